This design comes from an exercise in tuning for small area on the open sky130 flow, not from production work.
Where RTL was checked, it was by simulation tests only, not by an equivalence proof against the original.
Runs are listed by start time; runs that overlapped did not see each other's results, and the first one shown may already differ from the original design.
Not every run is shown, and edits may drop behaviour that the tests do not exercise.
No functional check of the RTL was part of run 18.

==> design.v <==
module Concatenate(
input [3:0] x10, x1,
output [6:0] out);
assign out = x10*(4'd10)+x1;
endmodule
module  Calc( 
input clk,
input [3:0] A10, A1, B10, B1,
input [2:0] operation,
output reg signed [14:0] outRes,
output reg flag
    );
wire [6:0]A,B;
Concatenate first(A10,A1,A);
Concatenate second(B10,B1,B);
always @(posedge clk) begin
case(operation) 
0 : begin           
flag=0;
outRes= B1+B10*10+A1*100+A10*1000;
end
1 : begin
outRes=A+B;
flag=0;
end
2 : begin
flag=0;
if(A>=B)
outRes=A-B;
else begin 
outRes=A-B;
 flag=1;
end
end
3 : begin
flag=0;
outRes=A*B;
end
4 : begin
flag=0;
outRes=(B==0)?15'd0:A/B;
end
default: begin           
flag=0;
outRes= B1+B10*10+A1*100+A10*1000;
end
endcase
end
endmodule
module breakDigits(
input [14:0] num,
output  [3:0] A1000, A100, A10, A1
    );
assign A1=num%10;
assign A10=(num/10)%10;
assign A100=(num/100)%10;
assign A1000=(num/1000);
endmodule
module sevSeg(input en, input [3:0] in, output reg [7:0] out);
    always @(*) begin
        if(en)
            case(in)
                 4'b0000: out = 8'b10000001;  
                 4'b0001: out = 8'b11001111;  
                 4'b0010: out = 8'b10010010;  
                 4'b0011: out = 8'b10000110;  
                 4'b0100: out = 8'b11001100;  
                 4'b0101: out = 8'b10100100;  
                 4'b0110: out = 8'b10100000;  
                 4'b0111: out = 8'b10001111;  
                 4'b1000: out = 8'b10000000;  
                 4'b1001: out = 8'b10000100;  
                 4'b1010: out=  8'b11111110; 
                 default: out=  8'b11111111;
            endcase
        else 
          out=8'b1111_111; 
     end       
endmodule
module debouncer(input clk, inp, output out);
reg Qmeta, Qsynch, Q1, Q2, Q3;
always @(posedge clk) begin
Qmeta <= inp;
Qsynch <=Qmeta;
Q1<= Qsynch;
Q2<= Q1;
Q3<=Q2;
end
assign out = Q1 & Q2 & Q3;
endmodule
module risingEdge(input clk, rst, level, output z);
    reg [1:0] state, nextState;
    parameter [1:0] A=2'b00, B=2'b01, C=2'b10;
    always @ (level or state)
    case (state)
    A: if (level) nextState = B;
    else nextState = A;
    B: if (level) nextState = C;
    else nextState = A;
    C: if (level) nextState = C;
    else nextState = A;
    default: nextState = A;
    endcase
    always @ (posedge clk or posedge rst) begin
    if(rst)
    state <= A;
    else
    state <= nextState;
    end
    assign z = (state == B);  
endmodule
module dbAndRise(
input clk, rst,
input [8:0] in, 
output [8:0] out
);
wire [8:0] w;
debouncer d0(clk, in[0], w[0]);
risingEdge r0(clk, rst, w[0], out[0]);
debouncer d1(clk, in[1], w[1]);
risingEdge r1(clk, rst, w[1], out[1]);
debouncer d2(clk, in[2], w[2]);
risingEdge r2(clk, rst, w[2], out[2]);
debouncer d3(clk, in[3], w[3]);
risingEdge r3(clk, rst, w[3], out[3]);
assign out[7:4] = in[7:4];
debouncer d8(clk, in[8], w[8]);
risingEdge r8(clk, rst, w[8], out[8]);
endmodule
module modNum #(parameter n=10, bits=4)(
input clk, reset, enable,
output reg [bits-1:0] count
    );
always @(posedge clk, posedge reset) begin
   if (reset ==1)
        count<=0;
    else begin
    if(enable ==1)begin
        if(count == n-1)
            count<=0;
        else
            count<=count+1;
        end
    else
        count<=count;
    end
end
endmodule
module handleNumberPresses(
input clk, reset,
input [3:0] But,
output  [3:0] A10, A1, B10, B1
);
modNum  modA10(clk, reset, But[0], A10);
modNum  modA1(clk, reset, But[1], A1);
modNum  modB10(clk, reset, But[2],B10);
modNum  modB1(clk, reset,But[3],B1);
endmodule
module handleOperationPresses(
input clk,
input [8:4] But,
output [2:0] operation);
assign operation = But[8]?0:But[4]?1:But[5]?2:But[6]?3:But[7]?4: 5;
endmodule
module clockDivider #(parameter n=50000000)(
input clk, reset,
output reg clk_out,
output rise
    );
reg [31:0] count;
always @ (posedge clk, posedge reset) begin
    if(reset == 1'b1)
        count<= 32'b0;
    else if(count == n-1)
        count<= 32'b0;
    else
        count<=count+1;
end
always @ (posedge clk, posedge reset) begin
    if(reset == 1'b1)
       clk_out<= 1'b0;
   else if(count == n-1)
       clk_out<= ~clk_out;
   else
       clk_out<=clk_out;
end
assign rise = (count == n-1) & ~clk_out;
endmodule
module  nBitCounter #(parameter n=2)(
input clk, 
reset, 
en,
output reg [n-1:0] count);
always @(posedge clk, posedge reset) begin
    if (reset ==1)
        count<=0;
    else if (en)
        count<=count+1;    
end
endmodule
module digitalCalc(
input clk, rst,
input [8:0] in,
output reg [3:0] digitSelect, 
output reg [7:0] out,
output signed [14:0] result
);
wire [8:0] But;  
dbAndRise stabilize(clk, rst, in, But);
wire [3:0] A10, A1, B10, B1; 
handleNumberPresses numberPresses(clk, rst ,But[3:0],A10, A1, B10, B1); 
wire [2:0] operation; 
handleOperationPresses operand(clk,But[8:4],operation);
wire signed [14:0] res;
wire neg;
Calc Calculator(clk, A10, A1, B10, B1, operation, res,neg);
assign result=res;
wire  [3:0] pr1, pr2, pr3, pr4;
breakDigits to_break((res<0?(0-res):res), pr1, pr2, pr3, pr4);
wire [7:0] outA10, outA1, outB10, outB1;
sevSeg ins4(1,(neg?10:pr1),outA10);
sevSeg ins5(1, pr2, outA1);
sevSeg ins6(1, pr3, outB10);
sevSeg ins7(1, pr4, outB1);
wire fastClock, fastRise; wire [1:0] twoCounter;
clockDivider #(4) divClk(clk, rst, fastClock, fastRise);
nBitCounter #(2) selctDig(clk, rst, fastRise, twoCounter);
always@(*) begin
    case(twoCounter) 
     2'b00: begin 
        digitSelect=4'b1110; 
        out=outB1;
     end
     2'b01: begin
      digitSelect=4'b1101; 
      out=outB10;
     end
     2'b10: begin
     digitSelect=4'b1011;
     out[6:0]=outA1[6:0];
     out[7]=0;
     end
     2'b11: begin 
     digitSelect=4'b0111; 
     out=outA10;
     end
    endcase
end
endmodule
==> run.sh <==
#!/bin/bash
# synth_recipe.tcl (not shown) runs the flow's synth.tcl, then flattens the netlist and writes it again
# the make line also repeats each setting of config.mk as NAME=value (left out here)
make -C /OpenROAD-flow-scripts/flow DESIGN_CONFIG=/design/flow/config.mk WORK_HOME=/design/flow/orfs CLKGATE_MAP_FILE= SYNTH_SCRIPT=/design/flow/synth_recipe.tcl finish
==> config.mk <==
export PLATFORM = sky130hd
export DESIGN_NAME = digitalCalc
export DESIGN_NICKNAME = digitalCalc
export VERILOG_FILES = /design/flow/design.v
export SDC_FILE = /design/flow/constraint.sdc
export NUM_CORES = 4
export LEC_CHECK = 0
export ABC_AREA = 1
export CAP_MARGIN = 20
export CORE_MARGIN = 2
export CORE_UTILIZATION = 40
export PLACE_DENSITY = 0.6
export SLEW_MARGIN = 20
==> constraint.sdc <==
create_clock -name core_clock -period 30.0 [get_ports {clk}]
set_input_delay 6.0000 -clock core_clock [delete_from_list [all_inputs] [get_ports {clk}]]
set_output_delay 6.0000 -clock core_clock [all_outputs]
set_load 0.01 [all_outputs]
==> results of run 1 <==
-- state kept, by name (all words and copies together), names as in the netlist, 4 cells and up --
name / cells
numberPresses.modA1.count: 4
numberPresses.modB10.count: 4
Calculator.outRes: 15
divClk.count: 32
numberPresses.modB1.count: 4
numberPresses.modA10.count: 4
-- cell type report --
class	instances	area, um^2	share of cell area (%)
multi-input combinational	2048	13190	69.37
sequential	102	2347	12.34
inverter	521	1972	10.37
tap	585	732.0	3.849
timing repair buffer	49	460.4	2.421
clock buffer	9	225.2	1.184
clock inverter	7	88.84	0.4671
-- placed cells by master, fill, tap and decap left out, types with 8 or more instances in the layout --
cell / n
nand2_1: 577
inv_1: 464
nor2_1: 259
ha_1: 249
nand3_1: 166
o21ai_0: 123
a21oi_1: 110
xor2_1: 76
dfrtp_1: 61
nand2_2: 58
xnor2_1: 49
nand4_1: 47
fa_1: 46
dfxtp_1: 41
inv_2: 40
clkdlybuf4s50_1: 37
o21ai_1: 33
a21o_1: 25
nor3_1: 24
nand3_2: 17
o21bai_1: 16
nor2_2: 15
nand2_4: 13
o21ai_2: 12
or2_2: 12
o31ai_1: 12
buf_4: 12
clkinv_1: 10
nor4_1: 10
clkbuf_16: 9
nor2_4: 8
o211ai_1: 8
nor3b_1: 8
conb_1: 8
-- per-layer routing --
metal / routed length (um) / part of all wire [%] / vias up
met5: 0 / 0 / -
met3: 1684 / 3.8 / 75
met2: 20950 / 47 / 299
met4: 1280 / 2.9 / 0
li1: - / - / 8670
met1: 20590 / 46 / 7688
-- logic make-up after synthesis --
| family | after synthesis | synth area share [%] |
|---|---|---|
| fa+ha+maj | 295 | 22.95 |
| mux | 2 | 0.1209 |
| other cells | 1 | 0.02132 |
| compound gates | 377 | 12.68 |
| flops | 102 | 13.35 |
| simple gates | 1235 | 32.24 |
| xor+xnor | 131 | 6.780 |
| buf+inv | 535 | 11.87 |
-- per-stage QoR --
step | util [%] | worst slack (ns) | hold WS (ns)
after floorplan | - | 6.236 | 0.3096
after global placement | 43.19 | 4.027 | 0.3125
after detailed placement | 43.19 | 2.933 | 0.3121
after CTS | 43.92 | 2.794 | 0.3309
after global routing | 43.96 | 0.05786 | 0.3379
final | 43.96 | 3.214 | 0.3290
-- how the worst max path moves through the flow --
stage / to / slack, ns / startpoint / depth (start not counted)
2_1_floorplan: Calculator.outRes[0] / 6.24 / numberPresses.modB10.count[1] / 180
3_3_place_gp: Calculator.outRes[0] / 4.03 / numberPresses.modB10.count[1] / 171
3_5_place_dp: Calculator.outRes[0] / 2.93 / numberPresses.modB10.count[1] / 171
4_1_cts: Calculator.outRes[0] / 2.79 / numberPresses.modB10.count[1] / 171
5_1_grt: Calculator.outRes[0] / 0.06 / numberPresses.modB10.count[1] / 171
6_report: Calculator.outRes[0] / 3.21 / numberPresses.modB10.count[1] / 171
-- what timing repair did --
item                                    CTS  global route
gates resized for setup                   0             4
endpoints found under the setup margin    0             1
hold endpoints to repair                  0             0
-- worst max-delay path: cells and delay by family, from the launching register on --
| kind | cells | cell delay [ns] |
|---|---|---|
| AOI/OAI and AO/OA | 63 | 10.73 |
| and+or+nand+nor | 64 | 7.32 |
| adders and majority gates | 16 | 4.89 |
| buffers and inverters | 28 | 3.22 |
| DFF | 1 | 0.46 |
==> out/results.ini, run 1 <==
[yosys]
syn_area_mm2 = 0.01759
ys.flop_type = dfrtp_1
synth_area_per_cell_um2 = 6.568
yosysWarnings = 14
yosysMostFrequentCell = nand2_1
synth-edff-count = 0
synth_async_sr_flop_share_pct = 59.80
yosysTopAreaCellShare_pct = 17.71
ys_seq_area_share_pct = 13.35
synthTopCellsByCount = nand2_1, inv_1, nor2_1, ha_1, nand3_1
synth.area.top_cells = ha_1, nand2_1, inv_1, dfrtp_1, nor2_1
synth_cells = 2678
synth_cell_types = 69
synth.ff_latch_count = 102
synth.largest_area_cell = ha_1

[outcome]
status = timing/DRC/antenna clean

[critical_path]
timing.rr.end = Calculator.outRes[0]
cp-start-kind = register
cpMaxStageDelayCell = fa_1
crit_fanout = 16
worstSetupPathType = register to register
crit_arrival_ns = 27.03
r2r_start = numberPresses.modB10.count[1]
regToRegSetupSlack_ns = 3.21
path_common_cell = a21o_1
cp_slowest_stage_delay_ns = 0.53
end_kind = register
required_ns = 30.24
r2r_cells = 171

[timing]
tns_ns = 0
rsz0062_at_grt = no
min_period_ns = 26.79
max_freq_ghz = 0.03733
timing.final.max_slew_violations = 0
worst_slew_pin_slew_ns = 1.021
fin_worst_skew_ns = 0.01980
hold_viol = 0
period_share_pct = 89.29
setup_viol = 0
max_slew_margin_pct = 31.65

[floorplan]
dieArea_mm2 = 0.04566
fp-row-count = 76
coreArea_mm2 = 0.04327
die_h_um = 213.7
dieWidth_um = 213.7
ioPinCount = 38
start_util_pct = 40.65

[cells_and_area]
fin_area_mm2 = 0.01902
final_cells = 3321
area_growth_pct = 8.131
fin_nets = 3037
fillers = 4451
drive_gt1_share_pct = 8.553
diodes = 0

[place]
io_buffer_count = 37
dp_hpwl_um = 36540
gp_congestion = 0.9091
place_inst = 3305
placed_cell_area_mm2 = 0.01869

[hold_path]
hp-class = register to register
min_path_cells = 0
min_from = stabilize.d3.Qmeta
whs_endpoint = stabilize.d3.Qsynch

[clocking]
clock_sinks = 102
insertion_delay_ns = 0.36
clock_path_buffers = 2
clkTransAtPathRegs_ns = 0.08
postCtsSetupBuffers = 0
cts_tree = yes
numCtsBuffers = 9
hold_buffers = 0
cts_root_buf = clkbuf_16
htree_num_levels = 3

[route]
drt_iter0_markers = 828
routed_via_density = 5.038
drt_pass1_iterations = 5
drt_wl_total_um = 44510
drc_errors = 0
num_vias = 16730
ant_nets = 0
drt-wirelength-per-cell_um = 13.40

[global_route]
grt.met3_usage_pct = 2.299
grt_pass1_wl_um = 75190
grt_max_degree = 62
grt-ovfl-total = 0
grt_pass1_vias = 16020
met2_usage_pct = 35.52
grt_most_used_layer = met2
use_met1_pct = 25.29
grt_use_total_pct = 20.00
antenna_found_initial = 0

[job]
cap_violations = 0

Power of run 1 is not shown: default switching activity piles up to over one toggle a cycle in this logic, so the estimate is an artifact.
==> run 2, diff against run 1 <==
==> design.v (replaced) <==
module Concatenate(
input [3:0] x10, x1,
output [6:0] out);
function [6:0] add7(input [6:0] a, input [6:0] b);
    integer i;
    reg c;
    begin
        c = 1'b0;
        for (i = 0; i < 7; i = i + 1) begin
            add7[i] = a[i] ^ b[i] ^ c;
            c = a[i] & b[i] | c & (a[i] ^ b[i]);
        end
    end
endfunction
assign out = add7(add7({2'b0, x10, 1'b0}, {3'b0, x1}), {x10[3:0], 3'b0});
endmodule
module Calc(
input clk,
input [3:0] A10, A1, B10, B1,
input [4:0] operation,
output reg [14:0] outRes
);
wire [6:0] A, B;
Concatenate first(A10, A1, A);
Concatenate second(B10, B1, B);
wire show = operation[0], add = operation[1], sub = operation[2],
     mul = operation[3], div = operation[4];
wire [6:0] Q;
divider quot(A, B, Q);
wire [6:0] M = ({7{mul}} & B) | ({7{show}} & 7'd100) | {6'd0, add | sub};
wire [7:0] S = ({8{show | add}} & {1'b0, B}) | ({8{sub}} & {1'b1, ~B}) | ({8{div}} & {1'b0, Q});
wire [14:0] X;
macc mac(A, M, S, sub, X);
always @(posedge clk)
    outRes <= {X[14:9] | {6{sub & ~X[8]}}, X[8] ^ sub, X[7:0]};
endmodule
module macc(input [6:0] A, M, input [7:0] S, input cin, output reg [14:0] X);
integer i, j;
reg c, a, b;
always @(*) begin
    X = {7'd0, S};
    for (i = 0; i < 7; i = i + 1) begin
        c = (i == 0) ? cin : 1'b0;
        for (j = i; j < 15; j = j + 1) begin
            a = X[j];
            b = (j - i < 7) ? (A[j - i] & M[i]) : 1'b0;
            X[j] = a ^ b ^ c;
            c = a & b | c & (a ^ b);
        end
    end
end
endmodule
module divider(input [6:0] A, B, output [6:0] Q);
integer i, j;
reg [6:0] rem, d, q;
reg hz, bo;
always @(*) begin
    rem = A;
    for (i = 6; i >= 0; i = i - 1) begin
        hz = 1'b1;
        for (j = 7 - i; j < 7; j = j + 1)
            hz = hz & ~B[j];
        bo = 1'b0;
        d = 7'd0;
        for (j = 0; j < 7 - i; j = j + 1) begin
            d[j] = rem[i + j] ^ B[j] ^ bo;
            bo = ~rem[i + j] & B[j] | ~(rem[i + j] ^ B[j]) & bo;
        end
        q[i] = hz & ~bo;
        for (j = 0; j < 7 - i; j = j + 1)
            if (q[i]) rem[i + j] = d[j];
    end
end
assign Q = q & {7{|B}};
endmodule
module breakDigits(
input [14:0] num,
input [1:0] sel,
output [3:0] digit
);
wire neg = num[14];
wire [6:0] nlow = ~num[6:0] + 7'd1;
wire [13:0] mag = neg ? {7'd0, nlow} : num[13:0];
function [3:0] add3(input [3:0] x);
    begin
        add3[3] = x[3] | x[2] & (x[1] | x[0]);
        add3[2] = x[2] & ~x[1] & ~x[0] | x[3] & x[0];
        add3[1] = ~x[2] & x[1] | x[2] & x[1] & x[0] | x[3] & ~x[0];
        add3[0] = ~x[3] & ~x[2] & x[0] | x[2] & x[1] & ~x[0] | x[3] & ~x[0];
    end
endfunction
function [15:0] bcd(input [13:0] n);
    integer i, j;
    begin
        bcd = 16'd0;
        for (i = 13; i >= 0; i = i - 1) begin
            for (j = 0; j < 4; j = j + 1)
                bcd[4*j +: 4] = add3(bcd[4*j +: 4]);
            bcd = {bcd[14:0], n[i]};
        end
    end
endfunction
wire [15:0] d = bcd(mag);
assign digit = (sel == 2'd3 && neg) ? 4'd10 : d[4*sel +: 4];
endmodule
module sevSeg(input [3:0] in, output reg [6:0] out);
    always @(*) begin
        case (in)
            4'd0: out = 7'b0000001;
            4'd1: out = 7'b1001111;
            4'd2: out = 7'b0010010;
            4'd3: out = 7'b0000110;
            4'd4: out = 7'b1001100;
            4'd5: out = 7'b0100100;
            4'd6: out = 7'b0100000;
            4'd7: out = 7'b0001111;
            4'd8: out = 7'b0000000;
            4'd9: out = 7'b0000100;
            default: out = 7'b1111110;
        endcase
    end
endmodule
module debouncer(input clk, inp, output out);
reg Qmeta, Qsynch;
reg [1:0] run;
always @(posedge clk) begin
    Qmeta <= inp;
    Qsynch <= Qmeta;
    run[0] <= Qsynch & (~run[0] | run[1]);
    run[1] <= Qsynch & (run[0] | run[1]);
end
assign out = run[1] & run[0];
endmodule
module risingEdge(input clk, rst, level, output z);
reg busy, edg;
always @(posedge clk or posedge rst) begin
    if (rst) begin
        busy <= 1'b0;
        edg <= 1'b0;
    end else begin
        busy <= level;
        edg <= level & ~busy;
    end
end
assign z = edg;
endmodule
module dbAndRise(
input clk, rst,
input [8:0] in,
output [8:0] out
);
wire [8:0] w;
debouncer d0(clk, in[0], w[0]);
risingEdge r0(clk, rst, w[0], out[0]);
debouncer d1(clk, in[1], w[1]);
risingEdge r1(clk, rst, w[1], out[1]);
debouncer d2(clk, in[2], w[2]);
risingEdge r2(clk, rst, w[2], out[2]);
debouncer d3(clk, in[3], w[3]);
risingEdge r3(clk, rst, w[3], out[3]);
assign out[7:4] = in[7:4];
debouncer d8(clk, in[8], w[8]);
risingEdge r8(clk, rst, w[8], out[8]);
endmodule
module modNum(
input clk, reset, enable,
output reg [3:0] count
);
always @(posedge clk, posedge reset) begin
    if (reset)
        count <= 4'd0;
    else if (enable)
        count <= (count == 4'd9) ? 4'd0 : count + 4'd1;
end
endmodule
module handleNumberPresses(
input clk, reset,
input [3:0] But,
output [3:0] A10, A1, B10, B1
);
modNum modA10(clk, reset, But[0], A10);
modNum modA1(clk, reset, But[1], A1);
modNum modB10(clk, reset, But[2], B10);
modNum modB1(clk, reset, But[3], B1);
endmodule
module handleOperationPresses(
input [8:4] But,
output [4:0] operation);
wire show = But[8] | ~(But[4] | But[5] | But[6] | But[7]);
assign operation[0] = show;
assign operation[1] = ~But[8] & But[4];
assign operation[2] = ~But[8] & ~But[4] & But[5];
assign operation[3] = ~But[8] & ~But[4] & ~But[5] & But[6];
assign operation[4] = ~But[8] & ~But[4] & ~But[5] & ~But[6] & But[7];
endmodule
module clockDivider(
input clk, reset,
output [1:0] digitIndex
);
wire [4:0] count;
nBitCounter #(5, 5'd4) scan(clk, reset, count);
assign digitIndex = count[4:3];
endmodule
module nBitCounter #(parameter n = 2, parameter [n-1:0] init = 0)(
input clk, reset,
output reg [n-1:0] count);
always @(posedge clk, posedge reset) begin
    if (reset)
        count <= init;
    else
        count <= count + 1'b1;
end
endmodule
module digitalCalc(
input clk, rst,
input [8:0] in,
output reg [3:0] digitSelect,
output [7:0] out,
output signed [14:0] result
);
wire [8:0] But;
dbAndRise stabilize(clk, rst, in, But);
wire [3:0] A10, A1, B10, B1;
handleNumberPresses numberPresses(clk, rst, But[3:0], A10, A1, B10, B1);
wire [4:0] operation;
handleOperationPresses operand(But[8:4], operation);
Calc Calculator(clk, A10, A1, B10, B1, operation, result);
wire [1:0] twoCounter;
clockDivider selctDig(clk, rst, twoCounter);
wire [3:0] digit;
breakDigits to_break(result, twoCounter, digit);
wire [6:0] seg;
sevSeg decode(digit, seg);
assign out = {~(twoCounter == 2'b10), seg};
always @(*) begin
    case (twoCounter)
        2'b00: digitSelect = 4'b1110;
        2'b01: digitSelect = 4'b1101;
        2'b10: digitSelect = 4'b1011;
        default: digitSelect = 4'b0111;
    endcase
end
endmodule
==> out/results.ini, run 2 <==
[clocking]
clock_sinks = 66  ; -35%
clkTransAtPathRegs_ns = 0.06  ; -0.02 ns
insertion_delay_ns = 0.33  ; -0.03 ns
postCtsResizedCells = 0  ; unchanged
numCtsBuffers = 9  ; unchanged
htree_num_levels = 3  ; unchanged
cts_root_buf = clkbuf_16
cts_tree = yes
postCtsSetupBuffers = 0  ; unchanged
hold_buffers = 0  ; unchanged
clock_path_buffers = 2  ; unchanged

[critical_path]
crit_arrival_ns = 21.90  ; -5.13 ns
timing.rr.end = Calculator.outRes[13]
r2r_cells = 93  ; -46%
cp-start-kind = register
end_kind = register
cpMaxStageDelayCell = fa_1
path_common_cell = fa_1
required_ns = 30.22  ; -0.02 ns
crit_fanout = 8  ; -8
r2r_start = numberPresses.modB10.count[0]
regToRegSetupSlack_ns = 8.32  ; +5.11 ns
cp_slowest_stage_delay_ns = 0.57  ; +0.04 ns
worstSetupPathType = register to register

[floorplan]
fp-row-count = 49  ; -36%
coreArea_mm2 = 0.01784  ; -59%
start_util_pct = 40.60  ; -0.052 points
dieWidth_um = 138.6  ; -35%
dieArea_mm2 = 0.01920  ; -58%
ioPinCount = 38  ; unchanged
die_h_um = 138.6  ; -35%

[outcome]
status = timing/DRC/antenna clean

[hold_path]
min_from = stabilize.d0.Qmeta
whs_endpoint = stabilize.d0.Qsynch
hp-class = register to register
min_path_cells = 0  ; unchanged

[yosys]
yosysMostFrequentCell = nand2_1
synth_async_sr_flop_share_pct = 46.97  ; -13 points
synth_area_per_cell_um2 = 6.938  ; +5.6%
syn_area_mm2 = 0.007243  ; -59%
synth.ff_latch_count = 66  ; -35%
synth.largest_area_cell = fa_1
yosysWarnings = 11  ; -3
synth-edff-count = 0  ; unchanged
yosysTopAreaCellShare_pct = 17.97  ; +0.25 points
ys.flop_type = dfxtp_1
synth.area.top_cells = fa_1, nand2_1, inv_1, dfrtp_1, dfxtp_1
ys_seq_area_share_pct = 20.40  ; +7.1 points
synthTopCellsByCount = nand2_1, inv_1, nor2_1, fa_1, nand3_1
synth_cell_types = 43  ; -38%
synth_cells = 1044  ; -61%

[route]
drt_wl_total_um = 14800  ; -67%
drt_pass1_iterations = 5  ; unchanged
num_vias = 6275  ; -62%
drt_iter0_markers = 273  ; -67%
drt-wirelength-per-cell_um = 11.20  ; -16%
drc_errors = 0  ; unchanged
routed_via_density = 4.747  ; -5.8%
ant_nets = 0  ; unchanged

[timing]
timing.final.max_slew_violations = 0  ; unchanged
worst_slew_pin_slew_ns = 0.6885  ; -0.3330 ns
min_period_ns = 21.68  ; -5.107 ns
max_slew_margin_pct = 53.93  ; +22 points
setup_viol = 0  ; unchanged
hold_viol = 0  ; unchanged
max_freq_ghz = 0.04613  ; +24%
rsz0062_at_grt = no
fin_worst_skew_ns = 0.01106  ; -0.008742 ns
period_share_pct = 72.26  ; -17 points
tns_ns = 0  ; unchanged

[place]
place_inst = 1306  ; -60%
gp_congestion = 0.8719  ; -4.1%
io_buffer_count = 37  ; unchanged
dp_hpwl_um = 12400  ; -66%

[global_route]
grt_pass1_wl_um = 26490  ; -65%
antenna_found_initial = 0  ; unchanged
grt-ovfl-total = 0  ; unchanged
grt_use_total_pct = 16.24  ; -3.8 points
grt_pass1_vias = 5961  ; -63%
grt_max_degree = 32  ; -48%

[cells_and_area]
fin_nets = 1204  ; -60%
regMostFlops = Calculator.outRes
layout_commonest_cell = nand2_1
final_cells = 1322  ; -60%
fillers = 1843  ; -59%
drive_gt1_share_pct = 8.326  ; -0.23 points
area_growth_pct = 13.11
largest_reg_flops = 15  ; -53%
diodes = 0  ; unchanged
final_cell_mix = nand2_1, inv_1, nor2_1

[job]
cap_violations = 0  ; unchanged

## run 2: cell types whose count changed in the layout (fill, tap and decap cells not counted), sizes merged, moves of 29 or more
cell,change
a21oi,-80
dfrtp,-31
ha,-209
inv,-289
nand2,-384
nand3,-113
nand4,-29
nor2,-132
o21ai,-124
xnor2,-48
xor2,-70
## run 2: how the worst max path moves through the flow
stage	from	to	slack (ns)	cells past startpoint
2_1_floorplan	numberPresses.modB1.count[1]	Calculator.outRes[13]	9.68	93
3_3_place_gp	numberPresses.modB1.count[1]	Calculator.outRes[13]	8.69	93
3_5_place_dp	numberPresses.modB1.count[1]	Calculator.outRes[13]	8.31	93
4_1_cts	numberPresses.modB10.count[0]	Calculator.outRes[13]	8.28	93
5_1_grt	numberPresses.modB1.count[1]	Calculator.outRes[13]	6.73	93
6_report	numberPresses.modB10.count[0]	Calculator.outRes[13]	8.32	93
## run 2: metal layers
| metal | routed length [um] | global-route usage [%] | part of all wire [%] |
|---|---|---|---|
| met1 | 7170 | 21.77 | 48 |
| met2 | 6998 | 28.14 | 47 |
| met3 | 447 | 2.417 | 3.0 |
| met4 | 189 | 3.222 | 1.3 |
| met5 | 0 | 0 | 0 |
## run 2: metrics by stage
step	util, %	setup WS, ns	area (um^2)	hold WS, ns
after floorplan	-	9.676	7243	0.3096
after global placement	44.13	8.691	7874	0.3099
after detailed placement	44.13	8.309	7874	0.3121
after CTS	45.92	8.278	8193	0.3257
after global routing	45.92	6.733	8193	0.3330
final	45.92	8.321	8193	0.3249
## run 2: worst max-delay path: cells and delay by family (launching register included)
| kind | cells | cell delay (ns) |
|---|---|---|
| adders and majority gates | 42 | 14.63 |
| and+or+nand+nor | 15 | 2.43 |
| buffers and inverters | 22 | 1.80 |
| AOI/OAI and AO/OA | 12 | 1.77 |
| DFF | 1 | 0.41 |
| muxes | 1 | 0.31 |
| xor gates and xnor gates | 1 | 0.20 |
## run 2: logic make-up after synthesis
logic type	share of synthesized area (%)
AND/OR/NAND/NOR	31.59
buffers and inverters	12.06
adder cells (fa/ha/maj)	24.87
AO/OA/AOI/OAI	8.810
flip-flops	20.40
XOR/XNOR	1.572
multiplexers	0.6910
## run 2: final cells by class
class	instances	area [um^2]	area share (%)
clock buffers	10	229.0	2.795
clock inverters	6	90.09	1.100
inverters	223	839.6	10.25
multi-input cells	750	4892	59.71
flip-flops and latches	66	1478	18.04
well taps	229	286.5	3.497
repair buffers	38	377.9	4.612
Power of run 2 is left out for the same reason.
==> run 3, diff against run 2 <==
==> flow/run.sh (new file) <==
#!/bin/bash
# Own layout flow: the standard synthesis, then the combinational logic between the
# registers is re-mapped by ABC for area (registers, their names and cell types untouched),
# then the standard layout from floorplan to finish, with small port buffers and a
# clock tree of small buffers. Each tool's output goes to a log file in this folder.
set -euo pipefail
W=$PWD
R=$W/orfs/results/$FLOW_PLATFORM/digitalCalc/base
LIB=$FLOW_HOME/platforms/$FLOW_PLATFORM/lib/sky130_fd_sc_hd__tt_025C_1v80.lib
YOSYS=${YOSYS_EXE:-$FLOW_HOME/../tools/install/yosys/bin/yosys}
[ -x "$YOSYS" ] || YOSYS=$(command -v yosys)

# 1. standard synthesis
bash standard.sh synth > $W/log_synth.txt 2>&1

# 2. re-map the combinational logic for area
cp $R/1_2_yosys.v $W/synth_standard.v
python3 $W/flow/libfuncs.py $LIB $W/comb_cells.v > $W/log_libfuncs.txt 2>&1
DONTUSE=$(grep -o -- "-dont_use [A-Za-z0-9_]*" $W/orfs/logs/$FLOW_PLATFORM/digitalCalc/base/1_2_yosys.log | sort -u | tr '\n' ' ')
cat > $W/area.abc <<'ABC'
strash
&get -n
&deepsyn -T 30 -S 2
&nf -R 1000
&put
strash
&get -n
&deepsyn -T 30
&nf -R 1000
&put
ABC
cat > $W/reopt.ys <<YS
read_verilog $W/comb_cells.v
read_liberty -lib -ignore_redef $LIB
read_verilog $W/synth_standard.v
hierarchy -top $FLOW_TOP
flatten
techmap
opt -purge
abc -script $W/area.abc -liberty $LIB $DONTUSE
opt_clean -purge
setundef -zero
hilomap -singleton -hicell sky130_fd_sc_hd__conb_1 HI -locell sky130_fd_sc_hd__conb_1 LO
insbuf -buf sky130_fd_sc_hd__buf_4 A X
opt_clean -purge
stat -liberty $LIB
write_verilog -noattr -noexpr -nohex -nodec $W/synth_area.v
YS
$YOSYS -s $W/reopt.ys > $W/log_reopt.txt 2>&1
cp $W/synth_area.v $R/1_2_yosys.v
rm -f $R/1_synth.odb $R/1_synth.sdc

# 3. standard layout from the re-mapped netlist
export BUFFER_PORTS_ARGS="-buffer_cell sky130_fd_sc_hd__buf_1"
export CTS_ARGS="-sink_clustering_enable -repair_clock_nets -buf_list {sky130_fd_sc_hd__clkbuf_4 sky130_fd_sc_hd__clkbuf_8} -root_buf sky130_fd_sc_hd__clkbuf_8 -dont_use_dummy_load"
bash standard.sh > $W/log_layout.txt 2>&1
==> flow/libfuncs.py (new file) <==
#!/usr/bin/env python3
"""Write Verilog models of the combinational cells of a liberty file (from their pin functions)."""
import re, sys
lib = open(sys.argv[1]).read()
out = []
pos = 0
def conv(f):
    f = f.strip().strip('"')
    f = f.replace('!', '~')
    # implicit AND: juxtaposed operands separated by space
    f = re.sub(r'(?<=[\w)])\s+(?=[\w(~])', ' & ', f)
    return f
for m in re.finditer(r'\n\s*cell\s*\(\s*"?([\w]+)"?\s*\)\s*\{', lib):
    name = m.group(1)
    # find the cell body by brace matching
    i = m.end(); depth = 1
    while depth:
        c = lib[i]
        if c == '{': depth += 1
        elif c == '}': depth -= 1
        i += 1
    body = lib[m.end():i]
    if re.search(r'\n\s*(ff|latch|statetable)\s*\(', body):
        continue
    pins = []
    for pm in re.finditer(r'\n\s*pin\s*\(\s*"?(\w+)"?\s*\)\s*\{', body):
        j = pm.end(); d = 1
        while d:
            c = body[j]
            if c == '{': d += 1
            elif c == '}': d -= 1
            j += 1
        pb = body[pm.end():j]
        dm = re.search(r'direction\s*:\s*"?(\w+)"?', pb)
        fm = re.search(r'\bfunction\s*:\s*"([^"]*)"', pb)
        pins.append((pm.group(1), dm.group(1) if dm else None, fm.group(1) if fm else None))
    outs = [p for p in pins if p[1] == 'output']
    ins = [p for p in pins if p[1] == 'input']
    if not outs or any(p[2] is None for p in outs):
        continue
    ports = [p[0] for p in ins] + [p[0] for p in outs]
    s = 'module %s(%s);\n' % (name, ', '.join(ports))
    for p in ins: s += '  input %s;\n' % p[0]
    for p in outs: s += '  output %s;\n  assign %s = %s;\n' % (p[0], p[0], conv(p[2]))
    s += 'endmodule\n'
    out.append(s)
open(sys.argv[2], 'w').write('\n'.join(out))
print(len(out), 'cells')
==> standard.sh (new file) <==
#!/bin/bash
# synth_recipe.tcl (not shown) runs the flow's synth.tcl, then flattens the netlist and writes it again
# the make line also repeats each setting of config.mk as NAME=value (left out here)
make -C /OpenROAD-flow-scripts/flow DESIGN_CONFIG=/design/flow/config.mk WORK_HOME=/design/flow/orfs CLKGATE_MAP_FILE= SYNTH_SCRIPT=/design/flow/synth_recipe.tcl "${@:-finish}"
removed: run.sh
==> out/results.ini, run 3 <==
[clocking]
cts_root_buf = clkbuf_8
clock_sinks = 66  ; unchanged
cts_tree = yes
postCtsResizedCells = 0  ; unchanged
clock_path_buffers = 2  ; unchanged
htree_num_levels = 3  ; unchanged
numCtsBuffers = 9  ; unchanged
postCtsSetupBuffers = 0  ; unchanged
hold_buffers = 0  ; unchanged
insertion_delay_ns = 0.34  ; about the same
clkTransAtPathRegs_ns = 0.07  ; about the same

[cells_and_area]
regMostFlops = Calculator.outRes
fin_nets = 879  ; -27%
area_growth_pct = 7.158
final_cell_mix = nand2_1, nor2_1, xnor2_1
layout_commonest_cell = nand2_1
diodes = 0  ; unchanged
drive_gt1_share_pct = 2.079  ; -6.2 points
largest_reg_flops = 15  ; unchanged

[route]
drt_wl_total_um = 13390  ; -9.5%
num_vias = 5513  ; -12%
drt_pass1_iterations = 5  ; unchanged
drt-wirelength-per-cell_um = 12.75  ; +14%
drc_errors = 0  ; unchanged
ant_nets = 0  ; unchanged
drt_iter0_markers = 246  ; -9.9%
routed_via_density = 5.250  ; +11%

[yosys]
syn_area_mm2 = 0.006048  ; -16%
yosysWarnings = 11  ; unchanged
synth_cells = 828  ; -21%
synth_area_per_cell_um2 = 7.305  ; +5.3%

[hold_path]
hp-class = register to register

[place]
gp_congestion = 0.9175  ; +5.2%
dp_hpwl_um = 10630  ; -14%
io_buffer_count = 37  ; unchanged

[timing]
hold_viol = 0  ; unchanged
min_period_ns = 16.88  ; -4.799 ns
timing.final.max_slew_violations = 0  ; unchanged
worst_slew_pin_slew_ns = 1.023  ; +0.3341 ns
period_share_pct = 56.27  ; -16 points
fin_worst_skew_ns = 0.02192  ; +0.01086 ns
max_slew_margin_pct = 31.83  ; -22 points
tns_ns = 0  ; unchanged
rsz0062_at_grt = no
setup_viol = 0  ; unchanged
max_freq_ghz = 0.05924  ; +28%

[critical_path]
path_common_cell = xnor2_1
crit_fanout = 12  ; +4
cp_slowest_stage_delay_ns = 0.81  ; +0.24 ns
cpMaxStageDelayCell = a21oi_1
required_ns = 30.22  ; about the same
end_kind = register
crit_arrival_ns = 17.10  ; -4.80 ns
worstSetupPathType = register to register
cp-start-kind = register

[outcome]
status = timing/DRC/antenna clean

[floorplan]
die_h_um = 127.0  ; -8.4%
fp-row-count = 44  ; -10%
dieWidth_um = 127.0  ; -8.4%
coreArea_mm2 = 0.01464  ; -18%
start_util_pct = 41.30  ; +0.70 points
ioPinCount = 38  ; unchanged
dieArea_mm2 = 0.01612  ; -16%

[global_route]
grt_pass1_wl_um = 22450  ; -15%
grt_use_total_pct = 16.87  ; +0.63 points
grt_pass1_vias = 4929  ; -17%
antenna_found_initial = 0  ; unchanged
grt_max_degree = 32  ; unchanged
grt-ovfl-total = 0  ; unchanged

[job]
cap_violations = 0  ; unchanged

==> run 3: cell type report <==
class / count / area (um^2)
Sequential cell: 66 / 1478
Multi-Input combinational cell: 705 / 4297
Tap cell: 184 / 230.2
Inverter: 41 / 153.9
Clock buffer: 9 / 123.9
Timing Repair Buffer: 45 / 198.9
Fill cell: 1484 / 8163
==> run 3: critical path: cells and delay by family (launching register included) <==
kind | cells | cell delay, ns
fa+ha+maj | 7 | 2.68
compound gates | 33 | 6.93
flops | 1 | 0.47
simple gates | 15 | 2.11
buf+inv | 3 | 0.53
xor+xnor | 17 | 3.43
mux | 2 | 0.59
==> run 3: worst paths after layout <==
check	start	to	slack, ns	cells after the start
worst max-delay path	numberPresses.modA10.count[1]	Calculator.outRes[12]	13.12	77
worst min-delay path	stabilize.d2.Qmeta	stabilize.d2.Qsynch	0.33	0
worst max register to register	numberPresses.modA10.count[1]	Calculator.outRes[12]	13.12	77
worst min register to register	stabilize.d2.Qmeta	stabilize.d2.Qsynch	0.33	0
max in group asynchronous	rst	selctDig.scan.count[2]	23.99	3
min in group asynchronous	rst	stabilize.r1.busy	5.69	3
==> run 3: routing by layer <==
| metal | up-vias | global-route usage [%] | share of wire [%] |
|---|---|---|---|
| met1 | 2488 | 21.37 | 49 |
| met3 | 13 | 3.248 | 2.6 |
| met2 | 79 | 29.29 | 47 |
| met4 | 0 | 4.719 | 1.1 |
| li1 | 2933 | - | - |
| met5 | - | 0 | 0 |
==> run 3: through the flow <==
stage	util (%)	cell area (um^2)	hold slack (ns)	cells	setup slack (ns)
floorplan	-	6048	0.3096	828	14.92
global placement	43.41	6357	0.3115	1041	13.62
detailed placement	43.41	6357	0.3138	1041	13.25
CTS	44.26	6481	0.3320	1050	13.17
global route	44.26	6481	0.3339	1050	11.48
finish	44.26	6481	0.3298	1050	13.12
Power of run 3 is left out for the same reason.
==> run 4, diff against run 3 <==
--- a/flow/run.sh
+++ b/flow/run.sh
@@ -35,5 +35,6 @@
 read_verilog $W/synth_standard.v
 hierarchy -top $FLOW_TOP
-flatten
+flatten -noscopeinfo
+rename -hide w:* i:* o:* %u %d
 techmap
 opt -purge
@@ -42,5 +43,5 @@
 setundef -zero
 hilomap -singleton -hicell sky130_fd_sc_hd__conb_1 HI -locell sky130_fd_sc_hd__conb_1 LO
-insbuf -buf sky130_fd_sc_hd__buf_4 A X
+insbuf -buf sky130_fd_sc_hd__buf_1 A X
 opt_clean -purge
 stat -liberty $LIB
--- a/config.mk
+++ b/config.mk
@@ -9,5 +9,6 @@
 export CAP_MARGIN = 20
 export CORE_MARGIN = 2
-export CORE_UTILIZATION = 40
-export PLACE_DENSITY = 0.6
+export CORE_UTILIZATION = 60
+export GPL_TIMING_DRIVEN = 0
+export PLACE_DENSITY = 0.7
 export SLEW_MARGIN = 20
==> out/results.ini, run 4 <==
[outcome]
status = timing/DRC/antenna clean

[clocking]
postCtsResizedCells = 0  ; unchanged
postCtsSetupBuffers = 0  ; unchanged
clkTransAtPathRegs_ns = 0.08  ; about the same
hold_buffers = 0  ; unchanged
htree_num_levels = 3  ; unchanged
cts_tree = yes
insertion_delay_ns = 0.35  ; about the same
clock_sinks = 66  ; unchanged
numCtsBuffers = 9  ; unchanged
cts_root_buf = clkbuf_8
clock_path_buffers = 2  ; unchanged

[place]
gp_congestion = 0.9048  ; -1.4%
dp_hpwl_um = 10930  ; +2.8%
placed_cell_area_mm2 = 0.006332  ; -0.39%
io_buffer_count = 37  ; unchanged

[cells_and_area]
multi_input_area_mm2 = 0.004407  ; +2.6%
layout_commonest_cell = nand2_1
regMostFlops = Calculator.outRes
final-seq-area_mm2 = 0.001478  ; unchanged
fin_nets = 886  ; +0.80%
area_growth_pct = 7.254  ; about the same
drive_gt1_share_pct = 1.375  ; -0.70 points
final_cell_mix = nand2_1, nor2_1, a21oi_1
diodes = 0  ; unchanged
largest_reg_flops = 15  ; unchanged
utilization_pct = 66.05  ; +22 points
fillers = 884  ; -40%
fin_area_mm2 = 0.006456  ; -0.39%

[floorplan]
ioPinCount = 38  ; unchanged
fp-row-count = 36  ; -18%
dieArea_mm2 = 0.01085  ; -33%
coreArea_mm2 = 0.009774  ; -33%
start_util_pct = 61.58  ; +20 points
die_h_um = 104.2  ; -18%
dieWidth_um = 104.2  ; -18%

[timing]
hold_viol = 0  ; unchanged
max_slew_margin_pct = 26.01  ; -5.8 points
period_share_pct = 59.52  ; +3.3 points
tns_ns = 0  ; unchanged
timing.final.max_slew_violations = 0  ; unchanged
rsz0062_at_grt = no
setup_viol = 0  ; unchanged
fin_worst_skew_ns = 0.02507  ; +0.003148 ns
min_period_ns = 17.86  ; +0.9769 ns
worst_slew_pin_slew_ns = 1.102  ; +0.07928 ns
max_freq_ghz = 0.05600  ; -5.5%

[yosys]
syn_area_mm2 = 0.006020  ; -0.48%
synth_cells = 827  ; -0.12%
synth_area_per_cell_um2 = 7.279  ; -0.36%
yosysWarnings = 11  ; unchanged

[critical_path]
cp-start-kind = register
cpMaxStageDelayCell = xor2_1
worst-path-buf-inv = 0  ; -3
crit_fanout = 12  ; unchanged
r2r_start = numberPresses.modA10.count[0]
critPathTopFamily = compound AO/OA/AOI/OAI gates
end_kind = register
critPathLaunch = numberPresses.modA10.count[0]
crit_arrival_ns = 18.13  ; +1.03 ns
required_ns = 30.27  ; +0.05 ns
worstSetupPathType = register to register
path_common_cell = a21oi_1
cp_slowest_stage_delay_ns = 0.82  ; about the same

[global_route]
antenna_found_initial = 0  ; unchanged
grt-ovfl-total = 0  ; unchanged
grt_use_total_pct = 26.15  ; +9.3 points
grt_pass1_wl_um = 23720  ; +5.7%
grt_max_degree = 32  ; unchanged
grt_pass1_vias = 5327  ; +8.1%

[route]
num_vias = 5943  ; +7.8%
routed_via_density = 5.908  ; +13%
drt-wirelength-per-cell_um = 14.04  ; +10%
drc_errors = 0  ; unchanged
ant_nets = 0  ; unchanged
drt_wl_total_um = 14120  ; +5.5%
drt_pass1_iterations = 5  ; unchanged
drt_iter0_markers = 319  ; +30%

[job]
cap_violations = 0  ; unchanged

[hold_path]
hp-class = register to register
min_from = stabilize.d3.Qmeta

## run 4: routing by layer
metal,share of wire [%],vias to the layer above,track usage (%)
met5,0,-,0
met4,1.7,0,7.722
met3,5.0,26,4.574
met2,49,173,46.95
met1,44,2761,31.95
li1,-,2983,-
## run 4: worst reg2reg max path, delay by kind of cell, from the launching register on
family,cells,cell delay (ns)
xor gates and xnor gates,19,4.70
AOI/OAI and AO/OA,31,6.91
and+or+nand+nor,29,4.16
DFF,1,0.60
adders and majority gates,4,1.48
## run 4: path summary, 6_finish.rpt
kind                                                      end  slack [ns]  depth (start not counted)
worst max register to register          Calculator.outRes[11]       12.14                         83
worst min-delay path                      stabilize.d3.Qsynch        0.31                          0
worst max-delay path                    Calculator.outRes[11]       12.14                         83
worst min register to register            stabilize.d3.Qsynch        0.31                          0
min in group asynchronous                    stabilize.r2.edg        5.69                          2
max in group asynchronous       numberPresses.modA10.count[0]       23.87                          2
## run 4: final cells by class
| class | count | area share [%] |
|---|---|---|
| multi-input combinational | 723 | 68.26 |
| clock buffer | 9 | 1.919 |
| timing repair buffer | 37 | 2.151 |
| sequential | 66 | 22.89 |
| inverter | 37 | 2.151 |
| tap | 133 | 2.578 |
| buffer | 1 | 0.05814 |
## run 4: stage by stage
step / std cells / hold WS, ns / setup slack (ns)
CTS: 1006 / 0.3139 / 12.46
global route: 1006 / 0.3192 / 10.47
floorplan: 827 / 0.3096 / 14.81
finish: 1006 / 0.3102 / 12.14
detailed placement: 997 / 0.3147 / 12.51
global placement: 997 / 0.3152 / 13.10
Power of run 4 is left out for the same reason.
==> run 5, diff against run 4 <==
==> flow/run.sh (replaced) <==
#!/bin/bash
# Own layout flow:
#  2. the same synthesis without Yosys's early "abc -fast" pass, kept only if its registers
#     (names and cell types) are exactly the standard synthesis's;
#  3. the combinational logic between the registers re-mapped by ABC for area (registers,
#     their names and cell types untouched);
#  4. the standard layout from floorplan to finish, with small port buffers and a clock
#     tree of small buffers.
# Each tool's output goes to a log file in this folder.
set -euo pipefail
W=$PWD
R=$W/orfs/results/$FLOW_PLATFORM/digitalCalc/base
L=$W/orfs/logs/$FLOW_PLATFORM/digitalCalc/base
LIB=$FLOW_HOME/platforms/$FLOW_PLATFORM/lib/sky130_fd_sc_hd__tt_025C_1v80.lib
YOSYS=${YOSYS_EXE:-$FLOW_HOME/../tools/install/yosys/bin/yosys}
[ -x "$YOSYS" ] || YOSYS=$(command -v yosys)
regs() { grep -E "^\s*sky130_fd_sc_hd__(df|dl|sdf|edf)" "$1" | awk '{print $1, $2}' | sort; }

# 1. standard synthesis
bash standard.sh synth > $W/log_synth_standard.txt 2>&1
cp $R/1_2_yosys.v $W/synth_standard.v
cp $L/1_2_yosys.log $W/log_yosys_standard.txt
regs $W/synth_standard.v > $W/regs_standard.txt

# 2. the same without the early abc pass
START=$W/synth_standard.v
if bash standard.sh clean_synth > $W/log_synth_noabc.txt 2>&1 &&
   SYNTH_ARGS=-noabc bash standard.sh synth >> $W/log_synth_noabc.txt 2>&1; then
    cp $R/1_2_yosys.v $W/synth_noabc.v
    regs $W/synth_noabc.v > $W/regs_noabc.txt
    if cmp -s $W/regs_standard.txt $W/regs_noabc.txt; then
        START=$W/synth_noabc.v
    fi
fi
echo "start netlist: $START" > $W/log_start.txt

# 3. re-map the combinational logic for area
python3 $W/flow/libfuncs.py $LIB $W/comb_cells.v > $W/log_libfuncs.txt 2>&1
DONTUSE=$(grep -o -- "-dont_use [A-Za-z0-9_]*" $W/log_yosys_standard.txt | sort -u | tr '\n' ' ')
cat > $W/area.abc <<'ABC'
strash
&get -n
&deepsyn -T 30 -S 2
&nf -R 1000
&put
strash
&get -n
&deepsyn -T 30
&nf -R 1000
&put
ABC
cat > $W/reopt.ys <<YS
read_verilog $W/comb_cells.v
read_liberty -lib -ignore_redef $LIB
read_verilog $START
hierarchy -top $FLOW_TOP
flatten -noscopeinfo
rename -hide w:* i:* o:* %u %d
techmap
opt -purge
abc -script $W/area.abc -liberty $LIB $DONTUSE
opt_clean -purge
setundef -zero
hilomap -singleton -hicell sky130_fd_sc_hd__conb_1 HI -locell sky130_fd_sc_hd__conb_1 LO
insbuf -buf sky130_fd_sc_hd__buf_1 A X
opt_clean -purge
stat -liberty $LIB
write_verilog -noattr -noexpr -nohex -nodec $W/synth_area.v
YS
$YOSYS -s $W/reopt.ys > $W/log_reopt.txt 2>&1
regs $W/synth_area.v > $W/regs_area.txt
cmp $W/regs_standard.txt $W/regs_area.txt
cp $W/synth_area.v $R/1_2_yosys.v
rm -f $R/1_synth.odb $R/1_synth.sdc

# 4. standard layout from the re-mapped netlist
export BUFFER_PORTS_ARGS="-buffer_cell sky130_fd_sc_hd__buf_1"
export CTS_ARGS="$(cat $W/flow/cts_args.txt)"
bash standard.sh > $W/log_layout.txt 2>&1
==> flow/cts_args.txt (new file) <==
-sink_clustering_enable -repair_clock_nets -buf_list {sky130_fd_sc_hd__clkbuf_4} -root_buf sky130_fd_sc_hd__clkbuf_4 -dont_use_dummy_load
--- a/config.mk
+++ b/config.mk
@@ -9,6 +9,6 @@
 export CAP_MARGIN = 20
 export CORE_MARGIN = 2
-export CORE_UTILIZATION = 60
+export CORE_UTILIZATION = 40
 export GPL_TIMING_DRIVEN = 0
-export PLACE_DENSITY = 0.7
+export PLACE_DENSITY = 0.6
 export SLEW_MARGIN = 20
==> out/results.ini, run 5 <==
[cells_and_area]
area_growth_pct = 7.767
layout_commonest_cell = nand2_1
fin_area_mm2 = 0.006389  ; -1.0%
fillers = 1509  ; +71%
final_cells = 1064  ; +5.8%
largest_reg_flops = 15  ; unchanged
final_cell_mix = nand2_1, nor2_1, xnor2_1
diodes = 0  ; unchanged
fin_nets = 893  ; +0.79%
regMostFlops = Calculator.outRes
drive_gt1_share_pct = 1.591  ; +0.22 points

[timing]
max_slew_margin_pct = 31.71  ; +5.7 points
rsz0062_at_grt = no
max_freq_ghz = 0.05582  ; -0.33%
fin_worst_skew_ns = 0.04160  ; +0.01653 ns
worst_slew_pin_slew_ns = 1.021  ; -0.08108 ns
setup_viol = 0  ; unchanged
period_share_pct = 59.72  ; +0.20 points
finalWorstSetupSlack_ns = 12.08  ; -0.05950 ns
timing.final.max_slew_violations = 0  ; unchanged
hold_viol = 0  ; unchanged
min_period_ns = 17.92  ; +0.05950 ns
tns_ns = 0  ; unchanged

[global_route]
grt_max_degree = 32  ; unchanged
grt-ovfl-total = 0  ; unchanged
grt_pass1_vias = 5059  ; -5.0%
grt_pass1_wl_um = 23560  ; -0.67%
grt_use_total_pct = 17.55  ; -8.6 points
antenna_found_initial = 0  ; unchanged

[route]
drt_iter0_markers = 367  ; +15%
drt-wirelength-per-cell_um = 12.80  ; -8.8%
num_vias = 5643  ; -5.0%
drc_errors = 0  ; unchanged
drt_pass1_iterations = 4  ; -1
routed_via_density = 5.304  ; -10%
ant_nets = 0  ; unchanged
drt_wl_total_um = 13620  ; -3.6%

[yosys]
syn_area_mm2 = 0.005928  ; -1.5%
yosysWarnings = 11  ; unchanged
synth_area_per_cell_um2 = 7.117  ; -2.2%
synth_cells = 833  ; +0.73%

[critical_path]
cp_slowest_stage_delay_ns = 0.61  ; -0.21 ns
end_kind = register
critPathTopFamily = compound AO/OA/AOI/OAI gates
worst-path-buf-inv = 1  ; +1
path_common_cell = a21oi_1
cpMaxStageDelayCell = mux2i_1
crit_fanout = 10  ; -2
worstSetupPathType = register to register
required_ns = 30.25  ; -0.02 ns
cp-start-kind = register
crit_arrival_ns = 18.17  ; +0.04 ns

[floorplan]
dieArea_mm2 = 0.01581  ; +46%
fp-row-count = 44  ; +22%
start_util_pct = 40.79  ; -21 points
coreArea_mm2 = 0.01453  ; +49%
ioPinCount = 38  ; unchanged
dieWidth_um = 125.7  ; +21%
die_h_um = 125.7  ; +21%

[hold_path]
hp-class = register to register

[place]
io_buffer_count = 37  ; unchanged
place_inst = 1055  ; +5.8%
gp_congestion = 0.8687  ; -4.0%
placed_cell_area_mm2 = 0.006321  ; -0.18%
dp_hpwl_um = 10590  ; -3.1%
post-place-ws_ns = 12.37  ; -0.1452 ns

[clocking]
clock_sinks = 66  ; unchanged
hold_buffers = 0  ; unchanged
postCtsResizedCells = 0  ; unchanged
insertion_delay_ns = 0.40  ; +0.05 ns
numCtsBuffers = 9  ; unchanged
cts_tree = yes
cts_root_buf = clkbuf_4
clock_path_buffers = 2  ; unchanged
clkTransAtPathRegs_ns = 0.11  ; +0.03 ns
postCtsSetupBuffers = 0  ; unchanged
htree_num_levels = 3  ; unchanged

[outcome]
status = timing/DRC/antenna clean

[job]
cap_violations = 0  ; unchanged

run 5: cell count changes in the layout (fill, tap and decap cells not counted), sizes merged, moves of 6 or more:
cell,before,now
nor2,92,114
a21oi,75,66
or3,9,3
a31oi,6,15
nand2,108,121
nand2b,24,16
xnor2,68,79
nand3,27,15
o21ai,49,66
run 5: per-stage QoR:
step	hold slack, ns	util, %
after CTS	0.3069	43.96
after global placement	0.3126	43.33
after global routing	0.3141	43.96
after detailed placement	0.3150	43.49
after floorplan	0.3096	-
final	0.3067	43.96
run 5: area by class of cell:
type / count / area [um^2] / share of cell area, %
multi-input cells: 727 / 4315 / 67.55
flip-flops and latches: 66 / 1478 / 23.13
well taps: 184 / 230.2 / 3.604
inverters: 39 / 147.6 / 2.311
repair buffers: 38 / 146.4 / 2.291
clock buffers: 9 / 67.56 / 1.058
plain buffers: 1 / 3.754 / 0.05875
run 5: path summary, 6_finish.rpt:
| path | startpoint | to | slack [ns] | cells past startpoint |
|---|---|---|---|---|
| worst max-delay path | numberPresses.modB10.count[0] | Calculator.outRes[12] | 12.08 | 90 |
| worst min-delay path | stabilize.d0.Qmeta | stabilize.d0.Qsynch | 0.31 | 0 |
| worst max register to register | numberPresses.modB10.count[0] | Calculator.outRes[12] | 12.08 | 90 |
| worst min register to register | stabilize.d0.Qmeta | stabilize.d0.Qsynch | 0.31 | 0 |
| max in group asynchronous | rst | selctDig.scan.count[2] | 24.02 | 2 |
| min in group asynchronous | rst | stabilize.r8.busy | 5.59 | 2 |
run 5: per-layer routing:
| metal | wire [um] | global-route usage [%] | up-vias |
|---|---|---|---|
| li1 | - | - | 2976 |
| met1 | 6757 | 25.10 | 2569 |
| met2 | 6239 | 28.36 | 87 |
| met3 | 484 | 2.761 | 11 |
| met4 | 137 | 3.232 | 0 |
| met5 | 0 | 0 | - |
run 5: worst reg2reg max path, delay by kind of cell, from the launching register on:
family | cells | cell delay (ns)
AO/OA/AOI/OAI | 34 | 6.13
XOR/XNOR | 15 | 3.10
adder cells (fa/ha/maj) | 6 | 2.21
buffers and inverters | 1 | 0.12
flip-flops | 1 | 0.53
multiplexers | 2 | 0.87
AND/OR/NAND/NOR | 32 | 4.84
Power of run 5 is left out for the same reason.
==> run 6, diff against run 5 <==
==> flow/cts_args.txt (replaced) <==
-sink_clustering_enable -repair_clock_nets -buf_list {sky130_fd_sc_hd__clkbuf_8} -root_buf sky130_fd_sc_hd__clkbuf_8 -sink_clustering_size 30 -dont_use_dummy_load
==> out/results.ini, run 6 <==
[hold_path]
hp-class = register to register

[cells_and_area]
fin_area_mm2 = 0.006445  ; +0.88%
layout_commonest_cell = nand2_1
fin_nets = 893  ; unchanged
final_cell_mix = nand2_1, nor2_1, xnor2_1
drive_gt1_share_pct = 1.591  ; unchanged
area_growth_pct = 8.717
regMostFlops = Calculator.outRes
largest_reg_flops = 15  ; unchanged
diodes = 0  ; unchanged

[clocking]
postCtsResizedCells = 0  ; unchanged
postCtsSetupBuffers = 0  ; unchanged
clock_path_buffers = 2  ; unchanged
numCtsBuffers = 9  ; unchanged
cts_root_buf = clkbuf_8
insertion_delay_ns = 0.33  ; -0.07 ns
cts_tree = yes
hold_buffers = 0  ; unchanged
htree_num_levels = 3  ; unchanged
clock_sinks = 66  ; unchanged
clkTransAtPathRegs_ns = 0.07  ; -0.04 ns

[global_route]
grt_pass1_vias = 5052  ; -0.14%
grt_use_total_pct = 17.59  ; +0.036 points
grt_max_degree = 32  ; unchanged
grt-ovfl-total = 0  ; unchanged
antenna_found_initial = 0  ; unchanged
grt_pass1_wl_um = 23580  ; about the same

[floorplan]
ioPinCount = 38  ; unchanged
die_h_um = 125.7  ; unchanged
dieArea_mm2 = 0.01581  ; unchanged
start_util_pct = 40.79  ; unchanged
fp-row-count = 44  ; unchanged
coreArea_mm2 = 0.01453  ; unchanged
dieWidth_um = 125.7  ; unchanged

[timing]
hold_viol = 0  ; unchanged
max_freq_ghz = 0.05581  ; about the same
worst_slew_pin_slew_ns = 1.033  ; +0.01260 ns
min_period_ns = 17.92  ; +0.003400 ns
period_share_pct = 59.73  ; about the same
setup_viol = 0  ; unchanged
timing.final.max_slew_violations = 0  ; unchanged
tns_ns = 0  ; unchanged
rsz0062_at_grt = no
fin_worst_skew_ns = 0.02640  ; -0.01520 ns
hold_slack_ns = 0.3116  ; +0.004887 ns
finalWorstSetupSlack_ns = 12.08  ; -0.003400 ns
max_slew_margin_pct = 30.87  ; -0.84 points

[critical_path]
cp-start-kind = register
cp_slowest_stage_delay_ns = 0.61  ; about the same
path_common_cell = a21oi_1
cpMaxStageDelayCell = mux2i_1
worstSetupPathType = register to register
end_kind = register
crit_arrival_ns = 18.11  ; -0.06 ns
crit_fanout = 10  ; unchanged
required_ns = 30.19  ; -0.06 ns

[place]
gp_congestion = 0.8687  ; unchanged
io_buffer_count = 37  ; unchanged
placed_cell_area_mm2 = 0.006321  ; unchanged
dp_hpwl_um = 10590  ; unchanged
post-place-ws_ns = 12.37  ; unchanged

[route]
drt_wl_total_um = 13610  ; about the same
drt-wirelength-per-cell_um = 12.79  ; about the same
drt-met1-wl_um = 6794  ; +0.55%
drt_pass1_iterations = 5  ; +1
drc_errors = 0  ; unchanged
ant_nets = 0  ; unchanged
num_vias = 5642  ; -0.018%
drt_iter0_markers = 372  ; +1.4%
met2WireLength_um = 6203  ; -0.58%
wl_met3_um = 469  ; -3.1%
routed_via_density = 5.303  ; about the same
routed.top_layer = met4

[yosys]
syn_area_mm2 = 0.005928  ; unchanged
synth_area_per_cell_um2 = 7.117  ; unchanged
yosysWarnings = 11  ; unchanged
synth_cells = 833  ; unchanged

[outcome]
status = timing/DRC/antenna clean

[job]
cap_violations = 0  ; unchanged

## run 6: metrics by stage
step,std cells,util [%]
global placement,1054,43.33
global route,1064,44.34
detailed placement,1055,43.49
floorplan,833,-
finish,1064,44.34
CTS,1064,44.34
## run 6: critical path: cells and delay by family, from the launching register on
family / cells / cell delay, ns
AOI/OAI and AO/OA: 34 / 6.16
xor gates and xnor gates: 15 / 3.09
adders and majority gates: 6 / 2.20
buffers and inverters: 1 / 0.12
DFF: 1 / 0.52
muxes: 2 / 0.87
and+or+nand+nor: 32 / 4.82
## run 6: routing by layer
layer  vias up  GRT usage (%)
li1       2973              -
met1      2570          25.15
met2        86          28.33
met3        13          2.889
met4         0          3.232
met5         -              0
## run 6: final timing paths
check,startpoint,to,slack [ns],depth (start not counted)
worst max-delay path,numberPresses.modB10.count[0],Calculator.outRes[12],12.08,90
worst min-delay path,stabilize.d0.Qmeta,stabilize.d0.Qsynch,0.31,0
max in group asynchronous,rst,selctDig.scan.count[2],23.96,2
worst min register to register,stabilize.d0.Qmeta,stabilize.d0.Qsynch,0.31,0
min in group asynchronous,rst,stabilize.r8.busy,5.67,2
worst max register to register,numberPresses.modB10.count[0],Calculator.outRes[12],12.08,90
## run 6: area by class of cell
class	count	area (um^2)
fill	1501	8089
tap	184	230.2
inverter	39	147.6
sequential	66	1478
multi-input combinational	727	4315
clock buffer	9	123.9
buffer	1	3.754
timing repair buffer	38	146.4
Power of run 6 is left out for the same reason.
==> run 7, diff against run 6 <==
--- a/design.v
+++ b/design.v
@@ -167,9 +167,14 @@
 output reg [3:0] count
 );
+wire [3:0] t;    
+assign t[0] = enable;
+assign t[1] = enable & count[0] & ~count[3];
+assign t[2] = enable & count[0] & count[1];
+assign t[3] = enable & count[0] & (count[3] | count[1] & count[2]);
 always @(posedge clk, posedge reset) begin
     if (reset)
         count <= 4'd0;
-    else if (enable)
-        count <= (count == 4'd9) ? 4'd0 : count + 4'd1;
+    else
+        count <= count ^ t;
 end
 endmodule
==> flow/cts_args.txt (replaced) <==
-sink_clustering_enable -repair_clock_nets -buf_list {sky130_fd_sc_hd__clkbuf_8} -root_buf sky130_fd_sc_hd__clkbuf_8 -sink_clustering_size 40 -sink_clustering_max_diameter 150 -dont_use_dummy_load
==> out/results.ini, run 7 <==
[clocking]
clock_sinks = 66  ; unchanged
cts_tree = yes
insertion_delay_ns = 0.34  ; about the same
hold_buffers = 0  ; unchanged
htree_num_levels = 3  ; unchanged
numCtsBuffers = 9  ; unchanged
cts_root_buf = clkbuf_8
postCtsResizedCells = 0  ; unchanged
postCtsSetupBuffers = 0  ; unchanged
clkTransAtPathRegs_ns = 0.07  ; about the same
clock_path_buffers = 2  ; unchanged

[floorplan]
ioPinCount = 38  ; unchanged
dieArea_mm2 = 0.01595  ; +0.88%
dieWidth_um = 126.3  ; +0.44%
fp-row-count = 44  ; unchanged
start_util_pct = 41.00  ; +0.21 points
die_h_um = 126.3  ; +0.44%
coreArea_mm2 = 0.01459  ; +0.38%

[route]
num_vias = 5588  ; -0.96%
routed_via_density = 5.262  ; -0.77%
drt_wl_total_um = 12930  ; -5.0%
drt_pass1_iterations = 5  ; unchanged
drc_errors = 0  ; unchanged
drt_iter0_markers = 263  ; -29%
drt-wirelength-per-cell_um = 12.18  ; -4.8%
ant_nets = 0  ; unchanged

[cells_and_area]
area_growth_pct = 8.555
fillers = 1508  ; +0.47%
largest_reg_flops = 15  ; unchanged
multi_input_area_mm2 = 0.004344  ; +0.67%
final_cell_mix = nand2_1, nor2_1, xnor2_1
fin_nets = 891  ; -0.22%
drive_gt1_share_pct = 1.595  ; +0.0036 points
final_cells = 1062  ; -0.19%
diodes = 0  ; unchanged
regMostFlops = Calculator.outRes
layout_commonest_cell = nand2_1
final-seq-area_mm2 = 0.001478  ; unchanged

[critical_path]
worstSetupPathType = register to register
timing.rr.end = Calculator.outRes[12]
cp-start-kind = register
crit_fanout = 10  ; unchanged
regToRegSetupSlack_ns = 12.01  ; -0.07 ns
worst-path-buf-inv = 3  ; +2
end_kind = register
cp_slowest_stage_delay_ns = 0.57  ; -0.04 ns
path_common_cell = xnor2_1
required_ns = 30.20  ; about the same
cpMaxStageDelayCell = dfrtp_1
r2r_cells = 94  ; +4.4%
r2r_start = numberPresses.modB10.count[0]
critPathTopFamily = compound AO/OA/AOI/OAI gates
crit_arrival_ns = 18.19  ; +0.08 ns

[timing]
max_slew_margin_pct = 28.73  ; -2.1 points
max_freq_ghz = 0.05558  ; -0.41%
timing.final.max_slew_violations = 0  ; unchanged
fin_worst_skew_ns = 0.01627  ; -0.01013 ns
finalWorstSetupSlack_ns = 12.01  ; -0.07380 ns
setup_viol = 0  ; unchanged
tns_ns = 0  ; unchanged
rsz0062_at_grt = no
min_period_ns = 17.99  ; +0.07380 ns
hold_viol = 0  ; unchanged
worst_slew_pin_slew_ns = 1.058  ; +0.02444 ns
period_share_pct = 59.98  ; +0.25 points

[yosys]
syn_area_mm2 = 0.005982  ; +0.91%
synth_area_per_cell_um2 = 7.199  ; +1.2%
synth_cells = 831  ; -0.24%
yosysWarnings = 11  ; unchanged

[global_route]
grt_use_total_pct = 16.74  ; -0.85 points
grt_pass1_vias = 4997  ; -1.1%
antenna_found_initial = 0  ; unchanged
grt_max_degree = 32  ; unchanged
grt-ovfl-total = 0  ; unchanged
grt_pass1_wl_um = 22520  ; -4.5%

[job]
cap_violations = 0  ; unchanged

[hold_path]
whs_endpoint = stabilize.d1.Qsynch
min_path_cells = 0  ; unchanged
hp-class = register to register
min_from = stabilize.d1.Qmeta

[place]
io_buffer_count = 37  ; unchanged
dp_hpwl_um = 10490  ; -1.0%
gp_congestion = 0.8518  ; -1.9%
post-place-ws_ns = 12.06  ; -0.3108 ns
place_inst = 1052  ; -0.28%

[outcome]
status = timing/DRC/antenna clean

run 7: changes by cell type in the layout (fill, tap and decap cells not counted), moves of 7 or more:
cell,delta
nor2_1,-8
o21ai_0,-8
nor2b_1,+7
a31oi_1,-7
nand3_1,+9
nand2_1,-12
run 7: worst max path at each step:
stage / start / end / cells after the start
after global routing: numberPresses.modB10.count[0] / Calculator.outRes[12] / 94
final: numberPresses.modB10.count[0] / Calculator.outRes[12] / 94
after detailed placement: numberPresses.modB10.count[0] / Calculator.outRes[12] / 94
after floorplan: numberPresses.modB10.count[0] / Calculator.outRes[12] / 91
after CTS: numberPresses.modB10.count[0] / Calculator.outRes[12] / 94
after global placement: numberPresses.modB10.count[0] / Calculator.outRes[12] / 94
run 7: routing by layer:
| metal | global-route usage [%] | up-vias | part of all wire [%] |
|---|---|---|---|
| met4 | 5.042 | 0 | 1.6 |
| li1 | - | 2963 | - |
| met5 | 0 | - | 0 |
| met2 | 28.59 | 72 | 47 |
| met3 | 3.248 | 14 | 2.7 |
| met1 | 21.46 | 2539 | 49 |
run 7: cell type report:
class | count | share of cell area, %
sequential | 66 | 22.76
timing repair buffer | 38 | 2.216
inverter | 45 | 2.620
buffer | 1 | 0.05780
multi-input combinational | 719 | 66.90
tap | 184 | 3.545
clock buffer | 9 | 1.908
run 7: per-stage QoR:
stage / hold slack, ns / instance area, um^2 / util [%]
after global routing: 0.3168 / 6494 / 44.51
after CTS: 0.3096 / 6484 / 44.44
after detailed placement: 0.3132 / 6360 / 43.59
final: 0.3090 / 6494 / 44.51
after global placement: 0.3102 / 6351 / 43.53
after floorplan: 0.3096 / 5982 / -
Power of run 7 is left out for the same reason.
==> run 8, diff against run 7 <==
--- a/flow/run.sh
+++ b/flow/run.sh
@@ -35,23 +35,15 @@
 echo "start netlist: $START" > $W/log_start.txt
 
-# 3. re-map the combinational logic for area
+# 3. re-map the combinational logic for area: several ABC runs (two start netlists, different
+#    seeds) in parallel; the smallest result whose registers match is kept
 python3 $W/flow/libfuncs.py $LIB $W/comb_cells.v > $W/log_libfuncs.txt 2>&1
 DONTUSE=$(grep -o -- "-dont_use [A-Za-z0-9_]*" $W/log_yosys_standard.txt | sort -u | tr '\n' ' ')
-cat > $W/area.abc <<'ABC'
-strash
-&get -n
-&deepsyn -T 30 -S 2
-&nf -R 1000
-&put
-strash
-&get -n
-&deepsyn -T 30
-&nf -R 1000
-&put
-ABC
-cat > $W/reopt.ys <<YS
+reopt() {  # reopt NAME START SEED1 SEED2 SEED3
+    local N=$1
+    printf 'strash\n&get -n\n&deepsyn -T 30 -S %s\n&nf -R 1000\n&put\nstrash\n&get -n\n&deepsyn -T 30 -S %s\n&nf -R 1000\n&put\nstrash\n&get -n\n&deepsyn -T 30 -S %s\n&nf -R 1000\n&put\n' $3 $4 $5 > $W/area_$N.abc
+    cat > $W/reopt_$N.ys <<YS
 read_verilog $W/comb_cells.v
 read_liberty -lib -ignore_redef $LIB
-read_verilog $START
+read_verilog $2
 hierarchy -top $FLOW_TOP
 flatten -noscopeinfo
@@ -59,5 +51,5 @@
 techmap
 opt -purge
-abc -script $W/area.abc -liberty $LIB $DONTUSE
+abc -script $W/area_$N.abc -liberty $LIB $DONTUSE
 opt_clean -purge
 setundef -zero
@@ -65,11 +57,25 @@
 insbuf -buf sky130_fd_sc_hd__buf_1 A X
 opt_clean -purge
-stat -liberty $LIB
-write_verilog -noattr -noexpr -nohex -nodec $W/synth_area.v
+tee -o $W/area_$N.txt stat -liberty $LIB
+write_verilog -noattr -noexpr -nohex -nodec $W/synth_area_$N.v
 YS
-$YOSYS -s $W/reopt.ys > $W/log_reopt.txt 2>&1
-regs $W/synth_area.v > $W/regs_area.txt
-cmp $W/regs_standard.txt $W/regs_area.txt
-cp $W/synth_area.v $R/1_2_yosys.v
+    $YOSYS -s $W/reopt_$N.ys > $W/log_reopt_$N.txt 2>&1 || true
+}
+reopt a $START 2 3 5 &
+reopt b $START 7 11 13 &
+reopt c $W/synth_standard.v 2 3 5 &
+reopt d $START 17 19 23 &
+wait
+BEST=""; BESTA=""
+for N in a b c d; do
+    [ -s $W/synth_area_$N.v ] || continue
+    regs $W/synth_area_$N.v > $W/regs_area_$N.txt
+    cmp -s $W/regs_standard.txt $W/regs_area_$N.txt || continue
+    A=$(grep "Chip area" $W/area_$N.txt | awk '{print $NF}')
+    echo "$N $A" >> $W/log_start.txt
+    if [ -z "$BEST" ] || python3 -c "import sys; sys.exit(0 if $A < $BESTA else 1)"; then BEST=$N; BESTA=$A; fi
+done
+echo "best: $BEST $BESTA" >> $W/log_start.txt
+cp $W/synth_area_$BEST.v $R/1_2_yosys.v
 rm -f $R/1_synth.odb $R/1_synth.sdc
 
==> flow/cts_args.txt (replaced) <==
-sink_clustering_enable -repair_clock_nets -buf_list {sky130_fd_sc_hd__clkbuf_4} -root_buf sky130_fd_sc_hd__clkbuf_4 -dont_use_dummy_load
==> out/results.ini, run 8 <==
[yosys]
synth_cells = 806  ; -3.0%
syn_area_mm2 = 0.005802  ; -3.0%
yosysWarnings = 11  ; unchanged
synth_area_per_cell_um2 = 7.198  ; about the same

[timing]
hold_viol = 0  ; unchanged
min_period_ns = 17.41  ; -0.5831 ns
setup_viol = 0  ; unchanged
fin_worst_skew_ns = 0.03273  ; +0.01646 ns
max_freq_ghz = 0.05744  ; +3.3%
max_slew_margin_pct = 28.74  ; about the same
period_share_pct = 58.03  ; -1.9 points
rsz0062_at_grt = no
timing.final.max_slew_violations = 0  ; unchanged
hold_slack_ns = 0.3297  ; +0.02077 ns
tns_ns = 0  ; unchanged
worst_slew_pin_slew_ns = 1.061  ; +0.002859 ns

[global_route]
grt-ovfl-total = 0  ; unchanged
grt_pass1_vias = 5154  ; +3.1%
grt_use_total_pct = 17.12  ; +0.39 points
antenna_found_initial = 0  ; unchanged
grt_max_degree = 32  ; unchanged
grt_pass1_wl_um = 22690  ; +0.77%

[cells_and_area]
final_cell_mix = nor2_1, nand2_1, a21oi_1
layout_commonest_cell = nor2_1
fin_nets = 865  ; -2.9%
diodes = 0  ; unchanged
multi_input_area_mm2 = 0.004189  ; -3.6%
area_growth_pct = 7.548
largest_reg_flops = 15  ; unchanged
drive_gt1_share_pct = 1.291  ; -0.30 points
final-seq-area_mm2 = 0.001478  ; unchanged
fillers = 1514  ; +0.40%
final_cells = 1036  ; -2.4%
regMostFlops = Calculator.outRes

[hold_path]
min_from = stabilize.d8.Qmeta
min_path_cells = 0  ; unchanged
hp-class = register to register
whs_endpoint = stabilize.d8.Qsynch

[clocking]
postCtsSetupBuffers = 0  ; unchanged
cts_root_buf = clkbuf_4
hold_buffers = 0  ; unchanged
clock_sinks = 66  ; unchanged
clock_path_buffers = 2  ; unchanged
numCtsBuffers = 9  ; unchanged
postCtsResizedCells = 0  ; unchanged
clkTransAtPathRegs_ns = 0.09  ; +0.02 ns
insertion_delay_ns = 0.42  ; +0.08 ns
htree_num_levels = 3  ; unchanged
cts_tree = yes

[place]
dp_hpwl_um = 10160  ; -3.1%
io_buffer_count = 37  ; unchanged
gp_congestion = 0.8553  ; +0.41%
place_inst = 1027  ; -2.4%

[route]
num_vias = 5460  ; -2.3%
drc_errors = 0  ; unchanged
ant_nets = 0  ; unchanged
drt_wl_total_um = 12620  ; -2.4%
drt_pass1_iterations = 4  ; -1
drt-wirelength-per-cell_um = 12.18  ; about the same
routed_via_density = 5.270  ; +0.16%
drt_iter0_markers = 243  ; -7.6%

[floorplan]
fp-row-count = 44  ; unchanged
die_h_um = 124.4  ; -1.5%
coreArea_mm2 = 0.01437  ; -1.5%
dieWidth_um = 124.4  ; -1.5%
start_util_pct = 40.38  ; -0.63 points
dieArea_mm2 = 0.01548  ; -2.9%
ioPinCount = 38  ; unchanged

[job]
cap_violations = 0  ; unchanged

[critical_path]
cp-start-kind = register
path_common_cell = o21ai_0
worstSetupPathType = register to output pin
r2r_cells = 86  ; -8.5%
end_kind = output pin
crit_fanout = 12  ; +2
cp_slowest_stage_delay_ns = 0.65  ; +0.08 ns
cpMaxStageDelayCell = dfxtp_1
regToRegSetupSlack_ns = 12.73  ; +0.72 ns
timing.rr.end = Calculator.outRes[12]
r2r_start = numberPresses.modA10.count[0]
required_ns = 24.00  ; -6.20 ns
crit_arrival_ns = 11.41  ; -6.78 ns

[outcome]
status = timing/DRC/antenna clean

## run 8: cell type report
class | count | share of cell area [%]
timing repair buffer | 37 | 2.226
sequential | 66 | 23.68
multi-input combinational | 704 | 67.13
buffer | 1 | 0.06016
tap | 184 | 3.690
inverter | 35 | 2.126
clock buffer | 9 | 1.083
## run 8: worst max-delay path by stage
stage,start,to,slack [ns],cells past startpoint
after global placement,numberPresses.modA10.count[0],Calculator.outRes[12],12.83,86
after detailed placement,numberPresses.modA10.count[0],Calculator.outRes[12],12.79,86
final,Calculator.outRes[14],out[3],12.59,47
after floorplan,Calculator.outRes[14],out[3],14.74,46
after global routing,numberPresses.modB10.count[0],Calculator.outRes[12],10.31,91
after CTS,Calculator.outRes[14],out[3],12.54,47
## run 8: metrics by stage
stage / cell area, um^2 / utilization [%] / worst slack (ns)
2_1_floorplan: 5802 / - / 14.74
3_3_place_gp: 6171 / 42.95 / 12.83
3_5_place_dp: 6172 / 42.96 / 12.79
4_1_cts: 6240 / 43.43 / 12.54
5_1_grt: 6240 / 43.43 / 10.31
6_report: 6240 / 43.43 / 12.59
## run 8: routing by layer
| metal | share of wire (%) | up-vias | global-route usage (%) | wire [um] |
|---|---|---|---|---|
| li1 | - | 2913 | - | - |
| met1 | 47 | 2466 | 21.55 | 5981 |
| met2 | 48 | 61 | 30.12 | 6074 |
| met3 | 2.7 | 20 | 2.620 | 343 |
| met4 | 1.8 | 0 | 5.221 | 221 |
| met5 | 0 | - | 0 | 0 |
## run 8: critical path, delay by kind of cell (launching register included)
kind                      cells  cell delay (ns)
AOI/OAI and AO/OA            25             6.18
DFF                           1             0.65
buffers and inverters         5             0.97
and+or+nand+nor              12             2.04
muxes                         1             0.32
xor gates and xnor gates      4             0.82
Power of run 8 is left out for the same reason.
==> run 9, diff against run 8 <==
--- a/flow/run.sh
+++ b/flow/run.sh
@@ -35,15 +35,17 @@
 echo "start netlist: $START" > $W/log_start.txt
 
-# 3. re-map the combinational logic for area: several ABC runs (two start netlists, different
-#    seeds) in parallel; the smallest result whose registers match is kept
+# 3. re-map the combinational logic for area. Four chains run in parallel (two from each start
+#    netlist); each chain runs ABC round after round (deep synthesis with a new seed, then area
+#    mapping) on its best netlist so far and keeps a round's result only if it is smaller. The
+#    smallest result whose registers match the standard synthesis's is kept.
 python3 $W/flow/libfuncs.py $LIB $W/comb_cells.v > $W/log_libfuncs.txt 2>&1
 DONTUSE=$(grep -o -- "-dont_use [A-Za-z0-9_]*" $W/log_yosys_standard.txt | sort -u | tr '\n' ' ')
-reopt() {  # reopt NAME START SEED1 SEED2 SEED3
-    local N=$1
-    printf 'strash\n&get -n\n&deepsyn -T 30 -S %s\n&nf -R 1000\n&put\nstrash\n&get -n\n&deepsyn -T 30 -S %s\n&nf -R 1000\n&put\nstrash\n&get -n\n&deepsyn -T 30 -S %s\n&nf -R 1000\n&put\n' $3 $4 $5 > $W/area_$N.abc
-    cat > $W/reopt_$N.ys <<YS
+ROUNDS=${REOPT_ROUNDS:-8}
+round() {  # round IN OUT SEED TAG
+    printf 'strash\n&get -n\n&deepsyn -T 30 -S %s\n&nf -R 1000\n&put\n' $3 > $W/area_$4.abc
+    cat > $W/reopt_$4.ys <<YS
 read_verilog $W/comb_cells.v
 read_liberty -lib -ignore_redef $LIB
-read_verilog $2
+read_verilog $1
 hierarchy -top $FLOW_TOP
 flatten -noscopeinfo
@@ -51,5 +53,5 @@
 techmap
 opt -purge
-abc -script $W/area_$N.abc -liberty $LIB $DONTUSE
+abc -script $W/area_$4.abc -liberty $LIB $DONTUSE
 opt_clean -purge
 setundef -zero
@@ -57,25 +59,31 @@
 insbuf -buf sky130_fd_sc_hd__buf_1 A X
 opt_clean -purge
-tee -o $W/area_$N.txt stat -liberty $LIB
-write_verilog -noattr -noexpr -nohex -nodec $W/synth_area_$N.v
+tee -q -o $W/area_$4.txt stat -liberty $LIB
+write_verilog -noattr -noexpr -nohex -nodec $2
 YS
-    $YOSYS -s $W/reopt_$N.ys > $W/log_reopt_$N.txt 2>&1 || true
+    $YOSYS -s $W/reopt_$4.ys > $W/log_reopt_$4.txt 2>&1 || return 1
+    regs $2 | cmp -s $W/regs_standard.txt - || return 1
+    grep "Chip area" $W/area_$4.txt | awk '{print $NF}'
 }
-reopt a $START 2 3 5 &
-reopt b $START 7 11 13 &
-reopt c $W/synth_standard.v 2 3 5 &
-reopt d $START 17 19 23 &
+chain() {  # chain NAME START SEEDBASE
+    local best=$2 besta=1e99 k a
+    for k in $(seq 1 $ROUNDS); do
+        if a=$(round $best $W/try_$1_$k.v $(( $3 + k )) $1_$k); then
+            echo "$1 round $k: $a" >> $W/log_chain_$1.txt
+            if python3 -c "import sys; sys.exit(0 if $a < $besta else 1)"; then best=$W/try_$1_$k.v; besta=$a; fi
+        fi
+    done
+    echo "$besta $best" > $W/best_$1.txt
+}
+chain a $START 100 &
+chain b $START 200 &
+chain c $W/synth_standard.v 300 &
+chain d $W/synth_standard.v 400 &
 wait
-BEST=""; BESTA=""
-for N in a b c d; do
-    [ -s $W/synth_area_$N.v ] || continue
-    regs $W/synth_area_$N.v > $W/regs_area_$N.txt
-    cmp -s $W/regs_standard.txt $W/regs_area_$N.txt || continue
-    A=$(grep "Chip area" $W/area_$N.txt | awk '{print $NF}')
-    echo "$N $A" >> $W/log_start.txt
-    if [ -z "$BEST" ] || python3 -c "import sys; sys.exit(0 if $A < $BESTA else 1)"; then BEST=$N; BESTA=$A; fi
-done
-echo "best: $BEST $BESTA" >> $W/log_start.txt
-cp $W/synth_area_$BEST.v $R/1_2_yosys.v
+sort -g $W/best_?.txt > $W/log_best.txt
+BEST=$(head -1 $W/log_best.txt | awk '{print $2}')
+echo "best: $(head -1 $W/log_best.txt)" >> $W/log_start.txt
+cp $BEST $W/synth_area.v
+cp $W/synth_area.v $R/1_2_yosys.v
 rm -f $R/1_synth.odb $R/1_synth.sdc
 
==> out/results.ini, run 9 <==
[outcome]
status = timing/DRC/antenna clean

[clocking]
clock_path_buffers = 2  ; unchanged
hold_buffers = 0  ; unchanged
postCtsResizedCells = 0  ; unchanged
cts_root_buf = clkbuf_4
clock_sinks = 66  ; unchanged
cts_tree = yes
numCtsBuffers = 9  ; unchanged
insertion_delay_ns = 0.41  ; about the same
htree_num_levels = 3  ; unchanged
postCtsSetupBuffers = 0  ; unchanged
clkTransAtPathRegs_ns = 0.12  ; +0.03 ns

[timing]
period_share_pct = 65.21  ; +7.2 points
worst_slew_pin_slew_ns = 1.026  ; -0.03423 ns
max_slew_margin_pct = 30.84  ; +2.1 points
setup_viol = 0  ; unchanged
hold_viol = 0  ; unchanged
max_freq_ghz = 0.05112  ; -11%
rsz0062_at_grt = no
fin_worst_skew_ns = 0.03829  ; +0.005568 ns
min_period_ns = 19.56  ; +2.151 ns
timing.final.max_slew_violations = 0  ; unchanged
tns_ns = 0  ; unchanged

[route]
num_vias = 5344  ; -2.1%
drt_iter0_markers = 232  ; -4.5%
drt_pass1_iterations = 4  ; unchanged
ant_nets = 0  ; unchanged
routed_via_density = 5.188  ; -1.6%
drc_errors = 0  ; unchanged
drt-wirelength-per-cell_um = 11.91  ; -2.2%
drt_wl_total_um = 12270  ; -2.8%

[global_route]
grt_use_total_pct = 16.60  ; -0.52 points
grt-ovfl-total = 0  ; unchanged
grt_max_degree = 24  ; -25%
grt_pass1_vias = 4731  ; -8.2%
antenna_found_initial = 0  ; unchanged
grt_pass1_wl_um = 20800  ; -8.4%

[critical_path]
end_kind = register
crit_arrival_ns = 19.84  ; +8.43 ns
path_common_cell = a21oi_1
cp_slowest_stage_delay_ns = 0.81  ; +0.16 ns
cpMaxStageDelayCell = o21ai_0
worstSetupPathType = register to register
cp-start-kind = register
required_ns = 30.28  ; +6.28 ns
crit_fanout = 8  ; -4

[floorplan]
dieArea_mm2 = 0.01541  ; -0.51%
ioPinCount = 38  ; unchanged
coreArea_mm2 = 0.01399  ; -2.6%
fp-row-count = 43  ; -2.3%
dieWidth_um = 124.1  ; -0.25%
die_h_um = 124.1  ; -0.25%
start_util_pct = 41.26  ; +0.88 points

[cells_and_area]
final_cell_mix = nand2_1, nor2_1, a21oi_1
area_growth_pct = 8.259
diodes = 0  ; unchanged
fin_nets = 863  ; -0.23%
largest_reg_flops = 15  ; unchanged
drive_gt1_share_pct = 1.765  ; +0.47 points
regMostFlops = Calculator.outRes
layout_commonest_cell = nand2_1
final_cells = 1030  ; -0.58%

[hold_path]
hp-class = register to register

[yosys]
yosysWarnings = 11  ; unchanged
synth_cells = 803  ; -0.37%
syn_area_mm2 = 0.005772  ; -0.52%
synth_area_per_cell_um2 = 7.188  ; -0.15%

[job]
cap_violations = 0  ; unchanged

[place]
place_inst = 1021  ; -0.58%
dp_hpwl_um = 9822  ; -3.3%
io_buffer_count = 37  ; unchanged
gp_congestion = 0.8722  ; +2.0%

## run 9: final timing paths
path                            slack, ns                     to  cells past startpoint                           from
worst max-delay path                10.44  Calculator.outRes[13]                     93  numberPresses.modB10.count[1]
worst min-delay path                 0.31    stabilize.d8.Qsynch                      0             stabilize.d8.Qmeta
worst max register to register      10.44  Calculator.outRes[13]                     93  numberPresses.modB10.count[1]
worst min register to register       0.31    stabilize.d8.Qsynch                      0             stabilize.d8.Qmeta
max in group asynchronous           24.05       stabilize.r2.edg                      3                            rst
min in group asynchronous            5.48      stabilize.r0.busy                      2                            rst
## run 9: metal layers
metal	track usage, %	vias to the layer above	share of wire, %
met5	0	-	0
met1	20.48	2408	48
li1	-	2873	-
met4	4.073	0	1.2
met2	29.85	53	48
met3	2.885	10	2.4
## run 9: cell type report
cell class | instances | area (um^2)
Fill cell | 1488 | 7740
Multi-Input combinational cell | 693 | 4159
Sequential cell | 66 | 1478
Tap cell | 180 | 225.2
Inverter | 43 | 161.4
Timing Repair Buffer | 38 | 153.9
Clock buffer | 9 | 67.56
Buffer | 1 | 3.754
## run 9: worst max-delay path, delay by kind of cell, from the launching register on
kind	cells	cell delay (ns)
AOI/OAI and AO/OA	33	6.89
and+or+nand+nor	35	5.46
xor gates and xnor gates	14	3.10
adders and majority gates	8	2.97
buffers and inverters	3	0.53
DFF	1	0.46
## run 9: stage by stage
step | hold WS (ns) | instance area, um^2 | utilization (%) | setup slack [ns]
floorplan | 0.3096 | 5772 | - | 13.35
global placement | 0.3119 | 6136 | 43.86 | 10.59
detailed placement | 0.3143 | 6166 | 44.08 | 10.56
CTS | 0.3068 | 6233 | 44.56 | 10.41
global route | 0.3016 | 6248 | 44.67 | 8.261
finish | 0.3095 | 6248 | 44.67 | 10.44
Power of run 9 is left out for the same reason.
==> run 10, diff against run 9 <==
--- a/flow/run.sh
+++ b/flow/run.sh
@@ -41,7 +41,11 @@
 python3 $W/flow/libfuncs.py $LIB $W/comb_cells.v > $W/log_libfuncs.txt 2>&1
 DONTUSE=$(grep -o -- "-dont_use [A-Za-z0-9_]*" $W/log_yosys_standard.txt | sort -u | tr '\n' ' ')
-ROUNDS=${REOPT_ROUNDS:-8}
+ROUNDS=${REOPT_ROUNDS:-3}
 round() {  # round IN OUT SEED TAG
-    printf 'strash\n&get -n\n&deepsyn -T 30 -S %s\n&nf -R 1000\n&put\n' $3 > $W/area_$4.abc
+    local k
+    : > $W/area_$4.abc
+    for k in 1 2 3; do
+        printf 'strash\n&get -n\n&deepsyn -T 30 -S %s\n&nf -R 1000\n&put\n' $(( $3 * 10 + k )) >> $W/area_$4.abc
+    done
     cat > $W/reopt_$4.ys <<YS
 read_verilog $W/comb_cells.v
--- a/config.mk
+++ b/config.mk
@@ -7,8 +7,8 @@
 export LEC_CHECK = 0
 export ABC_AREA = 1
-export CAP_MARGIN = 20
+export CAP_MARGIN = 0
 export CORE_MARGIN = 2
 export CORE_UTILIZATION = 40
 export GPL_TIMING_DRIVEN = 0
 export PLACE_DENSITY = 0.6
-export SLEW_MARGIN = 20
+export SLEW_MARGIN = 0
==> out/results.ini, run 10 <==
[outcome]
status = timing/DRC/antenna clean

[floorplan]
dieWidth_um = 123.9  ; -0.15%
die_h_um = 123.9  ; -0.15%
coreArea_mm2 = 0.01399  ; unchanged
start_util_pct = 41.14  ; -0.13 points
ioPinCount = 38  ; unchanged
dieArea_mm2 = 0.01536  ; -0.29%
fp-row-count = 43  ; unchanged

[route]
drt_pass1_iterations = 5  ; +1
num_vias = 5562  ; +4.1%
drt-wirelength-per-cell_um = 13.31  ; +12%
drt_iter0_markers = 309  ; +33%
ant_nets = 0  ; unchanged
routed_via_density = 5.458  ; +5.2%
drt_wl_total_um = 13560  ; +11%
drc_errors = 0  ; unchanged

[critical_path]
cp.depth = 82  ; -12%
end_kind = register
required_ns = 30.28  ; about the same
r2r_start = numberPresses.modA10.count[0]
critPathLaunch = numberPresses.modA10.count[0]
timing.rr.end = Calculator.outRes[12]
crit_end = Calculator.outRes[12]
crit_fanout = 15  ; +7
regToRegSetupSlack_ns = 13.25  ; +2.82 ns
r2r_cells = 82  ; -12%
cpMaxStageDelayCell = xor2_1
worst-path-buf-inv = 2  ; -1
path_common_cell = nand2_1
crit_arrival_ns = 17.03  ; -2.81 ns
critPathTopFamily = compound AO/OA/AOI/OAI gates
cp_slowest_stage_delay_ns = 0.69  ; -0.12 ns
cp-start-kind = register
worstSetupPathType = register to register

[cells_and_area]
area_growth_pct = 7.697
largest_reg_flops = 15  ; unchanged
diodes = 0  ; unchanged
fillers = 1497  ; +0.60%
drive_gt1_share_pct = 1.311  ; -0.45 points
regMostFlops = Calculator.outRes
final_cell_mix = nand2_1, nor2_1, o21ai_0
fin_nets = 852  ; -1.3%
layout_commonest_cell = nand2_1

[global_route]
grt_max_degree = 32  ; +33%
grt_pass1_wl_um = 22360  ; +7.5%
grt_pass1_vias = 4708  ; -0.49%
grt-ovfl-total = 0  ; unchanged
grt_use_total_pct = 18.15  ; +1.6 points
antenna_found_initial = 0  ; unchanged

[clocking]
clkTransAtPathRegs_ns = 0.09  ; -0.03 ns
postCtsResizedCells = 0  ; unchanged
cts_root_buf = clkbuf_4
insertion_delay_ns = 0.43  ; +0.02 ns
cts_tree = yes
clock_sinks = 66  ; unchanged
numCtsBuffers = 9  ; unchanged
clock_path_buffers = 2  ; unchanged
postCtsSetupBuffers = 0  ; unchanged
hold_buffers = 0  ; unchanged
htree_num_levels = 3  ; unchanged

[place]
gp_congestion = 0.8703  ; -0.22%
io_buffer_count = 37  ; unchanged
dp_hpwl_um = 10250  ; +4.3%

[timing]
max_slew_margin_pct = 12.23  ; -19 points
timing.final.max_slew_violations = 0  ; unchanged
min_period_ns = 16.75  ; -2.816 ns
hold_viol = 0  ; unchanged
setup_viol = 0  ; unchanged
fin_worst_skew_ns = 0.03027  ; -0.008021 ns
max_freq_ghz = 0.05972  ; +17%
rsz0062_at_grt = no
period_share_pct = 55.82  ; -9.4 points
worst_slew_pin_slew_ns = 1.317  ; +0.2901 ns
tns_ns = 0  ; unchanged

[yosys]
synth_cells = 792  ; -1.4%
syn_area_mm2 = 0.005754  ; -0.30%
yosysWarnings = 11  ; unchanged
synth_area_per_cell_um2 = 7.265  ; +1.1%

[hold_path]
hp-class = register to register

[job]
cap_violations = 0  ; unchanged

[run 10: area by class of cell]
cell class              instances  area (um^2)  area share (%)
plain buffers                   1        3.754         0.06057
clock buffers                   9        67.56           1.090
inverters                      34        127.6           2.059
multi-input cells             691         4145           66.89
flip-flops and latches         66         1478           23.84
well taps                     180        225.2           3.634
repair buffers                 38        150.1           2.423
[run 10: worst register-to-register path, delay by kind of cell, from the launching register on]
kind,cells,cell delay (ns)
XOR/XNOR,8,2.11
AO/OA/AOI/OAI,29,6.19
multiplexers,1,0.21
adder cells (fa/ha/maj),4,1.51
flip-flops,1,0.55
AND/OR/NAND/NOR,38,5.50
buffers and inverters,2,0.56
[run 10: how the worst min path moves through the flow]
stage	start	end	slack, ns	cells past startpoint
finish	stabilize.d8.Qmeta	stabilize.d8.Qsynch	0.32	0
global route	stabilize.d8.Qmeta	stabilize.d8.Qsynch	0.34	0
CTS	stabilize.d8.Qmeta	stabilize.d8.Qsynch	0.32	0
detailed placement	stabilize.d3.Qmeta	stabilize.d3.Qsynch	0.32	0
global placement	stabilize.d8.Qmeta	stabilize.d8.Qsynch	0.31	0
floorplan	stabilize.d0.Qmeta	stabilize.d0.Qsynch	0.31	0
[run 10: layer usage]
layer	global-route usage, %	up-vias	share of wire [%]
li1	-	2918	-
met1	25.59	2554	52
met2	29.12	81	44
met3	3.205	9	3.5
met4	3.792	0	0.78
met5	0	-	0
[run 10: through the flow]
stage               util [%]  worst slack (ns)  area, um^2  instances  hold WS [ns]
floorplan                  -             16.10        5754        792        0.3096
global placement       43.74             13.44        6118       1009        0.3109
detailed placement     43.82             13.40        6130       1010        0.3153
CTS                    44.30             13.32        6197       1019        0.3214
global route           44.30             11.43        6197       1019        0.3377
finish                 44.30             13.25        6197       1019        0.3234
Power of run 10 is left out for the same reason.
==> run 11, diff against run 10 <==
--- a/design.v
+++ b/design.v
@@ -82,25 +82,37 @@
 wire [6:0] nlow = ~num[6:0] + 7'd1;
 wire [13:0] mag = neg ? {7'd0, nlow} : num[13:0];
+function [13:0] base100(input [13:0] n);    
+    reg [6:0] h, l;
+    integer i;
+    begin
+        h = 7'd0;
+        l = 7'd0;
+        for (i = 13; i >= 0; i = i - 1) begin
+            if (l >= 7'd50) l = l + 7'd14;
+            {h, l} = {h[5:0], l, n[i]};
+        end
+        base100 = {h, l};
+    end
+endfunction
 function [3:0] add3(input [3:0] x);
+    case (x)
+    4'd5: add3 = 4'd8; 4'd6: add3 = 4'd9; 4'd7: add3 = 4'd10; 4'd8: add3 = 4'd11; 4'd9: add3 = 4'd12;
+    default: add3 = x;
+    endcase
+endfunction
+function [7:0] bcd7(input [6:0] x);    
+    integer i;
     begin
-        add3[3] = x[3] | x[2] & (x[1] | x[0]);
-        add3[2] = x[2] & ~x[1] & ~x[0] | x[3] & x[0];
-        add3[1] = ~x[2] & x[1] | x[2] & x[1] & x[0] | x[3] & ~x[0];
-        add3[0] = ~x[3] & ~x[2] & x[0] | x[2] & x[1] & ~x[0] | x[3] & ~x[0];
-    end
-endfunction
-function [15:0] bcd(input [13:0] n);
-    integer i, j;
-    begin
-        bcd = 16'd0;
-        for (i = 13; i >= 0; i = i - 1) begin
-            for (j = 0; j < 4; j = j + 1)
-                bcd[4*j +: 4] = add3(bcd[4*j +: 4]);
-            bcd = {bcd[14:0], n[i]};
-        end
-    end
-endfunction
-wire [15:0] d = bcd(mag);
-assign digit = (sel == 2'd3 && neg) ? 4'd10 : d[4*sel +: 4];
+        bcd7 = 8'd0;
+        for (i = 6; i >= 0; i = i - 1) begin
+            bcd7[3:0] = add3(bcd7[3:0]);
+            bcd7[7:4] = add3(bcd7[7:4]);
+            bcd7 = {bcd7[6:0], x[i]};
+        end
+    end
+endfunction
+wire [13:0] hl = base100(mag);
+wire [7:0] two = bcd7(sel[1] ? hl[13:7] : hl[6:0]);
+assign digit = (sel == 2'd3 && neg) ? 4'd10 : sel[0] ? two[7:4] : two[3:0];
 endmodule
 module sevSeg(input [3:0] in, output reg [6:0] out);
==> out/results.ini, run 11 <==
[cells_and_area]
area_growth_pct = 7.768  ; about the same
largest_reg_flops = 15  ; unchanged
drive_gt1_share_pct = 1.244  ; -0.067 points
layout_commonest_cell = nand2_1
final_cell_mix = nand2_1, nor2_1, xnor2_1
diodes = 0  ; unchanged
regMostFlops = Calculator.outRes
fin_nets = 817  ; -4.1%

[global_route]
grt_pass1_vias = 5158  ; +9.6%
grt_max_degree = 32  ; unchanged
grt-ovfl-total = 0  ; unchanged
grt_use_total_pct = 18.63  ; +0.48 points
grt_pass1_wl_um = 22710  ; +1.5%
antenna_found_initial = 0  ; unchanged

[floorplan]
die_h_um = 121.2  ; -2.2%
start_util_pct = 41.15  ; about the same
ioPinCount = 38  ; unchanged
dieArea_mm2 = 0.01469  ; -4.4%
coreArea_mm2 = 0.01335  ; -4.6%
dieWidth_um = 121.2  ; -2.2%
fp-row-count = 42  ; -2.3%

[yosys]
synth_cells = 758  ; -4.3%
yosysWarnings = 11  ; unchanged
synth_area_per_cell_um2 = 7.246  ; -0.26%
syn_area_mm2 = 0.005493  ; -4.5%

[route]
drt-wirelength-per-cell_um = 13.29  ; -0.17%
routed_via_density = 5.501  ; +0.78%
drt_iter0_markers = 255  ; -17%
ant_nets = 0  ; unchanged
drt_pass1_iterations = 5  ; unchanged
num_vias = 5391  ; -3.1%
drt_wl_total_um = 13020  ; -4.0%
drc_errors = 0  ; unchanged

[critical_path]
required_ns = 24.00  ; -6.28 ns
crit_arrival_ns = 14.28  ; -2.75 ns
cpMaxStageDelayCell = a311oi_1
regToRegSetupSlack_ns = 11.36  ; -1.89 ns
r2r_start = numberPresses.modB10.count[0]
end_kind = output pin
crit_fanout = 6  ; -9
worstSetupPathType = register to output pin
timing.rr.end = Calculator.outRes[12]
critPathTopFamily = simple AND/OR/NAND/NOR gates
cp_slowest_stage_delay_ns = 0.48  ; -0.21 ns
r2r_cells = 97  ; +18%
worst-path-buf-inv = 3  ; +1
cp-start-kind = register

[clocking]
hold_buffers = 0  ; unchanged
cts_root_buf = clkbuf_4
clock_path_buffers = 2  ; unchanged
htree_num_levels = 3  ; unchanged
postCtsResizedCells = 0  ; unchanged
clkTransAtPathRegs_ns = 0.11  ; +0.02 ns
numCtsBuffers = 9  ; unchanged
insertion_delay_ns = 0.42  ; about the same
postCtsSetupBuffers = 0  ; unchanged
clock_sinks = 66  ; unchanged
cts_tree = yes

[timing]
max_freq_ghz = 0.04931  ; -17%
max_slew_margin_pct = 11.23  ; -1.0 points
hold_viol = 0  ; unchanged
min_period_ns = 20.28  ; +3.533 ns
timing.final.max_slew_violations = 0  ; unchanged
rsz0062_at_grt = no
period_share_pct = 67.60  ; +12 points
setup_viol = 0  ; unchanged
tns_ns = 0  ; unchanged
fin_worst_skew_ns = 0.04086  ; +0.01058 ns
worst_slew_pin_slew_ns = 1.322  ; +0.005449 ns

[job]
cap_violations = 0  ; unchanged

[hold_path]
min_path_cells = 0  ; unchanged
hp-class = register to register
min_from = stabilize.d1.Qmeta
whs_endpoint = stabilize.d1.Qsynch

[place]
io_buffer_count = 37  ; unchanged
gp_congestion = 0.9084  ; +4.4%
dp_hpwl_um = 10210  ; -0.36%

[outcome]
status = timing/DRC/antenna clean

-- run 11: changes by cell type in the layout (fill, tap and decap cells not counted), moves of 4 or more --
cell,delta
nand2_1,+18
xnor2_1,+16
o21ai_0,-11
nor2b_1,-9
nor3_1,-9
xor2_1,-9
nand2b_1,-8
nor2_1,-8
nand3_1,+5
nor3b_1,+4
o21a_1,+4
-- run 11: through the flow --
step                std cells  hold WS [ns]  utilization (%)  cell area [um^2]  setup WS [ns]
detailed placement        971        0.3190            43.84              5852          10.30
global route              980        0.3157            44.35              5919          8.210
floorplan                 758        0.3096                -              5493          12.10
finish                    980        0.3093            44.35              5919          9.721
global placement          971        0.3100            43.84              5852          10.89
CTS                       980        0.3102            44.35              5919          9.775
-- run 11: cell type report --
cell class | instances | area (um^2)
well taps | 176 | 220.2
inverters | 34 | 127.6
flip-flops and latches | 66 | 1478
clock buffers | 9 | 67.56
multi-input cells | 657 | 3884
plain buffers | 1 | 3.754
fillers | 1392 | 7428
repair buffers | 37 | 138.9
-- run 11: worst max path at each step --
stage                               startpoint      to  slack [ns]  cells after the start
after global placement    Calculator.outRes[9]  out[3]       10.89                     67
after CTS                 Calculator.outRes[9]  out[3]        9.78                     67
after global routing      Calculator.outRes[9]  out[3]        8.21                     67
final                     Calculator.outRes[9]  out[3]        9.72                     67
after detailed placement  Calculator.outRes[9]  out[3]       10.30                     67
after floorplan           Calculator.outRes[9]  out[3]       12.10                     66
-- run 11: metal layers --
layer | up-vias | routed length (um) | GRT usage (%)
li1 | 2747 | - | -
met1 | 2535 | 5687 | 21.37
met2 | 87 | 6617 | 34.97
met3 | 22 | 406 | 2.726
met4 | 0 | 310 | 6.394
met5 | - | 0 | 0
Power of run 11 is left out for the same reason.
==> run 12, diff against run 11 <==
--- a/flow/run.sh
+++ b/flow/run.sh
@@ -46,5 +46,5 @@
     : > $W/area_$4.abc
     for k in 1 2 3; do
-        printf 'strash\n&get -n\n&deepsyn -T 30 -S %s\n&nf -R 1000\n&put\n' $(( $3 * 10 + k )) >> $W/area_$4.abc
+        printf 'strash\n&get -n\n&deepsyn -T 30 -S %s\n&nf -p -a -F 8 -A 4 -R 1000\n&put\n' $(( ($3 * 3 + k) % 101 )) >> $W/area_$4.abc
     done
     cat > $W/reopt_$4.ys <<YS
@@ -80,8 +80,8 @@
     echo "$besta $best" > $W/best_$1.txt
 }
-chain a $START 100 &
-chain b $START 200 &
-chain c $W/synth_standard.v 300 &
-chain d $W/synth_standard.v 400 &
+chain a $START 10 &
+chain b $START 20 &
+chain c $W/synth_standard.v 30 &
+chain d $START 40 &
 wait
 sort -g $W/best_?.txt > $W/log_best.txt
==> out/results.ini, run 12 <==
[timing]
setup_viol = 0  ; unchanged
max_freq_ghz = 0.05466  ; +11%
rsz0062_at_grt = no
min_period_ns = 18.29  ; -1.985 ns
fin_worst_skew_ns = 0.03557  ; -0.005287 ns
period_share_pct = 60.98  ; -6.6 points
worst_slew_pin_slew_ns = 1.263  ; -0.05882 ns
tns_ns = 0  ; unchanged
timing.final.max_slew_violations = 0  ; unchanged
max_slew_margin_pct = 15.50  ; +4.3 points
hold_viol = 0  ; unchanged

[place]
dp_hpwl_um = 9885  ; -3.2%
io_buffer_count = 37  ; unchanged
gp_congestion = 0.8672  ; -4.5%

[clocking]
hold_buffers = 0  ; unchanged
numCtsBuffers = 9  ; unchanged
insertion_delay_ns = 0.40  ; -0.02 ns
clkTransAtPathRegs_ns = 0.07  ; -0.04 ns
postCtsSetupBuffers = 0  ; unchanged
postCtsResizedCells = 0  ; unchanged
cts_tree = yes
clock_path_buffers = 2  ; unchanged
cts_root_buf = clkbuf_4
clock_sinks = 66  ; unchanged
htree_num_levels = 3  ; unchanged

[hold_path]
min_from = stabilize.d8.Qmeta
hp-class = register to register
min_path_cells = 0  ; unchanged
whs_endpoint = stabilize.d8.Qsynch

[cells_and_area]
drive_gt1_share_pct = 1.558  ; +0.31 points
layout_commonest_cell = nor2_1
largest_reg_flops = 15  ; unchanged
fin_nets = 783  ; -4.2%
regMostFlops = Calculator.outRes
final_cell_mix = nor2_1, nand2_1, xnor2_1
diodes = 0  ; unchanged
area_growth_pct = 8.095

[global_route]
grt_max_degree = 32  ; unchanged
grt-ovfl-total = 0  ; unchanged
grt_use_total_pct = 17.56  ; -1.1 points
grt_pass1_wl_um = 21270  ; -6.4%
grt_pass1_vias = 4795  ; -7.0%
antenna_found_initial = 0  ; unchanged

[critical_path]
r2r_start = numberPresses.modB10.count[1]
timing.rr.end = Calculator.outRes[12]
end_kind = output pin
worstSetupPathType = register to output pin
r2r_cells = 92  ; -5.2%
path_common_cell = nor2_1
regToRegSetupSlack_ns = 11.96  ; +0.60 ns
cpMaxStageDelayCell = o21ai_0
cp_slowest_stage_delay_ns = 0.49  ; about the same
crit_arrival_ns = 12.29  ; -1.99 ns
required_ns = 24.00  ; about the same
crit_fanout = 6  ; unchanged
cp-start-kind = register

[yosys]
synth_area_per_cell_um2 = 7.537  ; +4.0%
yosysWarnings = 11  ; unchanged
syn_area_mm2 = 0.005456  ; -0.66%
synth_cells = 724  ; -4.5%

[floorplan]
ioPinCount = 38  ; unchanged
coreArea_mm2 = 0.01330  ; -0.39%
dieArea_mm2 = 0.01459  ; -0.64%
dieWidth_um = 120.8  ; -0.32%
start_util_pct = 41.04  ; -0.11 points
die_h_um = 120.8  ; -0.32%
fp-row-count = 42  ; unchanged

[route]
drt_pass1_iterations = 6  ; +1
ant_nets = 0  ; unchanged
drt-wirelength-per-cell_um = 13.29  ; about the same
num_vias = 5274  ; -2.2%
drt_iter0_markers = 337  ; +32%
drc_errors = 0  ; unchanged
drt_wl_total_um = 12570  ; -3.4%
routed_via_density = 5.575  ; +1.3%

[job]
cap_violations = 0  ; unchanged

[outcome]
status = timing/DRC/antenna clean

-- run 12: worst max-delay path by stage --
stage / from / endpoint / slack, ns
finish: Calculator.outRes[13] / out[3] / 11.71
global route: numberPresses.modB10.count[1] / Calculator.outRes[12] / 9.88
CTS: Calculator.outRes[13] / out[3] / 11.79
detailed placement: Calculator.outRes[13] / out[3] / 12.24
global placement: numberPresses.modB10.count[1] / Calculator.outRes[12] / 12.62
floorplan: Calculator.outRes[13] / out[3] / 13.99
-- run 12: critical path, delay by kind of cell (launching register included) --
family	cells	cell delay, ns
buffers and inverters	1	0.13
xor gates and xnor gates	8	1.54
AOI/OAI and AO/OA	16	4.09
adders and majority gates	1	0.19
and+or+nand+nor	30	5.56
DFF	1	0.41
-- run 12: per-stage QoR --
stage                     setup slack [ns]  area (um^2)  cells  util [%]  hold WS (ns)
final                                11.71         5898    946     44.36        0.3302
after global routing                 9.882         5898    946     44.36        0.3362
after CTS                            11.79         5883    946     44.25        0.3309
after detailed placement             12.24         5816    937     43.74        0.3121
after global placement               12.62         5816    937     43.74        0.3110
after floorplan                      13.99         5456    724         -        0.3096
-- run 12: final cells by class --
cell class / instances / area (um^2)
buffer: 1 / 3.754
clock buffer: 9 / 67.56
fill: 1386 / 7397
inverter: 31 / 116.4
multi-input combinational: 626 / 3874
sequential: 66 / 1478
tap: 176 / 220.2
timing repair buffer: 37 / 138.9
-- run 12: routing by layer --
metal | part of all wire, % | track usage [%] | up-vias
li1 | - | - | 2659
met1 | 45 | 21.56 | 2492
met2 | 50 | 31.36 | 109
met3 | 4.1 | 3.255 | 14
met4 | 1.7 | 4.724 | 0
met5 | 0 | 0 | -
Power of run 12 is left out for the same reason.
==> run 13, diff against run 12 <==
--- a/flow/run.sh
+++ b/flow/run.sh
@@ -41,5 +41,5 @@
 python3 $W/flow/libfuncs.py $LIB $W/comb_cells.v > $W/log_libfuncs.txt 2>&1
 DONTUSE=$(grep -o -- "-dont_use [A-Za-z0-9_]*" $W/log_yosys_standard.txt | sort -u | tr '\n' ' ')
-ROUNDS=${REOPT_ROUNDS:-3}
+ROUNDS=${REOPT_ROUNDS:-1}
 round() {  # round IN OUT SEED TAG
     local k
==> flow/cts_args.txt (replaced) <==
-sink_clustering_enable -repair_clock_nets -buf_list {sky130_fd_sc_hd__clkbuf_4} -root_buf sky130_fd_sc_hd__clkbuf_8 -dont_use_dummy_load
==> out/results.ini, run 13 <==
[place]
dp_hpwl_um = 9865  ; -0.21%
io_buffer_count = 37  ; unchanged
post-place-ws_ns = 11.50  ; -0.7315 ns
gp_congestion = 0.8623  ; -0.57%
place_inst = 968  ; +3.3%
placed_cell_area_mm2 = 0.005838  ; +0.39%

[timing]
hold_viol = 0  ; unchanged
rsz0062_at_grt = no
min_period_ns = 18.87  ; +0.5772 ns
max_slew_margin_pct = 11.84  ; -3.7 points
fin_worst_skew_ns = 0.01996  ; -0.01561 ns
period_share_pct = 62.90  ; +1.9 points
setup_viol = 0  ; unchanged
tns_ns = 0  ; unchanged
finalWorstSetupSlack_ns = 11.13  ; -0.5772 ns
worst_slew_pin_slew_ns = 1.313  ; +0.04971 ns
max_freq_ghz = 0.05299  ; -3.1%
timing.final.max_slew_violations = 0  ; unchanged

[cells_and_area]
fillers = 1386  ; unchanged
fin_area_mm2 = 0.005962  ; +1.1%
largest_reg_flops = 15  ; unchanged
final_cells = 977  ; +3.3%
regMostFlops = Calculator.outRes
drive_gt1_share_pct = 1.373  ; -0.19 points
fin_nets = 814  ; +4.0%
diodes = 0  ; unchanged
layout_commonest_cell = nand2_1
area_growth_pct = 8.964
final_cell_mix = nand2_1, a21oi_1, nor2_1

[clocking]
clock_sinks = 66  ; unchanged
numCtsBuffers = 9  ; unchanged
htree_num_levels = 3  ; unchanged
postCtsResizedCells = 0  ; unchanged
hold_buffers = 0  ; unchanged
insertion_delay_ns = 0.36  ; -0.04 ns
cts_tree = yes
clkTransAtPathRegs_ns = 0.07  ; about the same
clock_path_buffers = 2  ; unchanged
postCtsSetupBuffers = 0  ; unchanged
cts_root_buf = clkbuf_8

[route]
drt_wl_total_um = 12960  ; +3.1%
num_vias = 5364  ; +1.7%
drc_errors = 0  ; unchanged
drt_pass1_iterations = 5  ; -1
drt_iter0_markers = 382  ; +13%
drt-wirelength-per-cell_um = 13.27  ; -0.18%
ant_nets = 0  ; unchanged
routed_via_density = 5.490  ; -1.5%

[critical_path]
critPathTopFamily = compound AO/OA/AOI/OAI gates
regToRegSetupSlack_ns = 11.13  ; -0.83 ns
end_kind = register
required_ns = 30.25  ; +6.25 ns
crit_arrival_ns = 19.12  ; +6.83 ns
cp_slowest_stage_delay_ns = 0.94  ; +0.45 ns
timing.rr.end = Calculator.outRes[12]
cpMaxStageDelayCell = xnor2_1
crit_fanout = 16  ; +10
r2r_cells = 89  ; -3.3%
worstSetupPathType = register to register
worst-path-buf-inv = 2  ; +1
path_common_cell = a21oi_1
r2r_start = numberPresses.modA10.count[1]
cp-start-kind = register

[hold_path]
hp-class = register to register
whs_endpoint = stabilize.d8.Qsynch
min_from = stabilize.d8.Qmeta
min_path_cells = 0  ; unchanged

[global_route]
grt_pass1_wl_um = 21780  ; +2.4%
grt_max_degree = 32  ; unchanged
antenna_found_initial = 0  ; unchanged
grt_use_total_pct = 18.12  ; +0.56 points
grt-ovfl-total = 0  ; unchanged
grt_pass1_vias = 4837  ; +0.88%

[floorplan]
fp-row-count = 42  ; unchanged
dieArea_mm2 = 0.01463  ; +0.27%
die_h_um = 121.0  ; +0.13%
ioPinCount = 38  ; unchanged
dieWidth_um = 121.0  ; +0.13%
coreArea_mm2 = 0.01330  ; unchanged
start_util_pct = 41.15  ; +0.11 points

[job]
cap_violations = 0  ; unchanged

[yosys]
synth_area_per_cell_um2 = 7.247  ; -3.8%
synth_cells = 755  ; +4.3%
yosysWarnings = 11  ; unchanged
syn_area_mm2 = 0.005471  ; +0.28%

[outcome]
status = timing/DRC/antenna clean

[run 13: layout make-up]
| type | instances | area (um^2) | share of cell area, % |
|---|---|---|---|
| Tap cell | 176 | 220.2 | 3.694 |
| Clock buffer | 9 | 123.9 | 2.078 |
| Inverter | 21 | 78.83 | 1.322 |
| Buffer | 1 | 3.754 | 0.06296 |
| Sequential cell | 66 | 1478 | 24.78 |
| Timing Repair Buffer | 37 | 138.9 | 2.329 |
| Multi-Input combinational cell | 667 | 3919 | 65.73 |
[run 13: worst max path at each step]
stage                                       start                     to  slack [ns]  cells past startpoint
CTS                 numberPresses.modA10.count[1]  Calculator.outRes[12]       11.41                     89
finish              numberPresses.modA10.count[1]  Calculator.outRes[12]       11.13                     89
global route        numberPresses.modA10.count[1]  Calculator.outRes[12]        8.96                     90
global placement    numberPresses.modA10.count[1]  Calculator.outRes[12]       11.74                     90
detailed placement  numberPresses.modA10.count[1]  Calculator.outRes[12]       11.50                     89
floorplan                   Calculator.outRes[13]                 out[6]       14.33                     55
[run 13: metal layers]
metal  wire length [um]  track usage [%]
met2               6318            31.78
met4                182            5.233
met1               6019            22.64
met3                442            3.195
met5                  0                0
[run 13: stage by stage]
step / utilization (%) / hold slack [ns]
after floorplan: - / 0.3096
after global placement: 43.85 / 0.3110
after detailed placement: 43.91 / 0.3143
after CTS: 44.84 / 0.3271
after global routing: 44.84 / 0.3305
final: 44.84 / 0.3241
Power of run 13 is left out for the same reason.
==> run 14, diff against run 13 <==
==> flow/cts_args.txt (replaced) <==
-sink_clustering_enable -repair_clock_nets -buf_list {sky130_fd_sc_hd__clkbuf_4} -root_buf sky130_fd_sc_hd__clkbuf_4 -sink_clustering_size 7 -sink_clustering_max_diameter 60 -dont_use_dummy_load
==> out/results.ini, run 14 <==
[floorplan]
coreArea_mm2 = 0.01330  ; unchanged
dieWidth_um = 121.0  ; unchanged
start_util_pct = 41.15  ; unchanged
fp-row-count = 42  ; unchanged
die_h_um = 121.0  ; unchanged
ioPinCount = 38  ; unchanged
dieArea_mm2 = 0.01463  ; unchanged

[cells_and_area]
final-seq-area_mm2 = 0.001478  ; unchanged
final_cell_mix = nand2_1, a21oi_1, nor2_1
drive_gt1_share_pct = 1.373  ; unchanged
area_growth_pct = 7.935
diodes = 0  ; unchanged
layout_commonest_cell = nand2_1
largest_reg_flops = 15  ; unchanged
fin_nets = 814  ; unchanged
regMostFlops = Calculator.outRes
multi_input_area_mm2 = 0.003919  ; unchanged
fillers = 1394  ; +0.58%

[yosys]
syn_area_mm2 = 0.005471  ; unchanged
synth_area_per_cell_um2 = 7.247  ; unchanged
synth_cells = 755  ; unchanged
yosysWarnings = 11  ; unchanged

[clocking]
cts_root_buf = clkbuf_4
clock_sinks = 66  ; unchanged
postCtsResizedCells = 0  ; unchanged
clock_path_buffers = 2  ; unchanged
numCtsBuffers = 9  ; unchanged
insertion_delay_ns = 0.41  ; +0.05 ns
postCtsSetupBuffers = 0  ; unchanged
cts_tree = yes
hold_buffers = 0  ; unchanged
clkTransAtPathRegs_ns = 0.11  ; +0.04 ns
htree_num_levels = 3  ; unchanged

[place]
io_buffer_count = 37  ; unchanged
gp_congestion = 0.8623  ; unchanged
dp_hpwl_um = 9865  ; unchanged

[timing]
min_period_ns = 18.87  ; -0.003300 ns
fin_worst_skew_ns = 0.03215  ; +0.01220 ns
hold_viol = 0  ; unchanged
max_slew_margin_pct = 13.39  ; +1.5 points
tns_ns = 0  ; unchanged
period_share_pct = 62.89  ; about the same
setup_viol = 0  ; unchanged
worst_slew_pin_slew_ns = 1.290  ; -0.02300 ns
max_freq_ghz = 0.05300  ; about the same
timing.final.max_slew_violations = 0  ; unchanged
rsz0062_at_grt = no

[global_route]
grt_pass1_vias = 4813  ; -0.50%
grt_pass1_wl_um = 21650  ; -0.57%
antenna_found_initial = 0  ; unchanged
grt_use_total_pct = 17.97  ; -0.15 points
grt_max_degree = 32  ; unchanged
grt-ovfl-total = 0  ; unchanged

[route]
drt-wirelength-per-cell_um = 13.15  ; -0.86%
routed_via_density = 5.478  ; -0.22%
num_vias = 5352  ; -0.22%
drc_errors = 0  ; unchanged
ant_nets = 0  ; unchanged
drt_wl_total_um = 12850  ; -0.86%
drt_iter0_markers = 414  ; +8.4%
drt_pass1_iterations = 5  ; unchanged

[critical_path]
worstSetupPathType = register to register
cpMaxStageDelayCell = xnor2_1
crit_fanout = 16  ; unchanged
end_kind = register
cp_slowest_stage_delay_ns = 0.95  ; about the same
path_common_cell = a21oi_1
cp-start-kind = register
crit_arrival_ns = 19.17  ; +0.05 ns
required_ns = 30.31  ; +0.06 ns

[outcome]
status = timing/DRC/antenna clean

[job]
cap_violations = 0  ; unchanged

[hold_path]
hp-class = register to register

## run 14: critical path, delay by kind of cell, from the launching register on
kind,cells,cell delay (ns)
muxes,1,0.27
xor gates and xnor gates,12,3.07
AOI/OAI and AO/OA,47,9.53
DFF,1,0.49
and+or+nand+nor,26,3.79
buffers and inverters,2,0.77
adders and majority gates,2,0.77
## run 14: area by class of cell
class,instances,area share (%)
flip-flops and latches,66,25.02
well taps,176,3.729
multi-input cells,667,66.36
repair buffers,37,2.352
inverters,21,1.335
plain buffers,1,0.06356
clock buffers,9,1.144
## run 14: worst paths after layout
check	from	to	slack [ns]	cells after the start
worst max-delay path	numberPresses.modA10.count[1]	Calculator.outRes[12]	11.13	90
worst min-delay path	stabilize.d3.Qmeta	stabilize.d3.Qsynch	0.33	0
max in group asynchronous	rst	stabilize.r8.edg	23.80	2
min in group asynchronous	rst	selctDig.scan.count[1]	5.68	2
worst min register to register	stabilize.d3.Qmeta	stabilize.d3.Qsynch	0.33	0
worst max register to register	numberPresses.modA10.count[1]	Calculator.outRes[12]	11.13	90
## run 14: per-stage QoR
step	instances	instance area (um^2)	worst slack, ns	hold WS [ns]	util, %
after global routing	977	5906	8.937	0.3349	44.42
after CTS	977	5906	11.39	0.3265	44.42
after global placement	968	5831	11.74	0.3110	43.85
after detailed placement	968	5838	11.50	0.3143	43.91
final	977	5906	11.13	0.3287	44.42
after floorplan	755	5472	14.33	0.3096	-
## run 14: routing by layer
metal	track usage, %	wire length, um
met4	5.015	139
met2	31.67	6249
met5	0	0
met3	3.055	437
met1	22.47	6026
Power of run 14 is left out for the same reason.
==> run 15, diff against run 14 <==
--- a/design.v
+++ b/design.v
@@ -139,8 +139,8 @@
     Qmeta <= inp;
     Qsynch <= Qmeta;
-    run[0] <= Qsynch & (~run[0] | run[1]);
+    run[0] <= Qsynch & ~run[1];
     run[1] <= Qsynch & (run[0] | run[1]);
 end
-assign out = run[1] & run[0];
+assign out = run[1] & ~run[0];
 endmodule
 module risingEdge(input clk, rst, level, output z);
--- a/flow/run.sh
+++ b/flow/run.sh
@@ -41,5 +41,5 @@
 python3 $W/flow/libfuncs.py $LIB $W/comb_cells.v > $W/log_libfuncs.txt 2>&1
 DONTUSE=$(grep -o -- "-dont_use [A-Za-z0-9_]*" $W/log_yosys_standard.txt | sort -u | tr '\n' ' ')
-ROUNDS=${REOPT_ROUNDS:-1}
+ROUNDS=${REOPT_ROUNDS:-3}
 round() {  # round IN OUT SEED TAG
     local k
==> out/results.ini, run 15 <==
[outcome]
status = timing/DRC/antenna clean

[floorplan]
die_h_um = 120.4  ; -0.44%
start_util_pct = 40.94  ; -0.21 points
ioPinCount = 38  ; unchanged
dieArea_mm2 = 0.01450  ; -0.88%
coreArea_mm2 = 0.01324  ; -0.40%
fp-row-count = 42  ; unchanged
dieWidth_um = 120.4  ; -0.44%

[cells_and_area]
drive_gt1_share_pct = 1.527  ; +0.15 points
fillers = 1381  ; -0.93%
fin_nets = 799  ; -1.8%
area_growth_pct = 8.216
regMostFlops = Calculator.outRes
diodes = 0  ; unchanged
largest_reg_flops = 15  ; unchanged
final_cell_mix = nand2_1, a21oi_1, nor2_1
layout_commonest_cell = nand2_1

[critical_path]
worst-path-buf-inv = 1  ; -1
cpMaxStageDelayCell = o311ai_0
worstSetupPathType = register to output pin
crit_fanout = 6  ; -10
cp-start-kind = register
end_kind = output pin
crit_arrival_ns = 11.56  ; -7.61 ns
cp_slowest_stage_delay_ns = 0.53  ; -0.42 ns
critPathTopFamily = simple AND/OR/NAND/NOR gates
required_ns = 24.00  ; -6.31 ns

[route]
routed_via_density = 5.565  ; +1.6%
drt-wirelength-per-cell_um = 13.42  ; +2.0%
wl_met3_um = 530  ; +21%
drt_pass1_iterations = 5  ; unchanged
met2WireLength_um = 6336  ; +1.4%
drt_iter0_markers = 293  ; -29%
num_vias = 5354  ; +0.037%
drt_wl_total_um = 12910  ; +0.46%
routed.top_layer = met4
drt-met1-wl_um = 5828  ; -3.3%
ant_nets = 0  ; unchanged
drc_errors = 0  ; unchanged

[clocking]
clock_path_buffers = 2  ; unchanged
cts_root_buf = clkbuf_4
cts_tree = yes
htree_num_levels = 3  ; unchanged
postCtsSetupBuffers = 0  ; unchanged
numCtsBuffers = 9  ; unchanged
clock_sinks = 66  ; unchanged
postCtsResizedCells = 0  ; unchanged
insertion_delay_ns = 0.41  ; about the same
hold_buffers = 0  ; unchanged
clkTransAtPathRegs_ns = 0.12  ; about the same

[timing]
rsz0062_at_grt = no
fin_worst_skew_ns = 0.03840  ; +0.006252 ns
setup_viol = 0  ; unchanged
tns_ns = 0  ; unchanged
hold_viol = 0  ; unchanged
max_slew_margin_pct = 17.76  ; +4.4 points
max_freq_ghz = 0.05696  ; +7.5%
period_share_pct = 58.52  ; -4.4 points
worst_slew_pin_slew_ns = 1.225  ; -0.06506 ns
timing.final.max_slew_violations = 0  ; unchanged
min_period_ns = 17.56  ; -1.311 ns

[global_route]
grt_use_total_pct = 18.02  ; +0.055 points
antenna_found_initial = 0  ; unchanged
grt_pass1_wl_um = 21800  ; +0.67%
grt_max_degree = 32  ; unchanged
grt-ovfl-total = 0  ; unchanged
grt_pass1_vias = 4917  ; +2.2%

[hold_path]
hp-class = register to register

[place]
io_buffer_count = 37  ; unchanged
dp_hpwl_um = 9961  ; +0.98%
gp_congestion = 0.8373  ; -2.9%

[yosys]
synth_area_per_cell_um2 = 7.336  ; +1.2%
yosysWarnings = 11  ; unchanged
syn_area_mm2 = 0.005421  ; -0.91%
synth_cells = 739  ; -2.1%

[job]
cap_violations = 0  ; unchanged

==> run 15: through the flow <==
stage | cells | area, um^2 | setup WS [ns] | utilization, % | hold slack (ns)
2_1_floorplan | 739 | 5421 | 14.70 | - | 0.3096
3_3_place_gp | 952 | 5781 | 13.32 | 43.65 | 0.3117
3_5_place_dp | 953 | 5799 | 13.07 | 43.79 | 0.3136
4_1_cts | 962 | 5867 | 12.57 | 44.30 | 0.3250
5_1_grt | 962 | 5867 | 11.55 | 44.30 | 0.3253
6_report | 962 | 5867 | 12.44 | 44.30 | 0.3233
==> run 15: cell type report <==
type / count / area, um^2 / area share (%)
sequential: 66 / 1478 / 25.19
tap: 176 / 220.2 / 3.753
timing repair buffer: 38 / 150.1 / 2.559
clock buffer: 9 / 67.56 / 1.152
multi-input combinational: 643 / 3839 / 65.43
inverter: 29 / 108.9 / 1.855
buffer: 1 / 3.754 / 0.06398
==> run 15: final timing paths <==
path	from	to	slack [ns]	cells past startpoint
min in group asynchronous	rst	stabilize.r3.busy	5.67	2
max in group asynchronous	rst	numberPresses.modA1.count[3]	23.82	2
max	Calculator.outRes[10]	out[6]	12.44	53
min	stabilize.d2.Qmeta	stabilize.d2.Qsynch	0.32	0
min reg2reg	stabilize.d2.Qmeta	stabilize.d2.Qsynch	0.32	0
max reg2reg	numberPresses.modB10.count[1]	Calculator.outRes[12]	16.30	70
==> run 15: routing by layer <==
metal	vias up	global-route usage, %
met5	-	0
li1	2721	-
met1	2521	21.83
met3	17	3.585
met4	0	4.869
met2	95	32.38
Power of run 15 is left out for the same reason.
==> run 16, diff against run 15 <==
--- a/flow/run.sh
+++ b/flow/run.sh
@@ -41,5 +41,5 @@
 python3 $W/flow/libfuncs.py $LIB $W/comb_cells.v > $W/log_libfuncs.txt 2>&1
 DONTUSE=$(grep -o -- "-dont_use [A-Za-z0-9_]*" $W/log_yosys_standard.txt | sort -u | tr '\n' ' ')
-ROUNDS=${REOPT_ROUNDS:-3}
+ROUNDS=${REOPT_ROUNDS:-5}
 round() {  # round IN OUT SEED TAG
     local k
==> out/results.ini, run 16 <==
[outcome]
status = timing/DRC/antenna clean

[global_route]
grt.met3_usage_pct = 3.585  ; unchanged
grt_pass1_vias = 4917  ; unchanged
antenna_found_initial = 0  ; unchanged
grt-ovfl-total = 0  ; unchanged
grt_most_used_layer = met2
grt_pass1_wl_um = 21800  ; unchanged
use_met1_pct = 21.83  ; unchanged
met2_usage_pct = 32.38  ; unchanged
grt_max_degree = 32  ; unchanged
grt_use_total_pct = 18.02  ; unchanged

[clocking]
insertion_delay_ns = 0.41  ; about the same
postCtsSetupBuffers = 0  ; unchanged
clock_sinks = 66  ; unchanged
postCtsResizedCells = 0  ; unchanged
cts_root_buf = clkbuf_4
clock_path_buffers = 2  ; unchanged
hold_buffers = 0  ; unchanged
clkTransAtPathRegs_ns = 0.12  ; about the same
numCtsBuffers = 9  ; unchanged
cts_tree = yes
htree_num_levels = 3  ; unchanged

[route]
ant_nets = 0  ; unchanged
drc_errors = 0  ; unchanged
num_vias = 5354  ; unchanged
drt_pass1_iterations = 5  ; unchanged
drt-wirelength-per-cell_um = 13.42  ; unchanged
drt_iter0_markers = 293  ; unchanged
drt_wl_total_um = 12910  ; unchanged
routed_via_density = 5.565  ; unchanged

[cells_and_area]
multi_input_area_mm2 = 0.003839  ; unchanged
utilization_pct = 44.30  ; unchanged
largest_reg_flops = 15  ; unchanged
fin_nets = 799  ; unchanged
diodes = 0  ; unchanged
drive_gt1_share_pct = 1.527  ; unchanged
fillers = 1381  ; unchanged
area_growth_pct = 8.216  ; unchanged
regMostFlops = Calculator.outRes
final_cell_mix = nand2_1, a21oi_1, nor2_1
final-seq-area_mm2 = 0.001478  ; unchanged
layout_commonest_cell = nand2_1

[yosys]
synth_area_per_cell_um2 = 7.336  ; unchanged
synth_cells = 739  ; unchanged
yosysWarnings = 11  ; unchanged
syn_area_mm2 = 0.005421  ; unchanged

[place]
dp_hpwl_um = 9961  ; unchanged
post-place-ws_ns = 13.07  ; unchanged
io_buffer_count = 37  ; unchanged
gp_congestion = 0.8373  ; unchanged

[floorplan]
fp-row-count = 42  ; unchanged
die_h_um = 120.4  ; unchanged
coreArea_mm2 = 0.01324  ; unchanged
ioPinCount = 38  ; unchanged
dieArea_mm2 = 0.01450  ; unchanged
dieWidth_um = 120.4  ; unchanged
start_util_pct = 40.94  ; unchanged

[timing]
worst_slew_pin_slew_ns = 1.225  ; unchanged
period_share_pct = 58.52  ; unchanged
hold_viol = 0  ; unchanged
tns_ns = 0  ; unchanged
max_freq_ghz = 0.05696  ; unchanged
finalWorstSetupSlack_ns = 12.44  ; unchanged
max_slew_margin_pct = 17.76  ; unchanged
min_period_ns = 17.56  ; unchanged
fin_worst_skew_ns = 0.03840  ; unchanged
timing.final.max_slew_violations = 0  ; unchanged
rsz0062_at_grt = no
setup_viol = 0  ; unchanged

[critical_path]
cp-start-kind = register
end_kind = output pin
worst-path-buf-inv = 1  ; unchanged
worstSetupPathType = register to output pin
crit_fanout = 6  ; unchanged
cp_slowest_stage_delay_ns = 0.53  ; about the same
required_ns = 24.00  ; about the same
cpMaxStageDelayCell = o311ai_0
critPathTopFamily = simple AND/OR/NAND/NOR gates
crit_arrival_ns = 11.56  ; about the same

[hold_path]
hp-class = register to register

[job]
cap_violations = 0  ; unchanged

-- run 16: routing by layer --
| metal | vias to the layer above | wire, um |
|---|---|---|
| met2 | 95 | 6336 |
| met1 | 2521 | 5828 |
| met3 | 17 | 530 |
| li1 | 2721 | - |
| met5 | - | 0 |
| met4 | 0 | 216 |
-- run 16: path summary, 6_finish.rpt --
path	from	slack [ns]	end	cells past startpoint
worst min register to register	stabilize.d2.Qmeta	0.32	stabilize.d2.Qsynch	0
max in group asynchronous	rst	23.82	numberPresses.modA1.count[3]	2
min in group asynchronous	rst	5.67	stabilize.r3.busy	2
worst max-delay path	Calculator.outRes[10]	12.44	out[6]	53
worst min-delay path	stabilize.d2.Qmeta	0.32	stabilize.d2.Qsynch	0
worst max register to register	numberPresses.modB10.count[1]	16.30	Calculator.outRes[12]	70
-- run 16: cell type report --
class,instances,area share (%)
clock buffer,9,1.152
multi-input combinational,643,65.43
timing repair buffer,38,2.559
tap,176,3.753
sequential,66,25.19
buffer,1,0.06398
inverter,29,1.855
-- run 16: per-stage QoR --
stage	hold WS, ns	cell area (um^2)	std cells
finish	0.3233	5867	962
global route	0.3253	5867	962
CTS	0.3250	5867	962
detailed placement	0.3136	5799	953
global placement	0.3117	5781	952
floorplan	0.3096	5421	739
Power of run 16 is left out for the same reason.
==> run 17, diff against run 16 <==
--- a/flow/run.sh
+++ b/flow/run.sh
@@ -42,10 +42,11 @@
 DONTUSE=$(grep -o -- "-dont_use [A-Za-z0-9_]*" $W/log_yosys_standard.txt | sort -u | tr '\n' ' ')
 ROUNDS=${REOPT_ROUNDS:-5}
-round() {  # round IN OUT SEED TAG
-    local k
-    : > $W/area_$4.abc
-    for k in 1 2 3; do
-        printf 'strash\n&get -n\n&deepsyn -T 30 -S %s\n&nf -p -a -F 8 -A 4 -R 1000\n&put\n' $(( ($3 * 3 + k) % 101 )) >> $W/area_$4.abc
-    done
+deep() {  # deep SEED: ABC commands for one deep-synthesis round with area mapping
+    printf 'strash\n&get -n\n&deepsyn -T 30 -S %s\n&nf -p -a -F 8 -A 4 -R 1000\n&put\n' $1
+}
+polish() {  # ABC commands that re-map with structural choices
+    printf 'strash\ndch -f\n&get -n\n&nf -p -a -F 8 -A 4 -R 1000\n&put\n'
+}
+round() {  # round IN OUT ABCFILE TAG: prints the area of OUT if its registers match
     cat > $W/reopt_$4.ys <<YS
 read_verilog $W/comb_cells.v
@@ -57,5 +58,5 @@
 techmap
 opt -purge
-abc -script $W/area_$4.abc -liberty $LIB $DONTUSE
+abc -script $3 -liberty $LIB $DONTUSE
 opt_clean -purge
 setundef -zero
@@ -70,8 +71,10 @@
     grep "Chip area" $W/area_$4.txt | awk '{print $NF}'
 }
-chain() {  # chain NAME START SEEDBASE
-    local best=$2 besta=1e99 k a
+chain() {  # chain NAME START SEEDBASE: keeps a step's result only if it is smaller
+    local best=$2 besta=1e99 k a s
     for k in $(seq 1 $ROUNDS); do
-        if a=$(round $best $W/try_$1_$k.v $(( $3 + k )) $1_$k); then
+        s=$(( ($3 + k) * 3 ))
+        { deep $(( s % 101 )); deep $(( (s + 1) % 101 )); deep $(( (s + 2) % 101 )); } > $W/area_$1_$k.abc
+        if a=$(round $best $W/try_$1_$k.v $W/area_$1_$k.abc $1_$k); then
             echo "$1 round $k: $a" >> $W/log_chain_$1.txt
             if python3 -c "import sys; sys.exit(0 if $a < $besta else 1)"; then best=$W/try_$1_$k.v; besta=$a; fi
@@ -87,4 +90,15 @@
 sort -g $W/best_?.txt > $W/log_best.txt
 BEST=$(head -1 $W/log_best.txt | awk '{print $2}')
+# polish the smallest netlist a few ways; keep any smaller result
+polish > $W/area_p1.abc
+{ deep 91; polish; } > $W/area_p2.abc
+{ deep 93; deep 94; polish; } > $W/area_p3.abc
+{ polish; polish; } > $W/area_p4.abc
+for P in p1 p2 p3 p4; do
+    ( a=$(round $BEST $W/try_$P.v $W/area_$P.abc $P) && echo "$a $W/try_$P.v" > $W/best_$P.txt ) &
+done
+wait
+sort -g $W/best_*.txt > $W/log_best.txt
+BEST=$(head -1 $W/log_best.txt | awk '{print $2}')
 echo "best: $(head -1 $W/log_best.txt)" >> $W/log_start.txt
 cp $BEST $W/synth_area.v
==> out/results.ini, run 17 <==
[outcome]
status = timing/DRC/antenna clean

[timing]
setup_viol = 0  ; unchanged
timing.final.max_slew_violations = 0  ; unchanged
min_period_ns = 18.11  ; +0.5578 ns
period_share_pct = 60.38  ; +1.9 points
tns_ns = 0  ; unchanged
worst_slew_pin_slew_ns = 1.321  ; +0.09618 ns
rsz0062_at_grt = no
fin_worst_skew_ns = 0.03608  ; -0.002324 ns
max_freq_ghz = 0.05520  ; -3.1%
hold_viol = 0  ; unchanged
max_slew_margin_pct = 11.30  ; -6.5 points

[cells_and_area]
area_growth_pct = 8.036
drive_gt1_share_pct = 1.396  ; -0.13 points
final_cell_mix = nand2_1, nor2_1, o21ai_0
regMostFlops = Calculator.outRes
utilization_pct = 44.33  ; about the same
largest_reg_flops = 15  ; unchanged
diodes = 0  ; unchanged
fin_area_mm2 = 0.005871  ; about the same
layout_commonest_cell = nand2_1
fin_nets = 801  ; +0.25%

[clocking]
numCtsBuffers = 9  ; unchanged
clock_path_buffers = 2  ; unchanged
clock_sinks = 66  ; unchanged
hold_buffers = 0  ; unchanged
postCtsSetupBuffers = 0  ; unchanged
postCtsResizedCells = 0  ; unchanged
cts_root_buf = clkbuf_4
cts_tree = yes
htree_num_levels = 3  ; unchanged
clkTransAtPathRegs_ns = 0.09  ; -0.03 ns
insertion_delay_ns = 0.42  ; about the same

[place]
dp_hpwl_um = 9784  ; -1.8%
placed_cell_area_mm2 = 0.005803  ; about the same
io_buffer_count = 37  ; unchanged
gp_congestion = 0.8183  ; -2.3%

[route]
drt_wl_total_um = 12430  ; -3.8%
drt_pass1_iterations = 5  ; unchanged
drc_errors = 0  ; unchanged
drt-wirelength-per-cell_um = 12.89  ; -4.0%
ant_nets = 0  ; unchanged
num_vias = 5215  ; -2.6%
routed_via_density = 5.410  ; -2.8%
drt_iter0_markers = 341  ; +16%

[critical_path]
crit_fanout = 15  ; +9
timing.rr.end = Calculator.outRes[12]
cpMaxStageDelayCell = o31ai_1
crit_arrival_ns = 12.11  ; +0.55 ns
worstSetupPathType = register to output pin
r2r_cells = 86  ; +23%
critPathTopFamily = simple AND/OR/NAND/NOR gates
path_common_cell = nor2_1
worst-path-buf-inv = 2  ; +1
cp_slowest_stage_delay_ns = 0.73  ; +0.20 ns
regToRegSetupSlack_ns = 12.31  ; -3.99 ns
r2r_start = numberPresses.modA10.count[1]
required_ns = 24.00  ; about the same
end_kind = output pin
cp-start-kind = register

[job]
cap_violations = 0  ; unchanged

[global_route]
grt_pass1_vias = 4807  ; -2.2%
grt-ovfl-total = 0  ; unchanged
grt_pass1_wl_um = 21290  ; -2.3%
grt_use_total_pct = 17.47  ; -0.55 points
antenna_found_initial = 0  ; unchanged
grt_max_degree = 32  ; unchanged

[floorplan]
coreArea_mm2 = 0.01324  ; unchanged
dieArea_mm2 = 0.01453  ; +0.22%
start_util_pct = 41.03  ; +0.094 points
fp-row-count = 42  ; unchanged
ioPinCount = 38  ; unchanged
dieWidth_um = 120.6  ; +0.11%
die_h_um = 120.6  ; +0.11%

[hold_path]
min_path_cells = 0  ; unchanged
hp-class = register to register
whs_endpoint = stabilize.d8.Qsynch
min_from = stabilize.d8.Qmeta

[yosys]
yosysWarnings = 11  ; unchanged
synth_cells = 741  ; +0.27%
synth_area_per_cell_um2 = 7.333  ; about the same
syn_area_mm2 = 0.005434  ; +0.23%

## run 17: per-stage QoR
step           cells  hold WS, ns  setup WS, ns
2_1_floorplan    741       0.3096         14.51
3_3_place_gp     954       0.3159         12.88
3_5_place_dp     955       0.3150         12.45
4_1_cts          964       0.3419         11.97
5_1_grt          964       0.3466         10.33
6_report         964       0.3380         11.89
## run 17: cell type report
class / instances / area (um^2)
Buffer: 1 / 3.754
Clock buffer: 9 / 67.56
Fill cell: 1393 / 7372
Inverter: 20 / 75.07
Multi-Input combinational cell: 654 / 3877
Sequential cell: 66 / 1478
Tap cell: 176 / 220.2
Timing Repair Buffer: 38 / 148.9
## run 17: how the worst max path moves through the flow
| stage | startpoint | to | slack, ns | depth (start not counted) |
|---|---|---|---|---|
| finish | Calculator.outRes[14] | out[2] | 11.89 | 53 |
| global route | numberPresses.modB10.count[1] | Calculator.outRes[12] | 10.33 | 88 |
| CTS | Calculator.outRes[14] | out[2] | 11.97 | 53 |
| detailed placement | Calculator.outRes[14] | out[2] | 12.45 | 53 |
| global placement | Calculator.outRes[14] | out[3] | 12.88 | 53 |
| floorplan | Calculator.outRes[11] | out[3] | 14.51 | 52 |
## run 17: metal layers
metal	track usage (%)	up-vias	wire length (um)
met1	21.50	2387	5420
met4	5.523	0	281
li1	-	2685	-
met2	31.07	120	6126
met3	2.830	23	597
met5	0	-	0
Power of run 17 is left out for the same reason.
==> run 18, diff against run 17 <==
--- a/design.v
+++ b/design.v
@@ -81,5 +81,4 @@
 wire neg = num[14];
 wire [6:0] nlow = ~num[6:0] + 7'd1;
-wire [13:0] mag = neg ? {7'd0, nlow} : num[13:0];
 function [13:0] base100(input [13:0] n);    
     reg [6:0] h, l;
@@ -112,5 +111,6 @@
     end
 endfunction
-wire [13:0] hl = base100(mag);
+wire [13:0] hl0 = base100(num[13:0]);
+wire [13:0] hl = neg ? {7'd0, nlow} : hl0;
 wire [7:0] two = bcd7(sel[1] ? hl[13:7] : hl[6:0]);
 assign digit = (sel == 2'd3 && neg) ? 4'd10 : sel[0] ? two[7:4] : two[3:0];
--- a/flow/run.sh
+++ b/flow/run.sh
@@ -42,11 +42,10 @@
 DONTUSE=$(grep -o -- "-dont_use [A-Za-z0-9_]*" $W/log_yosys_standard.txt | sort -u | tr '\n' ' ')
 ROUNDS=${REOPT_ROUNDS:-5}
-deep() {  # deep SEED: ABC commands for one deep-synthesis round with area mapping
-    printf 'strash\n&get -n\n&deepsyn -T 30 -S %s\n&nf -p -a -F 8 -A 4 -R 1000\n&put\n' $1
-}
-polish() {  # ABC commands that re-map with structural choices
-    printf 'strash\ndch -f\n&get -n\n&nf -p -a -F 8 -A 4 -R 1000\n&put\n'
-}
-round() {  # round IN OUT ABCFILE TAG: prints the area of OUT if its registers match
+round() {  # round IN OUT SEED TAG
+    local k
+    : > $W/area_$4.abc
+    for k in 1 2 3; do
+        printf 'strash\n&get -n\n&deepsyn -T 30 -S %s\n&nf -p -a -F 8 -A 4 -R 1000\n&put\n' $(( ($3 * 3 + k) % 101 )) >> $W/area_$4.abc
+    done
     cat > $W/reopt_$4.ys <<YS
 read_verilog $W/comb_cells.v
@@ -58,5 +57,5 @@
 techmap
 opt -purge
-abc -script $3 -liberty $LIB $DONTUSE
+abc -script $W/area_$4.abc -liberty $LIB $DONTUSE
 opt_clean -purge
 setundef -zero
@@ -71,10 +70,8 @@
     grep "Chip area" $W/area_$4.txt | awk '{print $NF}'
 }
-chain() {  # chain NAME START SEEDBASE: keeps a step's result only if it is smaller
-    local best=$2 besta=1e99 k a s
+chain() {  # chain NAME START SEEDBASE
+    local best=$2 besta=1e99 k a
     for k in $(seq 1 $ROUNDS); do
-        s=$(( ($3 + k) * 3 ))
-        { deep $(( s % 101 )); deep $(( (s + 1) % 101 )); deep $(( (s + 2) % 101 )); } > $W/area_$1_$k.abc
-        if a=$(round $best $W/try_$1_$k.v $W/area_$1_$k.abc $1_$k); then
+        if a=$(round $best $W/try_$1_$k.v $(( $3 + k )) $1_$k); then
             echo "$1 round $k: $a" >> $W/log_chain_$1.txt
             if python3 -c "import sys; sys.exit(0 if $a < $besta else 1)"; then best=$W/try_$1_$k.v; besta=$a; fi
@@ -90,15 +87,4 @@
 sort -g $W/best_?.txt > $W/log_best.txt
 BEST=$(head -1 $W/log_best.txt | awk '{print $2}')
-# polish the smallest netlist a few ways; keep any smaller result
-polish > $W/area_p1.abc
-{ deep 91; polish; } > $W/area_p2.abc
-{ deep 93; deep 94; polish; } > $W/area_p3.abc
-{ polish; polish; } > $W/area_p4.abc
-for P in p1 p2 p3 p4; do
-    ( a=$(round $BEST $W/try_$P.v $W/area_$P.abc $P) && echo "$a $W/try_$P.v" > $W/best_$P.txt ) &
-done
-wait
-sort -g $W/best_*.txt > $W/log_best.txt
-BEST=$(head -1 $W/log_best.txt | awk '{print $2}')
 echo "best: $(head -1 $W/log_best.txt)" >> $W/log_start.txt
 cp $BEST $W/synth_area.v
==> out/results.ini, run 18 <==
[critical_path]
path_common_cell = nor2_1
required_ns = 24.00  ; about the same
timing.rr.end = Calculator.outRes[12]
crit_arrival_ns = 12.94  ; +0.83 ns
cp-start-kind = register
crit_fanout = 5  ; -10
worstSetupPathType = register to output pin
regToRegSetupSlack_ns = 12.65  ; +0.34 ns
end_kind = output pin
r2r_start = numberPresses.modA10.count[1]
cp_slowest_stage_delay_ns = 0.72  ; about the same
r2r_cells = 83  ; -3.5%
cpMaxStageDelayCell = o311ai_0

[timing]
min_period_ns = 18.94  ; +0.8239 ns
max_freq_ghz = 0.05280  ; -4.4%
fin_worst_skew_ns = 0.03521  ; -0.0008683 ns
hold_viol = 0  ; unchanged
worst_slew_pin_slew_ns = 1.365  ; +0.04395 ns
period_share_pct = 63.13  ; +2.7 points
timing.final.max_slew_violations = 0  ; unchanged
rsz0062_at_grt = no
setup_viol = 0  ; unchanged
tns_ns = 0  ; unchanged
max_slew_margin_pct = 8.347  ; -3.0 points

[route]
ant_nets = 0  ; unchanged
drt_pass1_iterations = 4  ; -1
drt-wirelength-per-cell_um = 13.01  ; +0.95%
drc_errors = 0  ; unchanged
drt_wl_total_um = 12480  ; +0.43%
num_vias = 5238  ; +0.44%
routed_via_density = 5.462  ; +0.96%
drt_iter0_markers = 260  ; -24%

[floorplan]
die_h_um = 120.5  ; about the same
start_util_pct = 41.02  ; about the same
dieWidth_um = 120.5  ; about the same
fp-row-count = 42  ; unchanged
ioPinCount = 38  ; unchanged
dieArea_mm2 = 0.01453  ; about the same
coreArea_mm2 = 0.01324  ; unchanged

[yosys]
synth_cells = 737  ; -0.54%
yosysWarnings = 11  ; unchanged
synth_area_per_cell_um2 = 7.371  ; +0.52%
syn_area_mm2 = 0.005433  ; about the same

[cells_and_area]
fin_nets = 796  ; -0.62%
area_growth_pct = 7.854
layout_commonest_cell = nand2_1
largest_reg_flops = 15  ; unchanged
diodes = 0  ; unchanged
final_cells = 959  ; -0.52%
final_cell_mix = nand2_1, a21oi_1, nor2_1
regMostFlops = Calculator.outRes
drive_gt1_share_pct = 1.277  ; -0.12 points

[hold_path]
min_from = stabilize.d2.Qmeta
whs_endpoint = stabilize.d2.Qsynch
hp-class = register to register
min_path_cells = 0  ; unchanged

[place]
gp_congestion = 0.8441  ; +3.2%
place_inst = 950  ; -0.52%
io_buffer_count = 37  ; unchanged
dp_hpwl_um = 9730  ; -0.55%

[clocking]
hold_buffers = 0  ; unchanged
cts_tree = yes
clock_sinks = 66  ; unchanged
insertion_delay_ns = 0.40  ; -0.02 ns
postCtsResizedCells = 0  ; unchanged
cts_root_buf = clkbuf_4
postCtsSetupBuffers = 0  ; unchanged
clkTransAtPathRegs_ns = 0.11  ; +0.02 ns
numCtsBuffers = 9  ; unchanged
htree_num_levels = 3  ; unchanged
clock_path_buffers = 2  ; unchanged

[global_route]
grt_pass1_vias = 4930  ; +2.6%
grt_max_degree = 32  ; unchanged
antenna_found_initial = 0  ; unchanged
grt_use_total_pct = 17.63  ; +0.16 points
grt-ovfl-total = 0  ; unchanged
grt_pass1_wl_um = 21600  ; +1.5%

[job]
cap_violations = 0  ; unchanged

[outcome]
status = timing/DRC/antenna clean

[run 18: through the flow]
stage / utilization, % / setup slack (ns) / hold WS [ns] / cell area (um^2)
3_5_place_dp: 43.74 / 11.59 / 0.3154 / 5792
3_3_place_gp: 43.74 / 12.10 / 0.3136 / 5792
6_report: 44.25 / 11.06 / 0.3264 / 5859
4_1_cts: 44.25 / 11.09 / 0.3179 / 5859
5_1_grt: 44.25 / 9.560 / 0.3353 / 5859
2_1_floorplan: - / 13.07 / 0.3096 / 5433
[run 18: area by class of cell]
cell class | instances | area [um^2]
fillers | 1380 | 7383
multi-input cells | 656 | 3899
flip-flops and latches | 66 | 1478
well taps | 176 | 220.2
repair buffers | 37 | 138.9
clock buffers | 9 | 67.56
inverters | 14 | 52.55
plain buffers | 1 | 3.754
[run 18: how the worst max path moves through the flow]
stage / startpoint / to / cells after the start
floorplan: Calculator.outRes[10] / out[2] / 60
global placement: Calculator.outRes[10] / out[2] / 61
detailed placement: Calculator.outRes[10] / out[2] / 63
CTS: Calculator.outRes[10] / out[2] / 63
global route: Calculator.outRes[10] / out[2] / 63
finish: Calculator.outRes[10] / out[2] / 63
[run 18: routing by layer]
metal / part of all wire (%) / wire [um] / up-vias / global-route usage (%)
met2: 50 / 6224 / 65 / 31.89
met3: 3.2 / 403 / 17 / 3.019
met5: 0 / 0 / - / 0
li1: - / - / 2691 / -
met1: 45 / 5636 / 2465 / 20.92
met4: 1.7 / 214 / 0 / 6.105
[run 18: worst max-delay path, delay by kind of cell (launching register included)]
kind / cells / cell delay, ns
xor gates and xnor gates: 6 / 1.32
adders and majority gates: 2 / 0.76
buffers and inverters: 1 / 0.15
AOI/OAI and AO/OA: 24 / 4.82
DFF: 1 / 0.36
and+or+nand+nor: 30 / 5.13
Power of run 18 is left out for the same reason.
==> run 19, diff against run 18 <==
--- a/design.v
+++ b/design.v
@@ -81,4 +81,5 @@
 wire neg = num[14];
 wire [6:0] nlow = ~num[6:0] + 7'd1;
+wire [13:0] mag = neg ? {7'd0, nlow} : num[13:0];
 function [13:0] base100(input [13:0] n);    
     reg [6:0] h, l;
@@ -111,6 +112,5 @@
     end
 endfunction
-wire [13:0] hl0 = base100(num[13:0]);
-wire [13:0] hl = neg ? {7'd0, nlow} : hl0;
+wire [13:0] hl = base100(mag);
 wire [7:0] two = bcd7(sel[1] ? hl[13:7] : hl[6:0]);
 assign digit = (sel == 2'd3 && neg) ? 4'd10 : sel[0] ? two[7:4] : two[3:0];
--- a/flow/run.sh
+++ b/flow/run.sh
@@ -35,6 +35,6 @@
 echo "start netlist: $START" > $W/log_start.txt
 
-# 3. re-map the combinational logic for area. Four chains run in parallel (two from each start
-#    netlist); each chain runs ABC round after round (deep synthesis with a new seed, then area
+# 3. re-map the combinational logic for area. Eight chains, four at a time, from the two start
+#    netlists; each chain runs ABC round after round (deep synthesis with a new seed, then area
 #    mapping) on its best netlist so far and keeps a round's result only if it is smaller. The
 #    smallest result whose registers match the standard synthesis's is kept.
@@ -85,4 +85,9 @@
 chain d $START 40 &
 wait
+chain e $START 50 &
+chain f $W/synth_standard.v 60 &
+chain g $START 70 &
+chain h $W/synth_standard.v 80 &
+wait
 sort -g $W/best_?.txt > $W/log_best.txt
 BEST=$(head -1 $W/log_best.txt | awk '{print $2}')
==> out/results.ini, run 19 <==
[timing]
hold_slack_ns = 0.3169  ; -0.009550 ns
hold_viol = 0  ; unchanged
worst_slew_pin_slew_ns = 1.298  ; -0.06651 ns
period_share_pct = 60.99  ; -2.1 points
min_period_ns = 18.30  ; -0.6412 ns
fin_worst_skew_ns = 0.02362  ; -0.01159 ns
max_freq_ghz = 0.05465  ; +3.5%
max_slew_margin_pct = 13.43  ; +5.1 points
setup_viol = 0  ; unchanged
rsz0062_at_grt = no
timing.final.max_slew_violations = 0  ; unchanged
tns_ns = 0  ; unchanged

[route]
drt_pass1_iterations = 5  ; +1
num_vias = 5222  ; -0.31%
drt_iter0_markers = 270  ; +3.8%
ant_nets = 0  ; unchanged
drt_wl_total_um = 12530  ; +0.38%
routed_via_density = 5.485  ; +0.43%
drt-wirelength-per-cell_um = 13.16  ; +1.1%
drc_errors = 0  ; unchanged

[global_route]
grt_pass1_vias = 4864  ; -1.3%
grt-ovfl-total = 0  ; unchanged
grt_use_total_pct = 17.67  ; +0.046 points
grt_max_degree = 32  ; unchanged
antenna_found_initial = 0  ; unchanged
grt_pass1_wl_um = 21340  ; -1.2%

[place]
gp_congestion = 0.8710  ; +3.2%
io_buffer_count = 37  ; unchanged
place_inst = 943  ; -0.74%
dp_hpwl_um = 9756  ; +0.26%

[critical_path]
cp_slowest_stage_delay_ns = 0.43  ; -0.29 ns
r2r_cells = 87  ; +4.8%
worstSetupPathType = register to output pin
crit_arrival_ns = 12.30  ; -0.64 ns
path_common_cell = nor2_1
regToRegSetupSlack_ns = 11.75  ; -0.90 ns
cp-start-kind = register
end_kind = output pin
cpMaxStageDelayCell = dfxtp_1
crit_fanout = 6  ; +1
critPathLaunch = Calculator.outRes[10]
required_ns = 24.00  ; about the same
r2r_start = numberPresses.modA10.count[1]
timing.rr.end = Calculator.outRes[12]

[cells_and_area]
area_growth_pct = 8.605
layout_commonest_cell = nand2_1
fin_nets = 789  ; -0.88%
drive_gt1_share_pct = 1.933  ; +0.66 points
regMostFlops = Calculator.outRes
final_cells = 952  ; -0.73%
largest_reg_flops = 15  ; unchanged
final_cell_mix = nand2_1, nor2_1, a21oi_1
diodes = 0  ; unchanged

[hold_path]
hp-class = register to register
min_path_cells = 0  ; unchanged
min_from = stabilize.d2.Qmeta
whs_endpoint = stabilize.d2.Qsynch

[floorplan]
dieArea_mm2 = 0.01447  ; -0.42%
ioPinCount = 38  ; unchanged
coreArea_mm2 = 0.01324  ; unchanged
start_util_pct = 40.84  ; -0.18 points
die_h_um = 120.3  ; -0.21%
dieWidth_um = 120.3  ; -0.21%
fp-row-count = 42  ; unchanged

[yosys]
yosysWarnings = 11  ; unchanged
synth_cells = 729  ; -1.1%
syn_area_mm2 = 0.005409  ; -0.44%
synth_area_per_cell_um2 = 7.420  ; +0.66%

[clocking]
postCtsResizedCells = 0  ; unchanged
clkTransAtPathRegs_ns = 0.10  ; about the same
postCtsSetupBuffers = 0  ; unchanged
cts_root_buf = clkbuf_4
htree_num_levels = 3  ; unchanged
cts_tree = yes
clock_sinks = 66  ; unchanged
insertion_delay_ns = 0.40  ; about the same
clock_path_buffers = 2  ; unchanged
numCtsBuffers = 9  ; unchanged
hold_buffers = 0  ; unchanged

[outcome]
status = timing/DRC/antenna clean

[job]
cap_violations = 0  ; unchanged

## run 19: worst max-delay path by stage
stage / slack, ns / endpoint
6_report: 11.70 / out[3]
5_1_grt: 9.88 / Calculator.outRes[12]
4_1_cts: 11.69 / out[3]
3_5_place_dp: 11.97 / Calculator.outRes[12]
3_3_place_gp: 12.46 / Calculator.outRes[12]
2_1_floorplan: 14.01 / out[3]
## run 19: worst max-delay path, delay by kind of cell (launching register included)
family	cells	cell delay, ns
DFF	1	0.43
xor gates and xnor gates	6	1.20
AOI/OAI and AO/OA	15	3.25
and+or+nand+nor	38	6.80
buffers and inverters	2	0.21
## run 19: area by class of cell
class	instances	area (um^2)
Inverter	22	82.58
Sequential cell	66	1478
Fill cell	1397	7368
Timing Repair Buffer	38	150.1
Multi-Input combinational cell	640	3872
Buffer	1	3.754
Clock buffer	9	67.56
Tap cell	176	220.2
## run 19: per-layer routing
metal / wire length (um) / GRT usage, % / share of wire (%)
met5: 0 / 0 / 0
met4: 301 / 6.468 / 2.4
met3: 385 / 3.019 / 3.1
met2: 6262 / 32.10 / 50
met1: 5577 / 20.81 / 45
## run 19: metrics by stage
step	utilization (%)	setup slack [ns]	area (um^2)
6_report	44.36	11.70	5874
5_1_grt	44.36	9.875	5874
4_1_cts	44.30	11.69	5867
3_5_place_dp	43.79	11.97	5799
3_3_place_gp	43.56	12.46	5768
2_1_floorplan	-	14.01	5409
Power of run 19 is left out for the same reason.

re-timing with driven ports:
No port has a modelled driver above. Below, the same layouts with a new extraction and two added sets of constraints.
Step 1, drivers: a clkbuf_16 drives clk and a buf_2 each remaining input, both assumed.
Step 2, shift: input delay + t, output delay - t, t = (earliest + latest rising clock arrival at the registers) / 2. This alone moves slack from input paths to output paths.
Three values: ideal ports, drivers, drivers and shift; two values: the first two.
| run | t (ns) | slack for setup (ns) | hold slack, ns | worst setup path after step 2 | worst register clock-pin slew, ns |
|---|---|---|---|---|---|
| run 1 | 0.395 | 3.214 / 3.214 / 3.214 | 0.329 / 0.329 / 0.329 | register to register | 0.09 / 0.09 |
| run 2 | 0.365 | 8.321 / 8.321 / 8.321 | 0.325 / 0.325 / 0.325 | register to register | 0.06 / 0.06 |
| run 3 | 0.366 | 13.120 / 13.120 / 13.120 | 0.330 / 0.330 / 0.330 | register to register | 0.07 / 0.07 |
| run 4 | 0.373 | 12.144 / 12.144 / 12.144 | 0.310 / 0.310 / 0.310 | register to register | 0.08 / 0.08 |
| run 5 | 0.406 | 12.084 / 12.084 / 12.084 | 0.307 / 0.307 / 0.307 | register to register | 0.11 / 0.11 |
| run 6 | 0.357 | 12.081 / 12.081 / 12.081 | 0.312 / 0.312 / 0.312 | register to register | 0.07 / 0.07 |
| run 7 | 0.371 | 12.007 / 12.007 / 12.007 | 0.309 / 0.309 / 0.309 | register to register | 0.07 / 0.07 |
| run 8 | 0.428 | 12.590 / 12.560 / 12.734 | 0.330 / 0.330 / 0.330 | register to register | 0.10 / 0.10 |
| run 9 | 0.419 | 10.439 / 10.439 / 10.439 | 0.310 / 0.310 / 0.310 | register to register | 0.12 / 0.12 |
| run 10 | 0.443 | 13.254 / 13.254 / 13.254 | 0.323 / 0.323 / 0.323 | register to register | 0.12 / 0.12 |
| run 11 | 0.428 | 9.721 / 9.691 / 10.120 | 0.309 / 0.309 / 0.309 | register to output | 0.11 / 0.11 |
| run 12 | 0.404 | 11.707 / 11.678 / 11.961 | 0.330 / 0.330 / 0.330 | register to register | 0.12 / 0.12 |
| run 13 | 0.380 | 11.129 / 11.129 / 11.129 | 0.324 / 0.324 / 0.324 | register to register | 0.07 / 0.07 |
| run 14 | 0.429 | 11.133 / 11.133 / 11.133 | 0.329 / 0.329 / 0.329 | register to register | 0.11 / 0.11 |
| run 15 | 0.423 | 12.443 / 12.412 / 12.835 | 0.323 / 0.323 / 0.323 | register to output | 0.12 / 0.12 |
| run 16 | 0.423 | 12.443 / 12.412 / 12.835 | 0.323 / 0.323 / 0.323 | register to output | 0.12 / 0.12 |
| run 17 | 0.429 | 11.886 / 11.856 / 12.285 | 0.338 / 0.338 / 0.338 | register to output | 0.12 / 0.12 |
| run 18 | 0.417 | 11.062 / 11.033 / 11.450 | 0.326 / 0.326 / 0.326 | register to output | 0.11 / 0.11 |
| run 19 | 0.419 | 11.703 / 11.671 / 11.755 | 0.317 / 0.317 / 0.317 | register to register | 0.10 / 0.10 |
After both steps every run listed still meets setup and hold.
